This design comes from an exercise in tuning for small area and a short achievable clock period on the open sky130 flow, not from production work.
In this exercise RTL edits were held to simulation tests only and were not proved equivalent to the original.
The runs stand in the order in which they began. Some may have run side by side, so a run need not build on the results above it, and the first need not be the original design.
Not every run is shown, and edits may drop behaviour that the tests do not exercise.
No activity file was given, so power comes from the tool's default toggle rates.

==> flow/design.v <==
module rv16_instr_dmux(rv16_dminstr_in, opcode_out, rs1_addr_out, rs2_addr_out, rd_addr_out);
	parameter DATA = 16, OPCODE = 4;
	input [DATA-1:0]rv16_dminstr_in;
	output [OPCODE-1:0]opcode_out;
	output [OPCODE-1:0]rs1_addr_out;
	output [OPCODE-1:0]rs2_addr_out;
	output [OPCODE-1:0]rd_addr_out;
  assign opcode_out   = rv16_dminstr_in[3:0];
  assign rs1_addr_out = rv16_dminstr_in[7:4];
  assign rs2_addr_out = rv16_dminstr_in[11:8];
  assign rd_addr_out  = rv16_dminstr_in[15:12];
endmodule
module rv16_register_file(rd_addr_in,rs1_addr_in,rs2_addr_in,rd_reg_in,rv16_reg_clock,rv16_reg_reset,rs1_reg_out,rs2_reg_out);
	  parameter DATA = 16, OPCODE = 4;
	  input [OPCODE-1:0]rd_addr_in;
	  input [OPCODE-1:0]rs1_addr_in;
	  input [OPCODE-1:0]rs2_addr_in;
	  input [DATA-1:0]rd_reg_in;
	  input rv16_reg_clock, rv16_reg_reset;
	  output [DATA-1:0]rs1_reg_out;
	  output [DATA-1:0]rs2_reg_out;
	  reg[15:0] reg_file[15:0];
	  integer i;
	  assign rs1_reg_out = reg_file[rs1_addr_in];
	  assign rs2_reg_out = reg_file[rs2_addr_in];
	  always@(posedge rv16_reg_clock)
		begin
		  if(rv16_reg_reset)
			begin
			  for(i=0; i<16; i=i+1)
				reg_file[i] <=0;
			end
		  else if(rd_addr_in !=0)
			reg_file[rd_addr_in] <=rd_reg_in;
		end
endmodule
module rv16_rs1_demux(rs1_fudmux_in, rs1_fudemux_opcode, rs1_ADD_unit_reg, rs1_SUB_unit_reg ,
		rs1_MUL_unit_reg, rs1_DIV_unit_reg, rs1_XOR_unit_reg, rs1_AND_unit_reg, rs1_OR_unit_reg);
	parameter DATA = 16, OPCODE = 4;
	input [DATA-1:0]rs1_fudmux_in;
	input [OPCODE-1:0]rs1_fudemux_opcode;
	output [DATA-1:0]rs1_ADD_unit_reg, rs1_SUB_unit_reg ,rs1_MUL_unit_reg, rs1_DIV_unit_reg, rs1_XOR_unit_reg, rs1_AND_unit_reg, rs1_OR_unit_reg;
	assign rs1_ADD_unit_reg = rs1_fudmux_in & {DATA{(rs1_fudemux_opcode == 4'b0000)}};
	assign rs1_SUB_unit_reg = rs1_fudmux_in & {DATA{(rs1_fudemux_opcode == 4'b0001)}};
	assign rs1_MUL_unit_reg = rs1_fudmux_in & {DATA{(rs1_fudemux_opcode == 4'b0010)}};
	assign rs1_DIV_unit_reg = rs1_fudmux_in & {DATA{(rs1_fudemux_opcode == 4'b0011)}};
	assign rs1_XOR_unit_reg = rs1_fudmux_in & {DATA{(rs1_fudemux_opcode == 4'b0100)}};
	assign rs1_AND_unit_reg = rs1_fudmux_in & {DATA{(rs1_fudemux_opcode == 4'b0101)}};
	assign rs1_OR_unit_reg  = rs1_fudmux_in & {DATA{(rs1_fudemux_opcode == 4'b0110)}};
endmodule
module rv16_rs2_demux(rs2_fudmux_in, rs2_fudemux_opcode, rs2_ADD_unit_reg, rs2_SUB_unit_reg ,
		rs2_MUL_unit_reg, rs2_DIV_unit_reg, rs2_XOR_unit_reg, rs2_AND_unit_reg, rs2_OR_unit_reg);
	parameter DATA = 16, OPCODE = 4;
	input [DATA-1:0]rs2_fudmux_in;
	input [OPCODE-1:0]rs2_fudemux_opcode;
	output [DATA-1:0]rs2_ADD_unit_reg, rs2_SUB_unit_reg ,rs2_MUL_unit_reg, rs2_DIV_unit_reg, rs2_XOR_unit_reg, rs2_AND_unit_reg, rs2_OR_unit_reg;
	assign rs2_ADD_unit_reg = rs2_fudmux_in & {DATA{(rs2_fudemux_opcode == 4'b0000)}};
	assign rs2_SUB_unit_reg = rs2_fudmux_in & {DATA{(rs2_fudemux_opcode == 4'b0001)}};
	assign rs2_MUL_unit_reg = rs2_fudmux_in & {DATA{(rs2_fudemux_opcode == 4'b0010)}};
	assign rs2_DIV_unit_reg = rs2_fudmux_in & {DATA{(rs2_fudemux_opcode == 4'b0011)}};
	assign rs2_XOR_unit_reg = rs2_fudmux_in & {DATA{(rs2_fudemux_opcode == 4'b0100)}};
	assign rs2_AND_unit_reg = rs2_fudmux_in & {DATA{(rs2_fudemux_opcode == 4'b0101)}};
	assign rs2_OR_unit_reg  = rs2_fudmux_in & {DATA{(rs2_fudemux_opcode == 4'b0110)}};
endmodule
module rv16_add_unit(rs1_add_in, rs2_add_in, rp_cin, rd_add_out, rp_cout);
	parameter DATA = 16;
	input [DATA-1:0]rs1_add_in;
	input [DATA-1:0]rs2_add_in;
	input rp_cin;
	output [DATA-1:0]rd_add_out;
	output rp_cout;
	wire [DATA:0]c;
	assign c[0] = rp_cin;
	assign rp_cout = c[DATA];
	genvar k;
	generate
		for (k = 0; k < DATA; k = k + 1) begin : RP
			full_adder FA(.a(rs1_add_in[k]), .b(rs2_add_in[k]), .cin(c[k]), .f_out(rd_add_out[k]), .f_cout(c[k+1]));
		end
	endgenerate
endmodule
module half_adder(a,b,h_out,h_cout);
	input a,b;
	output h_out, h_cout;
	xor(h_out,a,b);
	and(h_cout,a,b);
endmodule
module full_adder(a,b,cin,f_out,f_cout);
	input a,b,cin;
	output f_cout, f_out;
	wire carry1, carry2, s;
	half_adder F1(.a(a), .b(b), .h_out(carry1), .h_cout(carry2));
	half_adder F2(.a(carry1), .b(cin), .h_out(f_out), .h_cout(s));
	or OR(f_cout,s,carry2);
endmodule
module rv16_sub_unit(rs1_sub_in,rs2_sub_in,bin,rd_sub_out,bout);
	parameter DATA = 16;
	input [DATA-1:0]rs1_sub_in;
	input [DATA-1:0]rs2_sub_in;
	input bin;
	output [DATA-1:0]rd_sub_out;
	output bout;
	wire [DATA:0]b;
	assign b[0] = bin;
	assign bout = b[DATA];
	genvar k;
	generate
		for (k = 0; k < DATA; k = k + 1) begin : F
			full_sub FS(rs1_sub_in[k],rs2_sub_in[k],b[k],rd_sub_out[k],b[k+1]);
		end
	endgenerate
endmodule
module full_sub(a,b,bin,f_out,f_bout);
	input a,b,bin;
	output f_bout,f_out;
	wire h_out, h_bout, b2;
	xor HXOR(h_out,a,b);
	and HAND(h_bout,~a,b);
	xor H2XOR(f_out,h_out,bin);
	and HAND2(b2,~h_out,bin);
	or HOR(f_bout,b2,h_bout);
endmodule
module full_add #(parameter DATA=16)
  (
    input [DATA-1:0] a,
    input [DATA-1:0] b,
    output [DATA-1:0] mul_o);
  assign mul_o = a + b;
endmodule
module rv16_mult_unit(rs1_mult_in, rs2_mult_in, rd_mult_out);
  parameter DATA = 16;
  input  [DATA-1:0] rs1_mult_in;
  input  [DATA-1:0] rs2_mult_in;
  output [2*DATA-1:0] rd_mult_out;
  wire [DATA-1:0] temp1 [0:DATA-1];
  wire [2*DATA-1:0] temp2 [0:DATA-1];
  wire [2*DATA-1:0] temp3 [0:DATA-1];
  assign temp1[0] = rs2_mult_in[0] ? rs1_mult_in : {DATA{1'b0}};
  assign temp2[0] = {{DATA{1'b0}}, temp1[0]};
  assign temp3[0] = temp2[0];
  genvar i;
  generate
    for(i=1; i<=DATA-1; i=i+1) begin : PP
      assign temp1[i] = rs2_mult_in[i] ? rs1_mult_in : {DATA{1'b0}};
      assign temp2[i] = {{DATA{1'b0}}, temp1[i]} << i;
      full_add #(2*DATA) fa ( .a (temp3[i-1]),
                              .b (temp2[i]),
                              .mul_o (temp3[i])
                            );
    end
  endgenerate
  assign rd_mult_out = temp3[DATA-1];
endmodule
module rv16_div_unit(rs1_div_in, rs2_div_in, rd_div_rem, rd_div_quo);
	parameter DATA=16;
	input [DATA-1:0] rs1_div_in, rs2_div_in;
	output reg [DATA-1:0] rd_div_quo, rd_div_rem;
	integer i;
	reg [DATA:0] divisor_copy;
	reg [DATA-1:0] dividend_copy;
	reg [DATA:0] temp;
	always @(rs1_div_in or rs2_div_in)
		begin
			divisor_copy = {1'b0, rs2_div_in};
			dividend_copy = rs1_div_in;
			temp = 0;
		  for(i = 0;i < DATA;i = i + 1)
			begin
			  temp = {temp[DATA-1:0], dividend_copy[DATA-1]};
			  dividend_copy[DATA-1:1] = dividend_copy[DATA-2:0];
				temp = temp - divisor_copy;
			  if(temp[DATA] == 1)
				begin
					dividend_copy[0] = 0;
					temp = temp + divisor_copy;
				end
				else
				begin
					dividend_copy[0] = 1;
				end
			end
			rd_div_quo = dividend_copy;
			rd_div_rem = temp[DATA-1:0];
		end
endmodule
module rv16_xor_unit(rs1_xor_in,rs2_xor_in,rd_xor_out);
	parameter DATA = 16;
	input [DATA-1:0]rs1_xor_in;
	input [DATA-1:0]rs2_xor_in;
	output [DATA-1:0]rd_xor_out;
	assign rd_xor_out = rs1_xor_in ^ rs2_xor_in;
endmodule
module rv16_and_unit(rs1_and_in,rs2_and_in,rd_and_out);
	parameter DATA = 16;
	input [DATA-1:0]rs1_and_in;
	input [DATA-1:0]rs2_and_in;
	output [DATA-1:0]rd_and_out;
	assign rd_and_out = rs1_and_in & rs2_and_in;
endmodule
module rv16_or_unit(rs1_or_in,rs2_or_in,rd_or_out);
	parameter DATA = 16;
	input [DATA-1:0]rs1_or_in;
	input [DATA-1:0]rs2_or_in;
	output [DATA-1:0]rd_or_out;
	assign rd_or_out = rs1_or_in | rs2_or_in;
endmodule
module rv16_rd_fumux(rd_ADD_in, rd_SUB_in, rd_MUL_in, rd_DIV_in, rd_XOR_in, rd_AND_in, rd_OR_in, rd_LD_in, rd_fumux_opcode, rd_fumux_out);
	parameter DATA = 16, OPCODE = 4;
	input [DATA-1:0]rd_ADD_in, rd_SUB_in, rd_MUL_in, rd_DIV_in, rd_XOR_in, rd_AND_in, rd_OR_in, rd_LD_in;
	input [OPCODE-1:0]rd_fumux_opcode;
	output [DATA-1:0]rd_fumux_out;
	assign rd_fumux_out = (rd_ADD_in & {DATA{(rd_fumux_opcode == 4'b0000)}})
	                    | (rd_SUB_in & {DATA{(rd_fumux_opcode == 4'b0001)}})
	                    | (rd_MUL_in & {DATA{(rd_fumux_opcode == 4'b0010)}})
	                    | (rd_DIV_in & {DATA{(rd_fumux_opcode == 4'b0011)}})
	                    | (rd_XOR_in & {DATA{(rd_fumux_opcode == 4'b0100)}})
	                    | (rd_AND_in & {DATA{(rd_fumux_opcode == 4'b0101)}})
	                    | (rd_OR_in  & {DATA{(rd_fumux_opcode == 4'b0110)}})
	                    | (rd_LD_in  & {DATA{(rd_fumux_opcode == 4'b0111)}});
endmodule
module rv16_cpu_top(rv16_cpu_clock, rv16_cpu_reset, rv16_cpu_dminstr_in, rv16_cpu_dmdata_in, rv16_cpu_addr_out, rv16_cpu_dmdata_out);
	parameter DATA = 16;
	parameter OPCODE = 4;
	input rv16_cpu_clock;
	input rv16_cpu_reset;
	input [DATA-1:0]rv16_cpu_dminstr_in;
	input [DATA-1:0]rv16_cpu_dmdata_in;
	output reg [DATA-1:0]rv16_cpu_addr_out;
	output reg [DATA-1:0]rv16_cpu_dmdata_out;
	wire [OPCODE-1:0]opcode_out;
	wire [OPCODE-1:0]rs1_addr_out;
	wire [OPCODE-1:0]rs2_addr_out;
	wire [OPCODE-1:0]rd_addr_out;
	rv16_instr_dmux IDMUX (.rv16_dminstr_in(rv16_cpu_dminstr_in), .opcode_out(opcode_out), .rs1_addr_out(rs1_addr_out), .rs2_addr_out(rs2_addr_out), .rd_addr_out(rd_addr_out));
	wire [DATA-1:0]rs1_reg_out;
	wire [DATA-1:0]rs2_reg_out;
	wire [DATA-1:0]rd_fumux_out;
	rv16_register_file REGF (.rd_addr_in(rd_addr_out), .rs1_addr_in(rs1_addr_out), .rs2_addr_in(rs2_addr_out), .rd_reg_in(rd_fumux_out),
						.rv16_reg_clock(rv16_cpu_clock), .rv16_reg_reset(rv16_cpu_reset), .rs1_reg_out(rs1_reg_out), .rs2_reg_out(rs2_reg_out));
	wire [DATA-1:0]rs1_ADD_unit_reg, rs1_SUB_unit_reg ,rs1_MUL_unit_reg, rs1_DIV_unit_reg, rs1_XOR_unit_reg, rs1_AND_unit_reg, rs1_OR_unit_reg;
	rv16_rs1_demux RS1DMUX (rs1_reg_out, opcode_out, rs1_ADD_unit_reg, rs1_SUB_unit_reg ,
		rs1_MUL_unit_reg, rs1_DIV_unit_reg, rs1_XOR_unit_reg, rs1_AND_unit_reg, rs1_OR_unit_reg);
	wire [DATA-1:0]rs2_ADD_unit_reg, rs2_SUB_unit_reg ,rs2_MUL_unit_reg, rs2_DIV_unit_reg, rs2_XOR_unit_reg, rs2_AND_unit_reg, rs2_OR_unit_reg;
	rv16_rs2_demux RS2DMUX (rs2_reg_out, opcode_out, rs2_ADD_unit_reg, rs2_SUB_unit_reg ,
		rs2_MUL_unit_reg, rs2_DIV_unit_reg, rs2_XOR_unit_reg, rs2_AND_unit_reg, rs2_OR_unit_reg);
	wire [DATA-1:0]rd_add_out;
	wire rp_cout;
	rv16_add_unit ADDERUNIT (.rs1_add_in(rs1_ADD_unit_reg), .rs2_add_in(rs2_ADD_unit_reg), .rp_cin(1'b0), .rd_add_out(rd_add_out), .rp_cout(rp_cout));
	wire [DATA-1:0]rd_sub_out;
	wire bout;
	rv16_sub_unit SUBUNIT (.rs1_sub_in(rs1_SUB_unit_reg), .rs2_sub_in(rs2_SUB_unit_reg), .bin(1'b0), .rd_sub_out(rd_sub_out), .bout(bout));
	wire [2*DATA-1:0]rd_mult_out;
	rv16_mult_unit MULTUNIT(.rs1_mult_in(rs1_MUL_unit_reg), .rs2_mult_in(rs2_MUL_unit_reg), .rd_mult_out(rd_mult_out));
	wire [DATA-1:0] rd_div_quo, rd_div_rem;
	rv16_div_unit DIVUNIT(.rs1_div_in(rs1_DIV_unit_reg), .rs2_div_in(rs2_DIV_unit_reg), .rd_div_quo(rd_div_quo), .rd_div_rem(rd_div_rem));
	wire [DATA-1:0]rd_xor_out;
	rv16_xor_unit XORUNIT(.rs1_xor_in(rs1_XOR_unit_reg), .rs2_xor_in(rs2_XOR_unit_reg), .rd_xor_out(rd_xor_out));
	wire [DATA-1:0]rd_and_out;
	rv16_and_unit ANDUNIT (rs1_AND_unit_reg,rs2_AND_unit_reg,rd_and_out);
	wire [DATA-1:0]rd_or_out;
	rv16_or_unit ORUNIT (rs1_OR_unit_reg,rs2_OR_unit_reg,rd_or_out);
	rv16_rd_fumux RDMUX (rd_add_out, rd_sub_out, rd_mult_out[DATA-1:0], rd_div_quo, rd_xor_out, rd_and_out, rd_or_out, rv16_cpu_dmdata_in,
		opcode_out, rd_fumux_out);
	always @(posedge rv16_cpu_clock)
		begin
			if(rv16_cpu_reset)
				begin
					rv16_cpu_addr_out   <= 0;
					rv16_cpu_dmdata_out <= 0;
				end
			else
				begin
					rv16_cpu_addr_out   <= {{(DATA-OPCODE){1'b0}}, rd_addr_out};
					rv16_cpu_dmdata_out <= rd_fumux_out;
				end
		end
endmodule
==> flow/run.sh <==
#!/bin/bash
# synth_recipe.tcl (not shown) runs the flow's synth.tcl, then flattens the netlist and writes it again
# the make line also repeats each setting of config.mk as NAME=value (left out here)
make -C /OpenROAD-flow-scripts/flow DESIGN_CONFIG=/design/flow/config.mk WORK_HOME=/design/flow/orfs CLKGATE_MAP_FILE= SYNTH_SCRIPT=/design/flow/synth_recipe.tcl finish
==> flow/config.mk <==
export PLATFORM = sky130hd
export DESIGN_NAME = rv16_cpu_top
export DESIGN_NICKNAME = rv16_cpu_top
export VERILOG_FILES = /design/flow/design.v
export SDC_FILE = /design/flow/constraint.sdc
export NUM_CORES = 4
export LEC_CHECK = 0
export CAP_MARGIN = 20
export CORE_MARGIN = 2
export CORE_UTILIZATION = 40
export SLEW_MARGIN = 20
==> flow/constraint.sdc <==
create_clock -name core_clock -period 66.0 [get_ports {rv16_cpu_clock}]
set_input_delay 13.2000 -clock core_clock [delete_from_list [all_inputs] [get_ports {rv16_cpu_clock}]]
set_output_delay 13.2000 -clock core_clock [all_outputs]
set_load 0.01 [all_outputs]
==> results of run 1 <==
-- routing by layer --
metal / part of all wire (%) / global-route usage, % / vias to the layer above
met5: 0 / 0 / -
met4: 3.2 / 6.97 / 0
met3: 10 / 6.00 / 224
met2: 44 / 40.2 / 1408
met1: 42 / 34.5 / 17524
li1: - / - / 17447
-- registers in the layout, summed over array words and instances (netlist names) --
name and cells:
REGF.reg_file 256, rv16_cpu_dmdata_out 16, rv16_cpu_addr_out 4
-- metrics by stage --
stage               instance area (µm²)  TNS (ns)  utilization (%)  hold slack, ns  worst slack [ns]
finish                            48700         0             47.8            1.76              2.81
global route                      48700     -7.27             47.8            1.81            -0.507
CTS                               47700         0             46.9            1.69            0.0184
detailed placement                46700    -16.04             45.9            1.67             -1.02
global placement                  46700    -0.890             45.8            1.66           -0.0600
floorplan                         41600         0                -            1.19            0.0265
-- synth_stat cells, types with 65 or more instances --
| cell | count |
|---|---|
| nand2_1 | 446 |
| xnor2_1 | 255 |
| fa_1 | 140 |
| clkbuf_1 | 137 |
| inv_1 | 238 |
| nor2_1 | 554 |
| o21ai_0 | 293 |
| mux2_2 | 69 |
| a21oi_1 | 205 |
| xor2_1 | 149 |
| nor2b_1 | 77 |
| nand2b_1 | 87 |
| nand3_1 | 68 |
| a21boi_0 | 65 |
| ha_1 | 543 |
| mux4_2 | 145 |
| edfxtp_1 | 256 |
| a21o_1 | 236 |
-- worst min-delay path by stage --
stage / endpoint / startpoint / slack [ns]
after floorplan: rv16_cpu_dmdata_out[6] / REGF.reg_file[0][6] / 1.19
after global placement: REGF.reg_file[3][13] / REGF.reg_file[4][13] / 1.66
after detailed placement: REGF.reg_file[15][13] / REGF.reg_file[11][13] / 1.67
after CTS: REGF.reg_file[11][13] / REGF.reg_file[11][13] / 1.69
after global routing: REGF.reg_file[5][10] / REGF.reg_file[2][10] / 1.81
final: REGF.reg_file[2][13] / REGF.reg_file[11][13] / 1.76
-- worst max-delay path, delay by kind of cell --
family          cells  cell delay (ns)
xor+xnor           26             5.50
compound gates    161            25.40
mux                13             3.66
simple gates       64             8.50
fa+ha+maj          18             5.11
buf+inv            17             1.95
-- what timing repair did --
item,CTS,global route
cloned,0,1
endpoints found under the setup margin,16,32
buffers inserted,3,54
pin swaps,9,202
hold endpoints to repair,0,0
gates resized for setup,10,182
hold buffers,0,0
-- kinds of logic (layout without fill, tap and decap cells) --
| family | after synthesis | after routing | share of synthesized area, % |
|---|---|---|---|
| buffers and inverters | 429 | 898 | 4.21 |
| DFF | 276 | 276 | 19.7 |
| xor gates and xnor gates | 406 | 406 | 8.72 |
| and+or+nand+nor | 1464 | 1464 | 16.0 |
| AOI/OAI and AO/OA | 1083 | 1084 | 17.2 |
| adders and majority gates | 683 | 683 | 23.3 |
| muxes | 256 | 256 | 10.9 |
| other | 1 | 34 | 0.00912 |
-- cell type report --
cell class,count,area [µm²],share of cell area (%)
Timing Repair Buffer,605,4750,9.76
Multi-Input combinational cell,3921,32300,66.3
Clock inverter,20,178,0.365
Antenna cell,6,15.0,0.0308
Tap cell,1368,1710,3.51
Clock buffer,34,766,1.57
Inverter,239,897,1.84
Sequential cell,276,8090,16.6
==> results.txt, run 1 <==
* Crit Path Class: primary input to flop
* Final wirelength at 138000 µm
* Layout fillers at 9737
* Top-area cell type share of the netlist area at 18.7%
* Max Slew Vio Count at 0
* R2R depth at 298
* Layout cells sized above 1 at 19.7%
* Synth warn at 4
* CP startpoint: rv16_cpu_dminstr_in[4]
* TritonCTS clock tree: done
* Global route overflow at 0
* RR Startpoint: REGF.reg_file[15][15]
* Critical Path Slowest Stage Cell: mux4_2
* Number of synthesized flops with an enable pin at 256
* Total GRT Usage at 25.3%
* Final Cycle Share at between 90% and 100%
* Peak Freq at 0.0158 GHz
* Min-Delay Path Depth at 8
* Cells after synthesis at 4598
* Critical Path Fanout Max at 8
* Finished Layout Cells at approximately 6500
* Worst clock skew at 0.0456 ns
* Hold crit path type: flop to flop
* CTS Root Cell: clkbuf_16
* Sequential fraction of the synthesis area at slightly below 20%
* First-pass GRT wire length at between 200000 and 250000 µm
* Crit start category: primary input
* MaxCap Viol Count at 0
* First-iteration detailed-routing DRC count at roughly 3300
* Gpl congestion at 0.947
* Area growth from synthesis to layout at 18.5%
* IO Pins at between 60 and 70
* Number of global-route vias before repair at 35333
* Antenna violations before repair at 4
* Critical Path AT at 63.51 ns
* DR vias at 36603
* Clock Latency Late Sink at 0.60 ns
* Outcome: complete, no violations
* Pin count of the biggest net entering global routing at 53
* Post-Syn Area at just over 40000 µm²
* Die area at 105000 µm²
* Core box area at around 100000 µm²
* Crit. End Element: flop
* Overall die height at 325 µm
* CTS Buf Count at 30
* Via density at 5.66
* Port Buffer Count at 53
* Number of distinct library cells after synthesis at 90
* CTS clock-pin slew for the worst setup and hold paths at 0.06 ns
* Worst slew pin tran at 1.14 ns
* Longest Clk Path Bufs at 3
* 1st-pass router iterations at 8
* Crit path to: REGF.reg_file[6][0]
* R2R Setup Slk at 15.12 ns
* Row cnt at 117
* # setup viols final at 0
* Starting Density at 40.4%
* Area leader, netlist: edfxtp_1
* Clock period minus final worst setup slack at 63.19 ns
* Placed insts at 6351
* Count of state elements after synthesis at 276
* Synth async-reset ratio at 0%
* Top post-synthesis cells by area: edfxtp_1 (19%), ha_1 (17%), mux4_2 (7.9%), fa_1 (6.8%), xnor2_1 (5.4%)
* Max stage delay on crit path at 0.59 ns
* Synth Flop Type: edfxtp_1
* Clock tree sinks at 276
* R2r endpoint: REGF.reg_file[6][0]
* Post-route ant nets at 0
* Relative slew slack at 23.6%
* H-Tree Depth at 1
* WP data required at 66.32 ns
* Final hold vios at 0
* Commonest non-fill, non-tap cells in the layout: nor2_1 (544), buf_4 (540), ha_1 (539)
* Final nets at 5790
* Remaining DRCs at 0
* Die X-Extent at 325 µm
* Commonest non-fill, non-tap cell in the layout: nor2_1
* Synth Area per Inst at slightly below 9 µm²
* Routed wire per std cell at ~21 µm
* Cell with the most instances on the worst path: o21ai_1
* DP HPWL at around 100000 µm
Power of run 1 is left out: the tool's default activity adds up to more than one toggle a clock period on the data nets, which glitch-free logic cannot reach.
==> run 2, diff against run 1 <==
==> flow/design.v (replaced) <==
module rv16_instr_dmux(rv16_dminstr_in, opcode_out, rs1_addr_out, rs2_addr_out, rd_addr_out);
	parameter DATA = 16, OPCODE = 4;
	input [DATA-1:0]rv16_dminstr_in;
	output [OPCODE-1:0]opcode_out;
	output [OPCODE-1:0]rs1_addr_out;
	output [OPCODE-1:0]rs2_addr_out;
	output [OPCODE-1:0]rd_addr_out;
	assign opcode_out   = rv16_dminstr_in[3:0];
	assign rs1_addr_out = rv16_dminstr_in[7:4];
	assign rs2_addr_out = rv16_dminstr_in[11:8];
	assign rd_addr_out  = rv16_dminstr_in[15:12];
endmodule
module rv16_register_file(rd_addr_in,rs1_addr_in,rs2_addr_in,rd_reg_in,rv16_reg_clock,rv16_reg_reset,rs1_reg_out,rs2_reg_out);
	parameter DATA = 16, OPCODE = 4;
	input [OPCODE-1:0]rd_addr_in;
	input [OPCODE-1:0]rs1_addr_in;
	input [OPCODE-1:0]rs2_addr_in;
	input [DATA-1:0]rd_reg_in;
	input rv16_reg_clock, rv16_reg_reset;
	output [DATA-1:0]rs1_reg_out;
	output [DATA-1:0]rs2_reg_out;
	reg [DATA-1:0] reg_file [1:15];
	wire [DATA-1:0] rd_ports [0:15];
	assign rd_ports[0] = {DATA{1'b0}};
	genvar g;
	generate
		for (g = 1; g < 16; g = g + 1) begin : R
			assign rd_ports[g] = reg_file[g];
			always @(posedge rv16_reg_clock)
				if (rv16_reg_reset || rd_addr_in == g)
					reg_file[g] <= rv16_reg_reset ? {DATA{1'b0}} : rd_reg_in;
		end
	endgenerate
	assign rs1_reg_out = rd_ports[rs1_addr_in];
	assign rs2_reg_out = rd_ports[rs2_addr_in];
endmodule
module rv16_add_unit(a, b, sub, y);
	parameter DATA = 16;
	input [DATA-1:0] a, b;
	input sub;
	output [DATA-1:0] y;
	assign y = a + (b ^ {DATA{sub}}) + {{(DATA-1){1'b0}}, sub};
endmodule
module rv16_mult_unit(a, b, p);
	parameter DATA = 16;
	input  [DATA-1:0] a, b;
	output [DATA-1:0] p;
	assign p = a * b;
endmodule
module rv16_div_unit(a, b, q);
	parameter DATA = 16;
	input  [DATA-1:0] a, b;
	output [DATA-1:0] q;
	wire [DATA+1:0] b3 = {2'b00, b} + {1'b0, b, 1'b0};
	wire [DATA*DATA/2-1:0] rem;
	genvar i;
	generate
		for (i = 0; i < DATA/2; i = i + 1) begin : ROW
			localparam W = 2*i + 2;
			wire [W-1:0] t;
			wire [W:0] d1, d2, d3;
			wire big1, big2, big3;
			wire ge1, ge2, ge3;
			if (i == 0) begin : S0
				assign t = a[DATA-1 -: 2];
			end else begin : SN
				assign t = {rem[(i-1)*DATA +: W-2], a[DATA-1-2*i -: 2]};
			end
			if (W == DATA) begin : HL
				assign big1 = 1'b0;
				assign big2 = b[DATA-1];
				assign big3 = |b3[DATA+1:DATA];
			end else begin : HN
				assign big1 = |b[DATA-1:W];
				assign big2 = |b[DATA-1:W-1];
				assign big3 = b >= ((2**W + 2) / 3);
			end
			assign d1 = {1'b0, t} - {1'b0, b[W-1:0]};
			assign d2 = {1'b0, t} - {1'b0, b[W-2:0], 1'b0};
			assign d3 = {1'b0, t} - {1'b0, b3[W-1:0]};
			assign ge1 = ~big1 & ~d1[W];
			assign ge2 = ~big2 & ~d2[W];
			assign ge3 = ~big3 & ~d3[W];
			assign q[DATA-1-2*i] = ge2;
			assign q[DATA-2-2*i] = ge3 | (ge1 & ~ge2);
			if (i < DATA/2-1) begin : RM
				assign rem[i*DATA +: W] = ge3 ? d3[W-1:0] : ge2 ? d2[W-1:0] : ge1 ? d1[W-1:0] : t;
				assign rem[i*DATA+W +: DATA-W] = {(DATA-W){1'b0}};
			end else begin : RL
				assign rem[i*DATA +: DATA] = {DATA{1'b0}};
			end
		end
	endgenerate
endmodule
module rv16_xor_unit(rs1_xor_in,rs2_xor_in,rd_xor_out);
	parameter DATA = 16;
	input [DATA-1:0]rs1_xor_in;
	input [DATA-1:0]rs2_xor_in;
	output [DATA-1:0]rd_xor_out;
	assign rd_xor_out = rs1_xor_in ^ rs2_xor_in;
endmodule
module rv16_and_unit(rs1_and_in,rs2_and_in,rd_and_out);
	parameter DATA = 16;
	input [DATA-1:0]rs1_and_in;
	input [DATA-1:0]rs2_and_in;
	output [DATA-1:0]rd_and_out;
	assign rd_and_out = rs1_and_in & rs2_and_in;
endmodule
module rv16_or_unit(rs1_or_in,rs2_or_in,rd_or_out);
	parameter DATA = 16;
	input [DATA-1:0]rs1_or_in;
	input [DATA-1:0]rs2_or_in;
	output [DATA-1:0]rd_or_out;
	assign rd_or_out = rs1_or_in | rs2_or_in;
endmodule
module rv16_rd_fumux(rd_ADDSUB_in, rd_MUL_in, rd_DIV_in, rd_XOR_in, rd_AND_in, rd_OR_in, rd_LD_in, rd_fumux_opcode, rd_fumux_out);
	parameter DATA = 16, OPCODE = 4;
	input [DATA-1:0]rd_ADDSUB_in, rd_MUL_in, rd_DIV_in, rd_XOR_in, rd_AND_in, rd_OR_in, rd_LD_in;
	input [OPCODE-1:0]rd_fumux_opcode;
	output [DATA-1:0]rd_fumux_out;
	reg [DATA-1:0] other;
	always @(*)
		case (rd_fumux_opcode)
			4'd0, 4'd1: other = rd_ADDSUB_in;
			4'd2:       other = rd_MUL_in;
			4'd4:       other = rd_XOR_in;
			4'd5:       other = rd_AND_in;
			4'd6:       other = rd_OR_in;
			4'd7:       other = rd_LD_in;
			default:    other = {DATA{1'b0}};
		endcase
	assign rd_fumux_out = (rd_fumux_opcode == 4'd3) ? rd_DIV_in : other;
endmodule
module rv16_cpu_top(rv16_cpu_clock, rv16_cpu_reset, rv16_cpu_dminstr_in, rv16_cpu_dmdata_in, rv16_cpu_addr_out, rv16_cpu_dmdata_out);
	parameter DATA = 16;
	parameter OPCODE = 4;
	input rv16_cpu_clock;
	input rv16_cpu_reset;
	input [DATA-1:0]rv16_cpu_dminstr_in;
	input [DATA-1:0]rv16_cpu_dmdata_in;
	output reg [DATA-1:0]rv16_cpu_addr_out;
	output reg [DATA-1:0]rv16_cpu_dmdata_out;
	wire [OPCODE-1:0]opcode_out;
	wire [OPCODE-1:0]rs1_addr_out;
	wire [OPCODE-1:0]rs2_addr_out;
	wire [OPCODE-1:0]rd_addr_out;
	rv16_instr_dmux IDMUX (.rv16_dminstr_in(rv16_cpu_dminstr_in), .opcode_out(opcode_out), .rs1_addr_out(rs1_addr_out), .rs2_addr_out(rs2_addr_out), .rd_addr_out(rd_addr_out));
	wire [DATA-1:0]rs1_reg_out;
	wire [DATA-1:0]rs2_reg_out;
	wire [DATA-1:0]rd_fumux_out;
	rv16_register_file REGF (.rd_addr_in(rd_addr_out), .rs1_addr_in(rs1_addr_out), .rs2_addr_in(rs2_addr_out), .rd_reg_in(rd_fumux_out),
						.rv16_reg_clock(rv16_cpu_clock), .rv16_reg_reset(rv16_cpu_reset), .rs1_reg_out(rs1_reg_out), .rs2_reg_out(rs2_reg_out));
	wire [DATA-1:0]rd_addsub_out;
	rv16_add_unit ADDERUNIT (.a(rs1_reg_out), .b(rs2_reg_out), .sub(opcode_out[0]), .y(rd_addsub_out));
	wire [DATA-1:0]rd_mult_out;
	rv16_mult_unit MULTUNIT (.a(rs1_reg_out), .b(rs2_reg_out), .p(rd_mult_out));
	wire [DATA-1:0]rd_div_quo;
	rv16_div_unit DIVUNIT (.a(rs1_reg_out), .b(rs2_reg_out), .q(rd_div_quo));
	wire [DATA-1:0]rd_xor_out;
	rv16_xor_unit XORUNIT (.rs1_xor_in(rs1_reg_out), .rs2_xor_in(rs2_reg_out), .rd_xor_out(rd_xor_out));
	wire [DATA-1:0]rd_and_out;
	rv16_and_unit ANDUNIT (rs1_reg_out, rs2_reg_out, rd_and_out);
	wire [DATA-1:0]rd_or_out;
	rv16_or_unit ORUNIT (rs1_reg_out, rs2_reg_out, rd_or_out);
	rv16_rd_fumux RDMUX (rd_addsub_out, rd_mult_out, rd_div_quo, rd_xor_out, rd_and_out, rd_or_out, rv16_cpu_dmdata_in,
		opcode_out, rd_fumux_out);
	always @(posedge rv16_cpu_clock)
		begin
			if(rv16_cpu_reset)
				begin
					rv16_cpu_addr_out   <= 0;
					rv16_cpu_dmdata_out <= 0;
				end
			else
				begin
					rv16_cpu_addr_out   <= {{(DATA-OPCODE){1'b0}}, rd_addr_out};
					rv16_cpu_dmdata_out <= rd_fumux_out;
				end
		end
endmodule
==> results.txt, run 2 <==
* First-iteration detailed-routing DRC count at approximately 3500
* Top post-synthesis cells by area: edfxtp_1 (25%), ha_1 (16%), fa_1 (7.1%), xnor2_1 (3.4%), nand2_1 (3.2%)
* Final nets at 3625
* Synth async-reset ratio at 0%
* Outcome: complete, no violations
* Commonest non-fill, non-tap cells in the layout: ha_1 (360), nand2_1 (243), edfxtp_1 (240)
* Critical Path AT at 36.27 ns
* Overall die height at 273 µm
* Die area at 74500 µm²
* Gr busiest metal: met2
* R2r endpoint: REGF.reg_file[13][0]
* RR Startpoint: REGF.reg_file[12][11]
* Number of global-route vias before repair at 24903
* Number of distinct library cells after synthesis at roughly 110
* Crit Path Class: primary input to flop
* Final wirelength at 112000 µm
* Min-Delay Path Depth at 4
* CTS Root Cell: clkbuf_16
* Max Slew Vio Count at 0
* Global route overflow at 0
* Diodes inserted at 0
* # setup viols final at 0
* Cells after synthesis at 3089
* Clock tree sinks at 260
* Most common cell in the netlist: ha_1
* CTS clock-pin slew for the worst setup and hold paths at 0.07 ns
* Post-Syn Area at 28900 µm²
* CTS Buf Count at 26
* Cell with the most instances on the worst path: a21oi_1
* Synth cell count leaders: ha_1 (360), nand2_1 (243), edfxtp_1 (240)
* DR vias at around 26000
* Crit start category: primary input
* Area growth from synthesis to layout at 9.54%
* H-Tree Depth at 1
* Top-area cell type share of the netlist area at 24.9%
* Die X-Extent at 273 µm
* Worst clock skew at 0.0298 ns
* Routed wire per std cell at 27.3 µm
* 1st-pass router iterations at 8
* Total GRT Usage at about 29%
* R2R depth at 88
* Post-placement setup slack at 30.13 ns
* Post-route setup TNS at 0 ns
* Max reg flops at 240
* GRT met1 Usage at 39.9%
* IO Pins at 66
* Starting Density at about two fifths
* Sequential fraction of the synthesis area at 26.3%
* Core box area at 71500 µm²
* Resize count post-CTS at 0
* Hold crit path type: flop to flop
* Worst hold path endpoint: rv16_cpu_dmdata_out[15]
* Biggest regs: REGF.reg_file: 240 flops, rv16_cpu_dmdata_out: 16 flops, rv16_cpu_addr_out: 4 flops
* Synth Flop Type: edfxtp_1
* Port Buffer Count at 53
* First-pass GRT wire length at 164000 µm
* Postcts setup bufs at 0
* RSZ-0062 raised after global routing: false
* Row cnt at 98
* Area leader, netlist: edfxtp_1
* Final Cycle Share at between 50% and 60%
* Min-delay src: REGF.reg_file[2][15]
* Relative slew slack at 24.4%
* Grt met2 use at 45.9%
* Crit. End Element: flop
* DP HPWL at between 80000 and 90000 µm
* WP data required at 66.39 ns
* Fin worst setup slack at roughly 30 ns
* Routing usage on met3 at between 4 and 5%
* TritonCTS clock tree: done
* Pin count of the biggest net entering global routing at 63
* Remaining DRCs at 0
* Gpl congestion at 0.981
* Critical Path Slowest Stage Cell: o2111ai_1
* Post-route ant nets at 0
* Synth Area per Inst at 9.36 µm²
* Number of synthesized flops with an enable pin at 240
* Longest Clk Path Bufs at 3
* Layout cells sized above 1 at 8.61%
* # hold bufs at CTS at 0
* R2R Setup Slk at 43.51 ns
* Critical Path Fanout Max at 36
* Antenna violations before repair at 1
* Peak Freq at around 0.028 GHz
* Commonest non-fill, non-tap cell in the layout: ha_1
* Clock Latency Late Sink at 0.56 ns
* Max stage delay on crit path at 0.75 ns
* Clock period minus final worst setup slack at 35.88 ns
* Synth warn at 4
* Via density at 6.33
* MaxCap Viol Count at 0
* Final hold vios at 0
* Count of state elements after synthesis at 260
* Worst slew pin tran at about 1.1 ns
* Util after Layout at between 40% and 50%
* Biggest register: REGF.reg_file
[run 2: changes by cell type after synthesis, moves of 63 or more]
cell | before | now
nor2_1 | 554 | 176
nand2_1 | 446 | 243
a21o_1 | 236 | 47
ha_1 | 543 | 360
xnor2_1 | 255 | 112
mux4_2 | 145 | 7
o21ai_0 | 293 | 164
xor2_1 | 149 | 42
clkbuf_1 | 137 | 62
a21oi_1 | 205 | 142
[run 2: per-stage QoR]
step	instances	instance area [µm²]	hold slack (ns)
after detailed placement	4051	30700	1.19
after global routing	4099	31700	1.26
final	4099	31700	1.27
after CTS	4099	31700	1.21
after global placement	4051	30700	1.22
after floorplan	3100	29000	0.793
[run 2: area by class of cell]
type,count,area [µm²]
Clock inverter,10,178
Inverter,232,875
Clock buffer,38,777
Timing Repair Buffer,152,1240
Sequential cell,260,7610
Fill cell,6933,39800
Multi-Input combinational cell,2457,19800
Tap cell,950,1190
[run 2: cells by family (layout without fill, tap and decap cells)]
logic type | after synthesis | after routing | share of synthesized area (%)
AND/OR/NAND/NOR | 834 | 834 | 14.6
flip-flops | 260 | 260 | 26.3
AO/OA/AOI/OAI | 873 | 873 | 21.2
multiplexers | 121 | 121 | 4.69
buffers and inverters | 383 | 432 | 5.78
other | 1 | 12 | 0.0130
XOR/XNOR | 155 | 155 | 4.74
adder cells (fa/ha/maj) | 462 | 462 | 22.6
[run 2: worst max path at each step]
stage / start / end / slack, ns / cells past startpoint
global route: rv16_cpu_dminstr_in[10] / REGF.reg_file[13][0] / 28.41 / 91
global placement: rv16_cpu_dminstr_in[10] / REGF.reg_file[13][0] / 30.59 / 91
floorplan: rv16_cpu_dminstr_in[11] / REGF.reg_file[10][0] / 33.27 / 92
detailed placement: rv16_cpu_dminstr_in[10] / REGF.reg_file[13][0] / 30.13 / 90
CTS: rv16_cpu_dminstr_in[10] / REGF.reg_file[13][0] / 30.60 / 90
finish: rv16_cpu_dminstr_in[10] / REGF.reg_file[13][0] / 30.12 / 91
[run 2: metal layers]
| layer | vias up | routed length (µm) | share of wire [%] |
|---|---|---|---|
| li1 | 11516 | - | - |
| met1 | 12535 | 45600 | 41 |
| met2 | 1570 | 48900 | 44 |
| met3 | 336 | 11000 | 9.9 |
| met4 | 0 | 6240 | 5.6 |
| met5 | - | 0 | 0 |
[run 2: worst max-delay path, delay by kind of cell]
kind                       cells  cell delay [ns]
AOI/OAI and AO/OA             51            12.18
and+or+nand+nor               17             3.93
buffers and inverters         12             3.20
adders and majority gates      8             2.42
muxes                          3             1.18
Power of run 2 is not shown: the default activity estimate is doubtful for this run.
==> run 3, diff against run 2 <==
--- a/flow/config.mk
+++ b/flow/config.mk
@@ -9,3 +9,4 @@
 export CORE_MARGIN = 2
-export CORE_UTILIZATION = 40
+export CORE_UTILIZATION = 65
+export PLACE_DENSITY = 0.75
 export SLEW_MARGIN = 20
==> results.txt, run 3 <==
* Global route overflow at 0
* GRT met1 Usage at 56.3%
* Sequential fraction of the synthesis area at 26.3%
* Routing usage on met3 at 12.0%
* Cell with the most instances on the worst path: o21ai_0
* Crit start category: primary input
* 1st-pass router iterations at 7
* H-Tree Depth at 1
* RSZ-0062 raised after global routing: false
* Worst slew pin tran at 1.31 ns
* Area leader, netlist: edfxtp_1
* Synth warn at 4
* Postcts setup bufs at 0
* Via density at 7.31
* Biggest regs: REGF.reg_file: 240 flops, rv16_cpu_dmdata_out: 16 flops, rv16_cpu_addr_out: 4 flops
* Post-route ant nets at 0
* Top-area cell type share of the netlist area at about a quarter
* Top post-synthesis cells by area: edfxtp_1 (25%), ha_1 (16%), fa_1 (7.1%), xnor2_1 (3.4%), nand2_1 (3.2%)
* Area growth from synthesis to layout at 7.17%
* Diodes inserted at 0
* Cells after synthesis at 3089
* Remaining DRCs at 0
* Clock tree sinks at 260
* Grt met2 use at 74.2%
* Synth Area per Inst at 9.36 µm²
* Post-route setup TNS at 0 ns
* Max Slew Vio Count at 0
* Longest Clk Path Bufs at 3
* Core box area at between 40000 and 50000 µm²
* Number of global-route vias before repair at 26823
* TritonCTS clock tree: done
* IO Pins at 66
* Layout fillers at about 3400
* Most common cell in the netlist: ha_1
* CTS Root Cell: clkbuf_16
* Post-Syn Area at between 20000 and 30000 µm²
* Clock Latency Late Sink at 0.54 ns
* Worst clock skew at 0.0191 ns
* Commonest non-fill, non-tap cell in the layout: ha_1
* CTS clock-pin slew for the worst setup and hold paths at roughly 0.080 ns
* Critical path's top delay family: compound AO/OA/AOI/OAI gates
* Final hold vios at 0
* Synth cell count leaders: ha_1 (360), nand2_1 (243), edfxtp_1 (240)
* Resize count post-CTS at 0
* Hold crit path type: flop to flop
* Clock period minus final worst setup slack at about 38 ns
* Gr busiest metal: met2
* Layout cells sized above 1 at 8.23%
* MaxCap Viol Count at 0
* Final Cycle Share at 56.8%
* Starting Density at 65.7%
* Max reg flops at 240
* Routed wire per std cell at 30.3 µm
* Die area at about 46000 µm²
* First-pass GRT wire length at 167000 µm
* Port Buffer Count at 53
* Count of state elements after synthesis at 260
* Critical Path Slowest Stage Cell: a31oi_2
* Synth Flop Type: edfxtp_1
* Number of synthesized flops with an enable pin at 240
* Biggest register: REGF.reg_file
* # hold bufs at CTS at 0
* Commonest non-fill, non-tap cells in the layout: ha_1 (360), nand2_1 (243), edfxtp_1 (240)
* Crit. End Element: flop
* Outcome: complete, no violations
* Total GRT Usage at 47.9%
* Crit Path Class: primary input to flop
* Number of distinct library cells after synthesis at 112
* DR vias at 27240
* Pin count of the biggest net entering global routing at 57
* Max stage delay on crit path at 0.83 ns
* Antenna violations before repair at 1
* Final nets at roughly 3600
* Gpl congestion at approximately 1.1
* Final wirelength at around 110000 µm
* Row cnt at 77
* Relative slew slack at 11.7%
* DP HPWL at approximately 81000 µm
* Critical Path Fanout Max at 52
* Critical Path AT at about 38 ns
* Die X-Extent at 215 µm
* WP data required at 66.20 ns
* Buf/Inv on CP at 9
* Peak Freq at 0.0267 GHz
* Overall die height at 215 µm
* Synth async-reset ratio at 0%
* CTS Buf Count at 21
* # setup viols final at 0
* First-iteration detailed-routing DRC count at 3795
run 3: cell counts after synthesis:
No cell type changed its count.
run 3: path summary, 6_finish.rpt:
path / startpoint / to / slack [ns] / cells past startpoint
setup / recovery: rv16_cpu_dminstr_in[11] / REGF.reg_file[5][0] / 28.49 / 87
hold / removal: REGF.reg_file[2][15] / rv16_cpu_dmdata_out[15] / 0.97 / 3
setup reg to reg: REGF.reg_file[11][1] / REGF.reg_file[5][0] / 41.94 / 86
hold reg to reg: REGF.reg_file[2][15] / rv16_cpu_dmdata_out[15] / 0.97 / 3
run 3: layout make-up:
type	count	area [µm²]	share of cell area, %
Tap cell	592	741	2.39
Clock buffer	29	596	1.92
Multi-Input combinational cell	2457	19900	64.1
Sequential cell	260	7610	24.5
Clock inverter	9	133	0.428
Timing Repair Buffer	146	1190	3.84
Inverter	232	875	2.82
run 3: stage by stage:
stage | instance area [µm²] | worst slack (ns) | utilization [%] | instances | hold slack (ns)
floorplan | 29000 | 33.27 | - | 3100 | 0.793
global placement | 30200 | 29.57 | 68.5 | 3684 | 1.09
detailed placement | 30200 | 29.04 | 68.6 | 3684 | 1.12
CTS | 30900 | 29.45 | 70.2 | 3722 | 1.12
global route | 31000 | 26.99 | 70.4 | 3725 | 0.984
finish | 31000 | 28.49 | 70.4 | 3725 | 0.975
run 3: worst reg2reg max path: cells and delay by family, from the launching register on:
family,cells,cell delay (ns)
AND/OR/NAND/NOR,18,3.96
multiplexers,3,1.12
flip-flops,1,0.40
AO/OA/AOI/OAI,48,12.76
buffers and inverters,8,1.98
adder cells (fa/ha/maj),9,3.50
run 3: kinds of logic (layout without fill, tap and decap cells):
kind of cell	after synthesis	after routing	synth area share (%)
multiplexers	121	121	4.69
AND/OR/NAND/NOR	834	834	14.6
flip-flops	260	260	26.3
other	1	12	0.0130
XOR/XNOR	155	155	4.74
adder cells (fa/ha/maj)	462	462	22.6
buffers and inverters	383	416	5.78
AO/OA/AOI/OAI	873	873	21.2
run 3: layer usage:
layer / wire (µm) / part of all wire (%) / up-vias
li1: - / - / 11496
met1: 38300 / 34 / 12789
met2: 48500 / 43 / 2211
met3: 14600 / 13 / 742
met4: 11600 / 10 / 2
met5: 9 / 0.0080 / -
Power of run 3 is not shown: the default activity estimate is doubtful for this run.
==> run 4, diff against run 3 <==
--- a/flow/design.v
+++ b/flow/design.v
@@ -47,3 +47,166 @@
 	output [DATA-1:0] p;
-	assign p = a * b;
+	wire [DATA:0] bx = {b, 1'b0};
+	wire [DATA/2-1:0] neg;
+	wire [15:0] x0;
+	wire [13:0] x1;
+	wire [11:0] x2;
+	wire [9:0] x3;
+	wire [7:0] x4;
+	wire [5:0] x5;
+	wire [3:0] x6;
+	wire [1:0] x7;
+	genvar i;
+	generate
+		for (i = 0; i < DATA/2; i = i + 1) begin : R
+			wire b0 = bx[2*i], b1 = bx[2*i+1], b2 = bx[2*i+2];
+			wire one = b0 ^ b1;
+			wire two = (b2 & ~b1 & ~b0) | (~b2 & b1 & b0);
+			assign neg[i] = b2;
+		end
+	endgenerate
+	assign x0 = (({16{R[0].one}} & a[15:0]) | ({16{R[0].two}} & {a[14:0], 1'b0})) ^ {16{neg[0]}};
+	assign x1 = (({14{R[1].one}} & a[13:0]) | ({14{R[1].two}} & {a[12:0], 1'b0})) ^ {14{neg[1]}};
+	assign x2 = (({12{R[2].one}} & a[11:0]) | ({12{R[2].two}} & {a[10:0], 1'b0})) ^ {12{neg[2]}};
+	assign x3 = (({10{R[3].one}} & a[9:0]) | ({10{R[3].two}} & {a[8:0], 1'b0})) ^ {10{neg[3]}};
+	assign x4 = (({8{R[4].one}} & a[7:0]) | ({8{R[4].two}} & {a[6:0], 1'b0})) ^ {8{neg[4]}};
+	assign x5 = (({6{R[5].one}} & a[5:0]) | ({6{R[5].two}} & {a[4:0], 1'b0})) ^ {6{neg[5]}};
+	assign x6 = (({4{R[6].one}} & a[3:0]) | ({4{R[6].two}} & {a[2:0], 1'b0})) ^ {4{neg[6]}};
+	assign x7 = (({2{R[7].one}} & a[1:0]) | ({2{R[7].two}} & {a[0:0], 1'b0})) ^ {2{neg[7]}};
+	wire s0 = x0[0] ^ neg[0];
+	wire c0 = x0[0] & neg[0];
+	wire s1 = x0[1] ^ c0;
+	wire c1 = x0[1] & c0;
+	wire s2 = x0[2] ^ x1[0] ^ neg[1];
+	wire c2 = (x0[2] & x1[0]) | (x0[2] & neg[1]) | (x1[0] & neg[1]);
+	wire s3 = c1 ^ s2;
+	wire c3 = c1 & s2;
+	wire s4 = x0[3] ^ x1[1] ^ c2;
+	wire c4 = (x0[3] & x1[1]) | (x0[3] & c2) | (x1[1] & c2);
+	wire s5 = c3 ^ s4;
+	wire c5 = c3 & s4;
+	wire s6 = x0[4] ^ x1[2] ^ x2[0];
+	wire c6 = (x0[4] & x1[2]) | (x0[4] & x2[0]) | (x1[2] & x2[0]);
+	wire s7 = neg[2] ^ c4 ^ c5;
+	wire c7 = (neg[2] & c4) | (neg[2] & c5) | (c4 & c5);
+	wire s8 = s6 ^ s7;
+	wire c8 = s6 & s7;
+	wire s9 = x0[5] ^ x1[3] ^ x2[1];
+	wire c9 = (x0[5] & x1[3]) | (x0[5] & x2[1]) | (x1[3] & x2[1]);
+	wire s10 = c6 ^ c7 ^ c8;
+	wire c10 = (c6 & c7) | (c6 & c8) | (c7 & c8);
+	wire s11 = s9 ^ s10;
+	wire c11 = s9 & s10;
+	wire s12 = x0[6] ^ x1[4] ^ x2[2];
+	wire c12 = (x0[6] & x1[4]) | (x0[6] & x2[2]) | (x1[4] & x2[2]);
+	wire s13 = x3[0] ^ neg[3] ^ c9;
+	wire c13 = (x3[0] & neg[3]) | (x3[0] & c9) | (neg[3] & c9);
+	wire s14 = c10 ^ c11 ^ s12;
+	wire c14 = (c10 & c11) | (c10 & s12) | (c11 & s12);
+	wire s15 = s13 ^ s14;
+	wire c15 = s13 & s14;
+	wire s16 = x0[7] ^ x1[5] ^ x2[3];
+	wire c16 = (x0[7] & x1[5]) | (x0[7] & x2[3]) | (x1[5] & x2[3]);
+	wire s17 = x3[1] ^ c12 ^ c13;
+	wire c17 = (x3[1] & c12) | (x3[1] & c13) | (c12 & c13);
+	wire s18 = c14 ^ c15 ^ s16;
+	wire c18 = (c14 & c15) | (c14 & s16) | (c15 & s16);
+	wire s19 = s17 ^ s18;
+	wire c19 = s17 & s18;
+	wire s20 = x0[8] ^ x1[6] ^ x2[4];
+	wire c20 = (x0[8] & x1[6]) | (x0[8] & x2[4]) | (x1[6] & x2[4]);
+	wire s21 = x3[2] ^ x4[0] ^ neg[4];
+	wire c21 = (x3[2] & x4[0]) | (x3[2] & neg[4]) | (x4[0] & neg[4]);
+	wire s22 = c16 ^ c17 ^ c18;
+	wire c22 = (c16 & c17) | (c16 & c18) | (c17 & c18);
+	wire s23 = c19 ^ s20 ^ s21;
+	wire c23 = (c19 & s20) | (c19 & s21) | (s20 & s21);
+	wire s24 = s22 ^ s23;
+	wire c24 = s22 & s23;
+	wire s25 = x0[9] ^ x1[7] ^ x2[5];
+	wire c25 = (x0[9] & x1[7]) | (x0[9] & x2[5]) | (x1[7] & x2[5]);
+	wire s26 = x3[3] ^ x4[1] ^ c20;
+	wire c26 = (x3[3] & x4[1]) | (x3[3] & c20) | (x4[1] & c20);
+	wire s27 = c21 ^ c22 ^ c23;
+	wire c27 = (c21 & c22) | (c21 & c23) | (c22 & c23);
+	wire s28 = c24 ^ s25 ^ s26;
+	wire c28 = (c24 & s25) | (c24 & s26) | (s25 & s26);
+	wire s29 = s27 ^ s28;
+	wire c29 = s27 & s28;
+	wire s30 = x0[10] ^ x1[8] ^ x2[6];
+	wire c30 = (x0[10] & x1[8]) | (x0[10] & x2[6]) | (x1[8] & x2[6]);
+	wire s31 = x3[4] ^ x4[2] ^ x5[0];
+	wire c31 = (x3[4] & x4[2]) | (x3[4] & x5[0]) | (x4[2] & x5[0]);
+	wire s32 = neg[5] ^ c25 ^ c26;
+	wire c32 = (neg[5] & c25) | (neg[5] & c26) | (c25 & c26);
+	wire s33 = c27 ^ c28 ^ c29;
+	wire c33 = (c27 & c28) | (c27 & c29) | (c28 & c29);
+	wire s34 = s30 ^ s31 ^ s32;
+	wire c34 = (s30 & s31) | (s30 & s32) | (s31 & s32);
+	wire s35 = s33 ^ s34;
+	wire c35 = s33 & s34;
+	wire s36 = x0[11] ^ x1[9] ^ x2[7];
+	wire c36 = (x0[11] & x1[9]) | (x0[11] & x2[7]) | (x1[9] & x2[7]);
+	wire s37 = x3[5] ^ x4[3] ^ x5[1];
+	wire c37 = (x3[5] & x4[3]) | (x3[5] & x5[1]) | (x4[3] & x5[1]);
+	wire s38 = c30 ^ c31 ^ c32;
+	wire c38 = (c30 & c31) | (c30 & c32) | (c31 & c32);
+	wire s39 = c33 ^ c34 ^ c35;
+	wire c39 = (c33 & c34) | (c33 & c35) | (c34 & c35);
+	wire s40 = s36 ^ s37 ^ s38;
+	wire c40 = (s36 & s37) | (s36 & s38) | (s37 & s38);
+	wire s41 = s39 ^ s40;
+	wire c41 = s39 & s40;
+	wire s42 = x0[12] ^ x1[10] ^ x2[8];
+	wire c42 = (x0[12] & x1[10]) | (x0[12] & x2[8]) | (x1[10] & x2[8]);
+	wire s43 = x3[6] ^ x4[4] ^ x5[2];
+	wire c43 = (x3[6] & x4[4]) | (x3[6] & x5[2]) | (x4[4] & x5[2]);
+	wire s44 = x6[0] ^ neg[6] ^ c36;
+	wire c44 = (x6[0] & neg[6]) | (x6[0] & c36) | (neg[6] & c36);
+	wire s45 = c37 ^ c38 ^ c39;
+	wire c45 = (c37 & c38) | (c37 & c39) | (c38 & c39);
+	wire s46 = c40 ^ c41 ^ s42;
+	wire c46 = (c40 & c41) | (c40 & s42) | (c41 & s42);
+	wire s47 = s43 ^ s44 ^ s45;
+	wire c47 = (s43 & s44) | (s43 & s45) | (s44 & s45);
+	wire s48 = s46 ^ s47;
+	wire c48 = s46 & s47;
+	wire s49 = x0[13] ^ x1[11] ^ x2[9];
+	wire c49 = (x0[13] & x1[11]) | (x0[13] & x2[9]) | (x1[11] & x2[9]);
+	wire s50 = x3[7] ^ x4[5] ^ x5[3];
+	wire c50 = (x3[7] & x4[5]) | (x3[7] & x5[3]) | (x4[5] & x5[3]);
+	wire s51 = x6[1] ^ c42 ^ c43;
+	wire c51 = (x6[1] & c42) | (x6[1] & c43) | (c42 & c43);
+	wire s52 = c44 ^ c45 ^ c46;
+	wire c52 = (c44 & c45) | (c44 & c46) | (c45 & c46);
+	wire s53 = c47 ^ c48 ^ s49;
+	wire c53 = (c47 & c48) | (c47 & s49) | (c48 & s49);
+	wire s54 = s50 ^ s51 ^ s52;
+	wire c54 = (s50 & s51) | (s50 & s52) | (s51 & s52);
+	wire s55 = s53 ^ s54;
+	wire c55 = s53 & s54;
+	wire s56 = x0[14] ^ x1[12] ^ x2[10];
+	wire c56 = (x0[14] & x1[12]) | (x0[14] & x2[10]) | (x1[12] & x2[10]);
+	wire s57 = x3[8] ^ x4[6] ^ x5[4];
+	wire c57 = (x3[8] & x4[6]) | (x3[8] & x5[4]) | (x4[6] & x5[4]);
+	wire s58 = x6[2] ^ x7[0] ^ neg[7];
+	wire c58 = (x6[2] & x7[0]) | (x6[2] & neg[7]) | (x7[0] & neg[7]);
+	wire s59 = c49 ^ c50 ^ c51;
+	wire c59 = (c49 & c50) | (c49 & c51) | (c50 & c51);
+	wire s60 = c52 ^ c53 ^ c54;
+	wire c60 = (c52 & c53) | (c52 & c54) | (c53 & c54);
+	wire s61 = c55 ^ s56 ^ s57;
+	wire c61 = (c55 & s56) | (c55 & s57) | (s56 & s57);
+	wire s62 = s58 ^ s59 ^ s60;
+	wire c62 = (s58 & s59) | (s58 & s60) | (s59 & s60);
+	wire s63 = s61 ^ s62;
+	wire c63 = s61 & s62;
+	wire s64 = x0[15] ^ x1[13] ^ x2[11];
+	wire s65 = x3[9] ^ x4[7] ^ x5[5];
+	wire s66 = x6[3] ^ x7[1] ^ c56;
+	wire s67 = c57 ^ c58 ^ c59;
+	wire s68 = c60 ^ c61 ^ c62;
+	wire s69 = c63 ^ s64 ^ s65;
+	wire s70 = s66 ^ s67 ^ s68;
+	wire s71 = s69 ^ s70;
+	assign p = {s71, s63, s55, s48, s41, s35, s29, s24, s19, s15, s11, s8, s5, s3, s1, s0};
 endmodule
--- a/flow/config.mk
+++ b/flow/config.mk
@@ -7,6 +7,6 @@
 export LEC_CHECK = 0
+export ABC_AREA = 1
 export CAP_MARGIN = 20
 export CORE_MARGIN = 2
-export CORE_UTILIZATION = 65
-export PLACE_DENSITY = 0.75
+export CORE_UTILIZATION = 40
 export SLEW_MARGIN = 20
==> results.txt, run 4 <==
* Synth async-reset ratio at 0%
* Fin worst setup slack at between 30 and 40 ns
* Post-placement setup slack at 31.23 ns
* Longest Clk Path Bufs at 3
* Sequential fraction of the synthesis area at 29.4%
* Row cnt at 93
* Area growth from synthesis to layout at 11.7%
* Overall die height at 258 µm
* Clock period minus final worst setup slack at 34.86 ns
* IO Pins at 66
* CTS Root Cell: clkbuf_16
* Final Cycle Share at 52.8%
* Cells after synthesis at 3177
* Remaining DRCs at 0
* Cell with the most instances on the worst path: nand2_1
* Synth warn at 4
* Crit start category: primary input
* Synth cell count leaders: nand2_1 (607), inv_1 (464), ha_1 (330)
* Crit. End Element: flop
* Biggest register: REGF.reg_file
* Peak Freq at 0.0287 GHz
* Count of state elements after synthesis at 260
* Clock tree sinks at 260
* Max reg flops at 240
* Outcome: complete, no violations
* Core box area at 64100 µm²
* Commonest non-fill, non-tap cells in the layout: nand2_1 (607), inv_1 (464), ha_1 (330)
* Worst slew pin tran at 1.24 ns
* Layout fillers at 6300
* Critical Path Slowest Stage Cell: nor3_2
* Critical Path AT at 35.08 ns
* Biggest regs: REGF.reg_file: 240 flops, rv16_cpu_dmdata_out: 16 flops, rv16_cpu_addr_out: 4 flops
* Final nets at 3721
* H-Tree Depth at 1
* Number of synthesized flops with an enable pin at between 200 and 250
* WL met2 at 45100 µm
* 1st-pass router iterations at 6
* CTS Buf Count at 27
* Final wirelength at around 100000 µm
* Global route overflow at 0
* Die X-Extent at 258 µm
* Routed wire per std cell at 24.0 µm
* Commonest non-fill, non-tap cell in the layout: nand2_1
* DR vias at 24076
* Worst clock skew at 0.0185 ns
* Final hold slack at 1.20 ns
* First-pass GRT wire length at approximately 150000 µm
* Max stage delay on crit path at 0.98 ns
* Layout cells sized above 1 at approximately 7.1%
* Most common cell in the netlist: nand2_1
* Wl on met1 at between 40000 and 50000 µm
* Synth Flop Type: edfxtp_1
* Number of distinct library cells after synthesis at 67
* Port Buffer Count at 53
* Gpl congestion at around 1.0
* R2R depth at between 100 and 150
* Hold crit path type: flop to flop
* Diodes inserted at 0
* # setup viols final at 0
* DP HPWL at 73800 µm
* Number of global-route vias before repair at roughly 23000
* Pin count of the biggest net entering global routing at 36
* Synth Area per Inst at around 8.1 µm²
* Met3 WL at about 9500 µm
* Post-route setup TNS at 0 ns
* # hold bufs at CTS at 0
* Top-area cell type share of the netlist area at 27.9%
* Postcts setup bufs at 0
* Starting Density at 40.3%
* Clock Latency Late Sink at 0.55 ns
* Resize count post-CTS at 0
* Relative slew slack at between 10% and 20%
* Final hold vios at 0
* TritonCTS clock tree: done
* Area leader, netlist: edfxtp_1
* Min-Delay Path Depth at 8
* CTS clock-pin slew for the worst setup and hold paths at 0.06 ns
* RSZ-0062 raised after global routing: false
* Via density at a little under 6
* Antenna violations before repair at 0
* First-iteration detailed-routing DRC count at 2910
* MaxCap Viol Count at 0
* Crit Path Class: primary input to flop
* Die area at approximately 67000 µm²
* Post-Syn Area at 25800 µm²
* Top post-synthesis cells by area: edfxtp_1 (28%), ha_1 (16%), nand2_1 (8.8%), inv_1 (6.7%), xor2_1 (5.2%)
* Critical Path Fanout Max at 25
* WP data required at 66.22 ns
* Total GRT Usage at about 30%
* Post-route ant nets at 0
* DR top layer: met4
* Max Slew Vio Count at 0
run 4: cell count changes after synthesis, sizes merged, moves of 39 or more:
| cell | before | now |
|---|---|---|
| a21oi | 142 | 208 |
| a22oi | 39 | 0 |
| buf | 89 | 31 |
| inv | 230 | 482 |
| mux2 | 40 | 1 |
| mux2i | 74 | 1 |
| nand2 | 243 | 622 |
| nand2b | 43 | 0 |
| nand3 | 66 | 130 |
| nor2b | 81 | 0 |
| o21ai | 175 | 215 |
| o22ai | 39 | 101 |
| xnor2 | 112 | 47 |
| xor2 | 42 | 153 |
run 4: final cells by class:
class,count,area (µm²),share of cell area (%)
clock buffers,32,724,2.51
flip-flops and latches,260,7610,26.4
repair buffers,138,1170,4.05
multi-input cells,2372,16200,56.2
clock inverters,17,226,0.785
well taps,855,1070,3.71
inverters,492,1850,6.40
run 4: cells by family (layout without fill, tap and decap cells):
kind of cell    after synthesis  after routing  share of synthesized area (%)
flops                       260            260                           29.4
mux                           2              2                         0.0823
fa+ha+maj                   396            396                           21.1
buf+inv                     556            679                           8.34
xor+xnor                    200            200                           6.78
simple gates               1036           1036                           17.1
other cells                   1             12                         0.0145
compound gates              726            726                           17.1
run 4: stage by stage:
step | instance area [µm²] | instances | utilization [%]
after floorplan | 25900 | 3188 | -
after global placement | 27900 | 4117 | 43.5
after detailed placement | 27900 | 4117 | 43.5
after CTS | 28900 | 4166 | 45.0
after global routing | 28900 | 4166 | 45.0
final | 28900 | 4166 | 45.0
run 4: critical path: cells and delay by family:
family / cells / cell delay (ns)
adder cells (fa/ha/maj): 8 / 2.94
AND/OR/NAND/NOR: 41 / 6.95
AO/OA/AOI/OAI: 53 / 9.51
buffers and inverters: 13 / 2.43
run 4: worst paths after layout:
kind / end / start / slack [ns]
max: REGF.reg_file[12][0] / rv16_cpu_dminstr_in[9] / 31.14
min: rv16_cpu_dmdata_out[1] / REGF.reg_file[14][15] / 1.20
max reg2reg: REGF.reg_file[12][0] / REGF.reg_file[3][14] / 44.62
min reg2reg: rv16_cpu_dmdata_out[1] / REGF.reg_file[14][15] / 1.20
run 4: layer usage:
layer,global-route usage [%],vias to the layer above
met2,47.9,1354
met5,0,-
met4,13.6,0
met3,4.87,315
met1,37.9,11298
li1,-,11109
Power of run 4 is left out: the tool's default activity adds up to more than one toggle a clock period on the data nets, which glitch-free logic cannot reach.
==> run 5, diff against run 4 <==
--- a/flow/config.mk
+++ b/flow/config.mk
@@ -10,3 +10,4 @@
 export CORE_MARGIN = 2
-export CORE_UTILIZATION = 40
+export CORE_UTILIZATION = 60
+export PLACE_DENSITY = 0.7
 export SLEW_MARGIN = 20
==> results.txt, run 5 <==
* Hold crit path type: flop to flop
* Critical Path AT at approximately 35 ns
* Final nets at 3708
* Overall die height at between 200 and 250 µm
* Worst slew pin tran at 1.17 ns
* Via density at 6.45
* Synth async-reset ratio at 0%
* First-pass GRT wire length at about 140000 µm
* # setup viols final at 0
* Max stage delay on crit path at 0.71 ns
* R2R Setup Slk at 44.41 ns
* Cells after synthesis at about 3200
* CTS Buf Count at 24
* Most common cell in the netlist: nand2_1
* MaxCap Viol Count at 0
* Biggest regs: REGF.reg_file: 240 flops, rv16_cpu_dmdata_out: 16 flops, rv16_cpu_addr_out: 4 flops
* Clock tree sinks at 260
* Final hold slack at 1.11 ns
* First-iteration detailed-routing DRC count at 2875
* Port Buffer Count at 53
* WP data required at 66.22 ns
* Final Cycle Share at 53.2%
* Total GRT Usage at ~43%
* Crit start category: primary input
* Synth warn at 4
* Max Slew Vio Count at 0
* Number of synthesized flops with an enable pin at 240
* Count of state elements after synthesis at 260
* Synth Area per Inst at 8.13 µm²
* Peak Freq at 0.0285 GHz
* TritonCTS clock tree: done
* Number of distinct library cells after synthesis at 67
* Clock Latency Late Sink at 0.54 ns
* Crit. End Element: flop
* Sequential fraction of the synthesis area at 29.4%
* Final wirelength at 97000 µm
* Top post-synthesis cells by area: edfxtp_1 (28%), ha_1 (16%), nand2_1 (8.8%), inv_1 (6.7%), xor2_1 (5.2%)
* Critical Path Fanout Max at 25
* Finished Layout Cells at 3845
* Commonest non-fill, non-tap cells in the layout: nand2_1 (607), inv_1 (464), ha_1 (330)
* Gpl congestion at between 1 and 1.5
* IO Pins at 66
* Synth cell count leaders: nand2_1 (607), inv_1 (464), ha_1 (330)
* Area leader, netlist: edfxtp_1
* Global route overflow at 0
* H-Tree Depth at 1
* Die area at approximately 45000 µm²
* Row cnt at 76
* Post-route setup TNS at 0 ns
* Cell with the most instances on the worst path: nand2_1
* Max reg flops at between 200 and 250
* Critical Path Slowest Stage Cell: o21ai_0
* Longest Clk Path Bufs at 3
* Biggest register: REGF.reg_file
* DP HPWL at 71400 µm
* CTS Root Cell: clkbuf_16
* Core box area at between 40000 and 50000 µm²
* Commonest non-fill, non-tap cell in the layout: nand2_1
* Outcome: complete, no violations
* Die X-Extent at 212 µm
* Placed insts at between 3000 and 4000
* Post-Syn Area at 25800 µm²
* # hold bufs at CTS at 0
* 1st-pass router iterations at 6
* Starting Density at around three fifths
* CTS clock-pin slew for the worst setup and hold paths at 0.07 ns
* Resize count post-CTS at 0
* Post-route ant nets at 0
* Number of global-route vias before repair at between 20000 and 25000
* Pin count of the biggest net entering global routing at 37
* Routed wire per std cell at between 20 and 30 µm
* Post-placement setup slack at about 31 ns
* DR vias at 24790
* Top-area cell type share of the netlist area at approximately 28%
* Clock period minus final worst setup slack at 35.09 ns
* Antenna violations before repair at 3
* Fin worst setup slack at a little over 30 ns
* Crit Path Class: primary input to flop
* RSZ-0062 raised after global routing: false
* Worst clock skew at 0.0183 ns
* Final hold vios at 0
* Synth Flop Type: edfxtp_1
* Postcts setup bufs at 0
* Relative slew slack at 21.6%
* Layout cells sized above 1 at 6.80%
* Remaining DRCs at 0
* Area growth from synthesis to layout at 9.61%
[run 5: cell count changes in the layout (fill, tap and decap cells not counted), moves of 2 or more]
| cell | change |
|---|---|
| buf_4 | -10 |
| inv_6 | +4 |
| clkbuf_8 | -3 |
| clkinv_4 | +3 |
| diode_2 | +3 |
| a21oi_1 | -2 |
| a21oi_2 | +2 |
| bufinv_16 | -2 |
| clkbuf_1 | -2 |
| clkbuf_16 | -2 |
| clkinv_2 | -2 |
| xor2_1 | -2 |
| xor2_2 | +2 |
[run 5: final cells by class]
cell class,count,area [µm²]
well taps,546,683
flip-flops and latches,260,7610
diodes,3,7.51
clock buffers,25,626
fillers,3706,14500
multi-input cells,2372,16300
repair buffers,128,1090
clock inverters,19,210
inverters,492,1850
[run 5: critical path, delay by kind of cell]
kind	cells	cell delay [ns]
AOI/OAI and AO/OA	53	9.64
and+or+nand+nor	46	6.99
adders and majority gates	8	2.72
buffers and inverters	17	2.68
[run 5: path summary, 6_finish.rpt]
check / from / endpoint / cells after the start
worst max-delay path: rv16_cpu_dminstr_in[9] / REGF.reg_file[8][0] / 124
worst min-delay path: REGF.reg_file[14][15] / rv16_cpu_dmdata_out[1] / 7
worst max register to register: REGF.reg_file[10][14] / REGF.reg_file[8][0] / 121
worst min register to register: REGF.reg_file[14][15] / rv16_cpu_dmdata_out[1] / 7
[run 5: per-layer routing]
metal | track usage (%) | routed length, µm | vias to the layer above
li1 | - | - | 11068
met1 | 51.9 | 34500 | 11533
met2 | 70.1 | 43400 | 1679
met3 | 7.33 | 10700 | 508
met4 | 31.2 | 8430 | 2
met5 | 0 | 16 | -
[run 5: stage by stage]
stage                     area, µm²  util (%)
after floorplan               25900         -
final                         28300      66.2
after global routing          28300      66.2
after CTS                     28300      66.2
after detailed placement      27500      64.2
after global placement        27500      64.2
[run 5: cell families after synthesis]
group	Yosys count	synth area share, %
and+or+nand+nor	1036	17.1
buffers and inverters	556	8.34
DFF	260	29.4
xor gates and xnor gates	200	6.78
AOI/OAI and AO/OA	726	17.1
muxes	2	0.0823
other	1	0.0145
adders and majority gates	396	21.1
Power of run 5 is left out for the same reason.
==> run 6, diff against run 5 <==
--- a/flow/config.mk
+++ b/flow/config.mk
@@ -10,4 +10,4 @@
 export CORE_MARGIN = 2
-export CORE_UTILIZATION = 60
-export PLACE_DENSITY = 0.7
+export CORE_UTILIZATION = 72
+export PLACE_DENSITY = 0.82
 export SLEW_MARGIN = 20
==> results.txt, run 6 <==
* Outcome: complete, no violations
* Critical Path Fanout Max at 25
* Number of global-route vias before repair at between 20000 and 30000
* Number of distinct library cells after synthesis at 67
* Longest Clk Path Bufs at 3
* Crit Path Class: primary input to flop
* Gpl congestion at between 1 and 1.5
* Routed wire per std cell at roughly 26 µm
* Max stage delay on crit path at ~1.1 ns
* Diodes inserted at 0
* 1st-pass router iterations at 9
* Sequential fraction of the synthesis area at 29.4%
* Cell with the most instances on the worst path: nand2_1
* Pin count of the biggest net entering global routing at 36
* Post-route ant nets at 0
* Top-area cell type share of the netlist area at 27.9%
* CTS Root Cell: clkbuf_16
* Antenna violations before repair at 1
* Crit. End Element: flop
* Area leader, netlist: edfxtp_1
* Synth cell count leaders: nand2_1 (607), inv_1 (464), ha_1 (330)
* H-Tree Depth at 1
* Overall die height at between 150 and 200 µm
* # hold bufs at CTS at 0
* CTS clock-pin slew for the worst setup and hold paths at 0.07 ns
* CTS Buf Count at 22
* Postcts setup bufs at 0
* Synth Area per Inst at 8.13 µm²
* First-pass GRT wire length at 148000 µm
* Worst slew pin tran at 1.25 ns
* Clock Latency Late Sink at 0.53 ns
* Row cnt at 69
* # setup viols final at 0
* Commonest non-fill, non-tap cells in the layout: nand2_1 (607), inv_1 (464), ha_1 (330)
* Die area at 37400 µm²
* Resize count post-CTS at 0
* Core box area at 35500 µm²
* Final Cycle Share at between 50% and 60%
* WP data required at ~66 ns
* Commonest non-fill, non-tap cell in the layout: nand2_1
* Biggest regs: REGF.reg_file: 240 flops, rv16_cpu_dmdata_out: 16 flops, rv16_cpu_addr_out: 4 flops
* Peak Freq at about 0.029 GHz
* Synth Flop Type: edfxtp_1
* Max reg flops at 240
* Placed insts at 3709
* Clock period minus final worst setup slack at 34.89 ns
* Die X-Extent at 193 µm
* Area growth from synthesis to layout at 8.82%
* RSZ-0062 raised after global routing: false
* DR vias at 25960
* Layout cells sized above 1 at 6.51%
* Global route overflow at 0
* Clock tree sinks at 260
* Synth warn at 4
* Count of state elements after synthesis at 260
* DP HPWL at around 70000 µm
* Relative slew slack at 16.1%
* Total GRT Usage at 51.8%
* Top post-synthesis cells by area: edfxtp_1 (28%), ha_1 (16%), nand2_1 (8.8%), inv_1 (6.7%), xor2_1 (5.2%)
* Cells after synthesis at 3177
* Final hold slack at 1.17 ns
* Final hold vios at 0
* IO Pins at 66
* Hold crit path type: flop to flop
* Worst clock skew at approximately 0.027 ns
* First-iteration detailed-routing DRC count at 4085
* Critical Path Slowest Stage Cell: inv_1
* Critical Path AT at roughly 35 ns
* Remaining DRCs at 0
* Via density at approximately 6.9
* Number of synthesized flops with an enable pin at 240
* Post-route setup TNS at 0 ns
* Most common cell in the netlist: nand2_1
* Max Slew Vio Count at 0
* Synth async-reset ratio at 0%
* Biggest register: REGF.reg_file
* Final nets at 3702
* Crit start category: primary input
* Final wirelength at 98300 µm
* Port Buffer Count at 53
* Finished Layout Cells at 3749
* MaxCap Viol Count at 0
* Post-Syn Area at 25800 µm²
* Starting Density at 72.8%
* TritonCTS clock tree: done
-- run 6: cell types whose count changed in the layout (fill, tap and decap cells not counted), sizes merged --
| cell | before | now |
|---|---|---|
| diode | 3 | 0 |
| clkinv | 19 | 16 |
| inv | 486 | 483 |
| clkinvlp | 3 | 1 |
| bufinv | 3 | 4 |
| clkbuf | 25 | 28 |
| buf | 75 | 71 |
-- run 6: logic make-up (layout without fill, tap and decap cells) --
| logic type | Yosys count | count (layout) | share of synthesized area, % |
|---|---|---|---|
| buffers and inverters | 556 | 656 | 8.34 |
| xor gates and xnor gates | 200 | 200 | 6.78 |
| adders and majority gates | 396 | 396 | 21.1 |
| and+or+nand+nor | 1036 | 1036 | 17.1 |
| AOI/OAI and AO/OA | 726 | 726 | 17.1 |
| DFF | 260 | 260 | 29.4 |
| other | 1 | 12 | 0.0145 |
| muxes | 2 | 2 | 0.0823 |
-- run 6: routing by layer --
metal  GRT usage, %  vias to the layer above  wire length (µm)
met5              0                        -                14
met4           44.0                        2             11000
met3           14.9                      871             14900
met2           78.9                     2376             41400
met1           60.3                    11659             31000
li1               -                    11052                 -
-- run 6: final timing paths --
kind / start / end / slack (ns) / cells after the start
max: rv16_cpu_dminstr_in[10] / REGF.reg_file[14][0] / 31.11 / 121
max reg2reg: REGF.reg_file[10][14] / REGF.reg_file[14][0] / 44.76 / 124
min: REGF.reg_file[15][15] / rv16_cpu_dmdata_out[1] / 1.17 / 7
min reg2reg: REGF.reg_file[15][15] / rv16_cpu_dmdata_out[1] / 1.17 / 7
-- run 6: area by class of cell --
| type | count | area, µm² |
|---|---|---|
| multi-input combinational | 2372 | 16200 |
| tap | 461 | 577 |
| timing repair buffer | 124 | 1060 |
| clock buffer | 28 | 614 |
| clock inverter | 12 | 169 |
| fill | 2460 | 7360 |
| sequential | 260 | 7610 |
| inverter | 492 | 1850 |
-- run 6: worst max-delay path: cells and delay by family --
family                     cells  cell delay (ns)
buffers and inverters         17             3.84
and+or+nand+nor               41             5.88
AOI/OAI and AO/OA             55             9.28
adders and majority gates      8             2.86
-- run 6: per-stage QoR --
| step | area [µm²] | setup slack, ns | util, % |
|---|---|---|---|
| after floorplan | 25900 | 36.08 | - |
| after global placement | 27300 | 32.43 | 77.0 |
| after detailed placement | 27300 | 31.49 | 77.0 |
| after CTS | 28100 | 31.98 | 79.2 |
| after global routing | 28100 | 29.31 | 79.3 |
| final | 28100 | 31.11 | 79.3 |
Power of run 6 is left out for the same reason.
==> run 7, diff against run 6 <==
--- a/flow/design.v
+++ b/flow/design.v
@@ -214,2 +214,3 @@
 	parameter DATA = 16;
+	parameter K = 4;
 	input  [DATA-1:0] a, b;
@@ -217,8 +218,18 @@
 	wire [DATA+1:0] b3 = {2'b00, b} + {1'b0, b, 1'b0};
-	wire [DATA*DATA/2-1:0] rem;
+	wire [K-1:0] at = a[DATA-1 -: K];
+	wire [K-1:0] bl = b[K-1:0];
+	wire bigk = |b[DATA-1:K];
+	wire [K-1:0] qt, rt;
+	rv16_div_top4 TOP (.at(at), .bl(bl), .q(qt), .r(rt));
+	wire [K-1:0] q0 = bigk ? {K{1'b0}} : qt;
+	wire [K-1:0] r0 = bigk ? at : rt;
+	assign q[DATA-1 -: K] = q0;
+	localparam NR = (DATA - K) / 2;
+	wire [DATA*(NR+1)-1:0] rem;
+	assign rem[0 +: DATA] = {{(DATA-K){1'b0}}, r0};
 	genvar i;
 	generate
-		for (i = 0; i < DATA/2; i = i + 1) begin : ROW
-			localparam W = 2*i + 2;
-			wire [W-1:0] t;
+		for (i = 1; i <= NR; i = i + 1) begin : ROW
+			localparam W = K + 2*i;
+			wire [W-1:0] t = {rem[(i-1)*DATA +: W-2], a[DATA-1-K-2*(i-1) -: 2]};
 			wire [W:0] d1, d2, d3;
@@ -226,7 +237,2 @@
 			wire ge1, ge2, ge3;
-			if (i == 0) begin : S0
-				assign t = a[DATA-1 -: 2];
-			end else begin : SN
-				assign t = {rem[(i-1)*DATA +: W-2], a[DATA-1-2*i -: 2]};
-			end
 			if (W == DATA) begin : HL
@@ -246,5 +252,5 @@
 			assign ge3 = ~big3 & ~d3[W];
-			assign q[DATA-1-2*i] = ge2;
-			assign q[DATA-2-2*i] = ge3 | (ge1 & ~ge2);
-			if (i < DATA/2-1) begin : RM
+			assign q[DATA-1-K-2*(i-1)] = ge2;
+			assign q[DATA-2-K-2*(i-1)] = ge3 | (ge1 & ~ge2);
+			if (i < NR) begin : RM
 				assign rem[i*DATA +: W] = ge3 ? d3[W-1:0] : ge2 ? d2[W-1:0] : ge1 ? d1[W-1:0] : t;
@@ -257,2 +263,266 @@
 endmodule
+module rv16_div_top4(at, bl, q, r);
+	input  [3:0] at, bl;
+	output reg [3:0] q, r;
+	always @(*)
+		case ({at, bl})
+			8'd0: begin q = 4'd15; r = 4'd0; end
+			8'd1: begin q = 4'd0; r = 4'd0; end
+			8'd2: begin q = 4'd0; r = 4'd0; end
+			8'd3: begin q = 4'd0; r = 4'd0; end
+			8'd4: begin q = 4'd0; r = 4'd0; end
+			8'd5: begin q = 4'd0; r = 4'd0; end
+			8'd6: begin q = 4'd0; r = 4'd0; end
+			8'd7: begin q = 4'd0; r = 4'd0; end
+			8'd8: begin q = 4'd0; r = 4'd0; end
+			8'd9: begin q = 4'd0; r = 4'd0; end
+			8'd10: begin q = 4'd0; r = 4'd0; end
+			8'd11: begin q = 4'd0; r = 4'd0; end
+			8'd12: begin q = 4'd0; r = 4'd0; end
+			8'd13: begin q = 4'd0; r = 4'd0; end
+			8'd14: begin q = 4'd0; r = 4'd0; end
+			8'd15: begin q = 4'd0; r = 4'd0; end
+			8'd16: begin q = 4'd15; r = 4'd1; end
+			8'd17: begin q = 4'd1; r = 4'd0; end
+			8'd18: begin q = 4'd0; r = 4'd1; end
+			8'd19: begin q = 4'd0; r = 4'd1; end
+			8'd20: begin q = 4'd0; r = 4'd1; end
+			8'd21: begin q = 4'd0; r = 4'd1; end
+			8'd22: begin q = 4'd0; r = 4'd1; end
+			8'd23: begin q = 4'd0; r = 4'd1; end
+			8'd24: begin q = 4'd0; r = 4'd1; end
+			8'd25: begin q = 4'd0; r = 4'd1; end
+			8'd26: begin q = 4'd0; r = 4'd1; end
+			8'd27: begin q = 4'd0; r = 4'd1; end
+			8'd28: begin q = 4'd0; r = 4'd1; end
+			8'd29: begin q = 4'd0; r = 4'd1; end
+			8'd30: begin q = 4'd0; r = 4'd1; end
+			8'd31: begin q = 4'd0; r = 4'd1; end
+			8'd32: begin q = 4'd15; r = 4'd2; end
+			8'd33: begin q = 4'd2; r = 4'd0; end
+			8'd34: begin q = 4'd1; r = 4'd0; end
+			8'd35: begin q = 4'd0; r = 4'd2; end
+			8'd36: begin q = 4'd0; r = 4'd2; end
+			8'd37: begin q = 4'd0; r = 4'd2; end
+			8'd38: begin q = 4'd0; r = 4'd2; end
+			8'd39: begin q = 4'd0; r = 4'd2; end
+			8'd40: begin q = 4'd0; r = 4'd2; end
+			8'd41: begin q = 4'd0; r = 4'd2; end
+			8'd42: begin q = 4'd0; r = 4'd2; end
+			8'd43: begin q = 4'd0; r = 4'd2; end
+			8'd44: begin q = 4'd0; r = 4'd2; end
+			8'd45: begin q = 4'd0; r = 4'd2; end
+			8'd46: begin q = 4'd0; r = 4'd2; end
+			8'd47: begin q = 4'd0; r = 4'd2; end
+			8'd48: begin q = 4'd15; r = 4'd3; end
+			8'd49: begin q = 4'd3; r = 4'd0; end
+			8'd50: begin q = 4'd1; r = 4'd1; end
+			8'd51: begin q = 4'd1; r = 4'd0; end
+			8'd52: begin q = 4'd0; r = 4'd3; end
+			8'd53: begin q = 4'd0; r = 4'd3; end
+			8'd54: begin q = 4'd0; r = 4'd3; end
+			8'd55: begin q = 4'd0; r = 4'd3; end
+			8'd56: begin q = 4'd0; r = 4'd3; end
+			8'd57: begin q = 4'd0; r = 4'd3; end
+			8'd58: begin q = 4'd0; r = 4'd3; end
+			8'd59: begin q = 4'd0; r = 4'd3; end
+			8'd60: begin q = 4'd0; r = 4'd3; end
+			8'd61: begin q = 4'd0; r = 4'd3; end
+			8'd62: begin q = 4'd0; r = 4'd3; end
+			8'd63: begin q = 4'd0; r = 4'd3; end
+			8'd64: begin q = 4'd15; r = 4'd4; end
+			8'd65: begin q = 4'd4; r = 4'd0; end
+			8'd66: begin q = 4'd2; r = 4'd0; end
+			8'd67: begin q = 4'd1; r = 4'd1; end
+			8'd68: begin q = 4'd1; r = 4'd0; end
+			8'd69: begin q = 4'd0; r = 4'd4; end
+			8'd70: begin q = 4'd0; r = 4'd4; end
+			8'd71: begin q = 4'd0; r = 4'd4; end
+			8'd72: begin q = 4'd0; r = 4'd4; end
+			8'd73: begin q = 4'd0; r = 4'd4; end
+			8'd74: begin q = 4'd0; r = 4'd4; end
+			8'd75: begin q = 4'd0; r = 4'd4; end
+			8'd76: begin q = 4'd0; r = 4'd4; end
+			8'd77: begin q = 4'd0; r = 4'd4; end
+			8'd78: begin q = 4'd0; r = 4'd4; end
+			8'd79: begin q = 4'd0; r = 4'd4; end
+			8'd80: begin q = 4'd15; r = 4'd5; end
+			8'd81: begin q = 4'd5; r = 4'd0; end
+			8'd82: begin q = 4'd2; r = 4'd1; end
+			8'd83: begin q = 4'd1; r = 4'd2; end
+			8'd84: begin q = 4'd1; r = 4'd1; end
+			8'd85: begin q = 4'd1; r = 4'd0; end
+			8'd86: begin q = 4'd0; r = 4'd5; end
+			8'd87: begin q = 4'd0; r = 4'd5; end
+			8'd88: begin q = 4'd0; r = 4'd5; end
+			8'd89: begin q = 4'd0; r = 4'd5; end
+			8'd90: begin q = 4'd0; r = 4'd5; end
+			8'd91: begin q = 4'd0; r = 4'd5; end
+			8'd92: begin q = 4'd0; r = 4'd5; end
+			8'd93: begin q = 4'd0; r = 4'd5; end
+			8'd94: begin q = 4'd0; r = 4'd5; end
+			8'd95: begin q = 4'd0; r = 4'd5; end
+			8'd96: begin q = 4'd15; r = 4'd6; end
+			8'd97: begin q = 4'd6; r = 4'd0; end
+			8'd98: begin q = 4'd3; r = 4'd0; end
+			8'd99: begin q = 4'd2; r = 4'd0; end
+			8'd100: begin q = 4'd1; r = 4'd2; end
+			8'd101: begin q = 4'd1; r = 4'd1; end
+			8'd102: begin q = 4'd1; r = 4'd0; end
+			8'd103: begin q = 4'd0; r = 4'd6; end
+			8'd104: begin q = 4'd0; r = 4'd6; end
+			8'd105: begin q = 4'd0; r = 4'd6; end
+			8'd106: begin q = 4'd0; r = 4'd6; end
+			8'd107: begin q = 4'd0; r = 4'd6; end
+			8'd108: begin q = 4'd0; r = 4'd6; end
+			8'd109: begin q = 4'd0; r = 4'd6; end
+			8'd110: begin q = 4'd0; r = 4'd6; end
+			8'd111: begin q = 4'd0; r = 4'd6; end
+			8'd112: begin q = 4'd15; r = 4'd7; end
+			8'd113: begin q = 4'd7; r = 4'd0; end
+			8'd114: begin q = 4'd3; r = 4'd1; end
+			8'd115: begin q = 4'd2; r = 4'd1; end
+			8'd116: begin q = 4'd1; r = 4'd3; end
+			8'd117: begin q = 4'd1; r = 4'd2; end
+			8'd118: begin q = 4'd1; r = 4'd1; end
+			8'd119: begin q = 4'd1; r = 4'd0; end
+			8'd120: begin q = 4'd0; r = 4'd7; end
+			8'd121: begin q = 4'd0; r = 4'd7; end
+			8'd122: begin q = 4'd0; r = 4'd7; end
+			8'd123: begin q = 4'd0; r = 4'd7; end
+			8'd124: begin q = 4'd0; r = 4'd7; end
+			8'd125: begin q = 4'd0; r = 4'd7; end
+			8'd126: begin q = 4'd0; r = 4'd7; end
+			8'd127: begin q = 4'd0; r = 4'd7; end
+			8'd128: begin q = 4'd15; r = 4'd8; end
+			8'd129: begin q = 4'd8; r = 4'd0; end
+			8'd130: begin q = 4'd4; r = 4'd0; end
+			8'd131: begin q = 4'd2; r = 4'd2; end
+			8'd132: begin q = 4'd2; r = 4'd0; end
+			8'd133: begin q = 4'd1; r = 4'd3; end
+			8'd134: begin q = 4'd1; r = 4'd2; end
+			8'd135: begin q = 4'd1; r = 4'd1; end
+			8'd136: begin q = 4'd1; r = 4'd0; end
+			8'd137: begin q = 4'd0; r = 4'd8; end
+			8'd138: begin q = 4'd0; r = 4'd8; end
+			8'd139: begin q = 4'd0; r = 4'd8; end
+			8'd140: begin q = 4'd0; r = 4'd8; end
+			8'd141: begin q = 4'd0; r = 4'd8; end
+			8'd142: begin q = 4'd0; r = 4'd8; end
+			8'd143: begin q = 4'd0; r = 4'd8; end
+			8'd144: begin q = 4'd15; r = 4'd9; end
+			8'd145: begin q = 4'd9; r = 4'd0; end
+			8'd146: begin q = 4'd4; r = 4'd1; end
+			8'd147: begin q = 4'd3; r = 4'd0; end
+			8'd148: begin q = 4'd2; r = 4'd1; end
+			8'd149: begin q = 4'd1; r = 4'd4; end
+			8'd150: begin q = 4'd1; r = 4'd3; end
+			8'd151: begin q = 4'd1; r = 4'd2; end
+			8'd152: begin q = 4'd1; r = 4'd1; end
+			8'd153: begin q = 4'd1; r = 4'd0; end
+			8'd154: begin q = 4'd0; r = 4'd9; end
+			8'd155: begin q = 4'd0; r = 4'd9; end
+			8'd156: begin q = 4'd0; r = 4'd9; end
+			8'd157: begin q = 4'd0; r = 4'd9; end
+			8'd158: begin q = 4'd0; r = 4'd9; end
+			8'd159: begin q = 4'd0; r = 4'd9; end
+			8'd160: begin q = 4'd15; r = 4'd10; end
+			8'd161: begin q = 4'd10; r = 4'd0; end
+			8'd162: begin q = 4'd5; r = 4'd0; end
+			8'd163: begin q = 4'd3; r = 4'd1; end
+			8'd164: begin q = 4'd2; r = 4'd2; end
+			8'd165: begin q = 4'd2; r = 4'd0; end
+			8'd166: begin q = 4'd1; r = 4'd4; end
+			8'd167: begin q = 4'd1; r = 4'd3; end
+			8'd168: begin q = 4'd1; r = 4'd2; end
+			8'd169: begin q = 4'd1; r = 4'd1; end
+			8'd170: begin q = 4'd1; r = 4'd0; end
+			8'd171: begin q = 4'd0; r = 4'd10; end
+			8'd172: begin q = 4'd0; r = 4'd10; end
+			8'd173: begin q = 4'd0; r = 4'd10; end
+			8'd174: begin q = 4'd0; r = 4'd10; end
+			8'd175: begin q = 4'd0; r = 4'd10; end
+			8'd176: begin q = 4'd15; r = 4'd11; end
+			8'd177: begin q = 4'd11; r = 4'd0; end
+			8'd178: begin q = 4'd5; r = 4'd1; end
+			8'd179: begin q = 4'd3; r = 4'd2; end
+			8'd180: begin q = 4'd2; r = 4'd3; end
+			8'd181: begin q = 4'd2; r = 4'd1; end
+			8'd182: begin q = 4'd1; r = 4'd5; end
+			8'd183: begin q = 4'd1; r = 4'd4; end
+			8'd184: begin q = 4'd1; r = 4'd3; end
+			8'd185: begin q = 4'd1; r = 4'd2; end
+			8'd186: begin q = 4'd1; r = 4'd1; end
+			8'd187: begin q = 4'd1; r = 4'd0; end
+			8'd188: begin q = 4'd0; r = 4'd11; end
+			8'd189: begin q = 4'd0; r = 4'd11; end
+			8'd190: begin q = 4'd0; r = 4'd11; end
+			8'd191: begin q = 4'd0; r = 4'd11; end
+			8'd192: begin q = 4'd15; r = 4'd12; end
+			8'd193: begin q = 4'd12; r = 4'd0; end
+			8'd194: begin q = 4'd6; r = 4'd0; end
+			8'd195: begin q = 4'd4; r = 4'd0; end
+			8'd196: begin q = 4'd3; r = 4'd0; end
+			8'd197: begin q = 4'd2; r = 4'd2; end
+			8'd198: begin q = 4'd2; r = 4'd0; end
+			8'd199: begin q = 4'd1; r = 4'd5; end
+			8'd200: begin q = 4'd1; r = 4'd4; end
+			8'd201: begin q = 4'd1; r = 4'd3; end
+			8'd202: begin q = 4'd1; r = 4'd2; end
+			8'd203: begin q = 4'd1; r = 4'd1; end
+			8'd204: begin q = 4'd1; r = 4'd0; end
+			8'd205: begin q = 4'd0; r = 4'd12; end
+			8'd206: begin q = 4'd0; r = 4'd12; end
+			8'd207: begin q = 4'd0; r = 4'd12; end
+			8'd208: begin q = 4'd15; r = 4'd13; end
+			8'd209: begin q = 4'd13; r = 4'd0; end
+			8'd210: begin q = 4'd6; r = 4'd1; end
+			8'd211: begin q = 4'd4; r = 4'd1; end
+			8'd212: begin q = 4'd3; r = 4'd1; end
+			8'd213: begin q = 4'd2; r = 4'd3; end
+			8'd214: begin q = 4'd2; r = 4'd1; end
+			8'd215: begin q = 4'd1; r = 4'd6; end
+			8'd216: begin q = 4'd1; r = 4'd5; end
+			8'd217: begin q = 4'd1; r = 4'd4; end
+			8'd218: begin q = 4'd1; r = 4'd3; end
+			8'd219: begin q = 4'd1; r = 4'd2; end
+			8'd220: begin q = 4'd1; r = 4'd1; end
+			8'd221: begin q = 4'd1; r = 4'd0; end
+			8'd222: begin q = 4'd0; r = 4'd13; end
+			8'd223: begin q = 4'd0; r = 4'd13; end
+			8'd224: begin q = 4'd15; r = 4'd14; end
+			8'd225: begin q = 4'd14; r = 4'd0; end
+			8'd226: begin q = 4'd7; r = 4'd0; end
+			8'd227: begin q = 4'd4; r = 4'd2; end
+			8'd228: begin q = 4'd3; r = 4'd2; end
+			8'd229: begin q = 4'd2; r = 4'd4; end
+			8'd230: begin q = 4'd2; r = 4'd2; end
+			8'd231: begin q = 4'd2; r = 4'd0; end
+			8'd232: begin q = 4'd1; r = 4'd6; end
+			8'd233: begin q = 4'd1; r = 4'd5; end
+			8'd234: begin q = 4'd1; r = 4'd4; end
+			8'd235: begin q = 4'd1; r = 4'd3; end
+			8'd236: begin q = 4'd1; r = 4'd2; end
+			8'd237: begin q = 4'd1; r = 4'd1; end
+			8'd238: begin q = 4'd1; r = 4'd0; end
+			8'd239: begin q = 4'd0; r = 4'd14; end
+			8'd240: begin q = 4'd15; r = 4'd15; end
+			8'd241: begin q = 4'd15; r = 4'd0; end
+			8'd242: begin q = 4'd7; r = 4'd1; end
+			8'd243: begin q = 4'd5; r = 4'd0; end
+			8'd244: begin q = 4'd3; r = 4'd3; end
+			8'd245: begin q = 4'd3; r = 4'd0; end
+			8'd246: begin q = 4'd2; r = 4'd3; end
+			8'd247: begin q = 4'd2; r = 4'd1; end
+			8'd248: begin q = 4'd1; r = 4'd7; end
+			8'd249: begin q = 4'd1; r = 4'd6; end
+			8'd250: begin q = 4'd1; r = 4'd5; end
+			8'd251: begin q = 4'd1; r = 4'd4; end
+			8'd252: begin q = 4'd1; r = 4'd3; end
+			8'd253: begin q = 4'd1; r = 4'd2; end
+			8'd254: begin q = 4'd1; r = 4'd1; end
+			8'd255: begin q = 4'd1; r = 4'd0; end
+			default: begin q = 4'd0; r = 4'd0; end
+		endcase
+endmodule
 module rv16_xor_unit(rs1_xor_in,rs2_xor_in,rd_xor_out);
--- a/flow/config.mk
+++ b/flow/config.mk
@@ -10,4 +10,3 @@
 export CORE_MARGIN = 2
-export CORE_UTILIZATION = 72
-export PLACE_DENSITY = 0.82
+export CORE_UTILIZATION = 40
 export SLEW_MARGIN = 20
==> results.txt, run 7 <==
* Outcome: complete, no violations
* Cell with the most instances on the worst path: nand2_1
* MaxCap Viol Count at 0
* WP data required at 66.27 ns
* Sequential fraction of the synthesis area at 28.2%
* Max stage delay on crit path at 0.67 ns
* Synth Flop Type: edfxtp_1
* Clock period minus final worst setup slack at between 30 and 40 ns
* Row cnt at 95
* Overall die height at 264 µm
* Synth Area per Inst at 7.76 µm²
* Final nets at just under 4000
* DP HPWL at between 70000 and 80000 µm
* RSZ-0062 raised after global routing: false
* Final Cycle Share at 47.5%
* Routed wire per std cell at 23.5 µm
* Antenna violations before repair at 1
* Post-Syn Area at 27000 µm²
* Crit path to: REGF.reg_file[3][0]
* GRT met1 Usage at 39.5%
* Critical Path Fanout Max at 16
* Critical Path AT at 31.59 ns
* CTS Buf Count at 26
* Biggest register: REGF.reg_file
* Max Slew Vio Count at 0
* Crit start category: primary input
* Peak Freq at 0.0319 GHz
* 1st-pass router iterations at 6
* Number of global-route vias before repair at 24229
* R2r endpoint: REGF.reg_file[3][0]
* CTS Root Cell: clkbuf_16
* Gr busiest metal: met2
* Final wirelength at 105000 µm
* Count of state elements after synthesis at 260
* Cell depth of the worst setup path at 96
* # setup viols final at 0
* Gpl congestion at 0.952
* Crit. End Element: flop
* Cells after synthesis at 3476
* Area leader, netlist: edfxtp_1
* Final hold vios at 0
* Layout fillers at approximately 6700
* Total GRT Usage at 29.2%
* Die area at 69500 µm²
* Relative slew slack at 28.0%
* Number of synthesized flops with an enable pin at 240
* Crit Path Class: primary input to flop
* Number of distinct library cells after synthesis at 67
* Global route overflow at 0
* Top-area cell type share of the netlist area at 26.7%
* Area growth from synthesis to layout at 10.9%
* Core box area at 66900 µm²
* Clock Latency Late Sink at 0.55 ns
* Synth cell count leaders: nand2_1 (797), inv_1 (439), ha_1 (312)
* CP startpoint: rv16_cpu_dminstr_in[9]
* First-iteration detailed-routing DRC count at 2885
* Biggest regs: REGF.reg_file: 240 flops, rv16_cpu_dmdata_out: 16 flops, rv16_cpu_addr_out: 4 flops
* Longest Clk Path Bufs at 3
* Post-route setup TNS at 0 ns
* Grt met2 use at 46.7%
* Layout cells sized above 1 at 7.08%
* Commonest non-fill, non-tap cell in the layout: nand2_1
* Clock tree sinks at 260
* Diodes inserted at 0
* IO Pins at 66
* CTS clock-pin slew for the worst setup and hold paths at roughly 0.07 ns
* Remaining DRCs at 0
* Most common cell in the netlist: nand2_1
* Max reg flops at 240
* Routing usage on met3 at 4.19%
* Postcts setup bufs at 0
* Resize count post-CTS at 0
* Synth async-reset ratio at 0%
* Hold crit path type: flop to flop
* First-pass GRT wire length at roughly 150000 µm
* Synth warn at 5
* Commonest non-fill, non-tap cells in the layout: nand2_1 (797), inv_1 (439), ha_1 (312)
* Die X-Extent at 264 µm
* Worst slew pin tran at about 1.1 ns
* Critical path's top delay family: compound AO/OA/AOI/OAI gates
* Via density at 5.79
* Post-route ant nets at 0
* Pin count of the biggest net entering global routing at 47
* R2R depth at 91
* Starting Density at a little over 40%
* Buf/Inv on CP at 17
* Critical Path Slowest Stage Cell: nand2_1
* H-Tree Depth at 1
* Worst clock skew at 0.0166 ns
* # hold bufs at CTS at 0
* RR Startpoint: REGF.reg_file[12][7]
* TritonCTS clock tree: done
* Util after Layout at 44.7%
* R2R Setup Slk at 48.58 ns
* Port Buffer Count at 53
* Top post-synthesis cells by area: edfxtp_1 (27%), ha_1 (14%), nand2_1 (11%), inv_1 (6.1%), xor2_1 (5.1%)
* DR vias at 25835
run 7: changes by cell type in the layout (fill, tap and decap cells not counted), moves of 14 or more:
cell	change
buf_4	+24
ha_1	-18
inv_1	-25
nand2_1	+190
nand3_1	+36
nor2_1	+49
xnor2_1	-14
run 7: stage by stage:
step,worst slack (ns),instances,cell area (µm²),hold WS [ns]
2_1_floorplan,37.90,3487,27000,1.02
5_1_grt,32.87,4462,29900,1.36
3_5_place_dp,34.45,4414,29000,1.28
6_report,34.68,4462,29900,1.29
4_1_cts,34.94,4462,29900,1.30
3_3_place_gp,34.65,4414,29000,1.27
run 7: worst min-delay path by stage:
stage               slack [ns]            startpoint                     end  cells past startpoint
floorplan                 1.02  REGF.reg_file[6][15]  rv16_cpu_dmdata_out[1]                      5
global placement          1.27  REGF.reg_file[6][15]  rv16_cpu_dmdata_out[0]                      6
detailed placement        1.28  REGF.reg_file[6][15]  rv16_cpu_dmdata_out[0]                      6
CTS                       1.30  REGF.reg_file[6][15]  rv16_cpu_dmdata_out[0]                      6
global route              1.36  REGF.reg_file[6][15]  rv16_cpu_dmdata_out[0]                      6
finish                    1.29  REGF.reg_file[6][15]  rv16_cpu_dmdata_out[0]                      6
run 7: final cells by class:
cell class | instances | area, µm² | area share (%)
Multi-Input combinational cell | 2665 | 17300 | 58.0
Sequential cell | 260 | 7610 | 25.4
Inverter | 468 | 1760 | 5.88
Timing Repair Buffer | 148 | 1240 | 4.16
Tap cell | 873 | 1090 | 3.65
Clock buffer | 36 | 739 | 2.47
Clock inverter | 12 | 126 | 0.423
run 7: logic make-up (layout without fill, tap and decap cells):
kind of cell | after synthesis | count (layout) | synth area share [%]
AND/OR/NAND/NOR | 1340 | 1340 | 21.2
AO/OA/AOI/OAI | 750 | 750 | 17.1
buffers and inverters | 562 | 664 | 8.34
adder cells (fa/ha/maj) | 373 | 373 | 19.0
flip-flops | 260 | 260 | 28.2
XOR/XNOR | 190 | 190 | 6.17
other | 1 | 12 | 0.0139
run 7: tightest hold or removal path, cell delays in order (launching register included):
cell      delay [ns]
edfxtp_1        0.36
a211oi_1        0.09
nand2_2         0.23
a22oi_1         0.14
a31oi_1         0.13
a21oi_1         0.07
buf_4           0.19
run 7: layer usage:
metal,share of wire (%),up-vias
met1,41,12059
met4,4.6,2
met5,0.0067,-
met3,10,255
met2,44,1434
li1,-,12085
Power of run 7 is left out for the same reason.
==> run 8, diff against run 7 <==
--- a/flow/design.v
+++ b/flow/design.v
@@ -36,8 +36,12 @@
 endmodule
-module rv16_add_unit(a, b, sub, y);
+module rv16_add_unit(a, b, sub, dbl, y, b3hi);
 	parameter DATA = 16;
 	input [DATA-1:0] a, b;
-	input sub;
+	input sub, dbl;
 	output [DATA-1:0] y;
-	assign y = a + (b ^ {DATA{sub}}) + {{(DATA-1){1'b0}}, sub};
+	output [1:0] b3hi;
+	wire [DATA-1:0] x = dbl ? {b[DATA-2:0], 1'b0} : a;
+	wire [DATA:0] s = {1'b0, x} + {1'b0, b ^ {DATA{sub}}} + {{DATA{1'b0}}, sub};
+	assign y = s[DATA-1:0];
+	assign b3hi = {b[DATA-1] & s[DATA], b[DATA-1] ^ s[DATA]};
 endmodule
@@ -212,3 +216,3 @@
 endmodule
-module rv16_div_unit(a, b, q);
+module rv16_div_unit(a, b, b3, q);
 	parameter DATA = 16;
@@ -217,3 +221,3 @@
 	output [DATA-1:0] q;
-	wire [DATA+1:0] b3 = {2'b00, b} + {1'b0, b, 1'b0};
+	input  [DATA+1:0] b3;
 	wire [K-1:0] at = a[DATA-1 -: K];
@@ -586,3 +590,5 @@
 	wire [DATA-1:0]rd_addsub_out;
-	rv16_add_unit ADDERUNIT (.a(rs1_reg_out), .b(rs2_reg_out), .sub(opcode_out[0]), .y(rd_addsub_out));
+	wire [1:0] b3hi;
+	wire div_op = opcode_out[1];
+	rv16_add_unit ADDERUNIT (.a(rs1_reg_out), .b(rs2_reg_out), .sub(opcode_out[0] & ~div_op), .dbl(div_op), .y(rd_addsub_out), .b3hi(b3hi));
 	wire [DATA-1:0]rd_mult_out;
@@ -590,3 +596,3 @@
 	wire [DATA-1:0]rd_div_quo;
-	rv16_div_unit DIVUNIT (.a(rs1_reg_out), .b(rs2_reg_out), .q(rd_div_quo));
+	rv16_div_unit DIVUNIT (.a(rs1_reg_out), .b(rs2_reg_out), .b3({b3hi, rd_addsub_out}), .q(rd_div_quo));
 	wire [DATA-1:0]rd_xor_out;
==> results.txt, run 8 <==
* Outcome: complete, no violations
* Final hold slack at 1.42 ns
* Max stage delay on crit path at between 0.6 and 0.7 ns
* 1st-pass router iterations at 8
* Resize count post-CTS at 0
* Hold crit path type: flop to flop
* DR vias at 25411
* Max Slew Vio Count at 0
* Post-route setup TNS at 0 ns
* Cell with the most instances on the worst path: nand2_1
* Reg area at 7610 µm²
* Final nets at 3859
* Final hold vios at 0
* Critical Path AT at 32.02 ns
* R2r endpoint: REGF.reg_file[13][0]
* First-pass GRT wire length at ~160000 µm
* Starting Density at 40.5%
* MaxCap Viol Count at 0
* Post-route ant nets at 0
* Clock Latency Late Sink at 0.56 ns
* TritonCTS clock tree: done
* Biggest regs: REGF.reg_file: 240 flops, rv16_cpu_dmdata_out: 16 flops, rv16_cpu_addr_out: 4 flops
* Critical path's top delay family: compound AO/OA/AOI/OAI gates
* # hold bufs at CTS at 0
* Synth async-reset ratio at 0%
* H-Tree Depth at 1
* Count of state elements after synthesis at 260
* Area of the multi-input gates at 16700 µm²
* Final wirelength at approximately 110000 µm
* WP data required at 66.38 ns
* Synth cell count leaders: nand2_1 (838), inv_1 (411), ha_1 (279)
* CTS Root Cell: clkbuf_16
* # setup viols final at 0
* R2R Setup Slk at 48.10 ns
* Crit start category: primary input
* Global route overflow at 0
* Remaining DRCs at 0
* DP HPWL at 76300 µm
* Clock tree sinks at 260
* Area growth from synthesis to layout at 10.8%
* Postcts setup bufs at 0
* Total GRT Usage at 30.9%
* RR Startpoint: REGF.reg_file[7][1]
* Longest Clk Path Bufs at 3
* Die area at roughly 68000 µm²
* Most common cell in the netlist: nand2_1
* Overall die height at 260 µm
* Crit Path Class: primary input to flop
* Synth Flop Type: edfxtp_1
* CTS clock-pin slew for the worst setup and hold paths at about 0.07 ns
* Synth warn at 5
* Buf/Inv on CP at 16
* Cells after synthesis at around 3400
* Die X-Extent at 260 µm
* Critical Path Slowest Stage Cell: clkdlybuf4s50_1
* Via density at 5.82
* Crit path to: REGF.reg_file[13][0]
* Routed wire per std cell at about 24 µm
* Crit. End Element: flop
* Max reg flops at between 200 and 250
* Fin worst setup slack at 34.36 ns
* Number of global-route vias before repair at ~24000
* Number of synthesized flops with an enable pin at 240
* Post-Syn Area at 26200 µm²
* Top post-synthesis cells by area: edfxtp_1 (28%), ha_1 (13%), nand2_1 (12%), inv_1 (5.9%), fa_1 (4.6%)
* IO Pins at 66
* Biggest register: REGF.reg_file
* Row cnt at 93
* Commonest non-fill, non-tap cell in the layout: nand2_1
* Commonest non-fill, non-tap cells in the layout: nand2_1 (837), inv_1 (411), ha_1 (279)
* Critical Path Fanout Max at 41
* Top-area cell type share of the netlist area at between 20% and 30%
* Clock period minus final worst setup slack at 31.64 ns
* Number of distinct library cells after synthesis at 71
* CP startpoint: rv16_cpu_dminstr_in[8]
* Core box area at 64600 µm²
* Pin count of the biggest net entering global routing at 42
* Sequential fraction of the synthesis area at 29.1%
* Area leader, netlist: edfxtp_1
* RSZ-0062 raised after global routing: false
* Peak Freq at between 0.03 and 0.04 GHz
* Relative slew slack at 22.9%
* CTS Buf Count at 25
* Layout cells sized above 1 at a little over 7%
* Worst slew pin tran at 1.16 ns
* Worst clock skew at between 0.02 and 0.025 ns
* Final Cycle Share at 47.9%
* Cell depth of the worst setup path at 100
* First-iteration detailed-routing DRC count at 3400
* Gpl congestion at just over 1
* Layout fillers at 6537
* Port Buffer Count at 53
* Post-placement setup slack at 34.24 ns
* Synth Area per Inst at 7.67 µm²
* Antenna violations before repair at 2
* R2R depth at 94
==> run 8: changes by cell type in the layout (fill, tap and decap cells not counted), sizes merged, moves of 11 or more <==
| cell | previous run | this run |
|---|---|---|
| buf | 95 | 72 |
| ha | 312 | 279 |
| o21ai | 204 | 220 |
| a31oi | 23 | 5 |
| xor2 | 158 | 131 |
| nand2 | 809 | 856 |
| nor4 | 17 | 6 |
| a21oi | 219 | 204 |
| nand4 | 34 | 47 |
| a221oi | 52 | 38 |
| inv | 463 | 446 |
==> run 8: per-layer routing <==
| metal | track usage, % | vias to the layer above | part of all wire (%) |
|---|---|---|---|
| li1 | - | 11773 | - |
| met5 | 0 | - | 0.0095 |
| met3 | 4.82 | 364 | 9.9 |
| met1 | 40.4 | 11781 | 40 |
| met4 | 15.8 | 2 | 5.6 |
| met2 | 49.4 | 1491 | 45 |
==> run 8: how the worst min path moves through the flow <==
stage,cells after the start,slack [ns],endpoint,startpoint
after CTS,8,1.40,REGF.reg_file[11][12],REGF.reg_file[10][14]
after floorplan,5,1.00,rv16_cpu_dmdata_out[1],REGF.reg_file[5][15]
after detailed placement,8,1.40,REGF.reg_file[9][12],REGF.reg_file[10][14]
after global routing,8,1.48,REGF.reg_file[6][12],REGF.reg_file[12][14]
final,8,1.42,REGF.reg_file[11][12],REGF.reg_file[10][14]
after global placement,8,1.39,rv16_cpu_dmdata_out[12],REGF.reg_file[10][14]
==> run 8: kinds of logic after synthesis <==
family,count (synthesis),synth area share (%)
AOI/OAI and AO/OA,710,16.4
xor gates and xnor gates,172,5.75
adders and majority gates,339,17.9
buffers and inverters,543,8.18
DFF,260,29.1
other,1,0.0143
and+or+nand+nor,1389,22.6
==> run 8: cell type report <==
cell class | count | share of cell area (%)
antenna | 4 | 0.0345
clock buffer | 32 | 2.38
clock inverter | 14 | 0.737
inverter | 452 | 5.86
multi-input combinational | 2622 | 57.4
sequential | 260 | 26.2
tap | 855 | 3.69
timing repair buffer | 125 | 3.69
==> run 8: stage by stage <==
| stage | instance area (µm²) | instances | utilization, % |
|---|---|---|---|
| final | 29000 | 4364 | 44.9 |
| after global routing | 29000 | 4360 | 44.9 |
| after CTS | 29000 | 4360 | 44.9 |
| after detailed placement | 28100 | 4314 | 43.5 |
| after global placement | 28100 | 4313 | 43.5 |
| after floorplan | 26200 | 3425 | - |
==> run 8: worst register-to-register path: cells and delay by family, from the launching register on <==
kind                     cells  cell delay (ns)
AND/OR/NAND/NOR             35             4.50
adder cells (fa/ha/maj)      7             2.71
AO/OA/AOI/OAI               39             6.49
buffers and inverters       13             3.62
flip-flops                   1             0.39
Power of run 8 is left out for the same reason.
==> run 9, diff against run 8 <==
--- a/flow/design.v
+++ b/flow/design.v
@@ -36,3 +36,3 @@
 endmodule
-module rv16_add_unit(a, b, sub, dbl, y, b3hi);
+module rv16_add_unit(a, b, sub, dbl, y, b3hi, px, pa);
 	parameter DATA = 16;
@@ -42,4 +42,8 @@
 	output [1:0] b3hi;
+	output [DATA-1:0] px, pa;
 	wire [DATA-1:0] x = dbl ? {b[DATA-2:0], 1'b0} : a;
-	wire [DATA:0] s = {1'b0, x} + {1'b0, b ^ {DATA{sub}}} + {{DATA{1'b0}}, sub};
+	wire [DATA-1:0] bb = b ^ {DATA{sub}};
+	assign px = x ^ bb;
+	assign pa = x & bb;
+	wire [DATA:0] s = {1'b0, x} + {1'b0, bb} + {{DATA{1'b0}}, sub};
 	assign y = s[DATA-1:0];
@@ -592,3 +596,5 @@
 	wire div_op = opcode_out[1];
-	rv16_add_unit ADDERUNIT (.a(rs1_reg_out), .b(rs2_reg_out), .sub(opcode_out[0] & ~div_op), .dbl(div_op), .y(rd_addsub_out), .b3hi(b3hi));
+	wire [DATA-1:0] rd_xor_out, rd_and_out;
+	rv16_add_unit ADDERUNIT (.a(rs1_reg_out), .b(rs2_reg_out), .sub(opcode_out == 4'd1), .dbl(div_op), .y(rd_addsub_out), .b3hi(b3hi),
+		.px(rd_xor_out), .pa(rd_and_out));
 	wire [DATA-1:0]rd_mult_out;
@@ -597,6 +603,2 @@
 	rv16_div_unit DIVUNIT (.a(rs1_reg_out), .b(rs2_reg_out), .b3({b3hi, rd_addsub_out}), .q(rd_div_quo));
-	wire [DATA-1:0]rd_xor_out;
-	rv16_xor_unit XORUNIT (.rs1_xor_in(rs1_reg_out), .rs2_xor_in(rs2_reg_out), .rd_xor_out(rd_xor_out));
-	wire [DATA-1:0]rd_and_out;
-	rv16_and_unit ANDUNIT (rs1_reg_out, rs2_reg_out, rd_and_out);
 	wire [DATA-1:0]rd_or_out;
==> results.txt, run 9 <==
* CTS Root Cell: clkbuf_16
* Area leader, netlist: edfxtp_1
* Global route overflow at 0
* Antenna violations before repair at 3
* Die area at 67100 µm²
* Most common cell in the netlist: nand2_1
* Clock tree sinks at 260
* Row cnt at 93
* H-Tree Depth at 1
* DP HPWL at between 70000 and 80000 µm
* Post-route setup TNS at 0 ns
* Area growth from synthesis to layout at 10.7%
* Overall die height at 259 µm
* Sequential fraction of the synthesis area at between 20% and 30%
* Commonest non-fill, non-tap cell in the layout: nand2_1
* Final nets at 3820
* Crit. End Element: flop
* Crit Path Class: primary input to flop
* Port Buffer Count at 53
* Max Slew Vio Count at 0
* Total GRT Usage at 30.4%
* Diodes inserted at 0
* Core box area at 64300 µm²
* Synth Flop Type: edfxtp_1
* RSZ-0062 raised after global routing: false
* MaxCap Viol Count at 0
* Number of global-route vias before repair at 24494
* Pin count of the biggest net entering global routing at 37
* Gpl congestion at 1.00
* Biggest register: REGF.reg_file
* Count of state elements after synthesis at 260
* Cell with the most instances on the worst path: nand2_1
* Hold crit path type: flop to flop
* WP data required at 66.35 ns
* Crit start category: primary input
* TritonCTS clock tree: done
* Cells after synthesis at 3403
* Starting Density at 40.4%
* Critical Path AT at 32.41 ns
* Number of distinct library cells after synthesis at between 60 and 70
* Worst slew pin tran at ~1.1 ns
* Routed wire per std cell at approximately 24 µm
* # hold bufs at CTS at 0
* Postcts setup bufs at 0
* Final hold vios at 0
* Top post-synthesis cells by area: edfxtp_1 (28%), ha_1 (12%), nand2_1 (11%), inv_1 (6.2%), xor2_1 (5.0%)
* First-pass GRT wire length at 154000 µm
* Critical Path Slowest Stage Cell: nor2_1
* DR vias at 25624
* CTS clock-pin slew for the worst setup and hold paths at 0.07 ns
* Critical Path Fanout Max at 35
* Layout fillers at 6522
* Worst clock skew at approximately 0.017 ns
* Relative slew slack at 28.1%
* Commonest non-fill, non-tap cells in the layout: nand2_1 (781), inv_1 (431), ha_1 (248)
* Longest Clk Path Bufs at 3
* Layout cells sized above 1 at 7.23%
* # setup viols final at 0
* Synth Area per Inst at 7.65 µm²
* Biggest regs: REGF.reg_file: 240 flops, rv16_cpu_dmdata_out: 16 flops, rv16_cpu_addr_out: 4 flops
* IO Pins at 66
* Die X-Extent at approximately 260 µm
* Number of synthesized flops with an enable pin at 240
* First-iteration detailed-routing DRC count at 2947
* Resize count post-CTS at 0
* Synth cell count leaders: nand2_1 (782), inv_1 (431), ha_1 (248)
* Post-route ant nets at 0
* Remaining DRCs at 0
* 1st-pass router iterations at 6
* Clock Latency Late Sink at 0.55 ns
* Synth async-reset ratio at 0%
* Max stage delay on crit path at just under 0.7 ns
* Peak Freq at between 0.03 and 0.04 GHz
* Outcome: complete, no violations
* CTS Buf Count at 25
* Via density at 5.89
* Final wirelength at 104000 µm
* Post-Syn Area at 26000 µm²
* Clock period minus final worst setup slack at 32.06 ns
* Final Cycle Share at 48.6%
* Top-area cell type share of the netlist area at 27.7%
* Max reg flops at between 200 and 250
* Synth warn at 5
run 9: changes by cell type in the layout (fill, tap and decap cells not counted), sizes merged, moves of 5 or more:
cell     change
xor2        +17
ha          -31
o21a         -5
nand2       -56
a2111oi      +6
xnor2       -11
o21ai        +8
buf          +9
nor4         +5
inv         +10
nand4       -12
nor2        +27
a221oi       +9
o22ai        +6
run 9: area by class of cell:
cell class / count / area (µm²) / share of cell area (%)
clock inverters: 15 / 189 / 0.656
clock buffers: 31 / 658 / 2.28
flip-flops and latches: 260 / 7610 / 26.4
inverters: 463 / 1740 / 6.03
multi-input cells: 2595 / 16400 / 56.9
repair buffers: 134 / 1140 / 3.95
well taps: 855 / 1070 / 3.71
run 9: worst paths after layout:
kind | to | slack [ns] | startpoint | cells after the start
hold / removal | rv16_cpu_dmdata_out[1] | 1.18 | REGF.reg_file[12][15] | 8
setup / recovery | REGF.reg_file[6][0] | 33.94 | rv16_cpu_dminstr_in[10] | 105
setup reg to reg | REGF.reg_file[6][0] | 47.99 | REGF.reg_file[14][1] | 100
hold reg to reg | rv16_cpu_dmdata_out[1] | 1.18 | REGF.reg_file[12][15] | 8
run 9: routing by layer:
layer | track usage (%) | share of wire (%) | up-vias
met4 | 15.3 | 5.8 | 4
met1 | 39.0 | 39 | 11958
li1 | - | - | 11781
met2 | 49.3 | 45 | 1537
met5 | 0 | 0.049 | -
met3 | 5.29 | 10 | 344
run 9: stage by stage:
step	util, %	area (µm²)	setup WS (ns)	cells	hold slack, ns
floorplan	-	26100	37.65	3414	0.968
global placement	43.4	27900	34.08	4307	1.13
detailed placement	43.4	27900	33.79	4307	1.15
CTS	44.8	28800	34.28	4353	1.15
global route	44.8	28800	32.02	4353	1.22
finish	44.8	28800	33.94	4353	1.18
run 9: kinds of logic after synthesis:
group / count (synthesis) / share of synthesized area [%]
flip-flops: 260 / 29.2
AO/OA/AOI/OAI: 742 / 17.4
XOR/XNOR: 178 / 5.99
AND/OR/NAND/NOR: 1356 / 22.3
adder cells (fa/ha/maj): 307 / 16.5
other: 1 / 0.0144
buffers and inverters: 559 / 8.54
run 9: worst max-delay path: cells and delay by family:
kind | cells | cell delay [ns]
buf+inv | 17 | 3.73
compound gates | 34 | 6.43
fa+ha+maj | 7 | 2.76
simple gates | 47 | 6.18
Power of run 9 is left out for the same reason.
==> run 10, diff against run 9 <==
--- a/flow/design.v
+++ b/flow/design.v
@@ -36,3 +36,3 @@
 endmodule
-module rv16_add_unit(a, b, sub, dbl, y, b3hi, px, pa);
+module rv16_add_unit(a, b, sub, dbl, y, b3hi);
 	parameter DATA = 16;
@@ -42,8 +42,4 @@
 	output [1:0] b3hi;
-	output [DATA-1:0] px, pa;
 	wire [DATA-1:0] x = dbl ? {b[DATA-2:0], 1'b0} : a;
-	wire [DATA-1:0] bb = b ^ {DATA{sub}};
-	assign px = x ^ bb;
-	assign pa = x & bb;
-	wire [DATA:0] s = {1'b0, x} + {1'b0, bb} + {{DATA{1'b0}}, sub};
+	wire [DATA:0] s = {1'b0, x} + {1'b0, b ^ {DATA{sub}}} + {{DATA{1'b0}}, sub};
 	assign y = s[DATA-1:0];
@@ -55,166 +51,26 @@
 	output [DATA-1:0] p;
-	wire [DATA:0] bx = {b, 1'b0};
-	wire [DATA/2-1:0] neg;
-	wire [15:0] x0;
-	wire [13:0] x1;
-	wire [11:0] x2;
-	wire [9:0] x3;
-	wire [7:0] x4;
-	wire [5:0] x5;
-	wire [3:0] x6;
-	wire [1:0] x7;
-	genvar i;
+	wire [DATA-1:0] s [0:DATA-1];
+	wire [DATA-1:0] c [0:DATA-1];
+	assign s[0] = a & {DATA{b[0]}};
+	assign c[0] = {DATA{1'b0}};
+	genvar i, k;
 	generate
-		for (i = 0; i < DATA/2; i = i + 1) begin : R
-			wire b0 = bx[2*i], b1 = bx[2*i+1], b2 = bx[2*i+2];
-			wire one = b0 ^ b1;
-			wire two = (b2 & ~b1 & ~b0) | (~b2 & b1 & b0);
-			assign neg[i] = b2;
+		for (i = 1; i < DATA; i = i + 1) begin : ROW
+			wire [DATA-1:0] pp = (a << i) & {DATA{b[i]}};
+			for (k = 0; k < DATA; k = k + 1) begin : COL
+				if (k < i) begin : PASS
+					assign s[i][k] = s[i-1][k];
+					assign c[i][k] = 1'b0;
+				end else begin : ADD
+					wire co;
+					assign {co, s[i][k]} = s[i-1][k] + pp[k] + c[i-1][k];
+					if (k + 1 < DATA) begin : CO
+						assign c[i][k+1] = co;
+					end
+				end
+			end
+			assign c[i][i] = 1'b0;
 		end
 	endgenerate
-	assign x0 = (({16{R[0].one}} & a[15:0]) | ({16{R[0].two}} & {a[14:0], 1'b0})) ^ {16{neg[0]}};
-	assign x1 = (({14{R[1].one}} & a[13:0]) | ({14{R[1].two}} & {a[12:0], 1'b0})) ^ {14{neg[1]}};
-	assign x2 = (({12{R[2].one}} & a[11:0]) | ({12{R[2].two}} & {a[10:0], 1'b0})) ^ {12{neg[2]}};
-	assign x3 = (({10{R[3].one}} & a[9:0]) | ({10{R[3].two}} & {a[8:0], 1'b0})) ^ {10{neg[3]}};
-	assign x4 = (({8{R[4].one}} & a[7:0]) | ({8{R[4].two}} & {a[6:0], 1'b0})) ^ {8{neg[4]}};
-	assign x5 = (({6{R[5].one}} & a[5:0]) | ({6{R[5].two}} & {a[4:0], 1'b0})) ^ {6{neg[5]}};
-	assign x6 = (({4{R[6].one}} & a[3:0]) | ({4{R[6].two}} & {a[2:0], 1'b0})) ^ {4{neg[6]}};
-	assign x7 = (({2{R[7].one}} & a[1:0]) | ({2{R[7].two}} & {a[0:0], 1'b0})) ^ {2{neg[7]}};
-	wire s0 = x0[0] ^ neg[0];
-	wire c0 = x0[0] & neg[0];
-	wire s1 = x0[1] ^ c0;
-	wire c1 = x0[1] & c0;
-	wire s2 = x0[2] ^ x1[0] ^ neg[1];
-	wire c2 = (x0[2] & x1[0]) | (x0[2] & neg[1]) | (x1[0] & neg[1]);
-	wire s3 = c1 ^ s2;
-	wire c3 = c1 & s2;
-	wire s4 = x0[3] ^ x1[1] ^ c2;
-	wire c4 = (x0[3] & x1[1]) | (x0[3] & c2) | (x1[1] & c2);
-	wire s5 = c3 ^ s4;
-	wire c5 = c3 & s4;
-	wire s6 = x0[4] ^ x1[2] ^ x2[0];
-	wire c6 = (x0[4] & x1[2]) | (x0[4] & x2[0]) | (x1[2] & x2[0]);
-	wire s7 = neg[2] ^ c4 ^ c5;
-	wire c7 = (neg[2] & c4) | (neg[2] & c5) | (c4 & c5);
-	wire s8 = s6 ^ s7;
-	wire c8 = s6 & s7;
-	wire s9 = x0[5] ^ x1[3] ^ x2[1];
-	wire c9 = (x0[5] & x1[3]) | (x0[5] & x2[1]) | (x1[3] & x2[1]);
-	wire s10 = c6 ^ c7 ^ c8;
-	wire c10 = (c6 & c7) | (c6 & c8) | (c7 & c8);
-	wire s11 = s9 ^ s10;
-	wire c11 = s9 & s10;
-	wire s12 = x0[6] ^ x1[4] ^ x2[2];
-	wire c12 = (x0[6] & x1[4]) | (x0[6] & x2[2]) | (x1[4] & x2[2]);
-	wire s13 = x3[0] ^ neg[3] ^ c9;
-	wire c13 = (x3[0] & neg[3]) | (x3[0] & c9) | (neg[3] & c9);
-	wire s14 = c10 ^ c11 ^ s12;
-	wire c14 = (c10 & c11) | (c10 & s12) | (c11 & s12);
-	wire s15 = s13 ^ s14;
-	wire c15 = s13 & s14;
-	wire s16 = x0[7] ^ x1[5] ^ x2[3];
-	wire c16 = (x0[7] & x1[5]) | (x0[7] & x2[3]) | (x1[5] & x2[3]);
-	wire s17 = x3[1] ^ c12 ^ c13;
-	wire c17 = (x3[1] & c12) | (x3[1] & c13) | (c12 & c13);
-	wire s18 = c14 ^ c15 ^ s16;
-	wire c18 = (c14 & c15) | (c14 & s16) | (c15 & s16);
-	wire s19 = s17 ^ s18;
-	wire c19 = s17 & s18;
-	wire s20 = x0[8] ^ x1[6] ^ x2[4];
-	wire c20 = (x0[8] & x1[6]) | (x0[8] & x2[4]) | (x1[6] & x2[4]);
-	wire s21 = x3[2] ^ x4[0] ^ neg[4];
-	wire c21 = (x3[2] & x4[0]) | (x3[2] & neg[4]) | (x4[0] & neg[4]);
-	wire s22 = c16 ^ c17 ^ c18;
-	wire c22 = (c16 & c17) | (c16 & c18) | (c17 & c18);
-	wire s23 = c19 ^ s20 ^ s21;
-	wire c23 = (c19 & s20) | (c19 & s21) | (s20 & s21);
-	wire s24 = s22 ^ s23;
-	wire c24 = s22 & s23;
-	wire s25 = x0[9] ^ x1[7] ^ x2[5];
-	wire c25 = (x0[9] & x1[7]) | (x0[9] & x2[5]) | (x1[7] & x2[5]);
-	wire s26 = x3[3] ^ x4[1] ^ c20;
-	wire c26 = (x3[3] & x4[1]) | (x3[3] & c20) | (x4[1] & c20);
-	wire s27 = c21 ^ c22 ^ c23;
-	wire c27 = (c21 & c22) | (c21 & c23) | (c22 & c23);
-	wire s28 = c24 ^ s25 ^ s26;
-	wire c28 = (c24 & s25) | (c24 & s26) | (s25 & s26);
-	wire s29 = s27 ^ s28;
-	wire c29 = s27 & s28;
-	wire s30 = x0[10] ^ x1[8] ^ x2[6];
-	wire c30 = (x0[10] & x1[8]) | (x0[10] & x2[6]) | (x1[8] & x2[6]);
-	wire s31 = x3[4] ^ x4[2] ^ x5[0];
-	wire c31 = (x3[4] & x4[2]) | (x3[4] & x5[0]) | (x4[2] & x5[0]);
-	wire s32 = neg[5] ^ c25 ^ c26;
-	wire c32 = (neg[5] & c25) | (neg[5] & c26) | (c25 & c26);
-	wire s33 = c27 ^ c28 ^ c29;
-	wire c33 = (c27 & c28) | (c27 & c29) | (c28 & c29);
-	wire s34 = s30 ^ s31 ^ s32;
-	wire c34 = (s30 & s31) | (s30 & s32) | (s31 & s32);
-	wire s35 = s33 ^ s34;
-	wire c35 = s33 & s34;
-	wire s36 = x0[11] ^ x1[9] ^ x2[7];
-	wire c36 = (x0[11] & x1[9]) | (x0[11] & x2[7]) | (x1[9] & x2[7]);
-	wire s37 = x3[5] ^ x4[3] ^ x5[1];
-	wire c37 = (x3[5] & x4[3]) | (x3[5] & x5[1]) | (x4[3] & x5[1]);
-	wire s38 = c30 ^ c31 ^ c32;
-	wire c38 = (c30 & c31) | (c30 & c32) | (c31 & c32);
-	wire s39 = c33 ^ c34 ^ c35;
-	wire c39 = (c33 & c34) | (c33 & c35) | (c34 & c35);
-	wire s40 = s36 ^ s37 ^ s38;
-	wire c40 = (s36 & s37) | (s36 & s38) | (s37 & s38);
-	wire s41 = s39 ^ s40;
-	wire c41 = s39 & s40;
-	wire s42 = x0[12] ^ x1[10] ^ x2[8];
-	wire c42 = (x0[12] & x1[10]) | (x0[12] & x2[8]) | (x1[10] & x2[8]);
-	wire s43 = x3[6] ^ x4[4] ^ x5[2];
-	wire c43 = (x3[6] & x4[4]) | (x3[6] & x5[2]) | (x4[4] & x5[2]);
-	wire s44 = x6[0] ^ neg[6] ^ c36;
-	wire c44 = (x6[0] & neg[6]) | (x6[0] & c36) | (neg[6] & c36);
-	wire s45 = c37 ^ c38 ^ c39;
-	wire c45 = (c37 & c38) | (c37 & c39) | (c38 & c39);
-	wire s46 = c40 ^ c41 ^ s42;
-	wire c46 = (c40 & c41) | (c40 & s42) | (c41 & s42);
-	wire s47 = s43 ^ s44 ^ s45;
-	wire c47 = (s43 & s44) | (s43 & s45) | (s44 & s45);
-	wire s48 = s46 ^ s47;
-	wire c48 = s46 & s47;
-	wire s49 = x0[13] ^ x1[11] ^ x2[9];
-	wire c49 = (x0[13] & x1[11]) | (x0[13] & x2[9]) | (x1[11] & x2[9]);
-	wire s50 = x3[7] ^ x4[5] ^ x5[3];
-	wire c50 = (x3[7] & x4[5]) | (x3[7] & x5[3]) | (x4[5] & x5[3]);
-	wire s51 = x6[1] ^ c42 ^ c43;
-	wire c51 = (x6[1] & c42) | (x6[1] & c43) | (c42 & c43);
-	wire s52 = c44 ^ c45 ^ c46;
-	wire c52 = (c44 & c45) | (c44 & c46) | (c45 & c46);
-	wire s53 = c47 ^ c48 ^ s49;
-	wire c53 = (c47 & c48) | (c47 & s49) | (c48 & s49);
-	wire s54 = s50 ^ s51 ^ s52;
-	wire c54 = (s50 & s51) | (s50 & s52) | (s51 & s52);
-	wire s55 = s53 ^ s54;
-	wire c55 = s53 & s54;
-	wire s56 = x0[14] ^ x1[12] ^ x2[10];
-	wire c56 = (x0[14] & x1[12]) | (x0[14] & x2[10]) | (x1[12] & x2[10]);
-	wire s57 = x3[8] ^ x4[6] ^ x5[4];
-	wire c57 = (x3[8] & x4[6]) | (x3[8] & x5[4]) | (x4[6] & x5[4]);
-	wire s58 = x6[2] ^ x7[0] ^ neg[7];
-	wire c58 = (x6[2] & x7[0]) | (x6[2] & neg[7]) | (x7[0] & neg[7]);
-	wire s59 = c49 ^ c50 ^ c51;
-	wire c59 = (c49 & c50) | (c49 & c51) | (c50 & c51);
-	wire s60 = c52 ^ c53 ^ c54;
-	wire c60 = (c52 & c53) | (c52 & c54) | (c53 & c54);
-	wire s61 = c55 ^ s56 ^ s57;
-	wire c61 = (c55 & s56) | (c55 & s57) | (s56 & s57);
-	wire s62 = s58 ^ s59 ^ s60;
-	wire c62 = (s58 & s59) | (s58 & s60) | (s59 & s60);
-	wire s63 = s61 ^ s62;
-	wire c63 = s61 & s62;
-	wire s64 = x0[15] ^ x1[13] ^ x2[11];
-	wire s65 = x3[9] ^ x4[7] ^ x5[5];
-	wire s66 = x6[3] ^ x7[1] ^ c56;
-	wire s67 = c57 ^ c58 ^ c59;
-	wire s68 = c60 ^ c61 ^ c62;
-	wire s69 = c63 ^ s64 ^ s65;
-	wire s70 = s66 ^ s67 ^ s68;
-	wire s71 = s69 ^ s70;
-	assign p = {s71, s63, s55, s48, s41, s35, s29, s24, s19, s15, s11, s8, s5, s3, s1, s0};
+	assign p = s[DATA-1] + c[DATA-1];
 endmodule
@@ -596,5 +452,3 @@
 	wire div_op = opcode_out[1];
-	wire [DATA-1:0] rd_xor_out, rd_and_out;
-	rv16_add_unit ADDERUNIT (.a(rs1_reg_out), .b(rs2_reg_out), .sub(opcode_out == 4'd1), .dbl(div_op), .y(rd_addsub_out), .b3hi(b3hi),
-		.px(rd_xor_out), .pa(rd_and_out));
+	rv16_add_unit ADDERUNIT (.a(rs1_reg_out), .b(rs2_reg_out), .sub(opcode_out[0] & ~div_op), .dbl(div_op), .y(rd_addsub_out), .b3hi(b3hi));
 	wire [DATA-1:0]rd_mult_out;
@@ -603,2 +457,6 @@
 	rv16_div_unit DIVUNIT (.a(rs1_reg_out), .b(rs2_reg_out), .b3({b3hi, rd_addsub_out}), .q(rd_div_quo));
+	wire [DATA-1:0]rd_xor_out;
+	rv16_xor_unit XORUNIT (.rs1_xor_in(rs1_reg_out), .rs2_xor_in(rs2_reg_out), .rd_xor_out(rd_xor_out));
+	wire [DATA-1:0]rd_and_out;
+	rv16_and_unit ANDUNIT (rs1_reg_out, rs2_reg_out, rd_and_out);
 	wire [DATA-1:0]rd_or_out;
==> results.txt, run 10 <==
* Worst hold path endpoint: rv16_cpu_dmdata_out[0]
* Worst clock skew at roughly 0.035 ns
* CTS clock-pin slew for the worst setup and hold paths at 0.07 ns
* Post-route ant nets at 0
* Crit. End Element: flop
* Row cnt at 93
* Worst vdd ir at 0.0342 mV
* Post-Syn Area at approximately 26000 µm²
* Peak Freq at 0.0304 GHz
* R2R depth at a little under 100
* Port Buffer Count at 53
* Gpl congestion at 0.944
* Commonest non-fill, non-tap cell in the layout: nand2_1
* RR Startpoint: REGF.reg_file[13][1]
* Starting Density at 40.4%
* Clock tree sinks at 260
* XOR/XNOR share of the synthesized area at 4.17%
* IO Pins at 66
* Post-synthesis adder-cell area fraction at 21.7%
* Leakage power at 13.3 nW
* Synth warn at 6
* Crit Path Class: primary input to flop
* PwrDens at between 50 and 60 nW/µm²
* Antenna violations before repair at 2
* R2r endpoint: REGF.reg_file[2][0]
* Number of synthesized flops with an enable pin at 240
* Most common cell in the netlist: nand2_1
* Post-synthesis mux area share at 0%
* Pin count of the biggest net entering global routing at 43
* H-Tree Depth at 1
* Area growth from synthesis to layout at 11.0%
* Sequential fraction of the synthesis area at 29.2%
* Max stage delay on crit path at 0.79 ns
* Synth async-reset ratio at 0%
* DP HPWL at 70100 µm
* Die area at roughly 67000 µm²
* RSZ-0062 raised after global routing: false
* CTS Buf Count at 25
* Overall die height at 259 µm
* DR vias at 24437
* Top post-synthesis cells by area: edfxtp_1 (28%), ha_1 (13%), nand2_1 (12%), fa_1 (8.2%), inv_1 (5.6%)
* Biggest regs: REGF.reg_file: 240 flops, rv16_cpu_dmdata_out: 16 flops, rv16_cpu_addr_out: 4 flops
* Max reg flops at 240
* Remaining DRCs at 0
* CTS Root Cell: clkbuf_16
* Final wirelength at between 90000 and 100000 µm
* Count of state elements after synthesis at between 200 and 300
* Cells after synthesis at 3318
* First-iteration detailed-routing DRC count at around 3000
* TritonCTS clock tree: done
* Global route overflow at 0
* Final nets at 3823
* Area of the multi-input gates at approximately 17000 µm²
* CP startpoint: rv16_cpu_dminstr_in[5]
* Post-Synth Simple-Gate Area at a little under a quarter
* Worst slew pin tran at roughly 1.1 ns
* Resize count post-CTS at 0
* Commonest non-fill, non-tap cells in the layout: nand2_1 (799), inv_1 (390), nor2_1 (310)
* Diodes inserted at 0
* Post-route setup TNS at 0 ns
* Longest Clk Path Bufs at 3
* Biggest register: REGF.reg_file
* Reg area at ~7600 µm²
* WP data required at ~66 ns
* Die X-Extent at 259 µm
* Clock period minus final worst setup slack at about 33 ns
* MaxCap Viol Count at 0
* Crit start category: primary input
* Routed wire per std cell at 23.2 µm
* Outcome: complete, no violations
* Total GRT Usage at 29.0%
* Via density at between 5 and 6
* Max Slew Vio Count at 0
* Layout cells sized above 1 at 6.75%
* # hold bufs at CTS at 0
* Compound-Gate Fraction of Synth Area at 14.6%
* Min-Delay Path Depth at 5
* Core box area at 64300 µm²
* Min-delay src: REGF.reg_file[3][15]
* Critical Path Fanout Max at 17
* Critical Path Slowest Stage Cell: inv_1
* Final hold vios at 0
* Relative slew slack at 26.3%
* Top-area cell type share of the netlist area at 27.7%
* Number of distinct library cells after synthesis at 59
* Clock Latency Late Sink at 0.57 ns
* Number of global-route vias before repair at roughly 23000
* Hold crit path type: flop to flop
* Layout fillers at 6465
* R2R Setup Slk at approximately 47 ns
* 1st-pass router iterations at 6
* First-pass GRT wire length at 146000 µm
* Postcts setup bufs at 0
* Final Cycle Share at 49.9%
* Synth cell count leaders: nand2_1 (799), inv_1 (390), nor2_1 (320)
* Synth Flop Type: edfxtp_1
* # setup viols final at 0
* Largest family of logic cells by synthesized area: simple AND/OR/NAND/NOR gates
* Synth Area per Inst at 7.84 µm²
* Critical Path AT at 33.20 ns
* Area leader, netlist: edfxtp_1
* Final hold slack at ~1.1 ns
## run 10: worst max-delay path, delay by kind of cell
kind	cells	cell delay [ns]
AO/OA/AOI/OAI	47	7.08
buffers and inverters	16	3.47
adder cells (fa/ha/maj)	7	2.79
AND/OR/NAND/NOR	34	6.63
## run 10: logic make-up (layout without fill, tap and decap cells)
kind of cell | count (synthesis) | in the layout
AO/OA/AOI/OAI | 628 | 628
XOR/XNOR | 124 | 124
adder cells (fa/ha/maj) | 387 | 387
buffers and inverters | 508 | 599
flip-flops | 260 | 260
other | 1 | 12
AND/OR/NAND/NOR | 1410 | 1410
## run 10: cell type report
class / count / share of cell area [%]
Multi-Input combinational cell: 2561 / 57.5
Sequential cell: 260 / 26.3
Timing Repair Buffer: 141 / 4.12
Inverter: 413 / 5.37
Clock inverter: 10 / 0.511
Clock buffer: 35 / 2.43
Tap cell: 855 / 3.70
## run 10: worst max-delay path by stage
stage,end,depth (start not counted)
2_1_floorplan,REGF.reg_file[10][1],117
3_3_place_gp,REGF.reg_file[1][0],117
3_5_place_dp,REGF.reg_file[8][0],107
4_1_cts,REGF.reg_file[11][0],107
5_1_grt,REGF.reg_file[15][0],111
6_report,REGF.reg_file[2][0],104
## run 10: metal layers
layer / global-route usage [%] / wire length (µm)
met2: 43.2 / 41000
met1: 41.6 / 43100
met5: 0 / 0
met3: 5.88 / 10700
met4: 10.3 / 4280
## run 10: metrics by stage
step                util [%]  power [mW]  area (µm²)  worst slack [ns]  instances
global route            44.9        1.63       28900             30.88       4275
floorplan                  -        1.03       26100             37.28       3329
CTS                     44.9        1.46       28900             33.10       4275
global placement        43.6        1.30       28000             33.19       4229
detailed placement      43.6        1.31       28000             32.60       4230
finish                  44.9        1.47       28900             33.06       4275
## run 10: power breakdown
| part | internal (mW) | leakage [nW] | switching [mW] | total (mW) |
|---|---|---|---|---|
| logic | 0.423 | 10.3 | 0.693 | 1.12 |
| registers | 0.200 | 2.65 | 0.00710 | 0.207 |
| clock network | 0.0867 | 0.408 | 0.0650 | 0.152 |
==> run 11, diff against run 10 <==
--- a/flow/design.v
+++ b/flow/design.v
@@ -51,26 +51,166 @@
 	output [DATA-1:0] p;
-	wire [DATA-1:0] s [0:DATA-1];
-	wire [DATA-1:0] c [0:DATA-1];
-	assign s[0] = a & {DATA{b[0]}};
-	assign c[0] = {DATA{1'b0}};
-	genvar i, k;
+	wire [DATA:0] bx = {b, 1'b0};
+	wire [DATA/2-1:0] neg;
+	wire [15:0] x0;
+	wire [13:0] x1;
+	wire [11:0] x2;
+	wire [9:0] x3;
+	wire [7:0] x4;
+	wire [5:0] x5;
+	wire [3:0] x6;
+	wire [1:0] x7;
+	genvar i;
 	generate
-		for (i = 1; i < DATA; i = i + 1) begin : ROW
-			wire [DATA-1:0] pp = (a << i) & {DATA{b[i]}};
-			for (k = 0; k < DATA; k = k + 1) begin : COL
-				if (k < i) begin : PASS
-					assign s[i][k] = s[i-1][k];
-					assign c[i][k] = 1'b0;
-				end else begin : ADD
-					wire co;
-					assign {co, s[i][k]} = s[i-1][k] + pp[k] + c[i-1][k];
-					if (k + 1 < DATA) begin : CO
-						assign c[i][k+1] = co;
-					end
-				end
-			end
-			assign c[i][i] = 1'b0;
+		for (i = 0; i < DATA/2; i = i + 1) begin : R
+			wire b0 = bx[2*i], b1 = bx[2*i+1], b2 = bx[2*i+2];
+			wire one = b0 ^ b1;
+			wire two = (b2 & ~b1 & ~b0) | (~b2 & b1 & b0);
+			assign neg[i] = b2;
 		end
 	endgenerate
-	assign p = s[DATA-1] + c[DATA-1];
+	assign x0 = (({16{R[0].one}} & a[15:0]) | ({16{R[0].two}} & {a[14:0], 1'b0})) ^ {16{neg[0]}};
+	assign x1 = (({14{R[1].one}} & a[13:0]) | ({14{R[1].two}} & {a[12:0], 1'b0})) ^ {14{neg[1]}};
+	assign x2 = (({12{R[2].one}} & a[11:0]) | ({12{R[2].two}} & {a[10:0], 1'b0})) ^ {12{neg[2]}};
+	assign x3 = (({10{R[3].one}} & a[9:0]) | ({10{R[3].two}} & {a[8:0], 1'b0})) ^ {10{neg[3]}};
+	assign x4 = (({8{R[4].one}} & a[7:0]) | ({8{R[4].two}} & {a[6:0], 1'b0})) ^ {8{neg[4]}};
+	assign x5 = (({6{R[5].one}} & a[5:0]) | ({6{R[5].two}} & {a[4:0], 1'b0})) ^ {6{neg[5]}};
+	assign x6 = (({4{R[6].one}} & a[3:0]) | ({4{R[6].two}} & {a[2:0], 1'b0})) ^ {4{neg[6]}};
+	assign x7 = (({2{R[7].one}} & a[1:0]) | ({2{R[7].two}} & {a[0:0], 1'b0})) ^ {2{neg[7]}};
+	wire s0 = x0[0] ^ neg[0];
+	wire c0 = x0[0] & neg[0];
+	wire s1 = x0[1] ^ c0;
+	wire c1 = x0[1] & c0;
+	wire s2 = x0[2] ^ x1[0] ^ neg[1];
+	wire c2 = (x0[2] & x1[0]) | (x0[2] & neg[1]) | (x1[0] & neg[1]);
+	wire s3 = c1 ^ s2;
+	wire c3 = c1 & s2;
+	wire s4 = x0[3] ^ x1[1] ^ c2;
+	wire c4 = (x0[3] & x1[1]) | (x0[3] & c2) | (x1[1] & c2);
+	wire s5 = c3 ^ s4;
+	wire c5 = c3 & s4;
+	wire s6 = x0[4] ^ x1[2] ^ x2[0];
+	wire c6 = (x0[4] & x1[2]) | (x0[4] & x2[0]) | (x1[2] & x2[0]);
+	wire s7 = neg[2] ^ c4 ^ c5;
+	wire c7 = (neg[2] & c4) | (neg[2] & c5) | (c4 & c5);
+	wire s8 = s6 ^ s7;
+	wire c8 = s6 & s7;
+	wire s9 = x0[5] ^ x1[3] ^ x2[1];
+	wire c9 = (x0[5] & x1[3]) | (x0[5] & x2[1]) | (x1[3] & x2[1]);
+	wire s10 = c6 ^ c7 ^ c8;
+	wire c10 = (c6 & c7) | (c6 & c8) | (c7 & c8);
+	wire s11 = s9 ^ s10;
+	wire c11 = s9 & s10;
+	wire s12 = x0[6] ^ x1[4] ^ x2[2];
+	wire c12 = (x0[6] & x1[4]) | (x0[6] & x2[2]) | (x1[4] & x2[2]);
+	wire s13 = x3[0] ^ neg[3] ^ c9;
+	wire c13 = (x3[0] & neg[3]) | (x3[0] & c9) | (neg[3] & c9);
+	wire s14 = c10 ^ c11 ^ s12;
+	wire c14 = (c10 & c11) | (c10 & s12) | (c11 & s12);
+	wire s15 = s13 ^ s14;
+	wire c15 = s13 & s14;
+	wire s16 = x0[7] ^ x1[5] ^ x2[3];
+	wire c16 = (x0[7] & x1[5]) | (x0[7] & x2[3]) | (x1[5] & x2[3]);
+	wire s17 = x3[1] ^ c12 ^ c13;
+	wire c17 = (x3[1] & c12) | (x3[1] & c13) | (c12 & c13);
+	wire s18 = c14 ^ c15 ^ s16;
+	wire c18 = (c14 & c15) | (c14 & s16) | (c15 & s16);
+	wire s19 = s17 ^ s18;
+	wire c19 = s17 & s18;
+	wire s20 = x0[8] ^ x1[6] ^ x2[4];
+	wire c20 = (x0[8] & x1[6]) | (x0[8] & x2[4]) | (x1[6] & x2[4]);
+	wire s21 = x3[2] ^ x4[0] ^ neg[4];
+	wire c21 = (x3[2] & x4[0]) | (x3[2] & neg[4]) | (x4[0] & neg[4]);
+	wire s22 = c16 ^ c17 ^ c18;
+	wire c22 = (c16 & c17) | (c16 & c18) | (c17 & c18);
+	wire s23 = c19 ^ s20 ^ s21;
+	wire c23 = (c19 & s20) | (c19 & s21) | (s20 & s21);
+	wire s24 = s22 ^ s23;
+	wire c24 = s22 & s23;
+	wire s25 = x0[9] ^ x1[7] ^ x2[5];
+	wire c25 = (x0[9] & x1[7]) | (x0[9] & x2[5]) | (x1[7] & x2[5]);
+	wire s26 = x3[3] ^ x4[1] ^ c20;
+	wire c26 = (x3[3] & x4[1]) | (x3[3] & c20) | (x4[1] & c20);
+	wire s27 = c21 ^ c22 ^ c23;
+	wire c27 = (c21 & c22) | (c21 & c23) | (c22 & c23);
+	wire s28 = c24 ^ s25 ^ s26;
+	wire c28 = (c24 & s25) | (c24 & s26) | (s25 & s26);
+	wire s29 = s27 ^ s28;
+	wire c29 = s27 & s28;
+	wire s30 = x0[10] ^ x1[8] ^ x2[6];
+	wire c30 = (x0[10] & x1[8]) | (x0[10] & x2[6]) | (x1[8] & x2[6]);
+	wire s31 = x3[4] ^ x4[2] ^ x5[0];
+	wire c31 = (x3[4] & x4[2]) | (x3[4] & x5[0]) | (x4[2] & x5[0]);
+	wire s32 = neg[5] ^ c25 ^ c26;
+	wire c32 = (neg[5] & c25) | (neg[5] & c26) | (c25 & c26);
+	wire s33 = c27 ^ c28 ^ c29;
+	wire c33 = (c27 & c28) | (c27 & c29) | (c28 & c29);
+	wire s34 = s30 ^ s31 ^ s32;
+	wire c34 = (s30 & s31) | (s30 & s32) | (s31 & s32);
+	wire s35 = s33 ^ s34;
+	wire c35 = s33 & s34;
+	wire s36 = x0[11] ^ x1[9] ^ x2[7];
+	wire c36 = (x0[11] & x1[9]) | (x0[11] & x2[7]) | (x1[9] & x2[7]);
+	wire s37 = x3[5] ^ x4[3] ^ x5[1];
+	wire c37 = (x3[5] & x4[3]) | (x3[5] & x5[1]) | (x4[3] & x5[1]);
+	wire s38 = c30 ^ c31 ^ c32;
+	wire c38 = (c30 & c31) | (c30 & c32) | (c31 & c32);
+	wire s39 = c33 ^ c34 ^ c35;
+	wire c39 = (c33 & c34) | (c33 & c35) | (c34 & c35);
+	wire s40 = s36 ^ s37 ^ s38;
+	wire c40 = (s36 & s37) | (s36 & s38) | (s37 & s38);
+	wire s41 = s39 ^ s40;
+	wire c41 = s39 & s40;
+	wire s42 = x0[12] ^ x1[10] ^ x2[8];
+	wire c42 = (x0[12] & x1[10]) | (x0[12] & x2[8]) | (x1[10] & x2[8]);
+	wire s43 = x3[6] ^ x4[4] ^ x5[2];
+	wire c43 = (x3[6] & x4[4]) | (x3[6] & x5[2]) | (x4[4] & x5[2]);
+	wire s44 = x6[0] ^ neg[6] ^ c36;
+	wire c44 = (x6[0] & neg[6]) | (x6[0] & c36) | (neg[6] & c36);
+	wire s45 = c37 ^ c38 ^ c39;
+	wire c45 = (c37 & c38) | (c37 & c39) | (c38 & c39);
+	wire s46 = c40 ^ c41 ^ s42;
+	wire c46 = (c40 & c41) | (c40 & s42) | (c41 & s42);
+	wire s47 = s43 ^ s44 ^ s45;
+	wire c47 = (s43 & s44) | (s43 & s45) | (s44 & s45);
+	wire s48 = s46 ^ s47;
+	wire c48 = s46 & s47;
+	wire s49 = x0[13] ^ x1[11] ^ x2[9];
+	wire c49 = (x0[13] & x1[11]) | (x0[13] & x2[9]) | (x1[11] & x2[9]);
+	wire s50 = x3[7] ^ x4[5] ^ x5[3];
+	wire c50 = (x3[7] & x4[5]) | (x3[7] & x5[3]) | (x4[5] & x5[3]);
+	wire s51 = x6[1] ^ c42 ^ c43;
+	wire c51 = (x6[1] & c42) | (x6[1] & c43) | (c42 & c43);
+	wire s52 = c44 ^ c45 ^ c46;
+	wire c52 = (c44 & c45) | (c44 & c46) | (c45 & c46);
+	wire s53 = c47 ^ c48 ^ s49;
+	wire c53 = (c47 & c48) | (c47 & s49) | (c48 & s49);
+	wire s54 = s50 ^ s51 ^ s52;
+	wire c54 = (s50 & s51) | (s50 & s52) | (s51 & s52);
+	wire s55 = s53 ^ s54;
+	wire c55 = s53 & s54;
+	wire s56 = x0[14] ^ x1[12] ^ x2[10];
+	wire c56 = (x0[14] & x1[12]) | (x0[14] & x2[10]) | (x1[12] & x2[10]);
+	wire s57 = x3[8] ^ x4[6] ^ x5[4];
+	wire c57 = (x3[8] & x4[6]) | (x3[8] & x5[4]) | (x4[6] & x5[4]);
+	wire s58 = x6[2] ^ x7[0] ^ neg[7];
+	wire c58 = (x6[2] & x7[0]) | (x6[2] & neg[7]) | (x7[0] & neg[7]);
+	wire s59 = c49 ^ c50 ^ c51;
+	wire c59 = (c49 & c50) | (c49 & c51) | (c50 & c51);
+	wire s60 = c52 ^ c53 ^ c54;
+	wire c60 = (c52 & c53) | (c52 & c54) | (c53 & c54);
+	wire s61 = c55 ^ s56 ^ s57;
+	wire c61 = (c55 & s56) | (c55 & s57) | (s56 & s57);
+	wire s62 = s58 ^ s59 ^ s60;
+	wire c62 = (s58 & s59) | (s58 & s60) | (s59 & s60);
+	wire s63 = s61 ^ s62;
+	wire c63 = s61 & s62;
+	wire s64 = x0[15] ^ x1[13] ^ x2[11];
+	wire s65 = x3[9] ^ x4[7] ^ x5[5];
+	wire s66 = x6[3] ^ x7[1] ^ c56;
+	wire s67 = c57 ^ c58 ^ c59;
+	wire s68 = c60 ^ c61 ^ c62;
+	wire s69 = c63 ^ s64 ^ s65;
+	wire s70 = s66 ^ s67 ^ s68;
+	wire s71 = s69 ^ s70;
+	assign p = {s71, s63, s55, s48, s41, s35, s29, s24, s19, s15, s11, s8, s5, s3, s1, s0};
 endmodule
@@ -108,3 +248,3 @@
 				assign big2 = |b[DATA-1:W-1];
-				assign big3 = b >= ((2**W + 2) / 3);
+				assign big3 = |b3[DATA+1:W];
 			end
==> results.txt, run 11 <==
* Outcome: complete, no violations
* Compound-Gate Fraction of Synth Area at 17.2%
* Global route overflow at 0
* R2R depth at 100
* Crit start category: primary input
* Worst clock skew at 0.0246 ns
* Count of state elements after synthesis at 260
* Synth async-reset ratio at 0%
* Hold crit path type: flop to flop
* DR vias at 24895
* Top-area cell type share of the netlist area at approximately 28%
* H-Tree Depth at 1
* Max stage delay on crit path at about 0.86 ns
* Top post-synthesis cells by area: edfxtp_1 (28%), ha_1 (13%), nand2_1 (11%), inv_1 (5.9%), xor2_1 (4.9%)
* Final hold vios at 0
* TritonCTS clock tree: done
* RR Startpoint: REGF.reg_file[2][0]
* # setup viols final at 0
* CTS Root Cell: clkbuf_16
* Number of synthesized flops with an enable pin at 240
* R2r endpoint: REGF.reg_file[3][0]
* MaxCap Viol Count at 0
* Synth warn at 5
* Worst slew pin tran at between 1 and 1.5 ns
* Final nets at 3769
* CTS Buf Count at 27
* Biggest register: REGF.reg_file
* Post-Synth Simple-Gate Area at 21.0%
* Biggest regs: REGF.reg_file: 240 flops, rv16_cpu_dmdata_out: 16 flops, rv16_cpu_addr_out: 4 flops
* Area growth from synthesis to layout at 11.0%
* Clock tree sinks at 260
* Layout cells sized above 1 at 8.16%
* RSZ-0062 raised after global routing: false
* Post-route setup TNS at 0 ns
* Relative slew slack at 19.1%
* Starting Density at roughly 40%
* Critical Path Fanout Max at 35
* Clock period minus final worst setup slack at roughly 32 ns
* Synth Flop Type: edfxtp_1
* R2R Setup Slk at 47.71 ns
* Layout fillers at 6473
* Antenna violations before repair at 1
* Post-synthesis mux area share at less than 1%
* Commonest non-fill, non-tap cell in the layout: nand2_1
* Routed wire per std cell at 23.8 µm
* Crit Path Class: primary input to flop
* Max Slew Vio Count at 0
* Post-Syn Area at 26000 µm²
* Peak Freq at 0.0311 GHz
* XOR/XNOR share of the synthesized area at approximately 6.4%
* CTS clock-pin slew for the worst setup and hold paths at 0.06 ns
* WP data required at 66.37 ns
* Resize count post-CTS at 0
* Die X-Extent at between 200 and 300 µm
* Post-synthesis adder-cell area fraction at 17.8%
* Port Buffer Count at 53
* Final wirelength at 102000 µm
* Crit. End Element: flop
* Row cnt at 93
* Synth cell count leaders: nand2_1 (757), inv_1 (406), ha_1 (274)
* # hold bufs at CTS at 0
* Post-route ant nets at 0
* 1st-pass router iterations at 8
* First-iteration detailed-routing DRC count at 2891
* Core box area at 64300 µm²
* Cells after synthesis at roughly 3300
* Most common cell in the netlist: nand2_1
* Die area at 67000 µm²
* Synth Area per Inst at 7.83 µm²
* Area leader, netlist: edfxtp_1
* Gpl congestion at 0.959
* Postcts setup bufs at 0
* Diodes inserted at 0
* Min-delay src: REGF.reg_file[15][15]
* Remaining DRCs at 0
* Final Cycle Share at 48.8%
* Min-Delay Path Depth at 9
* DP HPWL at 72600 µm
* Commonest non-fill, non-tap cells in the layout: nand2_1 (757), inv_1 (405), ha_1 (274)
* Cell with the most instances on the worst path: nand2_1
* Critical Path Slowest Stage Cell: nor2_2
* Longest Clk Path Bufs at 3
* Number of global-route vias before repair at around 24000
* Via density at 5.82
* Max reg flops at 240
* Pin count of the biggest net entering global routing at 38
* Number of distinct library cells after synthesis at 76
* IO Pins at 66
* Clock Latency Late Sink at 0.58 ns
* Sequential fraction of the synthesis area at 29.3%
* Overall die height at 259 µm
* Total GRT Usage at 29.9%
* First-pass GRT wire length at approximately 150000 µm
* Worst hold path endpoint: rv16_cpu_dmdata_out[15]
* Critical Path AT at 32.57 ns
* Largest family of logic cells by synthesized area: simple AND/OR/NAND/NOR gates
run 11: cell count changes in the layout (fill, tap and decap cells not counted), sizes merged, moves of 7 or more:
| cell | change |
|---|---|
| fa | -47 |
| a211oi | +8 |
| xor2 | +69 |
| nand3 | -13 |
| nor2 | -106 |
| o211ai | -11 |
| a221oi | +8 |
| nand2 | -26 |
| o21bai | -10 |
| a21oi | +14 |
| inv | +31 |
| o21ai | +25 |
| clkinv | +7 |
| o22ai | +55 |
run 11: how the worst max path moves through the flow:
stage,startpoint,end,slack [ns],depth (start not counted)
final,rv16_cpu_dminstr_in[10],REGF.reg_file[3][0],33.79,105
after global routing,rv16_cpu_dminstr_in[10],REGF.reg_file[3][0],32.26,106
after detailed placement,rv16_cpu_dminstr_in[10],REGF.reg_file[10][0],33.55,105
after floorplan,rv16_cpu_dminstr_in[11],REGF.reg_file[10][0],37.79,111
after CTS,rv16_cpu_dminstr_in[10],REGF.reg_file[3][0],34.11,105
after global placement,rv16_cpu_dminstr_in[10],REGF.reg_file[1][0],33.75,106
run 11: cells by family (layout without fill, tap and decap cells):
family                     Yosys count  after routing
AOI/OAI and AO/OA                  730            730
adders and majority gates          334            334
other                                1             12
DFF                                260            260
xor gates and xnor gates           190            190
muxes                                1              1
and+or+nand+nor                   1263           1263
buffers and inverters              537            629
run 11: metrics by stage:
step,instance area (µm²),hold WS (ns),util (%),instances,worst slack (ns)
after floorplan,26000,0.989,-,3327,37.79
final,28800,1.45,44.8,4274,33.79
after detailed placement,28000,1.40,43.5,4227,33.55
after global placement,28000,1.42,43.5,4227,33.75
after global routing,28800,1.52,44.8,4274,32.26
after CTS,28800,1.41,44.8,4274,34.11
run 11: per-layer routing:
layer / vias up / wire, µm / GRT usage (%)
met5: - / 13 / 0
met4: 2 / 4710 / 11.7
met3: 281 / 11000 / 6.13
met2: 1388 / 43800 / 46.5
met1: 11674 / 42400 / 40.8
li1: 11550 / - / -
run 11: worst max-delay path: cells and delay by family:
family	cells	cell delay, ns
AO/OA/AOI/OAI	36	6.54
AND/OR/NAND/NOR	45	6.86
buffers and inverters	16	3.07
XOR/XNOR	1	0.16
adder cells (fa/ha/maj)	7	2.61
run 11: cell type report:
class / count / area [µm²] / area share [%]
Clock buffer: 31 / 701 / 2.43
Clock inverter: 16 / 164 / 0.568
Inverter: 444 / 1670 / 5.79
Multi-Input combinational cell: 2530 / 16500 / 57.1
Sequential cell: 260 / 7610 / 26.4
Tap cell: 855 / 1070 / 3.71
Timing Repair Buffer: 138 / 1170 / 4.05
Power of run 11 is left out: the tool's default activity adds up to more than one toggle a clock period on the data nets, which glitch-free logic cannot reach.

-- what the ideal ports hide --
In the flow no input, the clock included, has a driving cell. The finished layouts below were timed again as built, in two steps.
Step 1 sets driving cells, clkbuf_16 on the clock port and buf_2 on the other inputs (assumed; they add their load-dependent delay and slew).
Step 2 moves the port delays by t, midway between the first and last clock arrival at a register: inputs arrive t later, outputs are due t later. That takes back most of the time a late clock gives input paths.
a / b / c = no drivers / after step 1 / after step 2; a / b = the first two.
run	shift t [ns]	setup slack, ns	worst setup path after step 2	worst register clock-pin slew, ns
run 1	0.635	2.810 / 2.769 / 2.133	input to register	0.07 / 0.07
run 2	0.591	30.119 / 30.150 / 29.559	input to register	0.07 / 0.07
run 3	0.579	28.490 / 28.510 / 27.931	input to register	0.08 / 0.08
run 4	0.591	31.139 / 31.168 / 30.577	input to register	0.07 / 0.07
run 5	0.587	30.906 / 30.938 / 30.351	input to register	0.08 / 0.08
run 6	0.570	31.109 / 31.133 / 30.563	input to register	0.07 / 0.07
run 7	0.591	34.679 / 34.710 / 34.119	input to register	0.07 / 0.07
run 8	0.596	34.360 / 34.385 / 33.789	input to register	0.07 / 0.07
run 9	0.591	33.941 / 33.967 / 33.375	input to register	0.07 / 0.07
run 10	0.601	33.056 / 33.080 / 32.479	input to register	0.07 / 0.07
run 11	0.615	33.795 / 33.822 / 33.208	input to register	0.08 / 0.08
After both steps setup and hold are still met in every run listed. For run 1, which loses most, drivers alone change the setup slack by -0.041 ns; drivers and shift together by -0.677 ns.
